Context: an optimization exercise on an open-source flow, tuned for small area. The choices shown serve that exercise and are no tape-out recipe. Where RTL was checked, it was by simulation tests only, not by an equivalence proof against the original. Order is by start time. A run may have started before the one above it ended, and the first run may already hold edits. The series may have gaps, and a smaller design here may also do less where the tests do not look. Function not checked in runs 1 and 26: the RTL went through the layout flow alone.

### flow/config.mk
export PLATFORM = sky130hd
export DESIGN_NAME = apb_uart
export DESIGN_NICKNAME = apb_uart
export VERILOG_FILES = /design/flow/design.v
export SDC_FILE = /design/flow/constraint.sdc
export NUM_CORES = 4
export LEC_CHECK = 0
export CAP_MARGIN = 20
export CORE_MARGIN = 2
export CORE_UTILIZATION = 40
export SLEW_MARGIN = 20
### flow/constraint.sdc
create_clock -name core_clock -period 10.0 [get_ports {clk}]
set_input_delay 2.0000 -clock core_clock [delete_from_list [all_inputs] [get_ports {clk}]]
set_output_delay 2.0000 -clock core_clock [all_outputs]
set_load 0.01 [all_outputs]
### flow/design.v
module edge_detector (
   input    wire  clk,
                  data_in,
   output   wire  pulse_out
);
   reg  q;
   always @(posedge clk) begin
      q <= data_in;
   end
   assign pulse_out = data_in & ~q;
endmodule
module dual_port_RAM #(
   parameter WIDTH = 8,
   parameter DEPTH = 4,
   parameter ADDR_W = $clog2(DEPTH)
)(
   input  wire                clk,
   input  wire [WIDTH-1:0]    w_data,
   output reg  [WIDTH-1:0]    r_data,
   input  wire                w_en,
                              r_en,
   input  wire [ADDR_W-1:0]   w_addr,
                              r_addr
);
   reg [WIDTH-1:0] RAM [0:DEPTH-1];
   always @(posedge clk) begin
      if (w_en) begin
         RAM[w_addr] <= w_data;
      end
      else begin
         RAM[w_addr] <= RAM[w_addr];
      end
   end
   always @(posedge clk) begin
      if (r_en) begin
         r_data <= RAM[r_addr];
      end
      else begin
         r_data <= r_data;
      end
   end
endmodule
module syn_fifo #(
   parameter WIDTH = 8,
   parameter DEPTH = 16,
   parameter ADDR_W = $clog2(DEPTH)
)(
   input  wire             clk,
                           rst_n,
   input  wire [WIDTH-1:0] w_data,
   output wire [WIDTH-1:0] r_data,
   input  wire             w_request,
                           r_request,
   output wire             full_status,
                           empty_status
);
   reg   [ADDR_W:0]  w_ptr,
                     r_ptr;
   wire  w_en,
         r_en;
   assign w_en = w_request & ~full_status;
   assign r_en = r_request & ~empty_status;
   dual_port_RAM #(
      .WIDTH(WIDTH),
      .DEPTH(DEPTH)
   ) u_dual_port_RAM (
      .clk           (clk              ),
      .w_data        (w_data           ),
      .r_data        (r_data           ),
      .w_en          (w_en             ),
      .r_en          (r_en             ),
      .w_addr        (w_ptr[ADDR_W-1:0]),
      .r_addr        (r_ptr[ADDR_W-1:0])
   );
   always @(posedge clk, negedge rst_n) begin
      if (!rst_n) begin
         w_ptr <= 0;
      end
      else begin
         if (w_request & !full_status)  begin
            w_ptr <= w_ptr + 1'b1;
         end
         else begin
            w_ptr <= w_ptr;
         end
      end
   end
   always @(posedge clk, negedge rst_n) begin
      if (!rst_n) begin
         r_ptr <= 0;
      end
      else begin
         if (r_request & !empty_status)  begin
            r_ptr <= r_ptr + 1'b1;
         end
         else begin
            r_ptr <= r_ptr;
         end
      end
   end
   assign empty_status  = (w_ptr == r_ptr);
   assign full_status   = (w_ptr[ADDR_W-1:0] == r_ptr[ADDR_W-1:0]) && (w_ptr[ADDR_W] != r_ptr[ADDR_W]);
endmodule
module baud_generator (
   input  wire       clk,
                     rst_n,
                     en,
   input  wire [7:0] DLL,
                     DLH,
   output reg        baud_clk   
);
   wire  [15:0] divisor;
   reg   [15:0] counter;
   wire  [15:0] counter_compare;
   assign divisor = {DLH, DLL};
   assign counter_compare = divisor - 1;
   always @(posedge clk, negedge rst_n) begin
      if(!rst_n) begin
         baud_clk <= 0;
         counter <= 0;
      end
      else begin
         if (en) begin
            if (counter == counter_compare) begin
               baud_clk <= 1;
               counter <= 0;
            end
            else begin
               baud_clk <= 0;
               counter <= counter + 1;
            end
         end
         else begin
            counter <= counter;
         end
      end
   end
endmodule
module parity_gen (
   input  wire [7:0] tx_data,
   input  wire [1:0] WLS,
   input  wire       EPS,
   output wire       parity
);
   reg  xor_all;
   always @(*) begin
      case (WLS)
         2'b00: xor_all = tx_data[0]^tx_data[1]^tx_data[2]^tx_data[3]^tx_data[4];
         2'b01: xor_all = tx_data[0]^tx_data[1]^tx_data[2]^tx_data[3]^tx_data[4]^tx_data[5];
         2'b10: xor_all = tx_data[0]^tx_data[1]^tx_data[2]^tx_data[3]^tx_data[4]^tx_data[5]^tx_data[6];
         2'b11: xor_all = tx_data[0]^tx_data[1]^tx_data[2]^tx_data[3]^tx_data[4]^tx_data[5]^tx_data[6]^tx_data[7];
         default: xor_all = 1'b0; 
      endcase
   end
   assign parity = EPS ? xor_all : ~xor_all; 
endmodule
module PISO_reg (
   input  wire       clk,
                     en,
                     shift_load,
   input  wire [7:0] parallel_in,
   output wire       serial_out      
);
   reg [7:0] shift_reg;
   assign serial_out = shift_reg[0]; 
   always @(posedge clk) begin
      if (en) begin
         if (~shift_load) begin
            shift_reg <= parallel_in;
         end
         else begin
            shift_reg  <= {1'b0,shift_reg[7:1]};
         end
      end
      else begin
         shift_reg  <= shift_reg;
      end
   end
endmodule
module tx_tick_gen (
   input  wire       clk,
                     rst_n,
                     en,
                     OSM_SEL,
   output wire       tx_tick
);
   reg         tx_tick_tmp;
   reg   [3:0] counter;
   wire  [3:0] counter_compare;
   assign counter_compare = OSM_SEL ? (13 - 1) : (16 - 1);
   always @(posedge clk, negedge rst_n) begin
      if(!rst_n) begin
         tx_tick_tmp <= 0;
         counter <= 0;
      end
      else begin
         if (en) begin
            if (counter == counter_compare) begin
               tx_tick_tmp <= 1;
               counter <= 0;
            end
            else begin
               tx_tick_tmp <= 0;
               counter <= counter + 1;
            end
         end
         else begin
            counter <= counter;
         end
      end
   end
   edge_detector u_edge_detector (
      .clk        (clk        ),
      .data_in    (tx_tick_tmp),
      .pulse_out  (tx_tick    )
   );
 endmodule
module Tx_FSM (
   input  wire       clk,
                     rst_n,
                     tx_tick,
                     data_done,
                     PEN, STB,
                     tx_empty_status,
   output reg        syn_clr,
                     shift_load,
                     tx_done,
   output reg  [1:0] tx_control
);
   reg  [2:0] state, next_state;
   localparam IDLE   = 3'b000;
   localparam START  = 3'b001;
   localparam DATA   = 3'b010;
   localparam PARITY = 3'b011;
   localparam STOP1  = 3'b100;
   localparam STOP2  = 3'b101;
   always @(*) begin
      case (state) 
         IDLE:
            begin
               if (!tx_tick) begin
                  next_state = state;
               end
               else begin
                  if (!tx_empty_status) begin
                     next_state = START;
                  end
                  else begin
                     next_state = IDLE;
                  end
               end
            end
         START:
            begin
               if (!tx_tick) begin
                  next_state = state;
               end
               else begin
                  next_state = DATA;
               end
            end
         DATA:
            begin
               if (!tx_tick) begin
                  next_state = state;
               end
               else begin
                  if (!data_done) begin
                     next_state = state;
                  end
                  else begin
                     if (PEN) begin
                        next_state = PARITY;
                     end
                     else begin
                        next_state = STOP1;
                     end
                  end
               end
            end
         PARITY:
            begin
               if (!tx_tick) begin
                  next_state = PARITY;
               end
               else begin
                  next_state = STOP1;
               end
            end
         STOP1:
            begin
               if (!tx_tick) begin
                  next_state = STOP1;
               end
               else begin
                  if (STB) begin
                     next_state = STOP2;
                  end
                  else begin
                     if (tx_empty_status) begin
                        next_state = IDLE;
                     end
                     else begin
                        next_state = START;
                     end
                  end
               end
            end
         STOP2:
            begin
               if (!tx_tick) begin
                  next_state = STOP2;
               end 
               else begin
                  if (tx_empty_status) begin
                     next_state = IDLE;
                  end
                  else begin
                     next_state = START;
                  end
               end
            end
         default: next_state = IDLE;
      endcase
   end
   always @(posedge clk, negedge rst_n) begin
      if (!rst_n) begin
         state <= IDLE;
      end
      else begin
         state <= next_state;
      end
   end
   always @(*) begin
      case (state)
         IDLE:   {tx_done, tx_control, syn_clr, shift_load} = 5'b01100;
         START:  {tx_done, tx_control, syn_clr, shift_load} = 5'b10000;
         DATA:   {tx_done, tx_control, syn_clr, shift_load} = 5'b00111;
         PARITY: {tx_done, tx_control, syn_clr, shift_load} = 5'b01000;
         STOP1:  {tx_done, tx_control, syn_clr, shift_load} = 5'b01100;
         STOP2:  {tx_done, tx_control, syn_clr, shift_load} = 5'b01100;
         default: {tx_done, tx_control, syn_clr, shift_load} = 5'b01100;
      endcase
   end
endmodule
module UART_Tx(
   input  wire       clk,
                     rst_n,
                     tx_empty_status,
                     baud_clk,
                     PEN, EPS, STB, BGE,
                     OSM_SEL,
   input  wire [1:0] WLS,
   input  wire [7:0] tx_data,
   output wire       tx_done,
   output reg        UART_TX_O
);
   reg   [3:0] counter,
               counter_compare;
   wire        tx_tick,
               data_done,
               syn_clr,
               tx_done_tmp,
               shift_load,
               serial_out,
               parity;
   wire  [1:0] tx_control;
   tx_tick_gen u_tx_tick_gen (
      .clk              (clk           ),
      .rst_n            (rst_n         ),
      .en               (baud_clk & BGE),
      .OSM_SEL          (OSM_SEL       ),
      .tx_tick          (tx_tick       )
   );
   Tx_FSM u_Tx_FSM (
      .clk              (clk              ),
      .rst_n            (rst_n            ),
      .tx_tick          (tx_tick          ),
      .data_done        (data_done        ),
      .PEN              (PEN              ),
      .STB              (STB              ),
      .tx_empty_status  (tx_empty_status  ),
      .syn_clr          (syn_clr          ),
      .shift_load       (shift_load       ),
      .tx_done          (tx_done_tmp      ),
      .tx_control       (tx_control       )
   );
   edge_detector u_edge_detector (
      .clk        (clk        ),
      .data_in    (tx_done_tmp),
      .pulse_out  (tx_done    )
   );
   always @(posedge clk, negedge rst_n) begin
      if (!rst_n) begin
         counter <= 0;
      end
      else begin
         if (~syn_clr) begin
            counter <= 0;
         end
         else begin
            if (tx_tick) begin
               counter <= counter + 1;
            end
            else begin
               counter <= counter;
            end
         end
      end
   end
   always @(*) begin
      case (WLS)
         2'b00: counter_compare = 5 - 1;    
         2'b01: counter_compare = 6 - 1;     
         2'b10: counter_compare = 7 - 1;    
         2'b11: counter_compare = 8 - 1; 
         default: counter_compare = 5 - 1;
      endcase
   end
   assign data_done = (counter == counter_compare);
   PISO_reg u_PISO_reg (
      .clk        (clk        ),
      .en         (tx_tick    ),
      .shift_load (shift_load ),
      .parallel_in(tx_data    ),
      .serial_out (serial_out )
   );
   parity_gen u_parity_gen (
      .tx_data (tx_data ),
      .WLS     (WLS     ),
      .EPS     (EPS     ),
      .parity  (parity  )
   );
   always @(*) begin
      case (tx_control)
         2'b00: UART_TX_O = 1'b0;
         2'b01: UART_TX_O = serial_out;
         2'b10: UART_TX_O = parity;
         2'b11: UART_TX_O = 1'b1;
      endcase
   end
endmodule
module SIPO_reg (
   input  wire       clk,
                     en,
   input  wire       serial_in,
   output reg  [7:0] parallel_out     
);
   always @(posedge clk) begin
      if (en) begin
         parallel_out <= {serial_in, parallel_out[7:1]}; 
      end
      else begin
         parallel_out  <= parallel_out;
      end
   end
endmodule
module parity_store (
   input  wire    clk,
                  en,
                  data_in,
   output reg     parity
);
   always @(posedge clk) begin
      if (en) begin
         parity <= data_in;
      end
      else begin
         parity <= parity;
      end
   end
endmodule
module concat (
   input  wire [7:0] data_in,
   input  wire [1:0] WLS,
   output reg  [7:0] data_out
);
   always @(*) begin
      case (WLS)
         2'b00: data_out = {3'b000, data_in[7:3]};
         2'b01: data_out = {2'b00, data_in[7:2]};
         2'b10: data_out = {1'b0, data_in[7:1]};
         2'b11: data_out = data_in[7:0];
         default: data_out = 8'b0000_0000;
      endcase
   end
endmodule
module rx_tick_gen (
   input  wire    clk,
                  rst_n,
                  en,
                  OSM_SEL,
                  syn_clr,
   output wire    rx_tick
);
   reg         rx_tick_tmp;
   reg   [3:0] counter;
   wire  [3:0] counter_compare;
   wire  [3:0] counter_max;
   assign counter_compare = OSM_SEL ? (7 - 1) : (8 - 1);
   assign counter_max     = OSM_SEL ? (13 - 1) : (16 - 1);
   always @(posedge clk, negedge rst_n) begin
      if (!rst_n) begin
         rx_tick_tmp <= 0;
         counter <= 0;
      end
      else begin
         if (syn_clr) begin
            rx_tick_tmp <= 0;
            counter <= 0;
         end
         else begin
            if (en) begin
               if (counter == counter_compare) begin
                  rx_tick_tmp <= 1;
                  counter <= counter + 1;
               end
               else begin
                  if (counter == counter_max) begin
                     rx_tick_tmp <= 0;
                     counter <= 0;
                  end
                  else begin
                     rx_tick_tmp <= 0;
                     counter <= counter + 1;
                  end
               end
            end
            else begin
               counter <= counter;
            end            
         end
      end
   end
   edge_detector u_edge_detector (
      .clk        (clk        ),
      .data_in    (rx_tick_tmp),
      .pulse_out  (rx_tick    )
   );   
endmodule
module Rx_FSM (
   input  wire       clk,
                     rst_n,
                     rx_tick,
                     data_done,
                     PEN, STB,
                     UART_RX_I,
   output reg        syn_clr,
                     tick_clr,
                     par_en,
                     SIPO_en,
                     rx_done
);
   reg  [2:0] state, next_state;
   localparam GET_IDLE     = 3'b000;
   localparam GET_START    = 3'b001;
   localparam GET_DATA     = 3'b010;
   localparam GET_PARITY   = 3'b011;
   localparam GET_STOP1    = 3'b100;
   localparam GET_STOP2    = 3'b101;
   always @(*) begin
      case (state)
         GET_IDLE:   next_state = UART_RX_I ? GET_IDLE : GET_START;
         GET_START:
            begin
               if (!rx_tick) begin
                  next_state = state;
               end
               else begin
                  next_state = GET_DATA;
               end
            end
         GET_DATA:
            begin
               if (!rx_tick || !data_done) begin
                  next_state = state;
               end
               else begin
                  if (PEN) begin
                     next_state = GET_PARITY;
                  end
                  else begin
                     if (STB) begin
                        next_state = GET_STOP1;
                     end
                     else begin
                        next_state = GET_STOP2;
                     end
                  end
               end
            end
         GET_PARITY:
            begin
               if (!rx_tick) begin
                  next_state = state;
               end
               else begin
                  if (STB) begin
                     next_state = GET_STOP1;
                  end
                  else begin
                     next_state = GET_STOP2;
                  end
               end
            end
         GET_STOP1:
            begin
               if (!rx_tick) begin
                  next_state = state;
               end
               else begin
                  next_state = GET_STOP2;
               end
            end
         GET_STOP2:
            begin
               if (!rx_tick) begin
                  next_state = state;
               end
               else begin
                  if (UART_RX_I) begin
                     next_state =  GET_IDLE;
                  end
                  else begin
                     next_state = GET_START;
                  end
               end
            end
         default: next_state = GET_IDLE;
      endcase
   end
   always @(posedge clk, negedge rst_n) begin
      if (!rst_n) begin
         state <= GET_IDLE;
      end
      else begin
         state <= next_state;
      end
   end
   always @(*) begin
      case (state)
         GET_IDLE:   {rx_done, syn_clr, SIPO_en, par_en, tick_clr} = 5'b00001;
         GET_START:  {rx_done, syn_clr, SIPO_en, par_en, tick_clr} = 5'b00000;
         GET_DATA:   {rx_done, syn_clr, SIPO_en, par_en, tick_clr} = 5'b01100;
         GET_PARITY: {rx_done, syn_clr, SIPO_en, par_en, tick_clr} = 5'b00010;
         GET_STOP1:  {rx_done, syn_clr, SIPO_en, par_en, tick_clr} = 5'b00000;
         GET_STOP2:  {rx_done, syn_clr, SIPO_en, par_en, tick_clr} = 5'b10000;
         default:    {rx_done, syn_clr, SIPO_en, par_en, tick_clr} = 5'b00001;
      endcase
   end
endmodule
module UART_Rx (
   input  wire       clk,
                     baud_clk,
                     rst_n,
                     UART_RX_I,
                     PEN, STB, BGE,
                     OSM_SEL,
   input  wire [1:0] WLS,
   output wire       rx_done,
   output wire [7:0] rx_data
);
   reg   [3:0] counter,
               counter_compare;
   wire        syn_clr,
               rx_tick,
               rx_done_tmp,
               tick_clr,
               par_en,
               SIPO_en;
   wire  [7:0] rx_data_tmp;
   rx_tick_gen u_rx_tick_gen (
      .clk     (clk           ),
      .rst_n   (rst_n         ),
      .en      (baud_clk & BGE),
      .OSM_SEL (OSM_SEL       ),
      .syn_clr (tick_clr      ),
      .rx_tick (rx_tick       )
   );               
   Rx_FSM u_Rx_FSM (
      .clk        (clk        ),
      .rst_n      (rst_n      ),
      .rx_tick    (rx_tick    ),
      .data_done  (data_done  ),   
      .PEN        (PEN        ),
      .STB        (STB        ),
      .UART_RX_I  (UART_RX_I  ),
      .syn_clr    (syn_clr    ),
      .tick_clr   (tick_clr   ),
      .par_en     (par_en     ),
      .SIPO_en    (SIPO_en    ),
      .rx_done    (rx_done_tmp)   
   );
   edge_detector u_edge_detector (
      .clk        (clk        ),
      .data_in    (rx_done_tmp),
      .pulse_out  (rx_done    )
   );
   always @(posedge clk, negedge rst_n) begin
      if (!rst_n) begin
         counter <= 0;
      end
      else begin
         if (~syn_clr) begin
            counter <= 0;
         end 
         else begin
            if (rx_tick) begin
               counter <= counter + 1;
            end
            else begin
               counter <= counter;
            end            
         end
      end
   end
   always @(*) begin
      case (WLS)
         2'b00: counter_compare = 5 - 1;    
         2'b01: counter_compare = 6 - 1;     
         2'b10: counter_compare = 7 - 1;    
         2'b11: counter_compare = 8 - 1; 
         default: counter_compare = 5 - 1;
      endcase
   end
   assign data_done = (counter == counter_compare);
   SIPO_reg u_SIPO_reg (
      .clk           (clk              ),
      .en            (rx_tick & SIPO_en),
      .serial_in     (UART_RX_I        ),
      .parallel_out  (rx_data_tmp      )
   );
   parity_store u_parity_store (
      .clk     (clk              ),
      .en      (rx_tick & par_en ),
      .data_in (UART_RX_I        ),
      .parity  (                 )
   );
   concat u_concat (
      .data_in    (rx_data_tmp),
      .WLS        (WLS        ),
      .data_out   (rx_data    )
   );
endmodule
module UART_IP (
   input wire           clk,
                        rst_n,
                        en_tx_fifo_empty,
                        en_tx_fifo_full,
                        en_rx_fifo_empty,
                        en_rx_fifo_full,
                        tx_flag,
                        rx_flag,
                        PEN, EPS, STB, BGE, OSM_SEL,
   input  wire [1:0]    WLS,  
   input  wire [7:0]    TBR_i,
                        DLH, DLL,
   input  wire          UART_RX_I,
   output wire          UART_TX_O,
   output wire [7:0]    RBR_o,
   output wire          tx_fifo_empty,
                        tx_fifo_full,
                        rx_fifo_empty,
                        rx_fifo_full,
   output wire [7:0]    FSR_o
);
   wire        tx_empty_status,
               tx_full_status,
               rx_empty_status,
               rx_full_status,
               tx_done,
               rx_done,
               baud_clk;
   wire  [7:0] tx_data,
               rx_data;
   assign FSR_o = {4'b0000, rx_empty_status, rx_full_status, tx_empty_status, tx_full_status};
   assign tx_fifo_empty = en_tx_fifo_empty & tx_empty_status;
   assign tx_fifo_full  = en_tx_fifo_full  & tx_full_status;
   assign rx_fifo_empty = en_rx_fifo_empty & rx_empty_status;
   assign rx_fifo_full  = en_rx_fifo_full  & rx_full_status;
   baud_generator u_baud_generator (
      .clk        (clk     ),
      .rst_n      (rst_n   ),
      .en         (BGE     ),
      .DLH        (DLH     ),
      .DLL        (DLL     ),
      .baud_clk   (baud_clk)
   );
   syn_fifo #(
      .WIDTH         (8 ),
      .DEPTH         (16)
   ) u_Tx_FIFO (
      .clk           (clk              ),
      .rst_n         (rst_n            ),
      .w_data        (TBR_i            ),
      .r_data        (tx_data          ),
      .w_request     (tx_flag          ),
      .r_request     (tx_done          ),
      .full_status   (tx_full_status   ),
      .empty_status  (tx_empty_status  )
   );
   syn_fifo #(
      .WIDTH         (8 ),
      .DEPTH         (16)
   ) u_Rx_FIFO (
      .clk           (clk              ),
      .rst_n         (rst_n            ),
      .w_data        (rx_data          ),
      .r_data        (RBR_o            ),
      .w_request     (rx_done          ),
      .r_request     (rx_flag          ),
      .full_status   (rx_full_status   ),
      .empty_status  (rx_empty_status  )
   );
   UART_Tx u_UART_Tx (
      .clk              (clk              ),
      .rst_n            (rst_n            ),
      .tx_empty_status  (tx_empty_status  ),
      .baud_clk         (baud_clk         ),
      .PEN              (PEN              ),
      .EPS              (EPS              ),
      .STB              (STB              ),
      .BGE              (BGE              ),
      .OSM_SEL          (OSM_SEL          ),
      .WLS              (WLS              ),
      .tx_data          (tx_data          ),
      .tx_done          (tx_done          ),
      .UART_TX_O        (UART_TX_O        )
   );
   UART_Rx u_UART_Rx (
      .clk              (clk        ),
      .rst_n            (rst_n      ),
      .baud_clk         (baud_clk   ),
      .UART_RX_I        (UART_RX_I  ),
      .PEN              (PEN        ),
      .STB              (STB        ),
      .BGE              (BGE        ),
      .OSM_SEL          (OSM_SEL    ),
      .WLS              (WLS        ),
      .rx_done          (rx_done    ),
      .rx_data          (rx_data    )
   );
endmodule
module reg_bank (
   input  wire          clk,
                        rst_n,
                        w_e,
                        r_e,
   input  wire [7:0]    w_addr,
                        r_addr,
                        w_data,
   output reg  [7:0]    r_data,
   input  wire [7:0]    FSR,
                        RBR,
   output wire [7:0]    MDR,
                        DLL,
                        DLH,
                        LCR,
                        IER,
                        TBR,
   output reg           tx_flag,
   output wire          rx_flag
);
   reg [7:0] FSR_d;
   reg [7:0] MEM [0:7];
   assign MDR = MEM[0];
   assign DLL = MEM[1];
   assign DLH = MEM[2];
   assign LCR = MEM[3];
   assign IER = MEM[4];
   assign TBR = MEM[6];     
   always @(posedge clk, negedge rst_n) begin
      if (!rst_n) begin
         MEM[0] <= 0;
         MEM[1] <= 0;
         MEM[2] <= 0;
         MEM[3] <= 0;
         MEM[4] <= 0;
         MEM[6] <= 0;
      end
      else begin
         if (w_e) begin
            case (w_addr)
               0: MEM[0] <= {7'b0, w_data[0]};
               1: MEM[1] <= w_data;
               2: MEM[2] <= w_data;
               3: MEM[3] <= {2'b0, w_data[5:0]};
               4: MEM[4] <= {4'b0, w_data[3:0]};
               6: MEM[6] <= w_data;
            endcase
         end
      end
   end
   always @(posedge clk or negedge rst_n) begin
      if (!rst_n)
         FSR_d <= 8'b0;
      else
         FSR_d <= FSR;  
   end
   always @(*) begin
      MEM[7] = RBR;
   end
   always @(*) begin
      MEM[5] = FSR_d;
   end
   always @(*) begin
      case (r_addr)
         0: r_data = MEM[0];
         1: r_data = MEM[1];
         2: r_data = MEM[2];
         3: r_data = MEM[3];
         4: r_data = MEM[4];
         5: r_data = MEM[5];
         6: r_data = MEM[6];
         7: r_data = MEM[7];
         default: r_data = MEM[7];
      endcase
   end
   assign rx_flag = (r_addr == 7) ? 1'b1 : 1'b0;
   always @(posedge clk, negedge rst_n) begin
      if (!rst_n) begin
         tx_flag <= 0;
      end
      else begin
         if (w_e && (w_addr == 6)) begin
            tx_flag <= 1;
         end
         else begin
            tx_flag <= 0;
         end
      end
   end
endmodule
module apb_slave (
   input  wire          clk,
                        rst_n,
   input  wire          PENABLE,
                        PSEL,
                        PWRITE,
   input  wire [31:0]   PWDATA,
                        PADDR,
   output reg           PREADY,
   output wire          PSLVERR,
   output wire [31:0]   PRDATA,
   input  wire [7:0]    FSR,
                        RBR,
   output wire [7:0]    MDR,
                        DLL,
                        DLH,
                        LCR,
                        IER,
                        TBR,
   output wire          tx_flag,
   output wire          rx_flag   
);
   wire        w_en, r_en;
   wire  [7:0] r_data;
   wire        access_phase;
   reg         addr_vld;
   reg   [7:0] addr;
   assign access_phase = PENABLE & PSEL;
   reg delayed_access_phase_1;
   reg delayed_access_phase_2;
   always @(posedge clk or negedge rst_n) begin
       if (!rst_n) begin
           delayed_access_phase_1 <= 1'b0;
           delayed_access_phase_2 <= 1'b0;
           PREADY <= 1'b0;
       end else begin
           delayed_access_phase_1 <= access_phase; 
           delayed_access_phase_2 <= delayed_access_phase_1; 
           PREADY <= delayed_access_phase_2;
       end
   end
   always @(*) begin
      addr = PADDR[7:0];
      if (PADDR <= 8'h07) begin
         addr_vld = 1;
      end
      else begin
         addr_vld = 0;
      end
   end
   assign PSLVERR = PREADY && access_phase && (~addr_vld);
   assign r_en = PREADY && access_phase && addr_vld && (~PWRITE);
   assign w_en = PREADY && access_phase && addr_vld && PWRITE;
   reg_bank u_reg_bank (
      .clk     (clk     ),
      .rst_n   (rst_n   ),
      .w_e     (w_en    ),
      .r_e     (r_en    ),
      .w_addr  (addr    ),
      .r_addr  (addr    ),
      .w_data  (PWDATA[7:0]),
      .r_data  (r_data  ),
      .FSR     (FSR     ),
      .RBR     (RBR     ),
      .MDR     (MDR     ),
      .DLL     (DLL     ),
      .DLH     (DLH     ),
      .LCR     (LCR     ),
      .IER     (IER     ),
      .TBR     (TBR     ),
      .tx_flag (tx_flag ),
      .rx_flag (rx_flag )
   );
   assign PRDATA = r_en ? {24'b0, r_data} : {24'b0, r_data};
endmodule
module apb_uart (
   input  wire          clk,
                        rst_n,
   input  wire          UART_RX_I,
   output wire          UART_TX_O,
                        tx_fifo_empty,
                        tx_fifo_full,
                        rx_fifo_empty,
                        rx_fifo_full,
   input  wire          PENABLE,
                        PSEL,
                        PWRITE,
   input  wire [31:0]   PWDATA,
                        PADDR,
   output wire          PREADY,
   output wire          PSLVERR,
   output wire [31:0]   PRDATA
);
   wire [7:0]  MDR,
               DLL,
               DLH,
               LCR,
               IER,
               TBR,
               RBR,
               FSR;
   wire        tx_flag, tx_flag_tmp,
               rx_flag, rx_flag_tmp;
   apb_slave u_apb_slave (
      .clk     (clk     ),
      .rst_n   (rst_n   ),
      .PENABLE (PENABLE ),
      .PSEL    (PSEL    ),
      .PWRITE  (PWRITE  ),
      .PWDATA  (PWDATA  ),
      .PADDR   (PADDR   ),
      .PREADY  (PREADY  ),
      .PSLVERR (PSLVERR ),
      .PRDATA  (PRDATA  ),
      .FSR     (FSR     ),
      .RBR     (RBR     ),
      .MDR     (MDR     ),
      .DLL     (DLL     ),
      .DLH     (DLH     ),
      .LCR     (LCR     ),
      .IER     (IER     ),
      .TBR     (TBR     ),
      .tx_flag (tx_flag_tmp ),
      .rx_flag (rx_flag_tmp )
   );
   edge_detector u_tx_pulse (
      .clk(clk),
      .data_in(tx_flag_tmp),
      .pulse_out(tx_flag)
   );
   edge_detector u_rx_pulse (
      .clk(clk),
      .data_in(rx_flag_tmp),
      .pulse_out(rx_flag)
   );
   UART_IP u_UART_IP (
      .clk              (clk           ),
      .rst_n            (rst_n         ),
      .en_tx_fifo_empty (IER[1]        ),
      .en_tx_fifo_full  (IER[0]        ),
      .en_rx_fifo_empty (IER[3]        ),
      .en_rx_fifo_full  (IER[2]        ),
      .tx_flag          (tx_flag       ),
      .rx_flag          (rx_flag       ),
      .PEN              (LCR[3]        ),
      .EPS              (LCR[4]        ),
      .STB              (LCR[2]        ),
      .BGE              (LCR[5]        ),
      .OSM_SEL          (MDR[0]        ),
      .WLS              (LCR[1:0]      ),
      .TBR_i            (TBR           ),
      .DLL              (DLL           ),
      .DLH              (DLH           ),
      .UART_RX_I        (UART_RX_I     ),
      .UART_TX_O        (UART_TX_O     ),
      .RBR_o            (RBR           ),
      .tx_fifo_empty    (tx_fifo_empty ),
      .tx_fifo_full     (tx_fifo_full  ),
      .rx_fifo_empty    (rx_fifo_empty ),
      .rx_fifo_full     (rx_fifo_full  ),
      .FSR_o            (FSR           )
   );
endmodule
### flow/run.sh
#!/bin/bash
# synth_recipe.tcl (not shown) runs the flow's synth.tcl, then flattens the netlist and writes it again
# the make line also repeats each setting of config.mk as NAME=value (left out here)
make -C /OpenROAD-flow-scripts/flow DESIGN_CONFIG=/design/flow/config.mk WORK_HOME=/design/flow/orfs CLKGATE_MAP_FILE= SYNTH_SCRIPT=/design/flow/synth_recipe.tcl finish
==> run summary, run 1 <==
Setup WS post-layout=2.633 ns; synthesis warning total=19; Worst Path Arrival=about 5.4 ns; DR DRC count=0; worst slew pin tran=0.9818 ns; synth top area cells=edfxtp_1 (50%), dfrtp_1 (15%), mux4_2 (11%); average wire per standard cell=a little over 20 µm; H-tree Lvls=2; Most used DFF post-synth=edfxtp_1; Hold Path Class=reg2reg; hold path start=u_apb_slave.delayed_access_phase_2$_DFF_PN0_; Root Buffer=clkbuf_16; CP Class=in2out; Max-slew headroom=34.05%; largest net degree at the start of global routing=56; Clock Skews=between 0.02 and 0.03 ns; fmax=135.7 MHz; Detail Placement HPWL=24.63 mm; Critical Path RT=8.00 ns; Die Ht=212.0 µm; initial core utilization=approximately two fifths; vias in the first global route=9429; post-route cell area=19800 µm²; RSZ-0062 raised after global routing=false; max cap viols=0; clock buffer depth=3; post-cts resize count=0; area share of the largest cell type after synthesis=49.98%; gr ovfl total=0; FF+latch count, synth=a little under 400; PortBufs=60; GP Congestion=0.8190; 1st-iter DRT viols=766; crit path launch type=input port; Mean Syn Cell Area=15.42 µm²; CTS tree=built; Hold EP=u_apb_slave.PREADY$_DFF_PN0_; Via density=around 5.3; worst r2r src=u_UART_IP.u_Tx_FIFO.r_ptr[0]$_DFFE_PN0P_; setup_tns=0 ns; fin crit period=7.367 ns; worst r2r dst=u_UART_IP.u_Tx_FIFO.u_dual_port_RAM.RAM[15][2]$_DFFE_PP_; final setup violation count=0; CP max FO=7; cells after synthesis=1122; Unique masters post-synth=72; final count of pins violating max slew=0; Core Footprint=42890 µm²; global-route wire length before repair=55.92 mm; Post-Place Setup Slack=2.718 ns; Clock Sink Count=398; r2r setup slk=6.21 ns; Synth area leader=edfxtp_1; ANT cells=0; Final Hold Viols=0; DRT Wirelength=36.33 mm; synth cell count leaders=edfxtp_1 (288), dfrtp_1 (104), nand2_1 (92), mux4_2 (81), nor2_1 (55); drt pass-1 iters=5; die area=44940 µm²; FP Rows=76; Post-synth EDFFs=288; Via Count=9506; share of layout cells above drive strength 1=17.43%; Die Wd=212.0 µm; Layout area overhead=14.40%; final period utilization=73.67%; depth of the worst hold-timing path=0; cts bufs inserted=43; overall routing resource usage=16.50%; dpl cell area=18440 µm²; Post-synth ARST share=26.13%; Clock Latency Late Sink=0.56 ns; Crit. End Element=output pin; register area share after synthesis=65.71%; clk slew on worst S/H paths=roughly 0.060 ns; initial antenna violation count=1; postcts setup bufs=0; status=no timing/DRC/antenna violations; Worst Reg2Reg Path Length in Cells=7; hold_buf cts=0; I/O pin cnt=around 110; Detail Route Antenna Nets=0; nets@finish=1273; Cell Area, Synth=17300 µm²; most frequent cell after synthesis=edfxtp_1
==> routing by layer <==
layer | routed length [µm] | GRT usage (%) | vias up
li1 | - | - | 4367
met1 | 16290 | 23.22 | 4844
met2 | 17330 | 26.31 | 233
met3 | 1904 | 3.028 | 60
met4 | 793 | 4.784 | 2
met5 | 12 | 0 | -
==> layout by cell type, fill, tap and decap left out, types with 11 or more instances in the layout <==
master,count
edfxtp_1,288
dfrtp_1,102
nand2_1,92
mux4_2,81
clkdlybuf4s50_1,59
nor2_1,55
xnor2_1,49
clkbuf_16,44
mux2_2,41
o21ai_0,32
and2_1,26
conb_1,24
nor3_1,23
xor2_1,23
inv_1,22
nand3_1,20
nand4_1,18
a21oi_1,17
ha_1,16
buf_4,12
and3_1,11
clkbuf_1,11
==> logic make-up (layout without fill, tap and decap cells) <==
group / after synthesis / in the layout / share of synthesized area, %
mux: 133 / 133 / 13.85
flops: 398 / 398 / 65.71
buf+inv: 96 / 167 / 2.675
other cells: 1 / 24 / 0.02167
xor+xnor: 73 / 73 / 3.774
compound gates: 104 / 104 / 4.006
simple gates: 300 / 300 / 8.749
fa+ha+maj: 17 / 17 / 1.215
==> metrics by stage <==
stage	hold slack (ns)	utilization, %	std cells
6_report	0.3395	46.16	1801
5_1_grt	0.3418	46.16	1801
4_1_cts	0.3418	46.12	1801
3_5_place_dp	0.3387	42.99	1727
3_3_place_gp	0.3333	42.99	1727
2_1_floorplan	0.3312	-	1145
==> cell type report <==
cell class	instances	area, µm²
Clock buffer	61	1219
Clock inverter	13	122.6
Fill cell	3700	23090
Inverter	22	82.58
Multi-Input combinational cell	651	5585
Sequential cell	398	11370
Tap cell	585	732.0
Timing Repair Buffer	71	680.7
==> worst max-delay path: stages <==
cell and delay (ns):
clkdlybuf4s50_1 0.40, nor3_1 0.58, and2_0 0.39, nand2_1 0.22, nor3_1 0.67, a21oi_1 0.16
a21oi_1 0.17, a21o_1 0.19, clkdlybuf4s50_1 0.58
==> worst max path at each step <==
stage / startpoint / end / cells after the start
after floorplan: PADDR[3] / PRDATA[0] / 7
after global placement: PADDR[3] / PRDATA[0] / 8
after detailed placement: PADDR[3] / PRDATA[0] / 9
after CTS: PADDR[3] / PRDATA[0] / 9
after global routing: PADDR[3] / PRDATA[0] / 9
final: PADDR[3] / PRDATA[0] / 9
Power of run 1 is not shown: the default activity estimate is doubtful for this run.
==> run 2: changes to the inputs <==
==> flow/design.v (replaced) <==
module apb_uart (
   input  wire          clk,
                        rst_n,
   input  wire          UART_RX_I,
   output reg           UART_TX_O,
   output wire          tx_fifo_empty,
                        tx_fifo_full,
                        rx_fifo_empty,
                        rx_fifo_full,
   input  wire          PENABLE,
                        PSEL,
                        PWRITE,
   input  wire [31:0]   PWDATA,
                        PADDR,
   output reg           PREADY,
   output wire          PSLVERR,
   output wire [31:0]   PRDATA
);
   wire       access   = PSEL & PENABLE;
   wire       addr_vld = ~|PADDR[31:3];
   wire [7:0] addr     = PADDR[7:0];
   reg        dap1, dap2;
   always @(posedge clk or negedge rst_n) begin
      if (!rst_n) begin
         dap1   <= 1'b0;
         dap2   <= 1'b0;
         PREADY <= 1'b0;
      end else begin
         dap1   <= access;
         dap2   <= dap1;
         PREADY <= dap2;
      end
   end
   wire acc_rdy = PREADY & access;
   wire w_en    = acc_rdy & addr_vld & PWRITE;
   assign PSLVERR = acc_rdy & ~addr_vld;
   reg       mdr;
   reg [7:0] dll, dlh, tbr;
   reg [5:0] lcr;
   reg [3:0] ier;
   reg [3:0] fsr_d;
   reg       tx_flag;
   wire      t_empty, t_full, r_empty, r_full;
   always @(posedge clk or negedge rst_n) begin
      if (!rst_n) begin
         mdr     <= 1'b0;
         dll     <= 8'd0;
         dlh     <= 8'd0;
         lcr     <= 6'd0;
         ier     <= 4'd0;
         tbr     <= 8'd0;
         fsr_d   <= 4'd0;
         tx_flag <= 1'b0;
      end else begin
         if (w_en) begin
            case (PADDR[2:0])
               3'd0: mdr <= PWDATA[0];
               3'd1: dll <= PWDATA[7:0];
               3'd2: dlh <= PWDATA[7:0];
               3'd3: lcr <= PWDATA[5:0];
               3'd4: ier <= PWDATA[3:0];
               3'd6: tbr <= PWDATA[7:0];
               default: ;
            endcase
         end
         fsr_d   <= {r_empty, r_full, t_empty, t_full};
         tx_flag <= w_en & (PADDR[2:0] == 3'd6);
      end
   end
   wire       osm = mdr;
   wire [1:0] wls = lcr[1:0];
   wire       stb = lcr[2];
   wire       pen = lcr[3];
   wire       eps = lcr[4];
   wire       bge = lcr[5];
   reg  [7:0] rbr;
   reg  [7:0] rd;
   always @(*) begin
      case (addr)
         8'd0: rd = {7'd0, mdr};
         8'd1: rd = dll;
         8'd2: rd = dlh;
         8'd3: rd = {2'd0, lcr};
         8'd4: rd = {4'd0, ier};
         8'd5: rd = {4'd0, fsr_d};
         8'd6: rd = tbr;
         default: rd = rbr;
      endcase
   end
   assign PRDATA = {24'd0, rd};
   reg  tx_flag_q, rx_flag_q;
   wire rx_flag = (addr == 8'd7);
   always @(posedge clk) begin
      tx_flag_q <= tx_flag;
      rx_flag_q <= rx_flag;
   end
   wire tx_push = tx_flag & ~tx_flag_q;
   wire rx_pop  = rx_flag & ~rx_flag_q;
   assign tx_fifo_empty = ier[1] & t_empty;
   assign tx_fifo_full  = ier[0] & t_full;
   assign rx_fifo_empty = ier[3] & r_empty;
   assign rx_fifo_full  = ier[2] & r_full;
   reg  [15:0] bcnt;
   reg         baud_clk;
   wire [15:0] bcnt_inc = bcnt + 16'd1;
   always @(posedge clk or negedge rst_n) begin
      if (!rst_n) begin
         bcnt     <= 16'd0;
         baud_clk <= 1'b0;
      end else if (bge) begin
         if (bcnt_inc == {dlh, dll}) begin
            baud_clk <= 1'b1;
            bcnt     <= 16'd0;
         end else begin
            baud_clk <= 1'b0;
            bcnt     <= bcnt_inc;
         end
      end
   end
   wire baud_en = baud_clk & bge;
   reg  [4:0] twp, trp;
   reg  [7:0] tram [0:15];
   reg  [7:0] tx_data;
   wire       tx_pop;
   assign t_empty = (twp == trp);
   assign t_full  = (twp[3:0] == trp[3:0]) & (twp[4] ^ trp[4]);
   wire   t_wen   = tx_push & ~t_full;
   wire   t_ren   = tx_pop & ~t_empty;
   always @(posedge clk) begin
      if (t_wen) tram[twp[3:0]] <= tbr;
      if (t_ren) tx_data <= tram[trp[3:0]];
   end
   always @(posedge clk or negedge rst_n) begin
      if (!rst_n) begin
         twp <= 5'd0;
         trp <= 5'd0;
      end else begin
         if (t_wen) twp <= twp + 5'd1;
         if (t_ren) trp <= trp + 5'd1;
      end
   end
   reg  [4:0] rwp, rrp;
   reg  [7:0] rram [0:15];
   wire       rx_push;
   reg  [7:0] rx_data;
   assign r_empty = (rwp == rrp);
   assign r_full  = (rwp[3:0] == rrp[3:0]) & (rwp[4] ^ rrp[4]);
   wire   r_wen   = rx_push & ~r_full;
   wire   r_ren   = rx_pop & ~r_empty;
   always @(posedge clk) begin
      if (r_wen) rram[rwp[3:0]] <= rx_data;
      if (r_ren) rbr <= rram[rrp[3:0]];
   end
   always @(posedge clk or negedge rst_n) begin
      if (!rst_n) begin
         rwp <= 5'd0;
         rrp <= 5'd0;
      end else begin
         if (r_wen) rwp <= rwp + 5'd1;
         if (r_ren) rrp <= rrp + 5'd1;
      end
   end
   localparam [2:0] S_IDLE = 3'd0, S_START = 3'd1, S_DATA = 3'd2,
                    S_PARITY = 3'd3, S_STOP1 = 3'd4, S_STOP2 = 3'd5;
   reg  [3:0] ttc;
   reg        ttick;
   wire       ttc_end = (ttc == (osm ? 4'd12 : 4'd15));
   always @(posedge clk or negedge rst_n) begin
      if (!rst_n) begin
         ttc   <= 4'd0;
         ttick <= 1'b0;
      end else begin
         ttick <= baud_en & ttc_end;
         if (baud_en) ttc <= ttc_end ? 4'd0 : ttc + 4'd1;
      end
   end
   reg  [2:0] tst;
   reg  [3:0] tcnt;
   wire       t_in_data = (tst == S_DATA);
   wire       tdone     = (tcnt == {2'b01, wls});
   always @(posedge clk or negedge rst_n) begin
      if (!rst_n) begin
         tst <= S_IDLE;
      end else if (ttick) begin
         case (tst)
            S_IDLE:   if (!t_empty) tst <= S_START;
            S_START:  tst <= S_DATA;
            S_DATA:   if (tdone) tst <= pen ? S_PARITY : S_STOP1;
            S_PARITY: tst <= S_STOP1;
            S_STOP1:  tst <= stb ? S_STOP2 : (t_empty ? S_IDLE : S_START);
            S_STOP2:  tst <= t_empty ? S_IDLE : S_START;
            default:  tst <= S_IDLE;
         endcase
      end
   end
   always @(posedge clk or negedge rst_n) begin
      if (!rst_n)
         tcnt <= 4'd0;
      else if (!t_in_data)
         tcnt <= 4'd0;
      else if (ttick)
         tcnt <= tcnt + 4'd1;
   end
   reg  tstart_q, tovf;
   always @(posedge clk) begin
      tstart_q <= (tst == S_START);
      tovf     <= t_in_data & (tovf | (ttick & (tcnt[2:0] == 3'd7)));
   end
   assign tx_pop = (tst == S_START) & ~tstart_q;
   wire serial_out = ~tovf & tx_data[tcnt[2:0]];
   reg  xor_all;
   always @(*) begin
      case (wls)
         2'b00: xor_all = ^tx_data[4:0];
         2'b01: xor_all = ^tx_data[5:0];
         2'b10: xor_all = ^tx_data[6:0];
         default: xor_all = ^tx_data[7:0];
      endcase
   end
   wire parity = eps ? xor_all : ~xor_all;
   always @(*) begin
      case (tst)
         S_START:  UART_TX_O = 1'b0;
         S_DATA:   UART_TX_O = serial_out;
         S_PARITY: UART_TX_O = parity;
         default:  UART_TX_O = 1'b1;
      endcase
   end
   reg  [2:0] rst_s;
   wire       r_idle = (rst_s == S_IDLE);
   wire       r_in_data = (rst_s == S_DATA);
   reg  [3:0] rtc;
   reg        rtmp, rtq;
   wire [3:0] rtc_mid = osm ? 4'd6 : 4'd7;
   wire [3:0] rtc_max = osm ? 4'd12 : 4'd15;
   always @(posedge clk or negedge rst_n) begin
      if (!rst_n) begin
         rtc  <= 4'd0;
         rtmp <= 1'b0;
      end else if (r_idle) begin
         rtc  <= 4'd0;
         rtmp <= 1'b0;
      end else if (baud_en) begin
         if (rtc == rtc_mid) begin
            rtmp <= 1'b1;
            rtc  <= rtc + 4'd1;
         end else begin
            rtmp <= 1'b0;
            rtc  <= (rtc == rtc_max) ? 4'd0 : rtc + 4'd1;
         end
      end
   end
   always @(posedge clk) rtq <= rtmp;
   wire rtick = rtmp & ~rtq;
   reg  [3:0] rcnt;
   wire       rdone = (rcnt == {2'b01, wls});
   always @(posedge clk or negedge rst_n) begin
      if (!rst_n) begin
         rst_s <= S_IDLE;
      end else begin
         case (rst_s)
            S_IDLE:   if (!UART_RX_I) rst_s <= S_START;
            S_START:  if (rtick) rst_s <= S_DATA;
            S_DATA:   if (rtick & rdone)
                         rst_s <= pen ? S_PARITY : (stb ? S_STOP1 : S_STOP2);
            S_PARITY: if (rtick) rst_s <= stb ? S_STOP1 : S_STOP2;
            S_STOP1:  if (rtick) rst_s <= S_STOP2;
            S_STOP2:  if (rtick) rst_s <= UART_RX_I ? S_IDLE : S_START;
            default:  rst_s <= S_IDLE;
         endcase
      end
   end
   always @(posedge clk or negedge rst_n) begin
      if (!rst_n)
         rcnt <= 4'd0;
      else if (!r_in_data)
         rcnt <= 4'd0;
      else if (rtick)
         rcnt <= rcnt + 4'd1;
   end
   reg [7:0] sipo;
   reg       rstop2_q;
   always @(posedge clk) begin
      if (rtick & r_in_data) sipo <= {UART_RX_I, sipo[7:1]};
      rstop2_q <= (rst_s == S_STOP2);
   end
   assign rx_push = (rst_s == S_STOP2) & ~rstop2_q;
   always @(*) begin
      case (wls)
         2'b00: rx_data = {3'b000, sipo[7:3]};
         2'b01: rx_data = {2'b00, sipo[7:2]};
         2'b10: rx_data = {1'b0, sipo[7:1]};
         default: rx_data = sipo;
      endcase
   end
endmodule
==> flow/flow/run.sh (new file) <==
#!/bin/bash
# Standard ORFS layout, with port buffers of the smallest buffer cell and a CTS with no dummy loads.
set -euo pipefail
CTS="-sink_clustering_enable -repair_clock_nets -dont_use_dummy_load -buf_list \"sky130_fd_sc_hd__clkbuf_4\" -sink_clustering_size 10 -sink_clustering_max_diameter 40"
bash standard.sh "BUFFER_PORTS_ARGS=-buffer_cell sky130_fd_sc_hd__buf_1" "CTS_ARGS=$CTS" finish > standard_flow.log 2>&1
==> flow/standard.sh (new file) <==
#!/bin/bash
# synth_recipe.tcl (not shown) runs the flow's synth.tcl, then flattens the netlist and writes it again
# the make line also repeats each setting of config.mk as NAME=value (left out here)
make -C /OpenROAD-flow-scripts/flow DESIGN_CONFIG=/design/flow/config.mk WORK_HOME=/design/flow/orfs CLKGATE_MAP_FILE= SYNTH_SCRIPT=/design/flow/synth_recipe.tcl "${@:-finish}"
removed: flow/run.sh
==> run 2 against run 1 <==
Effect of this change: critical path depth shrank 2; die area decreased by 1.3%; clock-buffer cell count decreased by 4; via count is 0.64% lower; final cell count is 4.3% lower; fmax rose by 26%; still clean; sequential share of layout area increased by 3.6 points; synthesized cell count decreased by 1.4%; global-route usage fell by 0.18 points.
==> run summary, run 2 <==
Simple-Gate Fraction of Synth Area=8.083%; synth top area cells=edfxtp_1 (49%), dfrtp_1 (15%), mux4_2 (11%); Detail Placement HPWL=23.42 mm; fin crit period=between 5 and 6 ns; Via Count=approximately 9.4k; register area share after synthesis=65.19%; critical path's slowest cell=nor2_1; DRT Wirelength=35.58 mm; initial antenna violation count=3; fillers=between 3k and 4k; routed wl met2=16.82 mm; Critical Path Start=PADDR[3]; Adder-Cell Fraction of Synth Area=1.173%; clk slew on worst S/H paths=0.10 ns; max cap viols=0; crit path launch type=input port; Core Footprint=around 42000 µm²; fmax=around 170 MHz; largest net degree at the start of global routing=58; share of layout cells above drive strength 1=about 18%; Post-Place Setup Slack=4.123 ns; PortBufs=60; Setup WS post-layout=4.141 ns; mux contribution to synthesized area=~15%; Clock Latency Late Sink=0.82 ns; DR DRC count=0; Worst Path Arrival=3.86 ns; RSZ-0062 raised after global routing=false; CP max FO=15; clock buffer depth=3; Detail Route Antenna Nets=0; commonest non-fill, non-tap cell in the layout=edfxtp_1; hold_buf cts=0; die area=around 44000 µm²; met3 wire len=1.776 mm; I/O pin cnt=109; worst r2r src=rrp[0]$_DFFE_PN0P_; vias in the first global route=9355; hold path start=dap1$_DFF_PN0_; Most used DFF post-synth=edfxtp_1; Post-synth ARST share=26.67%; CP Class=in2out; storage element area=between 10000 and 15000 µm²; DR top layer=met5; synth cell count leaders=edfxtp_1 (280), dfrtp_1 (104), mux4_2 (83), nand2_1 (66), nor2_1 (66); nets@finish=1270; CP most frequent cell=buf_1; Layout area overhead=6.713%; Crit. End Element=output pin; Root Buffer=clkbuf_4; CP Buf/Inv Count=2; postcts setup bufs=0; Unique masters post-synth=65; Max-slew headroom=33.61%; Post-synth EDFFs=280; average wire per standard cell=between 20 and 25 µm; Via density=5.482; gr ovfl total=0; final period utilization=about three fifths; multi-input logic area=5555 µm²; Clock Sink Count=390; slowest stage delay, CP=0.48 ns; final setup violation count=0; FF+latch count, synth=390; Hold Path Class=reg2reg; 1st-iter DRT viols=between 800 and 900; Die Ht=210.6 µm; Top delay family on crit path=simple AND/OR/NAND/NOR gates; post-synthesis xor/xnor area fraction=3.232%; global-route wire length before repair=55.28 mm; area share of the largest cell type after synthesis=49.25%; Final Hold Viols=0; setup_tns=0 ns; overall routing resource usage=between 15 and 20%; main combinational cell family by area after synthesis=multiplexers; Synth area leader=edfxtp_1; initial core utilization=40.61%; M1 WL=16.25 mm; Critical Path RT=8.00 ns; H-tree Lvls=2; post-cts resize count=0; drt pass-1 iters=5; status=no timing/DRC/antenna violations; Cell Area, Synth=between 15000 and 20000 µm²; Compound-Gate Fraction of Synth Area=4.595%; synthesis warning total=1; Die Wd=210.6 µm; Mean Syn Cell Area=15.44 µm²; worst slew pin tran=0.9937 ns; most frequent cell after synthesis=edfxtp_1; CTS tree=built; final count of pins violating max slew=0; GP Congestion=slightly above 0.8; critical-path cell list=buf_1 > nor3_1 > nand2_1 > nor2_1 > a22oi_1 > o22ai_1 > buf_1; most frequent cells in the layout=edfxtp_1 (280), dfrtp_1 (102), mux4_2 (83); FP Rows=75; Clock Skews=roughly 0.084 ns; cells after synthesis=1106; cts bufs inserted=57
-- run 2: area by class of cell --
class,instances,share of cell area (%)
Sequential cell,390,61.10
Multi-Input combinational cell,637,30.49
Tap cell,539,3.701
Clock buffer,57,2.349
Timing Repair Buffer,74,1.834
Inverter,24,0.4944
Antenna cell,2,0.02747
-- run 2: logic make-up (layout without fill, tap and decap cells) --
kind of cell | Yosys count | in the layout
flip-flops | 390 | 390
adder cells (fa/ha/maj) | 16 | 16
XOR/XNOR | 63 | 63
buffers and inverters | 102 | 155
multiplexers | 141 | 141
AO/OA/AOI/OAI | 124 | 124
other | 1 | 26
AND/OR/NAND/NOR | 269 | 269
-- run 2: worst paths after layout --
path                                         end  slack (ns)  cells past startpoint
max reg2reg                rram[15][3]$_DFFE_PP_        6.31                      7
max                                    PRDATA[3]        4.14                      7
min                               dap2$_DFF_PN0_        0.36                      0
min in group asynchronous    tcnt[1]$_DFFE_PN0P_        1.28                      1
min reg2reg                       dap2$_DFF_PN0_        0.36                      0
max in group asynchronous     rrp[0]$_DFFE_PN0P_        7.44                      2
-- run 2: per-layer routing --
metal / GRT usage (%) / up-vias
met5: 0 / -
met2: 25.38 / 225
met4: 4.371 / 2
met3: 3.173 / 66
li1: - / 4341
met1: 23.59 / 4811
-- run 2: worst register-to-register path, delay by kind of cell (launching register included) --
family	cells	cell delay [ns]
xor+xnor	1	0.15
buf+inv	1	0.56
flops	1	0.35
simple gates	5	2.24
-- run 2: through the flow --
stage	std cells	area [µm²]	util (%)	hold slack (ns)
floorplan	1129	17160	-	0.3312
global placement	1664	17770	42.26	0.3356
detailed placement	1664	17770	42.26	0.3443
CTS	1721	18190	43.28	0.3688
global route	1723	18220	43.34	0.3841
finish	1723	18220	43.34	0.3628
Power of run 2 is not shown: the default activity estimate is doubtful for this run.
==> run 3: changes to the inputs <==
==> flow/flow/run.sh (replaced) <==
#!/bin/bash
# Standard ORFS layout, with port buffers of the smallest buffer cell and a CTS with no dummy loads.
set -euo pipefail
CTS="-sink_clustering_enable -repair_clock_nets -dont_use_dummy_load -buf_list \"sky130_fd_sc_hd__clkbuf_8\" -sink_clustering_size 20 -sink_clustering_max_diameter 60"
bash standard.sh "BUFFER_PORTS_ARGS=-buffer_cell sky130_fd_sc_hd__buf_1" "CTS_ARGS=$CTS" finish > standard_flow.log 2>&1
==> run 3 against run 2 <==
Effect of this change: via count down 1.9%; sequential share of layout area up 0.11 points; critical path depth up 1; final cell count down 1.7%; sequential cell count unchanged; first-iteration DRC count down 3.8%; die area unchanged; global-route usage down 0.35 points; register-to-register slack worse by 0.03 ns; synthesized area unchanged.
==> run summary, run 3 <==
CP Class=in2out; nets@finish=1242; drt pass-1 iters=5; GP Congestion=between 0.8 and 0.9; Clock Latency Late Sink=approximately 0.65 ns; fin crit period=approximately 5.9 ns; Via density=approximately 5.5; dpl cell area=between 15000 and 20000 µm²; Mean Syn Cell Area=approximately 15 µm²; fin cells=1693; Hold Path Class=reg2reg; Via Count=about 9.3k; post-route cell area=18190 µm²; Die Wd=210.6 µm; PortBufs=60; CTS tree=built; Final Hold Viols=0; Post-synth ARST share=26.67%; worst slew pin tran=between 1 and 1.5 ns; Crit. End Element=output pin; Max-slew headroom=32.70%; cells after synthesis=1106; DRT Wirelength=35.13 mm; DR DRC count=0; Die Ht=210.6 µm; FF+latch count, synth=390; clk slew on worst S/H paths=0.10 ns; Cell Area, Synth=17070 µm²; Layout area overhead=6.515%; fillers=3782; final period utilization=58.70%; Post-synth EDFFs=280; synth cell count leaders=edfxtp_1 (280), dfrtp_1 (104), mux4_2 (83), nand2_1 (66), nor2_1 (66); postcts setup bufs=0; final setup violation count=0; Clock Skews=0.1110 ns; I/O pin cnt=~110; post-cts resize count=0; share of layout cells above drive strength 1=between 10% and 20%; fmax=170.4 MHz; H-tree Lvls=1; multi-input logic area=between 5000 and 6000 µm²; max cap viols=0; storage element area=11130 µm²; most frequent cell after synthesis=edfxtp_1; clock buffer depth=3; commonest non-fill, non-tap cell in the layout=edfxtp_1; largest net degree at the start of global routing=between 50 and 60; RSZ-0062 raised after global routing=false; status=no timing/DRC/antenna violations; most frequent cells in the layout=edfxtp_1 (280), dfrtp_1 (102), mux4_2 (83); synth top area cells=edfxtp_1 (49%), dfrtp_1 (15%), mux4_2 (11%); synthesis warning total=1; Most used DFF post-synth=edfxtp_1; Detail Placement HPWL=approximately 23 mm; Post-Place Cells=1664; crit path launch type=input port; Unique masters post-synth=65; Core Footprint=~42000 µm²; initial core utilization=roughly two fifths; average wire per standard cell=slightly above 20 µm; die area=about 44000 µm²; Synth area leader=edfxtp_1; vias in the first global route=9060; register area share after synthesis=around two thirds; Clock Sink Count=390; 1st-iter DRT viols=846; cts bufs inserted=29; hold_buf cts=0; global-route wire length before repair=54.65 mm; setup_tns=0 ns; overall routing resource usage=15.96%; Detail Route Antenna Nets=0; Critical Path RT=8.00 ns; Worst Path Arrival=3.87 ns; worst hold slack=0.3229 ns; area share of the largest cell type after synthesis=49.25%; initial antenna violation count=1; CP max FO=13; FP Rows=75; ANT cells=0; final count of pins violating max slew=0; gr ovfl total=0; Root Buffer=clkbuf_8
## run 3: cell counts after synthesis
Identical to the previous run, type by type.
## run 3: through the flow
stage / util, % / worst slack [ns]
after detailed placement: 42.26 / 4.123
after CTS: 43.21 / 4.118
after floorplan: - / 4.876
final: 43.26 / 4.130
after global routing: 43.26 / 3.948
after global placement: 42.26 / 4.140
## run 3: final timing paths
check / startpoint / end / slack (ns) / cells past startpoint
min in group asynchronous: rst_n / trp[0]$_DFFE_PN0P_ / 1.45 / 1
max in group asynchronous: rst_n / rrp[0]$_DFFE_PN0P_ / 7.29 / 2
setup reg to reg: rrp[0]$_DFFE_PN0P_ / rram[15][2]$_DFFE_PP_ / 6.28 / 7
setup / recovery: PADDR[2] / PRDATA[3] / 4.13 / 8
hold reg to reg: tx_flag$_DFF_PN0_ / tx_flag_q$_DFF_P_ / 0.32 / 0
hold / removal: tx_flag$_DFF_PN0_ / tx_flag_q$_DFF_P_ / 0.32 / 0
## run 3: worst max-delay path, stage by stage
cell and delay [ns]:
buf_1 0.48, inv_1 0.34, nor2_1 0.25, a22oi_1 0.12, o22ai_1 0.16, nor2_1 0.07
o22ai_1 0.25, buf_1 0.20
## run 3: final cells by class
cell class | count | share of cell area, %
Timing Repair Buffer | 74 | 1.837
Tap cell | 539 | 3.708
Multi-Input combinational cell | 637 | 30.55
Clock buffer | 29 | 2.195
Sequential cell | 390 | 61.22
Inverter | 24 | 0.4954
## run 3: routing by layer
metal	share of wire [%]	GRT usage, %
met1	47	23.74
met2	48	25.26
met3	3.9	2.309
met4	1.7	3.060
met5	0.048	0
## run 3: cells by family after synthesis
| logic type | Yosys count | share of synthesized area [%] |
|---|---|---|
| flops | 390 | 65.19 |
| simple gates | 269 | 8.083 |
| mux | 141 | 14.62 |
| compound gates | 124 | 4.595 |
| buf+inv | 102 | 3.085 |
| xor+xnor | 63 | 3.232 |
| fa+ha+maj | 16 | 1.172 |
| other cells | 1 | 0.02196 |
Power of run 3 is not shown: the default activity estimate is doubtful for this run.
==> run 4: changes to the inputs <==
--- a/flow/design.v
+++ b/flow/design.v
@@ -103,17 +103,13 @@
    reg  [15:0] bcnt;
    reg         baud_clk;
-   wire [15:0] bcnt_inc = bcnt + 16'd1;
+   wire [15:0] bcnt_inc = bcnt + {15'd0, bge};
+   wire        bmatch   = bge & (bcnt_inc == {dlh, dll});
    always @(posedge clk or negedge rst_n) begin
       if (!rst_n) begin
          bcnt     <= 16'd0;
          baud_clk <= 1'b0;
-      end else if (bge) begin
-         if (bcnt_inc == {dlh, dll}) begin
-            baud_clk <= 1'b1;
-            bcnt     <= 16'd0;
-         end else begin
-            baud_clk <= 1'b0;
-            bcnt     <= bcnt_inc;
-         end
+      end else begin
+         bcnt     <= bmatch ? 16'd0 : bcnt_inc;
+         baud_clk <= bge ? bmatch : baud_clk;
       end
    end
@@ -136,6 +132,6 @@
          trp <= 5'd0;
       end else begin
-         if (t_wen) twp <= twp + 5'd1;
-         if (t_ren) trp <= trp + 5'd1;
+         twp <= twp + {4'd0, t_wen};
+         trp <= trp + {4'd0, t_ren};
       end
    end
@@ -157,6 +153,6 @@
          rrp <= 5'd0;
       end else begin
-         if (r_wen) rwp <= rwp + 5'd1;
-         if (r_ren) rrp <= rrp + 5'd1;
+         rwp <= rwp + {4'd0, r_wen};
+         rrp <= rrp + {4'd0, r_ren};
       end
    end
@@ -172,41 +168,40 @@
       end else begin
          ttick <= baud_en & ttc_end;
-         if (baud_en) ttc <= ttc_end ? 4'd0 : ttc + 4'd1;
-      end
-   end
-   reg  [2:0] tst;
-   reg  [3:0] tcnt;
-   wire       t_in_data = (tst == S_DATA);
-   wire       tdone     = (tcnt == {2'b01, wls});
-   always @(posedge clk or negedge rst_n) begin
-      if (!rst_n) begin
-         tst <= S_IDLE;
+         ttc   <= (baud_en & ttc_end) ? 4'd0 : ttc + {3'd0, baud_en};
+      end
+   end
+   reg  [4:0] ts;
+   wire       t_in_data = ts[4] | ts[3];
+   wire [3:0] tc        = {ts[4] & ts[3], ts[2:0]};
+   wire [3:0] tc1       = tc + 4'd1;
+   wire       tovf1     = ~ts[4] | (tc[2:0] == 3'd7);
+   wire       tdone     = (tc == {2'b01, wls});
+   wire [4:0] t_stop    = t_empty ? {2'b00, S_IDLE} : {2'b00, S_START};
+   always @(posedge clk or negedge rst_n) begin
+      if (!rst_n) begin
+         ts <= {2'b00, S_IDLE};
       end else if (ttick) begin
-         case (tst)
-            S_IDLE:   if (!t_empty) tst <= S_START;
-            S_START:  tst <= S_DATA;
-            S_DATA:   if (tdone) tst <= pen ? S_PARITY : S_STOP1;
-            S_PARITY: tst <= S_STOP1;
-            S_STOP1:  tst <= stb ? S_STOP2 : (t_empty ? S_IDLE : S_START);
-            S_STOP2:  tst <= t_empty ? S_IDLE : S_START;
-            default:  tst <= S_IDLE;
-         endcase
-      end
-   end
-   always @(posedge clk or negedge rst_n) begin
-      if (!rst_n)
-         tcnt <= 4'd0;
-      else if (!t_in_data)
-         tcnt <= 4'd0;
-      else if (ttick)
-         tcnt <= tcnt + 4'd1;
-   end
-   reg  tstart_q, tovf;
-   always @(posedge clk) begin
-      tstart_q <= (tst == S_START);
-      tovf     <= t_in_data & (tovf | (ttick & (tcnt[2:0] == 3'd7)));
-   end
-   assign tx_pop = (tst == S_START) & ~tstart_q;
-   wire serial_out = ~tovf & tx_data[tcnt[2:0]];
+         if (t_in_data) begin
+            if (tdone)
+               ts <= {2'b00, pen ? S_PARITY : S_STOP1};
+            else
+               ts <= (tovf1 & ~tc1[3]) ? {2'b01, tc1[2:0]} : {1'b1, tc1};
+         end else begin
+            case (ts[2:0])
+               S_IDLE:   if (!t_empty) ts <= {2'b00, S_START};
+               S_START:  ts <= 5'b10000;
+               S_PARITY: ts <= {2'b00, S_STOP1};
+               S_STOP1:  ts <= stb ? {2'b00, S_STOP2} : t_stop;
+               S_STOP2:  ts <= t_stop;
+               default:  ts <= {2'b00, S_IDLE};
+            endcase
+         end
+      end
+   end
+   wire t_start = (ts == {2'b00, S_START});
+   reg  tstart_q;
+   always @(posedge clk) tstart_q <= t_start;
+   assign tx_pop = t_start & ~tstart_q;
+   wire serial_out = ts[4] & ~ts[3] & tx_data[ts[2:0]];
    reg  xor_all;
    always @(*) begin
@@ -220,70 +215,58 @@
    wire parity = eps ? xor_all : ~xor_all;
    always @(*) begin
-      case (tst)
-         S_START:  UART_TX_O = 1'b0;
-         S_DATA:   UART_TX_O = serial_out;
-         S_PARITY: UART_TX_O = parity;
-         default:  UART_TX_O = 1'b1;
-      endcase
-   end
-   reg  [2:0] rst_s;
-   wire       r_idle = (rst_s == S_IDLE);
-   wire       r_in_data = (rst_s == S_DATA);
+      if (t_in_data)
+         UART_TX_O = serial_out;
+      else if (ts[2:0] == S_START)
+         UART_TX_O = 1'b0;
+      else if (ts[2:0] == S_PARITY)
+         UART_TX_O = parity;
+      else
+         UART_TX_O = 1'b1;
+   end
+   reg  [4:0] rs;
+   wire       r_in_data = rs[4];
+   wire       r_idle    = (rs == {2'b00, S_IDLE});
    reg  [3:0] rtc;
    reg        rtmp, rtq;
-   wire [3:0] rtc_mid = osm ? 4'd6 : 4'd7;
-   wire [3:0] rtc_max = osm ? 4'd12 : 4'd15;
+   wire       rtc_mid = (rtc == (osm ? 4'd6 : 4'd7));
+   wire       rtc_max = (rtc == (osm ? 4'd12 : 4'd15));
    always @(posedge clk or negedge rst_n) begin
       if (!rst_n) begin
          rtc  <= 4'd0;
          rtmp <= 1'b0;
-      end else if (r_idle) begin
-         rtc  <= 4'd0;
-         rtmp <= 1'b0;
-      end else if (baud_en) begin
-         if (rtc == rtc_mid) begin
-            rtmp <= 1'b1;
-            rtc  <= rtc + 4'd1;
-         end else begin
-            rtmp <= 1'b0;
-            rtc  <= (rtc == rtc_max) ? 4'd0 : rtc + 4'd1;
-         end
+      end else begin
+         rtc  <= (r_idle | (baud_en & rtc_max)) ? 4'd0 : rtc + {3'd0, baud_en};
+         rtmp <= ~r_idle & (baud_en ? rtc_mid : rtmp);
       end
    end
    always @(posedge clk) rtq <= rtmp;
    wire rtick = rtmp & ~rtq;
-   reg  [3:0] rcnt;
-   wire       rdone = (rcnt == {2'b01, wls});
-   always @(posedge clk or negedge rst_n) begin
-      if (!rst_n) begin
-         rst_s <= S_IDLE;
-      end else begin
-         case (rst_s)
-            S_IDLE:   if (!UART_RX_I) rst_s <= S_START;
-            S_START:  if (rtick) rst_s <= S_DATA;
-            S_DATA:   if (rtick & rdone)
-                         rst_s <= pen ? S_PARITY : (stb ? S_STOP1 : S_STOP2);
-            S_PARITY: if (rtick) rst_s <= stb ? S_STOP1 : S_STOP2;
-            S_STOP1:  if (rtick) rst_s <= S_STOP2;
-            S_STOP2:  if (rtick) rst_s <= UART_RX_I ? S_IDLE : S_START;
-            default:  rst_s <= S_IDLE;
+   wire rdone = (rs[3:0] == {2'b01, wls});
+   wire [4:0] r_stop = {2'b00, stb ? S_STOP1 : S_STOP2};
+   always @(posedge clk or negedge rst_n) begin
+      if (!rst_n) begin
+         rs <= {2'b00, S_IDLE};
+      end else if (r_in_data) begin
+         if (rtick)
+            rs <= rdone ? (pen ? {2'b00, S_PARITY} : r_stop) : {1'b1, rs[3:0] + 4'd1};
+      end else begin
+         case (rs[3:0])
+            {1'b0, S_IDLE}:   if (!UART_RX_I) rs <= {2'b00, S_START};
+            {1'b0, S_START}:  if (rtick) rs <= 5'b10000;
+            {1'b0, S_PARITY}: if (rtick) rs <= r_stop;
+            {1'b0, S_STOP1}:  if (rtick) rs <= {2'b00, S_STOP2};
+            {1'b0, S_STOP2}:  if (rtick) rs <= UART_RX_I ? {2'b00, S_IDLE} : {2'b00, S_START};
+            default:          rs <= {2'b00, S_IDLE};
          endcase
       end
    end
-   always @(posedge clk or negedge rst_n) begin
-      if (!rst_n)
-         rcnt <= 4'd0;
-      else if (!r_in_data)
-         rcnt <= 4'd0;
-      else if (rtick)
-         rcnt <= rcnt + 4'd1;
-   end
+   wire r_stop2 = (rs == {2'b00, S_STOP2});
    reg [7:0] sipo;
    reg       rstop2_q;
    always @(posedge clk) begin
       if (rtick & r_in_data) sipo <= {UART_RX_I, sipo[7:1]};
-      rstop2_q <= (rst_s == S_STOP2);
-   end
-   assign rx_push = (rst_s == S_STOP2) & ~rstop2_q;
+      rstop2_q <= r_stop2;
+   end
+   assign rx_push = r_stop2 & ~rstop2_q;
    always @(*) begin
       case (wls)
==> flow/flow/run.sh (replaced) <==
#!/bin/bash
# The standard layout, with three changes:
#  - synthesis: the standard synthesis (synth_recipe.tcl), then the combinational cells are
#    mapped again by ABC for area (flow/remap.tcl); the registers stay as they are;
#  - the port buffers are the smallest buffer cell (buf_1), and the buffers ABC added are removed;
#  - clock tree: clkbuf_8 cells, clusters of up to 20 sinks, no dummy loads.
# Each tool's output is in the ORFS logs under orfs/logs; make's output goes to standard_flow.log.
set -euo pipefail
WORK=$(pwd)
printf 'source %s/synth_recipe.tcl\nsource %s/flow/remap.tcl\n' "$WORK" "$WORK" > "$WORK/remap_synth.tcl"
CTS="-sink_clustering_enable -repair_clock_nets -dont_use_dummy_load -buf_list sky130_fd_sc_hd__clkbuf_8 -sink_clustering_size 20 -sink_clustering_max_diameter 60"
bash standard.sh "SYNTH_SCRIPT=$WORK/remap_synth.tcl" "BUFFER_PORTS_ARGS=-buffer_cell sky130_fd_sc_hd__buf_1" \
   "CTS_ARGS=$CTS" REMOVE_ABC_BUFFERS=1 finish > standard_flow.log 2>&1
==> flow/flow/area.script (new file) <==
strash
dch
map -a -B 0
&get -n
&st
&dch
&nf -R 1000
&put
topo
==> flow/flow/genmodels.py (new file) <==
# Writes Verilog models of the combinational cells of a liberty file (from each output pin's
# function), for yosys to techmap mapped cells back into logic.
import re, sys
lib = open(sys.argv[1]).read()
out = open(sys.argv[2], 'w')
names = []
cells = [(m.start(), m.group(1)) for m in re.finditer(r'\bcell\s*\(\s*"?([\w]+)"?\s*\)', lib)]
for i, (p, name) in enumerate(cells):
    body = lib[p:cells[i + 1][0] if i + 1 < len(cells) else len(lib)]
    if re.search(r'\b(ff|latch|statetable)\s*\(', body):
        continue
    pins = []
    for m in re.finditer(r'\bpin\s*\(\s*"?(\w+)"?\s*\)\s*\{', body):
        # pin body up to the matching brace
        d, j = 1, m.end()
        while d:
            d += {'{': 1, '}': -1}.get(body[j], 0); j += 1
        pb = body[m.end():j]
        dirm = re.search(r'direction\s*:\s*"?(\w+)"?', pb)
        fm = re.search(r'\bfunction\s*:\s*"([^"]*)"', pb)
        pins.append((m.group(1), dirm.group(1) if dirm else '', fm.group(1) if fm else None))
    outs = [p for p in pins if p[1] == 'output']
    ins = [p for p in pins if p[1] == 'input']
    if not outs or any(o[2] is None for o in outs) or 'tristate' in body or not ins and not outs:
        continue
    if any(re.search(r'\b(three_state)\b', body) for _ in [0]):
        continue
    names.append(name)
    out.write(f'module {name} ({", ".join(p[0] for p in ins + outs)});\n')
    for p in ins: out.write(f'  input {p[0]};\n')
    for p in outs:
        f = p[2]
        f = re.sub(r'\)\s*\(', ') & (', f)
        f = re.sub(r'(\w|\))\s+(?=[\w!(])', r'\1 & ', f)
        f = f.replace('!', '~').replace('*', '&').replace('+', '|')
        out.write(f'  output {p[0]};\n  assign {p[0]} = {f};\n')
    out.write('endmodule\n')
print(len(names), 'cells', file=sys.stderr)
==> flow/flow/remap.tcl (new file) <==
# Runs after synth_recipe.tcl, in the same Yosys session: maps the combinational cells of the
# standard synthesis back to logic and has ABC map that logic again for area. The registers are
# left as the standard synthesis made them (same instances, names and cell types).
set flowdir [file dirname [file normalize [info script]]]
set models $::env(OBJECTS_DIR)/comb_models.v
exec -- $::env(PYTHON_EXE) $flowdir/genmodels.py [lindex $::env(LIB_FILES) 0] $models
techmap -map $models
techmap
abc -script $flowdir/area.script {*}$lib_args {*}$lib_dont_use_args -constr $::env(OBJECTS_DIR)/abc.constr
opt_clean -purge
hilomap -singleton -hicell {*}$::env(TIEHI_CELL_AND_PORT) -locell {*}$::env(TIELO_CELL_AND_PORT)
splitnets
# left out here: clean up, hide names made inside functions
tee -o $::env(REPORTS_DIR)/remap_stat.txt stat {*}$lib_args
# left out here: write 1_2_yosys.v
==> run 4 against run 3 <==
Effect of this change: the run now fails in 1_2_yosys.
==> run summary, run 4 <==
status=aborted with a tool error; Fail Step=1_2_yosys; Tool Error=ERROR: TCL interpreter returned an error: 334 cells; synthesis warning total=1
==> run 5: changes to the inputs <==
==> flow/flow/run.sh (replaced) <==
#!/bin/bash
# Standard ORFS layout, with port buffers of the smallest buffer cell and a CTS with no dummy loads.
set -euo pipefail
CTS="-sink_clustering_enable -repair_clock_nets -dont_use_dummy_load -buf_list \"sky130_fd_sc_hd__clkbuf_8\" -sink_clustering_size 20 -sink_clustering_max_diameter 60"
bash standard.sh "BUFFER_PORTS_ARGS=-buffer_cell sky130_fd_sc_hd__buf_1" "CTS_ARGS=$CTS" finish > standard_flow.log 2>&1
removed: flow/flow/area.script
removed: flow/flow/genmodels.py
removed: flow/flow/remap.tcl
==> run 5 against run 4 <==
Effect of this change: now clean on timing, DRC and antenna.
==> run summary, run 5 <==
status=no timing/DRC/antenna violations; vias in the first global route=roughly 9k; nets@finish=approximately 1.2k; GP Congestion=0.7877; initial antenna violation count=0; initial core utilization=40.36%; die area=43890 µm²; Synth area leader=edfxtp_1; Worst Path Arrival=between 3 and 4 ns; cells after synthesis=1056; Clock Skews=~0.12 ns; worst slew pin tran=0.9229 ns; mux contribution to synthesized area=14.83%; PortBufs=60; Unique masters post-synth=65; Core Footprint=41850 µm²; 1st-iter DRT viols=590; clock buffer depth=3; DR DRC count=0; DRT Wirelength=34.66 mm; most frequent cell after synthesis=edfxtp_1; FP Rows=75; synth cell count leaders=edfxtp_1 (280), dfrtp_1 (100), mux4_2 (82), nor2_1 (53), xnor2_1 (47); area share of the largest cell type after synthesis=about half; Detail Placement HPWL=between 20 and 25 mm; max cap viols=0; Most used DFF post-synth=edfxtp_1; hold_buf cts=0; Compound-Gate Fraction of Synth Area=about 4.2%; overall routing resource usage=15.99%; fillers=3717; final period utilization=59.50%; Die Ht=about 210 µm; Clock Latency Late Sink=0.66 ns; main combinational cell family by area after synthesis=multiplexers; setup_tns=0 ns; share of layout cells above drive strength 1=~18%; Final Hold Viols=0; crit path launch type=input port; global-route wire length before repair=53.79 mm; I/O pin cnt=approximately 110; Post-synth EDFFs=280; CP Class=in2out; postcts setup bufs=0; final count of pins violating max slew=0; clk slew on worst S/H paths=0.11 ns; CTS tree=built; storage element area=between 10000 and 15000 µm²; register area share after synthesis=65.18%; Clock Sink Count=385; Max-slew headroom=38.35%; cts bufs inserted=31; most frequent cells in the layout=edfxtp_1 (280), dfrtp_1 (98), mux4_2 (82); RSZ-0062 raised after global routing=false; worst hold slack=0.3606 ns; Simple-Gate Fraction of Synth Area=7.006%; average wire per standard cell=20.98 µm; post-synthesis xor/xnor area fraction=under 10%; multi-input logic area=5513 µm²; Via Count=8913; Root Buffer=clkbuf_8; Die Wd=209.5 µm; Layout area overhead=6.977%; commonest non-fill, non-tap cell in the layout=edfxtp_1; Via density=5.395; fin crit period=5.950 ns; synth top area cells=edfxtp_1 (50%), dfrtp_1 (15%), mux4_2 (11%); Critical Path RT=8.00 ns; Adder-Cell Fraction of Synth Area=under 10%; fmax=168.1 MHz; Mean Syn Cell Area=16.00 µm²; FF+latch count, synth=385; Cell Area, Synth=16890 µm²; synthesis warning total=1; final setup violation count=0; Crit. End Element=output pin; largest net degree at the start of global routing=57; H-tree Lvls=1; CP max FO=24; Detail Route Antenna Nets=0; drt pass-1 iters=5; Post-synth ARST share=between 20% and 30%; Hold Path Class=reg2reg; post-cts resize count=0; gr ovfl total=0
## run 5: stage by stage
| stage | worst slack, ns | instances | util [%] | instance area (µm²) |
|---|---|---|---|---|
| final | 4.050 | 1652 | 43.18 | 18070 |
| after global routing | 3.852 | 1651 | 43.17 | 18070 |
| after CTS | 4.061 | 1650 | 43.12 | 18050 |
| after detailed placement | 4.050 | 1619 | 42.10 | 17620 |
| after global placement | 4.077 | 1619 | 42.09 | 17620 |
| after floorplan | 4.698 | 1079 | - | 16980 |
## run 5: final timing paths
kind | slack, ns | end | cells after the start | startpoint
worst max-delay path | 4.05 | PRDATA[1] | 8 | PADDR[0]
worst min-delay path | 0.36 | dap2$_DFF_PN0_ | 0 | dap1$_DFF_PN0_
worst max register to register | 6.49 | bcnt[9]$_DFF_PN0_ | 8 | lcr[5]$_DFFE_PN0P_
worst min register to register | 0.36 | dap2$_DFF_PN0_ | 0 | dap1$_DFF_PN0_
max in group asynchronous | 7.23 | rrp[0]$_DFF_PN0_ | 2 | rst_n
min in group asynchronous | 1.39 | trp[3]$_DFF_PN0_ | 1 | rst_n
## run 5: kinds of logic (layout without fill, tap and decap cells)
| group | after synthesis | in the layout |
|---|---|---|
| AOI/OAI and AO/OA | 110 | 110 |
| and+or+nand+nor | 223 | 223 |
| other | 1 | 25 |
| xor gates and xnor gates | 75 | 75 |
| adders and majority gates | 23 | 23 |
| buffers and inverters | 96 | 129 |
| muxes | 143 | 143 |
| DFF | 385 | 385 |
## run 5: final cells by class
type / instances / area share (%)
Antenna cell: 1 / 0.01385
Clock buffer: 31 / 2.361
Inverter: 19 / 0.3946
Multi-Input combinational cell: 598 / 30.50
Sequential cell: 385 / 60.94
Tap cell: 539 / 3.732
Timing Repair Buffer: 79 / 2.056
## run 5: critical path, stage by stage
cell and delay, ns:
buf_1 0.07, buf_4 0.26, nor2b_1 0.41, nand2_1 0.10, o211ai_1 0.13, o21ai_0 0.20, o21ai_0 0.54, buf_1 0.22
## run 5: metal layers
layer | vias up | GRT usage [%] | wire, µm
met1 | 4607 | 22.81 | 16050
li1 | 4103 | - | -
met2 | 158 | 26.39 | 16750
met4 | 0 | 3.766 | 680
met3 | 45 | 2.005 | 1179
met5 | - | 0 | 0
Power of run 5 is not shown: the default activity estimate is doubtful for this run.
==> run 6: changes to the inputs <==
==> flow/flow/run.sh (replaced) <==
#!/bin/bash
# The standard layout, with three changes:
#  - synthesis: the standard synthesis (synth_recipe.tcl), then the combinational cells are
#    mapped again by ABC for area (flow/remap.tcl); the registers stay as they are;
#  - the port buffers are the smallest buffer cell (buf_1), and the buffers ABC added are removed;
#  - clock tree: clkbuf_8 cells, clusters of up to 20 sinks, no dummy loads.
# Each tool's output is in the ORFS logs under orfs/logs; make's output goes to standard_flow.log.
set -euo pipefail
WORK=$(pwd)
printf 'source %s/synth_recipe.tcl\nsource %s/flow/remap.tcl\n' "$WORK" "$WORK" > "$WORK/remap_synth.tcl"
CTS="-sink_clustering_enable -repair_clock_nets -dont_use_dummy_load -buf_list sky130_fd_sc_hd__clkbuf_8 -sink_clustering_size 20 -sink_clustering_max_diameter 60"
bash standard.sh "SYNTH_SCRIPT=$WORK/remap_synth.tcl" "BUFFER_PORTS_ARGS=-buffer_cell sky130_fd_sc_hd__buf_1" \
   "CTS_ARGS=$CTS" REMOVE_ABC_BUFFERS=1 finish > standard_flow.log 2>&1
==> flow/flow/area.script (new file) <==
strash
dch
map -a -B 0
&get -n
&st
&dch
&nf -R 1000
&put
topo
==> flow/flow/genmodels.py (new file) <==
# Writes Verilog models of the combinational cells of a liberty file (from each output pin's
# function), for yosys to techmap mapped cells back into logic.
import re, sys
lib = open(sys.argv[1]).read()
out = open(sys.argv[2], 'w')
names = []
cells = [(m.start(), m.group(1)) for m in re.finditer(r'\bcell\s*\(\s*"?([\w]+)"?\s*\)', lib)]
for i, (p, name) in enumerate(cells):
    body = lib[p:cells[i + 1][0] if i + 1 < len(cells) else len(lib)]
    if re.search(r'\b(ff|latch|statetable)\s*\(', body):
        continue
    pins = []
    for m in re.finditer(r'\bpin\s*\(\s*"?(\w+)"?\s*\)\s*\{', body):
        # pin body up to the matching brace
        d, j = 1, m.end()
        while d:
            d += {'{': 1, '}': -1}.get(body[j], 0); j += 1
        pb = body[m.end():j]
        dirm = re.search(r'direction\s*:\s*"?(\w+)"?', pb)
        fm = re.search(r'\bfunction\s*:\s*"([^"]*)"', pb)
        pins.append((m.group(1), dirm.group(1) if dirm else '', fm.group(1) if fm else None))
    outs = [p for p in pins if p[1] == 'output']
    ins = [p for p in pins if p[1] == 'input']
    if not outs or any(o[2] is None for o in outs) or 'tristate' in body or not ins and not outs:
        continue
    if any(re.search(r'\b(three_state)\b', body) for _ in [0]):
        continue
    names.append(name)
    out.write(f'module {name} ({", ".join(p[0] for p in ins + outs)});\n')
    for p in ins: out.write(f'  input {p[0]};\n')
    for p in outs:
        f = p[2]
        f = re.sub(r'\)\s*\(', ') & (', f)
        f = re.sub(r'(\w|\))\s+(?=[\w!(])', r'\1 & ', f)
        f = f.replace('!', '~').replace('*', '&').replace('+', '|')
        out.write(f'  output {p[0]};\n  assign {p[0]} = {f};\n')
    out.write('endmodule\n')
==> flow/flow/remap.tcl (new file) <==
# Runs after synth_recipe.tcl, in the same Yosys session: maps the combinational cells of the
# standard synthesis back to logic and has ABC map that logic again for area. The registers are
# left as the standard synthesis made them (same instances, names and cell types).
set flowdir [file dirname [file normalize [info script]]]
set models $::env(OBJECTS_DIR)/comb_models.v
exec -- $::env(PYTHON_EXE) $flowdir/genmodels.py [lindex $::env(LIB_FILES) 0] $models
techmap -map $models
techmap
abc -script $flowdir/area.script {*}$lib_args {*}$lib_dont_use_args -constr $::env(OBJECTS_DIR)/abc.constr
opt_clean -purge
hilomap -singleton -hicell {*}$::env(TIEHI_CELL_AND_PORT) -locell {*}$::env(TIELO_CELL_AND_PORT)
splitnets
# left out here: clean up, hide names made inside functions
tee -o $::env(REPORTS_DIR)/remap_stat.txt stat {*}$lib_args
# left out here: write 1_2_yosys.v
==> run 6 against run 5 <==
Effect of this change: highest routed layer unchanged; final area fell by 3.5%; final cell count rose by 1.2%; fmax rose by 1.2%; core utilization rose by 0.91 points; synthesized area fell by 5.5%; routed wire length fell by 1.5%; still clean on timing, DRC and antenna.
==> run summary, run 6 <==
fmax=about 170 MHz; Cell Area, Synth=15960 µm²; Die Ht=slightly above 200 µm; clk slew on worst S/H paths=0.12 ns; Max-slew headroom=32.18%; average wire per standard cell=20.42 µm; global-route wire length before repair=52.21 mm; Detail Placement HPWL=about 22 mm; final setup violation count=0; final period utilization=58.80%; final count of pins violating max slew=0; vias in the first global route=8736; drt pass-1 iters=5; 1st-iter DRT viols=622; Clock Sink Count=385; overall routing resource usage=16.43%; clock buffer depth=3; fin crit period=5.880 ns; multi-input logic area=4931 µm²; Clock Latency Late Sink=0.60 ns; storage element area=11010 µm²; max cap viols=0; RSZ-0062 raised after global routing=false; CP Class=in2out; gr ovfl total=0; setup_tns=0 ns; cts bufs inserted=27; PortBufs=60; fillers=3556; largest net degree at the start of global routing=74; most frequent cells in the layout=edfxtp_1 (280), dfrtp_1 (98), nor2_1 (78); post-cts resize count=0; initial antenna violation count=1; DRT Wirelength=34.14 mm; Clock Skews=0.07434 ns; Via density=approximately 5.4; H-tree Lvls=1; Critical Path RT=8.00 ns; I/O pin cnt=109; Detail Route Antenna Nets=0; Die Wd=203.7 µm; crit path launch type=input port; Hold Path Class=reg2reg; cells after synthesis=1021; share of layout cells above drive strength 1=around a tenth; commonest non-fill, non-tap cell in the layout=edfxtp_1; Worst Path Arrival=3.88 ns; status=no timing/DRC/antenna violations; nets@finish=around 1.2k; Layout area overhead=9.267%; Crit. End Element=output pin; fin util=about 44%; worst slew pin tran=~1 ns; hold_buf cts=0; DR DRC count=0; Final Hold Viols=0; die area=41510 µm²; Core Footprint=about 40000 µm²; Root Buffer=clkbuf_8; FP Rows=73; initial core utilization=40.35%; CTS tree=built; GP Congestion=between 0.8 and 0.9; ANT cells=0; synthesis warning total=1; Via Count=9050; CP max FO=11; Mean Syn Cell Area=approximately 16 µm²; postcts setup bufs=0
==> run 6: cell types whose count changed in the layout (fill, tap and decap cells not counted), moves of 9 or more <==
cell	previous run	this run
mux2_2	38	0
nor2_1	53	78
nand3_1	33	13
o21ai_0	29	53
ha_1	23	0
mux4_2	82	60
mux2_1	0	37
a22oi_1	4	21
and2_0	0	16
clkinv_1	0	31
inv_1	19	0
xnor2_1	47	38
==> run 6: per-layer routing <==
| metal | track usage (%) | share of wire [%] |
|---|---|---|
| met5 | 0 | 0 |
| met4 | 3.754 | 2.2 |
| met3 | 1.614 | 3.2 |
| met2 | 27.11 | 49 |
| met1 | 23.63 | 45 |
==> run 6: cell type report <==
| type | instances | share of cell area [%] |
|---|---|---|
| flip-flops and latches | 385 | 63.16 |
| multi-input cells | 628 | 28.28 |
| well taps | 525 | 3.767 |
| clock buffers | 27 | 2.131 |
| repair buffers | 76 | 2.002 |
| inverters | 31 | 0.6673 |
==> run 6: per-stage QoR <==
| stage | hold WS (ns) | std cells | area [µm²] | setup WS, ns |
|---|---|---|---|---|
| after floorplan | 0.3312 | 1044 | 16050 | 4.950 |
| after global placement | 0.3358 | 1645 | 17060 | 4.228 |
| after detailed placement | 0.3411 | 1645 | 17060 | 4.146 |
| after CTS | 0.3461 | 1672 | 17430 | 4.141 |
| after global routing | 0.3428 | 1672 | 17440 | 3.883 |
| final | 0.3454 | 1672 | 17440 | 4.120 |
==> run 6: path summary, 6_finish.rpt <==
check	slack, ns	start	depth (start not counted)	to
worst max-delay path	4.12	PADDR[1]	7	PRDATA[4]
worst min-delay path	0.35	tx_flag$_DFF_PN0_	0	tx_flag_q$_DFF_P_
worst max register to register	6.31	lcr[5]$_DFFE_PN0P_	14	bcnt[0]$_DFF_PN0_
worst min register to register	0.35	tx_flag$_DFF_PN0_	0	tx_flag_q$_DFF_P_
max in group asynchronous	7.29	rst_n	2	rs[3]$_DFFE_PN0P_
min in group asynchronous	1.33	rst_n	1	bcnt[11]$_DFF_PN0_
==> run 6: critical path, stage by stage <==
cell and delay (ns):
buf_1 0.30, nor2b_1 0.68, o21ai_0 0.20, a22oi_1 0.21, a21oi_1 0.07, o21ai_0 0.23
buf_1 0.18
Power of run 6 is not shown: the default activity estimate is doubtful for this run.
==> run 7: changes to the inputs <==
--- a/flow/config.mk
+++ b/flow/config.mk
@@ -6,6 +6,6 @@
 export NUM_CORES = 4
 export LEC_CHECK = 0
-export CAP_MARGIN = 20
+export CAP_MARGIN = 0
 export CORE_MARGIN = 2
 export CORE_UTILIZATION = 40
-export SLEW_MARGIN = 20
+export SLEW_MARGIN = 0
==> run 7 against run 6 <==
Effect of this change: clock skew is 0.00092 ns lower; core utilization hardly changed; non-clock buffer count did not move; die area did not move; fmax hardly changed; critical path type unchanged; highest routed layer unchanged.
==> run summary, run 7 <==
average wire per standard cell=a little over 20 µm; global-route wire length before repair=52.21 mm; ANT cells=0; Critical Path RT=8.00 ns; PortBufs=60; Die Ht=203.7 µm; CTS tree=built; CP Class=in2out; met1 GRT Util=23.63%; DR DRC count=0; Clock Sink Count=385; Hold Path Class=reg2reg; final setup violation count=0; crit path launch type=input port; worst slew pin tran=1.207 ns; FP Rows=73; global routing's busiest layer=met2; synthesis warning total=1; initial core utilization=40.35%; Cell Area, Synth=around 16000 µm²; cells after synthesis=1021; initial antenna violation count=1; vias in the first global route=between 8k and 9k; commonest non-fill, non-tap cell in the layout=edfxtp_1; RSZ-0062 raised after global routing=false; GP Congestion=0.8352; post-cts resize count=0; Mean Syn Cell Area=15.63 µm²; final count of pins violating max slew=0; Via density=roughly 5.4; post-route cell area=17430 µm²; Final Hold Viols=0; max cap viols=0; status=no timing/DRC/antenna violations; Clock Latency Late Sink=around 0.60 ns; Via Count=9064; Worst Path Arrival=3.88 ns; clock buffer depth=3; most frequent cells in the layout=edfxtp_1 (280), dfrtp_1 (98), nor2_1 (79); Layout area overhead=9.228%; CP max FO=11; hold_buf cts=0; H-tree Lvls=1; overall routing resource usage=16.43%; share of layout cells above drive strength 1=9.329%; Die Wd=between 200 and 250 µm; largest net degree at the start of global routing=74; gr ovfl total=0; Detail Route Antenna Nets=0; die area=a little over 40000 µm²; DRT Wirelength=34.11 mm; Clock Skews=0.07342 ns; drt pass-1 iters=5; postcts setup bufs=0; nets@finish=1219; clk slew on worst S/H paths=0.12 ns; 1st-iter DRT viols=634; Detail Placement HPWL=22.46 mm; fillers=3555; Root Buffer=clkbuf_8; setup_tns=0 ns; cts bufs inserted=27; Crit. End Element=output pin; fmax=170.1 MHz; I/O pin cnt=roughly 110; dpl cell area=17060 µm²; Max-slew headroom=18.96%; fin crit period=5.880 ns; met3 Use GR=under 10%; final period utilization=just under 60%; met2 GRT Util=27.11%; Core Footprint=39550 µm²
run 7: cell count changes in the layout (fill, tap and decap cells not counted):
| cell | delta |
|---|---|
| o21ai_1 | +1 |
| o21ai_2 | -1 |
| nor2_1 | +1 |
| nor2_2 | -1 |
run 7: metal layers:
layer	vias to the layer above	routed length, µm
li1	4199	-
met1	4635	15500
met2	186	16760
met3	44	1094
met4	0	754
met5	-	0
run 7: stage by stage:
| step | worst slack (ns) | utilization [%] | cells | hold WS, ns |
|---|---|---|---|---|
| floorplan | 4.950 | - | 1044 | 0.3312 |
| global placement | 4.228 | 43.14 | 1645 | 0.3358 |
| detailed placement | 4.146 | 43.14 | 1645 | 0.3411 |
| CTS | 4.141 | 44.08 | 1672 | 0.3461 |
| global route | 3.883 | 44.08 | 1672 | 0.3428 |
| finish | 4.120 | 44.08 | 1672 | 0.3455 |
run 7: critical path, stage by stage:
cell and delay (ns):
buf_1 0.30, nor2b_1 0.68, o21ai_0 0.20, a22oi_1 0.21, a21oi_1 0.07, o21ai_0 0.23
buf_1 0.18
run 7: path summary, 6_finish.rpt:
path | startpoint | endpoint | slack [ns] | depth (start not counted)
max | PADDR[1] | PRDATA[4] | 4.12 | 7
min | tx_flag$_DFF_PN0_ | tx_flag_q$_DFF_P_ | 0.35 | 0
max reg2reg | lcr[5]$_DFFE_PN0P_ | bcnt[0]$_DFF_PN0_ | 6.31 | 14
min reg2reg | tx_flag$_DFF_PN0_ | tx_flag_q$_DFF_P_ | 0.35 | 0
max in group asynchronous | rst_n | rs[3]$_DFFE_PN0P_ | 7.29 | 2
min in group asynchronous | rst_n | bcnt[11]$_DFF_PN0_ | 1.33 | 1
run 7: final cells by class:
cell class	count	area [µm²]	area share [%]
Clock buffer	27	371.6	2.132
Inverter	31	116.4	0.6675
Multi-Input combinational cell	628	4925	28.25
Sequential cell	385	11010	63.18
Tap cell	525	656.9	3.768
Timing Repair Buffer	76	349.1	2.003
Power of run 7 is not shown: the default activity estimate is doubtful for this run.
==> run 8: changes to the inputs <==
--- a/flow/config.mk
+++ b/flow/config.mk
@@ -6,6 +6,7 @@
 export NUM_CORES = 4
 export LEC_CHECK = 0
-export CAP_MARGIN = 0
+export CAP_MARGIN = 20
 export CORE_MARGIN = 2
-export CORE_UTILIZATION = 40
-export SLEW_MARGIN = 0
+export CORE_UTILIZATION = 60
+export GPL_TIMING_DRIVEN = 0
+export SLEW_MARGIN = 20
==> run 8 against run 7 <==
Effect of this change: still clean on timing, DRC and antenna; first-iteration DRC count rose by 43%; register-to-register slack improved by 0.05 ns; clock skew rose by 0.017 ns; die area fell by 33%; fmax fell by 3.8%; global-route usage rose by 7.5 points.
==> run summary, run 8 <==
status=no timing/DRC/antenna violations; average wire per standard cell=between 20 and 25 µm; Hold Path Class=reg2reg; fillers=between 1.5k and 2k; Via Count=9129; r2r setup slk=6.36 ns; drt pass-1 iters=5; vias in the first global route=8861; largest net degree at the start of global routing=between 40 and 50; storage element area=11020 µm²; Cell Area, Synth=between 15000 and 20000 µm²; clk slew on worst S/H paths=around 0.060 ns; initial core utilization=61.24%; Final Hold Viols=0; PortBufs=60; synthesis warning total=1; hold_buf cts=0; post-cts resize count=0; postcts setup bufs=0; worst slew pin tran=0.9864 ns; nets@finish=between 1k and 1.5k; gr ovfl total=0; RSZ-0062 raised after global routing=false; fin crit period=6.110 ns; GP Congestion=0.8568; Max-slew headroom=roughly a third; cts bufs inserted=29; final setup violation count=0; Detail Placement HPWL=22.19 mm; die area=~28000 µm²; Die Wd=167.1 µm; Clock Sink Count=385; Clock Latency Late Sink=0.63 ns; Detail Route Antenna Nets=0; crit path launch type=input port; most frequent cells in the layout=edfxtp_1 (280), dfrtp_1 (96), nor2_1 (77); FP Rows=approximately 60; overall routing resource usage=23.90%; Setup WS post-layout=3.890 ns; Worst Path Arrival=4.11 ns; Crit. End Element=output pin; global-route wire length before repair=51.47 mm; H-tree Lvls=1; Via density=6.189; CP max FO=11; I/O pin cnt=109; fmax=163.7 MHz; ANT cells=0; commonest non-fill, non-tap cell in the layout=edfxtp_1; Core Footprint=26060 µm²; Mean Syn Cell Area=15.63 µm²; CP Class=in2out; Critical Path RT=about 8.0 ns; CTS tree=built; DRT Wirelength=33.12 mm; share of layout cells above drive strength 1=10.09%; final period utilization=about three fifths; Layout area overhead=8.436%; clock buffer depth=3; final count of pins violating max slew=0; Root Buffer=clkbuf_8; cells after synthesis=between 1k and 1.5k; max cap viols=0; 1st-iter DRT viols=905; multi-input logic area=4984 µm²; DR DRC count=0; Die Ht=about 170 µm; Clock Skews=around 0.090 ns; initial antenna violation count=0; setup_tns=0 ns; Post-Place Setup Slack=3.945 ns
run 8: metal layers:
metal	share of wire (%)	global-route usage (%)	wire (µm)
met4	1.9	4.648	644
met5	0	0	0
met3	6.5	2.505	2161
met2	47	37.48	15580
met1	44	37.40	14730
run 8: worst max-delay path: stages:
cell and delay (ns):
buf_1 0.30, nor2b_1 0.70, o21ai_0 0.21, a22oi_1 0.31, a21oi_1 0.11, o21ai_0 0.29, buf_1 0.19
run 8: layout make-up:
| type | count | area share, % |
|---|---|---|
| Clock buffer | 29 | 2.306 |
| Inverter | 31 | 0.6724 |
| Multi-Input combinational cell | 628 | 28.80 |
| Sequential cell | 385 | 63.68 |
| Tap cell | 335 | 2.422 |
| Timing Repair Buffer | 67 | 2.118 |
run 8: final timing paths:
kind,startpoint,cells past startpoint,end
min in group asynchronous,rst_n,1,trp[2]$_DFF_PN0_
min reg2reg,dap1$_DFF_PN0_,0,dap2$_DFF_PN0_
max,PADDR[1],7,PRDATA[4]
max in group asynchronous,rst_n,3,rrp[0]$_DFF_PN0_
min,dap1$_DFF_PN0_,0,dap2$_DFF_PN0_
max reg2reg,lcr[5]$_DFFE_PN0P_,14,bcnt[0]$_DFF_PN0_
run 8: stage by stage:
step	instances	hold WS [ns]	instance area (µm²)	util, %
2_1_floorplan	1044	0.3312	16050	-
3_3_place_gp	1439	0.3324	16690	64.05
3_5_place_dp	1446	0.3347	16900	64.87
4_1_cts	1475	0.3389	17300	66.40
5_1_grt	1475	0.3647	17310	66.41
6_report	1475	0.3490	17310	66.41
Power of run 8 is not shown: the default activity estimate is doubtful for this run.
==> run 9: changes to the inputs <==
--- a/flow/flow/run.sh
+++ b/flow/flow/run.sh
@@ -11,3 +11,3 @@
 CTS="-sink_clustering_enable -repair_clock_nets -dont_use_dummy_load -buf_list sky130_fd_sc_hd__clkbuf_8 -sink_clustering_size 20 -sink_clustering_max_diameter 60"
 bash standard.sh "SYNTH_SCRIPT=$WORK/remap_synth.tcl" "BUFFER_PORTS_ARGS=-buffer_cell sky130_fd_sc_hd__buf_1" \
-   "CTS_ARGS=$CTS" REMOVE_ABC_BUFFERS=1 finish > standard_flow.log 2>&1
+   "CTS_ARGS=$CTS" REMOVE_ABC_BUFFERS=1 SKIP_REPAIR_TIE_FANOUT=1 finish > standard_flow.log 2>&1
--- a/flow/config.mk
+++ b/flow/config.mk
@@ -8,5 +8,4 @@
 export CAP_MARGIN = 20
 export CORE_MARGIN = 2
-export CORE_UTILIZATION = 60
-export GPL_TIMING_DRIVEN = 0
+export CORE_UTILIZATION = 40
 export SLEW_MARGIN = 20
==> run 9 against run 8 <==
Effect of this change: critical path type unchanged; non-clock buffer count is 11 higher; die area is 49% higher; synthesized cell count stayed put; clock skew is 0.040 ns lower; worst hold slack better by 0.0027 ns.
==> run summary, run 9 <==
hold_buf cts=0; setup_tns=0 ns; largest net degree at the start of global routing=71; final period utilization=between 50% and 60%; final count of pins violating max slew=0; CP Class=in2out; initial core utilization=40.35%; DR DRC count=0; Via density=5.433; commonest non-fill, non-tap cell in the layout=edfxtp_1; post-cts resize count=0; Cell Area, Synth=15960 µm²; drt pass-1 iters=5; fin crit period=5.969 ns; crit path launch type=input port; Core Footprint=39550 µm²; Layout area overhead=9.079%; Hold Path Class=reg2reg; Die Ht=slightly above 200 µm; most frequent cells in the layout=edfxtp_1 (280), dfrtp_1 (98), nor2_1 (78); die area=41510 µm²; CP most frequent cell=buf_1; ANT cells=0; Mean Syn Cell Area=around 16 µm²; gr ovfl total=0; I/O pin cnt=109; Critical Path RT=around 8.0 ns; final setup violation count=0; postcts setup bufs=0; Detail Placement HPWL=22.80 mm; status=no timing/DRC/antenna violations; cts bufs inserted=30; CTS tree=built; PortBufs=60; slowest stage delay, CP=0.47 ns; clock buffer depth=3; Worst Path Arrival=just under 4 ns; Root Buffer=clkbuf_8; Clock Skews=roughly 0.051 ns; CP Buf/Inv Count=2; cells after synthesis=1021; vias in the first global route=9047; RSZ-0062 raised after global routing=false; Clock Latency Late Sink=0.63 ns; Max-slew headroom=26.40%; clk slew on worst S/H paths=0.08 ns; fmax=167.5 MHz; synthesis warning total=1; nets@finish=between 1k and 1.5k; GP Congestion=0.8298; critical path's slowest cell=nor3_1; CP max FO=8; Top delay family on crit path=simple AND/OR/NAND/NOR gates; worst slew pin tran=1.100 ns; average wire per standard cell=20.86 µm; critical-path cell list=buf_1 > nor3_1 > and2_0 > nand2_1 > a21oi_1 > o21ai_0 > buf_1; max cap viols=0; Detail Route Antenna Nets=0; H-tree Lvls=1; share of layout cells above drive strength 1=approximately a tenth; r2r setup slk=6.26 ns; Crit. End Element=output pin; DRT Wirelength=about 35 mm; Clock Sink Count=385; global-route wire length before repair=between 50 and 60 mm; 1st-iter DRT viols=665; Die Wd=203.7 µm; Final Hold Viols=0; initial antenna violation count=0; Via Count=8986; FP Rows=73; overall routing resource usage=16.94%
-- run 9: cell types whose count changed in the layout (fill, tap and decap cells not counted), sizes merged --
| cell | delta |
|---|---|
| conb | -23 |
| clkbuf | +2 |
| buf | +10 |
-- run 9: worst paths after layout --
kind	start	to	cells after the start
setup / recovery	PADDR[4]	PRDATA[2]	7
hold / removal	dap1$_DFF_PN0_	dap2$_DFF_PN0_	0
setup reg to reg	lcr[5]$_DFFE_PN0P_	bcnt[0]$_DFF_PN0_	14
hold reg to reg	dap1$_DFF_PN0_	dap2$_DFF_PN0_	0
max in group asynchronous	rst_n	rrp[0]$_DFF_PN0_	2
min in group asynchronous	rst_n	tx_flag$_DFF_PN0_	1
-- run 9: worst register-to-register path, stage by stage, from the launching register on --
cell,delay (ns)
dfrtp_1,0.57
and4_1,0.34
and3_1,0.35
nand3_1,0.26
clkinv_1,0.11
and3_1,0.22
and2_0,0.25
nand4_1,0.18
nand2_1,0.15
xor2_1,0.15
nand3_1,0.11
nor2_1,0.12
and4_1,0.58
a21oi_1,0.09
o21a_1,0.13
-- run 9: stage by stage --
| step | area, µm² | hold WS [ns] | utilization (%) | cells | worst slack [ns] |
|---|---|---|---|---|---|
| floorplan | 15960 | 0.3312 | - | 1021 | 4.950 |
| global placement | 16990 | 0.3351 | 42.96 | 1624 | 4.006 |
| detailed placement | 16990 | 0.3371 | 42.96 | 1624 | 4.010 |
| CTS | 17400 | 0.3555 | 44.00 | 1654 | 4.014 |
| global route | 17410 | 0.3628 | 44.02 | 1654 | 3.859 |
| finish | 17410 | 0.3516 | 44.02 | 1654 | 4.031 |
-- run 9: layout make-up --
cell class              instances  area, µm²
multi-input cells             605       4845
repair buffers                 78      364.1
clock buffers                  30      412.9
well taps                     525      656.9
flip-flops and latches        385      11010
inverters                      31      116.4
fillers                      3546      22140
-- run 9: per-layer routing --
metal | global-route usage, % | vias to the layer above | wire length [µm]
li1 | - | 4181 | -
met1 | 23.66 | 4549 | 15420
met2 | 27.93 | 199 | 16780
met3 | 2.205 | 57 | 1307
met4 | 4.849 | 0 | 991
met5 | 0 | - | 0
Power of run 9 is not shown: the default activity estimate is doubtful for this run.
==> run 10: changes to the inputs <==
--- a/flow/flow/run.sh
+++ b/flow/flow/run.sh
@@ -11,3 +11,3 @@
 CTS="-sink_clustering_enable -repair_clock_nets -dont_use_dummy_load -buf_list sky130_fd_sc_hd__clkbuf_8 -sink_clustering_size 20 -sink_clustering_max_diameter 60"
 bash standard.sh "SYNTH_SCRIPT=$WORK/remap_synth.tcl" "BUFFER_PORTS_ARGS=-buffer_cell sky130_fd_sc_hd__buf_1" \
-   "CTS_ARGS=$CTS" REMOVE_ABC_BUFFERS=1 SKIP_REPAIR_TIE_FANOUT=1 finish > standard_flow.log 2>&1
+   "CTS_ARGS=$CTS" REMOVE_ABC_BUFFERS=1 finish > standard_flow.log 2>&1
==> flow/flow/area.script (replaced) <==
strash
&get -n
&deepsyn -T 30
&put
dch
map -a -B 0
mfs2
&get -n
&st
&dch
&nf -R 1000
&put
topo
==> run 10 against run 9 <==
Effect of this change: synthesized area down 3.1%; final cell count up 7.1%; critical path depth down 1; clock skew up 0.014 ns; final area down 2.0%; worst setup slack worse by 0.0052 ns; register-to-register slack worse by 0.47 ns; critical path type unchanged; critical endpoint is now PRDATA[1].
==> run summary, run 10 <==
status=no timing/DRC/antenna violations; DR DRC count=0; CTS tree=built; initial core utilization=slightly above 40%; Mean Syn Cell Area=13.85 µm²; clk slew on worst S/H paths=0.09 ns; I/O pin cnt=109; final count of pins violating max slew=0; Hold Path Class=reg2reg; Hold EP=PREADY$_DFF_PN0_; Clock Skews=0.06460 ns; post-cts resize count=0; gr ovfl total=0; Critical Path RT=~8.0 ns; worst slew pin tran=1.157 ns; final period utilization=59.74%; 1st-iter DRT viols=882; nets@finish=1325; ANT cells=0; Final Hold Viols=0; PortBufs=60; Detail Placement HPWL=~25 mm; drt pass-1 iters=7; Die Ht=around 200 µm; H-tree Lvls=1; Detail Route Antenna Nets=0; average wire per standard cell=~22 µm; cts bufs inserted=30; Crit. End Element=output pin; hold path start=dap2$_DFF_PN0_; Die Wd=200.6 µm; Clock Sink Count=slightly below 400; FP Rows=72; RSZ-0062 raised after global routing=false; r2r setup slk=5.79 ns; DRT Wirelength=around 38 mm; CP Class=in2out; Cell Area, Synth=15460 µm²; synthesis warning total=1; Max-slew headroom=approximately 23%; fillers=3567; Worst Path Arrival=3.97 ns; clock buffer depth=3; vias in the first global route=9584; Via density=~5.6; setup_tns=0 ns; final setup violation count=0; cells after synthesis=1116; global-route wire length before repair=roughly 60 mm; share of layout cells above drive strength 1=5.666%; Core Footprint=38380 µm²; depth of the worst hold-timing path=0; Worst Reg2Reg Path Length in Cells=15; postcts setup bufs=0; CP max FO=13; commonest non-fill, non-tap cell in the layout=edfxtp_1; overall routing resource usage=18.85%; most frequent cells in the layout=edfxtp_1 (280), nor2_1 (107), dfrtp_1 (100); worst r2r src=lcr[5]$_DFFE_PN0P_; max cap viols=0; Layout area overhead=10.41%; fin crit period=5.974 ns; Via Count=9916; worst r2r dst=bcnt[0]$_DFF_PN0_; largest net degree at the start of global routing=67; hold_buf cts=0; die area=40230 µm²; Clock Latency Late Sink=0.64 ns; GP Congestion=roughly 0.85; crit path launch type=input port; initial antenna violation count=1; Root Buffer=clkbuf_8; fmax=approximately 170 MHz
==> run 10: worst max-delay path, cell delays in order <==
cell,delay [ns]
buf_1,0.23
and2_0,0.36
a21oi_1,0.59
o221ai_1,0.25
o31ai_1,0.34
buf_1,0.19
==> run 10: cell type report <==
| class | instances | area, µm² | share of cell area, % |
|---|---|---|---|
| Timing Repair Buffer | 84 | 409.1 | 2.397 |
| Sequential cell | 385 | 11010 | 64.51 |
| Clock buffer | 30 | 412.9 | 2.419 |
| Multi-Input combinational cell | 735 | 4516 | 26.46 |
| Tap cell | 518 | 648.1 | 3.797 |
| Inverter | 19 | 71.32 | 0.4179 |
==> run 10: worst max path at each step <==
stage	slack, ns	endpoint	startpoint
detailed placement	4.08	PRDATA[1]	PADDR[0]
finish	4.03	PRDATA[1]	PADDR[0]
global placement	4.07	PRDATA[1]	PADDR[0]
floorplan	4.72	PRDATA[1]	PADDR[4]
CTS	4.07	PRDATA[1]	PADDR[0]
global route	3.86	PRDATA[1]	PADDR[0]
==> run 10: through the flow <==
step                std cells  instance area [µm²]  util, %  setup slack [ns]  hold slack, ns
global route             1771                17070    44.47             3.862          0.3488
global placement         1741                16650    43.39             4.072          0.3367
floorplan                1139                15540        -             4.721          0.3312
detailed placement       1741                16650    43.39             4.083          0.3373
finish                   1771                17070    44.47             4.026          0.3297
CTS                      1771                17070    44.47             4.074          0.3382
==> run 10: metal layers <==
layer	wire [µm]	global-route usage, %	up-vias
li1	-	-	4581
met5	13	0	-
met3	1856	2.403	65
met4	965	5.344	2
met1	16810	26.36	4976
met2	18440	31.13	292
Power of run 10 is not shown: the default activity estimate is doubtful for this run.
==> run 11: changes to the inputs <==
--- a/flow/flow/run.sh
+++ b/flow/flow/run.sh
@@ -4,4 +4,5 @@
 #    mapped again by ABC for area (flow/remap.tcl); the registers stay as they are;
 #  - the port buffers are the smallest buffer cell (buf_1), and the buffers ABC added are removed;
+#  - one tie cell drives all the constant outputs;
 #  - clock tree: clkbuf_8 cells, clusters of up to 20 sinks, no dummy loads.
 # Each tool's output is in the ORFS logs under orfs/logs; make's output goes to standard_flow.log.
@@ -11,3 +12,3 @@
 CTS="-sink_clustering_enable -repair_clock_nets -dont_use_dummy_load -buf_list sky130_fd_sc_hd__clkbuf_8 -sink_clustering_size 20 -sink_clustering_max_diameter 60"
 bash standard.sh "SYNTH_SCRIPT=$WORK/remap_synth.tcl" "BUFFER_PORTS_ARGS=-buffer_cell sky130_fd_sc_hd__buf_1" \
-   "CTS_ARGS=$CTS" REMOVE_ABC_BUFFERS=1 finish > standard_flow.log 2>&1
+   "CTS_ARGS=$CTS" REMOVE_ABC_BUFFERS=1 SKIP_REPAIR_TIE_FANOUT=1 finish > standard_flow.log 2>&1
==> run 11 against run 10 <==
Effect of this change: still clean; first-iteration DRC count rose by 0.45%; fmax rose by 0.35%; routed wire length fell by 1.8%; highest routed layer is now met4; non-clock buffer count rose by 3; clock-buffer cell count fell by 1; clock skew rose by 0.00055 ns; die area did not move; critical path depth did not move.
==> run summary, run 11 <==
I/O pin cnt=109; multi-input logic area=4409 µm²; ANT cells=0; Detail Placement HPWL=24.27 mm; Worst Reg2Reg Path Length in Cells=15; Via Count=9836; global routing's busiest layer=met2; Detail Route Antenna Nets=0; fmax=168.0 MHz; gr ovfl total=0; FP Rows=just over 70; status=no timing/DRC/antenna violations; Mean Syn Cell Area=13.85 µm²; Cell Area, Synth=15460 µm²; Worst Path Arrival=~4 ns; final period utilization=59.53%; RSZ-0062 raised after global routing=false; vias in the first global route=9488; GP Congestion=0.8232; worst r2r dst=bcnt[0]$_DFF_PN0_; max cap viols=0; die area=40230 µm²; depth of the worst hold-timing path=0; fin crit period=5.953 ns; Critical Path RT=about 8 ns; r2r setup slk=about 5.9 ns; Clock Latency Late Sink=0.63 ns; cells after synthesis=1116; met3 Use GR=2.127%; Final Hold Viols=0; Layout area overhead=9.777%; global-route wire length before repair=~57 mm; share of layout cells above drive strength 1=5.601%; Crit. End Element=output pin; cts bufs inserted=29; most frequent cells in the layout=edfxtp_1 (280), nor2_1 (107), dfrtp_1 (100); Core Footprint=38380 µm²; worst r2r src=lcr[5]$_DFFE_PN0P_; fillers=3563; crit path launch type=input port; storage element area=11010 µm²; worst slew pin tran=approximately 1.2 ns; DRT Wirelength=37.41 mm; H-tree Lvls=1; Hold EP=dap2$_DFF_PN0_; Clock Skews=0.06514 ns; Die Wd=between 200 and 250 µm; Die Ht=approximately 200 µm; Root Buffer=clkbuf_8; CTS tree=built; hold_buf cts=0; PortBufs=60; setup_tns=0 ns; Hold Path Class=reg2reg; average wire per standard cell=21.38 µm; largest net degree at the start of global routing=76; Max-slew headroom=between 10% and 20%; clk slew on worst S/H paths=0.07 ns; 1st-iter DRT viols=886; CP Class=in2out; initial antenna violation count=0; Via density=around 5.6; hold path start=dap1$_DFF_PN0_; met1 GRT Util=a little over a quarter; final setup violation count=0; Clock Sink Count=385; commonest non-fill, non-tap cell in the layout=edfxtp_1; postcts setup bufs=0; initial core utilization=40.28%; met2 GRT Util=30.23%; synthesis warning total=1; final count of pins violating max slew=0; nets@finish=1304; clock buffer depth=3; drt pass-1 iters=5; CP max FO=11; post-cts resize count=0; DR DRC count=0; overall routing resource usage=18.40%
==> run 11: stage by stage <==
step	util, %	std cells	instance area, µm²	setup WS [ns]	hold WS, ns
floorplan	-	1116	15460	4.721	0.3312
global placement	43.17	1721	16570	4.016	0.3347
global route	44.22	1750	16970	3.841	0.3661
detailed placement	43.17	1721	16570	4.096	0.3417
finish	44.22	1750	16970	4.047	0.3600
CTS	44.21	1750	16970	4.081	0.3627
==> run 11: layout make-up <==
cell class | instances | share of cell area (%)
Multi-Input combinational cell | 712 | 25.98
Clock buffer | 29 | 2.352
Tap cell | 518 | 3.819
Inverter | 19 | 0.4203
Sequential cell | 385 | 64.88
Timing Repair Buffer | 87 | 2.544
==> run 11: metal layers <==
metal	up-vias	share of wire, %
li1	4558	-
met3	51	4.7
met5	-	0
met2	252	48
met1	4975	45
met4	0	1.9
==> run 11: critical path, cell delays in order <==
cell      delay, ns
buf_1          0.21
and2_0         0.36
a21oi_1        0.58
o221ai_1       0.25
o31ai_1        0.35
buf_1          0.19
==> run 11: how the worst max path moves through the flow <==
stage | startpoint | end | slack [ns] | cells past startpoint
after detailed placement | PADDR[1] | PRDATA[1] | 4.10 | 6
final | PADDR[1] | PRDATA[1] | 4.05 | 6
after global routing | PADDR[0] | PRDATA[1] | 3.84 | 6
after global placement | PADDR[0] | PRDATA[1] | 4.02 | 6
after floorplan | PADDR[4] | PRDATA[1] | 4.72 | 5
after CTS | PADDR[1] | PRDATA[1] | 4.08 | 6
Power of run 11 is not shown: the default activity estimate is doubtful for this run.
==> run 12: changes to the inputs <==
==> flow/flow/holdmux_map.v (new file) <==
module sky130_fd_sc_hd__mux2_1 (A0, A1, S, X);
  input A0, A1, S;
  output X;
  sky130_fd_sc_hd__a22o_1 _TECHMAP_REPLACE_ (.A1(S), .A2(A1), .B1(~S), .B2(A0), .X(X));
endmodule
==> flow/flow/not_map.v (new file) <==
module \$_NOT_ (A, Y);
  input A;
  output Y;
  sky130_fd_sc_hd__inv_1 _TECHMAP_REPLACE_ (.A(A), .Y(Y));
endmodule
--- a/flow/flow/remap.tcl
+++ b/flow/flow/remap.tcl
@@ -9,4 +9,11 @@
 abc -script $flowdir/area.script {*}$lib_args {*}$lib_dont_use_args -constr $::env(OBJECTS_DIR)/abc.constr
 opt_clean -purge
+# ABC maps the hold multiplexers of the async-reset registers to mux2 cells; an a22o with the
+# inverted select, shared by the bits of a register, is smaller.
+select -set holdmux t:sky130_fd_sc_hd__dfrtp_* %ci1:+[D] %ci1:+[X] t:sky130_fd_sc_hd__mux2_1 %i
+techmap -map $flowdir/holdmux_map.v @holdmux
+opt_merge
+techmap -map $flowdir/not_map.v
+opt_clean -purge
 hilomap -singleton -hicell {*}$::env(TIEHI_CELL_AND_PORT) -locell {*}$::env(TIELO_CELL_AND_PORT)
 splitnets
==> run 12 against run 11 <==
Effect of this change: the run now fails in 1_2_yosys.
==> run summary, run 12 <==
status=aborted with a tool error; Fail Step=1_2_yosys; Tool Error=ERROR: TCL interpreter returned an error: invalid command name "D"; synthesis warning total=1
==> run 13: changes to the inputs <==
--- a/flow/flow/remap.tcl
+++ b/flow/flow/remap.tcl
@@ -11,7 +11,7 @@
 # ABC maps the hold multiplexers of the async-reset registers to mux2 cells; an a22o with the
 # inverted select, shared by the bits of a register, is smaller.
-select -set holdmux t:sky130_fd_sc_hd__dfrtp_* %ci1:+[D] %ci1:+[X] t:sky130_fd_sc_hd__mux2_1 %i
+select -set holdmux t:sky130_fd_sc_hd__dfrtp_* %ci1:+\[D\] %ci1:+\[X\] t:sky130_fd_sc_hd__mux2_1 %i
 techmap -map $flowdir/holdmux_map.v @holdmux
-opt_merge
+opt_merge t:\$_NOT_
 techmap -map $flowdir/not_map.v
 opt_clean -purge
==> run 13 against run 12 <==
Effect of this change: the run fails in 1_synth.
==> run summary, run 13 <==
synthesis warning total=1; status=aborted with a tool error; Tool Error=[ERROR STA-0171] /design/flow/orfs/results/sky130hd/apb_uart/base/1_2_yosys.v line 5512, syntax error; Fail Step=1_synth
==> run 14: changes to the inputs <==
--- a/flow/flow/area.script
+++ b/flow/flow/area.script
@@ -12,2 +12,5 @@
 &put
 topo
+stime -c
+upsize -c
+dnsize -c
--- a/flow/flow/remap.tcl
+++ b/flow/flow/remap.tcl
@@ -13,4 +13,5 @@
 select -set holdmux t:sky130_fd_sc_hd__dfrtp_* %ci1:+\[D\] %ci1:+\[X\] t:sky130_fd_sc_hd__mux2_1 %i
 techmap -map $flowdir/holdmux_map.v @holdmux
+simplemap
 opt_merge t:\$_NOT_
 techmap -map $flowdir/not_map.v
==> run 14 against run 13 <==
Effect of this change: now clean on timing, DRC and antenna.
==> run summary, run 14 <==
GP Congestion=between 0.8 and 0.9; Core Footprint=38380 µm²; Top delay family on crit path=simple AND/OR/NAND/NOR gates; final count of pins violating max slew=0; PortBufs=60; cts bufs inserted=29; average wire per standard cell=21.27 µm; initial core utilization=40.31%; DR top layer=met4; Layout area overhead=9.600%; 1st-iter DRT viols=around 900; ANT cells=0; CP Buf/Inv Count=2; hold_buf cts=0; Worst Reg2Reg Path Length in Cells=14; CP Class=in2out; global-route wire length before repair=about 57 mm; fillers=3522; DR DRC count=0; FP Rows=72; initial antenna violation count=0; max cap viols=0; drt pass-1 iters=5; Via density=roughly 5.6; Die Ht=200.7 µm; M1 WL=16.47 mm; nets@finish=1308; Via Count=9877; commonest non-fill, non-tap cell in the layout=edfxtp_1; worst slew pin tran=1.143 ns; Mean Syn Cell Area=13.79 µm²; dpl cell area=16550 µm²; synthesis warning total=1; Clock Sink Count=385; Final Hold Viols=0; die area=about 40000 µm²; critical-path cell list=buf_1 > and2_0 > nand2_1 > nand3_1 > a221oi_1 > a31oi_1 > buf_1; overall routing resource usage=18.20%; I/O pin cnt=109; gr ovfl total=0; Critical Path RT=approximately 8.0 ns; Root Buffer=clkbuf_8; share of layout cells above drive strength 1=6.068%; most frequent cells in the layout=edfxtp_1 (280), nor2_1 (106), dfrtp_1 (100); CP most frequent cell=buf_1; Worst Path Arrival=3.82 ns; routed wl met2=approximately 18 mm; final setup violation count=0; Crit. End Element=output pin; H-tree Lvls=1; crit path launch type=input port; vias in the first global route=9555; RSZ-0062 raised after global routing=false; clk slew on worst S/H paths=0.10 ns; CP max FO=13; critical path's slowest cell=and2_0; cells after synthesis=1122; fmax=roughly 170 MHz; Clock Latency Late Sink=0.61 ns; slowest stage delay, CP=0.41 ns; multi-input logic area=4388 µm²; post-cts resize count=0; final period utilization=58.16%; setup_tns=0 ns; Cell Area, Synth=15470 µm²; fin crit period=approximately 5.8 ns; Max-slew headroom=23.51%; postcts setup bufs=0; CTS tree=built; number of cells on the critical path=7; Detail Route Antenna Nets=0; largest net degree at the start of global routing=68; Die Wd=200.7 µm; DRT Wirelength=around 37 mm; clock buffer depth=3; Detail Placement HPWL=around 24 mm; storage element area=roughly 11000 µm²; status=no timing/DRC/antenna violations; met3 wire len=1.693 mm; depth of the worst hold-timing path=0; post-route cell area=16960 µm²; Hold Path Class=reg2reg; Clock Skews=about 0.078 ns
==> run 14: worst paths after layout <==
kind	start	endpoint	slack, ns
min in group asynchronous	rst_n	twp[1]$_DFF_PN0_	1.38
max in group asynchronous	rst_n	ts[0]$_DFFE_PN0P_	7.34
min	dap2$_DFF_PN0_	PREADY$_DFF_PN0_	0.33
max reg2reg	lcr[5]$_DFFE_PN0P_	bcnt[0]$_DFF_PN0_	6.09
min reg2reg	dap2$_DFF_PN0_	PREADY$_DFF_PN0_	0.33
max	PADDR[0]	PRDATA[3]	4.18
==> run 14: per-stage QoR <==
stage	setup slack (ns)	hold slack (ns)	utilization, %	cells
after floorplan	4.721	0.3312	-	1122
after global placement	4.215	0.3371	43.13	1725
after detailed placement	4.203	0.3443	43.13	1725
after CTS	4.194	0.3365	44.17	1754
after global routing	4.003	0.3445	44.18	1754
final	4.184	0.3337	44.18	1754
==> run 14: layer usage <==
layer	vias to the layer above	GRT usage (%)
met5	-	0
met4	0	4.841
met3	59	2.110
met2	259	30.31
met1	4971	25.51
li1	4588	-
==> run 14: cell type report <==
cell class	instances	share of cell area [%]
clock buffer	29	2.354
inverter	25	0.5534
multi-input combinational	712	25.88
sequential	385	64.94
tap	518	3.822
timing repair buffer	85	2.457
Power of run 14 is not shown: the default activity estimate is doubtful for this run.
==> run 15: changes to the inputs <==
--- a/flow/flow/run.sh
+++ b/flow/flow/run.sh
@@ -12,3 +12,3 @@
 CTS="-sink_clustering_enable -repair_clock_nets -dont_use_dummy_load -buf_list sky130_fd_sc_hd__clkbuf_8 -sink_clustering_size 20 -sink_clustering_max_diameter 60"
 bash standard.sh "SYNTH_SCRIPT=$WORK/remap_synth.tcl" "BUFFER_PORTS_ARGS=-buffer_cell sky130_fd_sc_hd__buf_1" \
-   "CTS_ARGS=$CTS" REMOVE_ABC_BUFFERS=1 SKIP_REPAIR_TIE_FANOUT=1 finish > standard_flow.log 2>&1
+   "CTS_ARGS=$CTS" REMOVE_ABC_BUFFERS=1 SKIP_REPAIR_TIE_FANOUT=1 EARLY_SIZING_CAP_RATIO=2 "PRE_GLOBAL_PLACE_TCL=$WORK/flow/pre_gpl.tcl" finish > standard_flow.log 2>&1
==> flow/flow/area.script (replaced) <==
strash
&get -n
&deepsyn -T 30
&put
dch
map -a -B 0
mfs2
&get -n
&st
&dch
&nf -R 1000
&put
topo
==> flow/flow/pre_gpl.tcl (new file) <==
# Before global placement: size drivers up by their load early, before buffering.
set_opt_config -set_early_sizing_cap_ratio $::env(EARLY_SIZING_CAP_RATIO)
==> run 15 against run 14 <==
Effect of this change: clock skew is 0.016 ns lower; routed wire length is 3.9% higher; register-to-register slack worse by 0.30 ns; highest routed layer is now met5; core utilization is 0.54 points higher; fmax is 0.65% lower; via count is 0.93% higher.
==> run summary, run 15 <==
Clock Latency Late Sink=0.61 ns; r2r setup slk=between 5 and 6 ns; CP max FO=13; die area=40070 µm²; Core Footprint=37760 µm²; Crit. End Element=output pin; largest net degree at the start of global routing=55; overall routing resource usage=19.16%; clk slew on worst S/H paths=0.11 ns; most frequent cells in the layout=edfxtp_1 (280), nor2_1 (105), dfrtp_1 (100); post-cts resize count=0; CP Buf/Inv Count=2; ANT cells=0; worst slew pin tran=roughly 1.2 ns; status=no timing/DRC/antenna violations; depth of the worst hold-timing path=0; global-route wire length before repair=59.57 mm; CTS tree=built; hold_buf cts=0; Die Wd=200.2 µm; met1 GRT Util=26.40%; gr ovfl total=0; DR DRC count=0; Die Ht=200.2 µm; Final Hold Viols=0; critical path's slowest cell=a21oi_1; setup_tns=0 ns; average wire per standard cell=about 22 µm; DRT Wirelength=38.76 mm; Hold Path Class=reg2reg; slowest stage delay, CP=0.49 ns; Via Count=9969; H-tree Lvls=1; global routing's busiest layer=met2; Via density=5.700; multi-input logic area=4324 µm²; Detail Placement HPWL=25.28 mm; Worst Reg2Reg Path Length in Cells=15; commonest non-fill, non-tap cell in the layout=edfxtp_1; fin crit period=5.854 ns; Worst Path Arrival=3.85 ns; Layout area overhead=9.697%; RSZ-0062 raised after global routing=false; initial core utilization=40.77%; met3 Use GR=under 10%; Root Buffer=clkbuf_8; Mean Syn Cell Area=~14 µm²; Cell Area, Synth=15390 µm²; Top delay family on crit path=compound AO/OA/AOI/OAI gates; CP Class=in2out; Clock Sink Count=385; cells after synthesis=~1.1k; Critical Path RT=8.00 ns; worst r2r src=lcr[5]$_DFFE_PN0P_; crit path launch type=input port; final count of pins violating max slew=0; hold path start=dap1$_DFF_PN0_; fillers=~3.4k; clock buffer depth=3; max cap viols=0; cts bufs inserted=27; share of layout cells above drive strength 1=5.654%; storage element area=11010 µm²; final period utilization=58.54%; critical-path cell list=buf_1 > and2_0 > a21oi_1 > o221ai_1 > o31ai_1 > buf_1; Hold EP=dap2$_DFF_PN0_; FP Rows=between 70 and 80; Max-slew headroom=22.20%; worst r2r dst=bcnt[0]$_DFF_PN0_; vias in the first global route=approximately 9.8k; 1st-iter DRT viols=between 900 and 1k; GP Congestion=about 0.84; drt pass-1 iters=5; PortBufs=60; final setup violation count=0; postcts setup bufs=0; CP most frequent cell=buf_1; I/O pin cnt=109; synthesis warning total=1; initial antenna violation count=1; met2 GRT Util=around a third; Clock Skews=around 0.062 ns; fmax=170.8 MHz; nets@finish=1310; Detail Route Antenna Nets=0
run 15: cell types whose count changed in the layout (fill, tap and decap cells not counted), sizes merged:
cell,change
clkbuf,-2
buf,+4
run 15: stage by stage:
step	std cells	hold WS (ns)	cell area [µm²]	worst slack, ns	util [%]
6_report	1749	0.3627	16890	4.146	44.73
5_1_grt	1749	0.3809	16890	3.959	44.73
4_1_cts	1749	0.3655	16880	4.184	44.72
3_5_place_dp	1722	0.3404	16510	4.190	43.73
3_3_place_gp	1722	0.3371	16510	4.165	43.72
2_1_floorplan	1122	0.3312	15390	4.721	-
run 15: worst max-delay path by stage:
| stage | start | end | slack, ns | depth (start not counted) |
|---|---|---|---|---|
| 2_1_floorplan | PADDR[4] | PRDATA[1] | 4.72 | 5 |
| 3_3_place_gp | PADDR[0] | PRDATA[1] | 4.17 | 6 |
| 3_5_place_dp | PADDR[0] | PRDATA[1] | 4.19 | 6 |
| 4_1_cts | PADDR[0] | PRDATA[1] | 4.18 | 6 |
| 5_1_grt | PADDR[0] | PRDATA[3] | 3.96 | 7 |
| 6_report | PADDR[0] | PRDATA[1] | 4.15 | 6 |
run 15: worst register-to-register path, cell delays in order, from the launching register on:
cell and delay (ns):
dfrtp_1 0.66, nand2_1 0.16, nor3_1 0.26, and2_0 0.32, and3_1 0.34, nand4_1 0.15
nor2_1 0.35, nand3_1 0.19, nor2_1 0.26, xnor2_1 0.22, o21ai_0 0.16, xnor2_1 0.18
a2111oi_2 0.40, buf_4 0.28, o21bai_1 0.13, a21oi_1 0.06
run 15: final cells by class:
| class | instances | area share [%] |
|---|---|---|
| Sequential cell | 385 | 65.20 |
| Inverter | 25 | 0.5557 |
| Clock buffer | 27 | 2.201 |
| Tap cell | 511 | 3.786 |
| Timing Repair Buffer | 89 | 2.645 |
| Multi-Input combinational cell | 712 | 25.61 |
run 15: layer usage:
layer,wire length (µm),vias up,part of all wire (%)
met3,2080,68,5.4
met4,1106,2,2.9
met1,16840,5023,43
met5,5,-,0.013
li1,-,4583,-
met2,18730,293,48
Power of run 15 is not shown: the default activity estimate is doubtful for this run.
==> run 16: changes to the inputs <==
--- a/flow/flow/run.sh
+++ b/flow/flow/run.sh
@@ -12,3 +12,3 @@
 CTS="-sink_clustering_enable -repair_clock_nets -dont_use_dummy_load -buf_list sky130_fd_sc_hd__clkbuf_8 -sink_clustering_size 20 -sink_clustering_max_diameter 60"
 bash standard.sh "SYNTH_SCRIPT=$WORK/remap_synth.tcl" "BUFFER_PORTS_ARGS=-buffer_cell sky130_fd_sc_hd__buf_1" \
-   "CTS_ARGS=$CTS" REMOVE_ABC_BUFFERS=1 SKIP_REPAIR_TIE_FANOUT=1 EARLY_SIZING_CAP_RATIO=2 "PRE_GLOBAL_PLACE_TCL=$WORK/flow/pre_gpl.tcl" finish > standard_flow.log 2>&1
+   "CTS_ARGS=$CTS" REMOVE_ABC_BUFFERS=1 SKIP_REPAIR_TIE_FANOUT=1 EARLY_SIZING_CAP_RATIO=6 "PRE_GLOBAL_PLACE_TCL=$WORK/flow/pre_gpl.tcl" finish > standard_flow.log 2>&1
==> run 16 against run 15 <==
Effect of this change: non-clock buffer count unchanged; register-to-register slack about the same; synthesized cell count unchanged; final area unchanged; synthesized area unchanged; clock skew unchanged; final cell count unchanged; critical path type unchanged; fmax unchanged; clock-buffer cell count unchanged; core utilization unchanged; die area unchanged.
==> run summary, run 16 <==
I/O pin cnt=109; CP Class=in2out; Via Count=around 10k; largest net degree at the start of global routing=between 50 and 60; gr ovfl total=0; Die Wd=200.2 µm; critical path's slowest cell=a21oi_1; most frequent cells in the layout=edfxtp_1 (280), nor2_1 (105), dfrtp_1 (100); GP Congestion=0.8421; initial core utilization=about two fifths; Setup WS post-layout=4.146 ns; slowest stage delay, CP=approximately 0.49 ns; Max-slew headroom=22.20%; synthesis warning total=1; CTS tree=built; final setup violation count=0; status=no timing/DRC/antenna violations; commonest non-fill, non-tap cell in the layout=edfxtp_1; average wire per standard cell=approximately 22 µm; Critical Path RT=~8 ns; drt pass-1 iters=5; global routing's busiest layer=met2; cells after synthesis=1122; max cap viols=0; Detail Route Antenna Nets=0; Worst Path Arrival=~3.9 ns; final period utilization=58.54%; vias in the first global route=9825; postcts setup bufs=0; Clock Skews=0.06210 ns; fin crit period=5.854 ns; CP most frequent cell=buf_1; die area=around 40000 µm²; Post-Place Cells=1722; met1 GRT Util=26.40%; cts bufs inserted=27; post-cts resize count=0; fmax=170.8 MHz; Crit. End Element=output pin; H-tree Lvls=1; Root Buffer=clkbuf_8; final count of pins violating max slew=0; nets@finish=between 1k and 1.5k; clk slew on worst S/H paths=~0.11 ns; Final Hold Viols=0; Cell Area, Synth=between 15000 and 20000 µm²; Via density=between 5 and 6; initial antenna violation count=1; DR DRC count=0; met2 GRT Util=31.68%; Detail Placement HPWL=25.28 mm; met3 Use GR=2.701%; Post-Place Setup Slack=4.190 ns; DRT Wirelength=38.76 mm; 1st-iter DRT viols=slightly below 1k; RSZ-0062 raised after global routing=false; overall routing resource usage=a little under a fifth; share of layout cells above drive strength 1=5.654%; crit path launch type=input port; ANT cells=0; Core Footprint=about 38000 µm²; Layout area overhead=9.697%; critical-path cell list=buf_1 > and2_0 > a21oi_1 > o221ai_1 > o31ai_1 > buf_1; setup_tns=0 ns; fin cells=1749; PortBufs=60; Mean Syn Cell Area=between 10 and 15 µm²; Clock Sink Count=between 300 and 400; Hold Path Class=reg2reg; worst slew pin tran=1.163 ns; CP max FO=13; hold_buf cts=0; global-route wire length before repair=59.57 mm; FP Rows=71; clock buffer depth=3; Clock Latency Late Sink=0.61 ns; Die Ht=200.2 µm
==> run 16: per-stage QoR <==
stage	utilization [%]	instance area, µm²	hold slack [ns]
after floorplan	-	15390	0.3312
after global placement	43.72	16510	0.3371
after detailed placement	43.73	16510	0.3404
after CTS	44.72	16880	0.3655
after global routing	44.73	16890	0.3809
final	44.73	16890	0.3627
==> run 16: final cells by class <==
type	count	area, µm²
timing repair buffer	89	446.7
inverter	25	93.84
sequential	385	11010
clock buffer	27	371.6
fill	3434	20870
tap	511	639.4
multi-input combinational	712	4324
==> run 16: path summary, 6_finish.rpt <==
kind | from | endpoint | slack (ns) | depth (start not counted)
setup / recovery | PADDR[0] | PRDATA[1] | 4.15 | 6
hold / removal | dap1$_DFF_PN0_ | dap2$_DFF_PN0_ | 0.36 | 0
setup reg to reg | lcr[5]$_DFFE_PN0P_ | bcnt[0]$_DFF_PN0_ | 5.79 | 15
hold reg to reg | dap1$_DFF_PN0_ | dap2$_DFF_PN0_ | 0.36 | 0
max in group asynchronous | rst_n | ts[2]$_DFFE_PN0P_ | 7.30 | 2
min in group asynchronous | rst_n | twp[3]$_DFF_PN0_ | 1.43 | 1
==> run 16: worst max-delay path: cells and delay by family <==
kind | cells | cell delay [ns]
compound gates | 3 | 1.08
buf+inv | 2 | 0.42
simple gates | 1 | 0.34
==> run 16: layer usage <==
| layer | up-vias | routed length [µm] |
|---|---|---|
| li1 | 4583 | - |
| met1 | 5023 | 16840 |
| met2 | 293 | 18730 |
| met3 | 68 | 2080 |
| met4 | 2 | 1106 |
| met5 | - | 5 |
Power of run 16 is not shown: the default activity estimate is doubtful for this run.
==> run 17: changes to the inputs <==
--- a/flow/flow/run.sh
+++ b/flow/flow/run.sh
@@ -12,3 +12,3 @@
 CTS="-sink_clustering_enable -repair_clock_nets -dont_use_dummy_load -buf_list sky130_fd_sc_hd__clkbuf_8 -sink_clustering_size 20 -sink_clustering_max_diameter 60"
 bash standard.sh "SYNTH_SCRIPT=$WORK/remap_synth.tcl" "BUFFER_PORTS_ARGS=-buffer_cell sky130_fd_sc_hd__buf_1" \
-   "CTS_ARGS=$CTS" REMOVE_ABC_BUFFERS=1 SKIP_REPAIR_TIE_FANOUT=1 EARLY_SIZING_CAP_RATIO=6 "PRE_GLOBAL_PLACE_TCL=$WORK/flow/pre_gpl.tcl" finish > standard_flow.log 2>&1
+   "CTS_ARGS=$CTS" REMOVE_ABC_BUFFERS=1 SKIP_REPAIR_TIE_FANOUT=1 finish > standard_flow.log 2>&1
removed: flow/flow/pre_gpl.tcl
==> run 17 against run 16 <==
Effect of this change: still clean on timing, DRC and antenna; final cell count did not move; synthesized cell count stayed put; die area unchanged; sequential share of layout area unchanged; sequential cell count stayed put; worst hold slack unchanged; core utilization is the same; synthesized area unchanged; global-route usage stayed put; routed wire length unchanged; critical path depth did not move; final area stayed put.
==> run summary, run 17 <==
status=no timing/DRC/antenna violations; DR DRC count=0; Detail Route Antenna Nets=0; Detail Placement HPWL=around 25 mm; Die Wd=200.2 µm; final count of pins violating max slew=0; worst hold slack=0.3627 ns; Via Count=9969; fin util=44.73%; Core Footprint=37760 µm²; 1st-iter DRT viols=965; I/O pin cnt=109; Clock Latency Late Sink=0.61 ns; DRT Wirelength=38.76 mm; final period utilization=58.54%; multi-input logic area=4324 µm²; postcts setup bufs=0; fmax=170.8 MHz; Layout area overhead=9.697%; Die Ht=roughly 200 µm; Mean Syn Cell Area=13.72 µm²; ANT cells=0; average wire per standard cell=22.16 µm; RSZ-0062 raised after global routing=false; Root Buffer=clkbuf_8; clk slew on worst S/H paths=0.11 ns; Final Hold Viols=0; global-route wire length before repair=59.57 mm; fillers=~3.4k; CP Class=in2out; Critical Path RT=8.00 ns; CP max FO=13; die area=40070 µm²; Crit. End Element=output pin; initial core utilization=between 40% and 50%; Clock Sink Count=385; GP Congestion=0.8421; Max-slew headroom=22.20%; CTS tree=built; worst slew pin tran=1.163 ns; Via density=5.700; clock buffer depth=3; gr ovfl total=0; vias in the first global route=slightly below 10k; initial antenna violation count=1; share of layout cells above drive strength 1=5.654%; Cell Area, Synth=15390 µm²; nets@finish=1310; Post-Place Setup Slack=around 4.2 ns; storage element area=between 10000 and 15000 µm²; FP Rows=71; post-cts resize count=0; setup_tns=0 ns; Clock Skews=0.06210 ns; Setup WS post-layout=slightly above 4 ns; fin crit period=just under 6 ns; most frequent cells in the layout=edfxtp_1 (280), nor2_1 (105), dfrtp_1 (100); cells after synthesis=1122; synthesis warning total=1; crit path launch type=input port; cts bufs inserted=27; hold_buf cts=0; drt pass-1 iters=5; overall routing resource usage=19.16%; H-tree Lvls=1; max cap viols=0; largest net degree at the start of global routing=55; PortBufs=60; commonest non-fill, non-tap cell in the layout=edfxtp_1; Hold Path Class=reg2reg; final setup violation count=0; Worst Path Arrival=3.85 ns
==> run 17: critical path: stages <==
cell and delay (ns):
buf_1 0.23, and2_0 0.34, a21oi_1 0.49, o221ai_1 0.26, o31ai_1 0.33, buf_1 0.19
==> run 17: area by class of cell <==
type                            count  area share, %
Sequential cell                   385          65.20
Tap cell                          511          3.786
Clock buffer                       27          2.201
Timing Repair Buffer               89          2.645
Inverter                           25         0.5557
Multi-Input combinational cell    712          25.61
==> run 17: final timing paths <==
check,start,to,slack (ns),cells past startpoint
worst max register to register,lcr[5]$_DFFE_PN0P_,bcnt[0]$_DFF_PN0_,5.79,15
worst min register to register,dap1$_DFF_PN0_,dap2$_DFF_PN0_,0.36,0
worst max-delay path,PADDR[0],PRDATA[1],4.15,6
worst min-delay path,dap1$_DFF_PN0_,dap2$_DFF_PN0_,0.36,0
min in group asynchronous,rst_n,twp[3]$_DFF_PN0_,1.43,1
max in group asynchronous,rst_n,ts[2]$_DFFE_PN0P_,7.30,2
==> run 17: routing by layer <==
layer | vias to the layer above | wire [µm] | track usage (%)
li1 | 4583 | - | -
met1 | 5023 | 16840 | 26.40
met2 | 293 | 18730 | 31.68
met3 | 68 | 2080 | 2.701
met4 | 2 | 1106 | 5.677
met5 | - | 5 | 0
==> run 17: through the flow <==
stage,std cells,instance area [µm²]
final,1749,16890
after global routing,1749,16890
after CTS,1749,16880
after detailed placement,1722,16510
after global placement,1722,16510
after floorplan,1122,15390
Power of run 17 is not shown: the default activity estimate is doubtful for this run.
==> run 18: changes to the inputs <==
--- a/flow/flow/run.sh
+++ b/flow/flow/run.sh
@@ -12,3 +12,3 @@
 CTS="-sink_clustering_enable -repair_clock_nets -dont_use_dummy_load -buf_list sky130_fd_sc_hd__clkbuf_8 -sink_clustering_size 20 -sink_clustering_max_diameter 60"
 bash standard.sh "SYNTH_SCRIPT=$WORK/remap_synth.tcl" "BUFFER_PORTS_ARGS=-buffer_cell sky130_fd_sc_hd__buf_1" \
-   "CTS_ARGS=$CTS" REMOVE_ABC_BUFFERS=1 SKIP_REPAIR_TIE_FANOUT=1 finish > standard_flow.log 2>&1
+   "CTS_ARGS=$CTS" REMOVE_ABC_BUFFERS=1 SKIP_REPAIR_TIE_FANOUT=1 UPSIZE_MIN_FANOUT=12 finish > standard_flow.log 2>&1
--- a/flow/flow/remap.tcl
+++ b/flow/flow/remap.tcl
@@ -22,2 +22,4 @@
 tee -o $::env(REPORTS_DIR)/remap_stat.txt stat {*}$lib_args
 # left out here: write 1_2_yosys.v
+# weak cells with many loads: next drive strength (flow/upsize.py)
+exec -- $::env(PYTHON_EXE) $flowdir/upsize.py [lindex $::env(LIB_FILES) 0] $::env(RESULTS_DIR)/1_2_yosys.v $::env(UPSIZE_MIN_FANOUT)
==> flow/flow/upsize.py (new file) <==
# Gives the weakest combinational cells of a netlist that drive many loads the next drive
# strength of the same cell (same function and pins), so that placement does not have to
# buffer their nets. Usage: upsize.py LIB NETLIST MIN_FANOUT (rewrites NETLIST).
import re, sys
lib, path, fmin = sys.argv[1], sys.argv[2], int(sys.argv[3])
names = set(re.findall(r'cell\s*\(\s*"?(sky130_fd_sc_hd__\w+)"?\s*\)', open(lib).read()))
text = open(path).read()
inst = re.compile(r'^(\s*)(sky130_fd_sc_hd__(\w+?)_(\d+))(\s+\S+\s*\()(.*?)\);', re.M | re.S)
conn = re.compile(r'\.(\w+)\(\s*([^()]*?)\s*\)')
loads = {}
outs = {}
for m in inst.finditer(text):
    for pin, net in conn.findall(m.group(6)):
        if pin in ('X', 'Y', 'Q', 'Q_N', 'HI', 'LO', 'SUM', 'COUT'):
            continue
        loads[net] = loads.get(net, 0) + 1
ports = set(n.strip() for n in re.findall(r'^\s*output\s+(?:\[[^\]]*\]\s*)?([^;]+);', text, re.M))
def upsize(m):
    base, size = m.group(3), int(m.group(4))
    if size > 1 or base.startswith(('df', 'edf', 'sdf', 'dl', 'conb', 'buf', 'clk', 'inv', 'tap', 'fill', 'decap')):
        return m.group(0)
    out = [net for pin, net in conn.findall(m.group(6)) if pin in ('X', 'Y')]
    if len(out) != 1 or loads.get(out[0], 0) + (out[0].split('[')[0] in ports) < fmin:
        return m.group(0)
    bigger = f'sky130_fd_sc_hd__{base}_2'
    if bigger not in names:
        return m.group(0)
    return m.group(1) + bigger + m.group(5) + m.group(6) + ');'
new = inst.sub(upsize, text)
open(path, 'w').write(new)
==> run 18 against run 17 <==
Effect of this change: final cell count down 0.29%; final area about the same; sequential cell count unchanged; first-iteration DRC count down 4.4%; synthesized cell count unchanged; critical path depth unchanged; worst setup slack about the same; fmax about the same; non-clock buffer count down 7; clock skew up 0.063 ns; clock-buffer cell count up 2; largest cell class unchanged; highest routed layer is now met4.
==> run summary, run 18 <==
status=no timing/DRC/antenna violations; RSZ-0062 raised after global routing=false; Detail Route Antenna Nets=0; Clock Sink Count=between 300 and 400; postcts setup bufs=0; Via Count=9971; clock buffer depth=3; critical-path cell list=buf_1 > and2_0 > a21oi_1 > o221ai_1 > o31ai_1 > buf_1; slowest stage delay, CP=about 0.50 ns; Clock Latency Late Sink=0.65 ns; FP Rows=between 70 and 80; Critical Path RT=approximately 8 ns; clk slew on worst S/H paths=0.09 ns; ANT cells=0; synthesis warning total=1; fmax=170.8 MHz; crit path launch type=input port; I/O pin cnt=109; cells after synthesis=1122; average wire per standard cell=21.88 µm; critical path's slowest cell=a21oi_1; Via density=5.717; initial core utilization=40.80%; Root Buffer=clkbuf_8; gr ovfl total=0; nets@finish=about 1.3k; final setup violation count=0; share of layout cells above drive strength 1=6.245%; 1st-iter DRT viols=923; Clock Skews=0.1247 ns; post-cts resize count=0; CP Buf/Inv Count=2; initial antenna violation count=0; hold_buf cts=0; Mean Syn Cell Area=13.76 µm²; cts bufs inserted=29; fillers=about 3.5k; CP max FO=13; largest net degree at the start of global routing=67; max cap viols=0; fin crit period=5.855 ns; vias in the first global route=around 9.9k; drt pass-1 iters=6; Worst Reg2Reg Path Length in Cells=15; worst slew pin tran=1.156 ns; Final Hold Viols=0; Core Footprint=37840 µm²; commonest non-fill, non-tap cell in the layout=edfxtp_1; Die Wd=200.5 µm; CTS tree=built; global-route wire length before repair=59.06 mm; Die Ht=200.5 µm; Crit. End Element=output pin; DRT Wirelength=38.17 mm; GP Congestion=0.8187; die area=40190 µm²; Top delay family on crit path=compound AO/OA/AOI/OAI gates; final period utilization=58.55%; DR DRC count=0; most frequent cells in the layout=edfxtp_1 (280), nor2_1 (107), dfrtp_1 (100); number of cells on the critical path=6; Detail Placement HPWL=24.81 mm; PortBufs=60; Max-slew headroom=22.64%; Layout area overhead=9.409%; Hold Path Class=reg2reg; CP most frequent cell=buf_1; Worst Path Arrival=3.85 ns; final count of pins violating max slew=0; depth of the worst hold-timing path=0; Cell Area, Synth=15440 µm²; H-tree Lvls=1; CP Class=in2out; setup_tns=0 ns; overall routing resource usage=18.88%
-- run 18: per-layer routing --
metal | share of wire, % | vias to the layer above | global-route usage (%)
li1 | - | 4592 | -
met2 | 49 | 297 | 31.63
met5 | 0 | - | 0
met1 | 43 | 5022 | 25.84
met3 | 5.4 | 60 | 2.662
met4 | 2.7 | 0 | 5.344
-- run 18: area by class of cell --
cell class,instances,area (µm²),share of cell area (%)
multi-input cells,712,4348,25.74
flip-flops and latches,385,11010,65.18
repair buffers,82,401.6,2.378
well taps,511,639.4,3.785
inverters,25,93.84,0.5555
clock buffers,29,399.1,2.363
-- run 18: final timing paths --
kind,from,endpoint,slack [ns]
max,PADDR[0],PRDATA[1],4.15
min,dap1$_DFF_PN0_,dap2$_DFF_PN0_,0.35
max reg2reg,lcr[5]$_DFFE_PN0P_,bcnt[0]$_DFF_PN0_,5.91
min reg2reg,dap1$_DFF_PN0_,dap2$_DFF_PN0_,0.35
max in group asynchronous,rst_n,bcnt[8]$_DFF_PN0_,7.40
min in group asynchronous,rst_n,twp[2]$_DFF_PN0_,1.32
-- run 18: worst reg2reg max path, delay by kind of cell, from the launching register on --
| family | cells | cell delay (ns) |
|---|---|---|
| AOI/OAI and AO/OA | 4 | 0.63 |
| xor gates and xnor gates | 2 | 0.39 |
| buffers and inverters | 1 | 0.28 |
| DFF | 1 | 0.68 |
| and+or+nand+nor | 8 | 1.97 |
-- run 18: stage by stage --
stage	cell area [µm²]	utilization [%]	setup slack [ns]	cells	hold slack [ns]
CTS	16890	44.63	4.164	1744	0.3585
floorplan	15440	-	4.707	1122	0.3312
detailed placement	16490	43.58	4.167	1715	0.3379
global route	16890	44.64	3.938	1744	0.3659
finish	16890	44.64	4.145	1744	0.3545
global placement	16470	43.52	4.217	1713	0.3376
Power of run 18 is not shown: the default activity estimate is doubtful for this run.
==> run 19: changes to the inputs <==
--- a/flow/flow/run.sh
+++ b/flow/flow/run.sh
@@ -12,3 +12,3 @@
 CTS="-sink_clustering_enable -repair_clock_nets -dont_use_dummy_load -buf_list sky130_fd_sc_hd__clkbuf_8 -sink_clustering_size 20 -sink_clustering_max_diameter 60"
 bash standard.sh "SYNTH_SCRIPT=$WORK/remap_synth.tcl" "BUFFER_PORTS_ARGS=-buffer_cell sky130_fd_sc_hd__buf_1" \
-   "CTS_ARGS=$CTS" REMOVE_ABC_BUFFERS=1 SKIP_REPAIR_TIE_FANOUT=1 UPSIZE_MIN_FANOUT=12 finish > standard_flow.log 2>&1
+   "CTS_ARGS=$CTS" REMOVE_ABC_BUFFERS=1 SKIP_REPAIR_TIE_FANOUT=1 finish > standard_flow.log 2>&1
--- a/flow/flow/remap.tcl
+++ b/flow/flow/remap.tcl
@@ -22,4 +22,2 @@
 tee -o $::env(REPORTS_DIR)/remap_stat.txt stat {*}$lib_args
 # left out here: write 1_2_yosys.v
-# weak cells with many loads: next drive strength (flow/upsize.py)
-exec -- $::env(PYTHON_EXE) $flowdir/upsize.py [lindex $::env(LIB_FILES) 0] $::env(RESULTS_DIR)/1_2_yosys.v $::env(UPSIZE_MIN_FANOUT)
--- a/flow/config.mk
+++ b/flow/config.mk
@@ -8,4 +8,4 @@
 export CAP_MARGIN = 20
 export CORE_MARGIN = 2
-export CORE_UTILIZATION = 40
+export CORE_UTILIZATION = 30
 export SLEW_MARGIN = 20
removed: flow/flow/upsize.py
==> run 19 against run 18 <==
Effect of this change: non-clock buffer count is 6 higher; final area is 1.2% higher; synthesized area is 0.30% lower; register-to-register slack hardly changed; routed wire length is 2.5% higher; worst setup slack worse by 0.23 ns; first-iteration DRC count is 1.4% lower; core utilization is 11 points lower; clock skew is 0.076 ns lower; sequential share of layout area is 0.80 points lower; worst hold slack better by 0.013 ns; critical endpoint is now PRDATA[4]; synthesized cell count stayed put.
==> run summary, run 19 <==
status=no timing/DRC/antenna violations; CP most frequent cell=buf_1; global routing's busiest layer=met2; clock buffer depth=3; PortBufs=60; Critical Path RT=8.00 ns; Clock Skews=0.04886 ns; nets@finish=1308; Post-Place Cells=1889; fmax=164.4 MHz; vias in the first global route=9691; most frequent cells in the layout=edfxtp_1 (280), nor2_1 (106), dfrtp_1 (100); DRT Wirelength=39.12 mm; Die Ht=230.5 µm; Post-Place Setup Slack=3.924 ns; Worst Path Arrival=4.08 ns; die area=53140 µm²; r2r setup slk=about 5.9 ns; Cell Area, Synth=~15000 µm²; critical-path cell list=buf_1 > and2_0 > nand2_1 > nand3_1 > a221oi_1 > a21oi_1 > buf_1; Detail Placement HPWL=26.19 mm; Via Count=10.07k; Core Footprint=50990 µm²; Clock Sink Count=~390; Root Buffer=clkbuf_8; I/O pin cnt=109; Layout area overhead=11.10%; slowest stage delay, CP=0.45 ns; CP max FO=13; fin crit period=6.081 ns; met3 Use GR=2.372%; gr ovfl total=0; GP Congestion=0.8054; cells after synthesis=~1.1k; overall routing resource usage=14.51%; Clock Latency Late Sink=0.62 ns; CP Class=in2out; worst slew pin tran=1.054 ns; Setup WS post-layout=3.919 ns; average wire per standard cell=20.39 µm; hold path start=dap2$_DFF_PN0_; critical path's slowest cell=and2_0; cts bufs inserted=26; worst r2r dst=bcnt[0]$_DFF_PN0_; Max-slew headroom=between 20 and 30%; synthesis warning total=1; largest net degree at the start of global routing=79; Worst Reg2Reg Path Length in Cells=15; fin cells=1919; 1st-iter DRT viols=910; crit path launch type=input port; commonest non-fill, non-tap cell in the layout=edfxtp_1; met1 GRT Util=20.31%; fillers=4952; setup_tns=0 ns; max cap viols=0; initial antenna violation count=5; clk slew on worst S/H paths=0.10 ns; global-route wire length before repair=about 60 mm; Final Hold Viols=0; post-cts resize count=0; depth of the worst hold-timing path=0; final period utilization=between 60% and 70%; H-tree Lvls=1; worst r2r src=lcr[5]$_DFFE_PN0P_; FP Rows=83; initial core utilization=between 30% and 40%; fin util=33.54%; Detail Route Antenna Nets=0; final setup violation count=0; RSZ-0062 raised after global routing=false; share of layout cells above drive strength 1=5.744%; Via density=around 5.2; Hold Path Class=reg2reg; DR DRC count=0; Die Wd=230.5 µm; drt pass-1 iters=5; hold_buf cts=0; final count of pins violating max slew=0; CTS tree=built; postcts setup bufs=0; Hold EP=PREADY$_DFF_PN0_; met2 GRT Util=a little under a quarter; Crit. End Element=output pin; Mean Syn Cell Area=around 14 µm²
run 19: changes by cell type in the layout (fill, tap and decap cells not counted), sizes merged:
cell / change
diode: +3
buf: +6
clkbuf: -3
run 19: critical path: cells and delay by family:
family                 cells  cell delay [ns]
AOI/OAI and AO/OA          2             0.42
buffers and inverters      2             0.64
and+or+nand+nor            3             1.01
run 19: how the worst max path moves through the flow:
| stage | start | endpoint | slack [ns] | depth (start not counted) |
|---|---|---|---|---|
| after floorplan | PADDR[4] | PRDATA[1] | 4.72 | 5 |
| after global placement | PADDR[0] | PRDATA[4] | 3.89 | 7 |
| after detailed placement | PADDR[0] | PRDATA[4] | 3.92 | 7 |
| after CTS | PADDR[0] | PRDATA[4] | 3.92 | 7 |
| after global routing | PADDR[0] | PRDATA[4] | 3.79 | 7 |
| final | PADDR[0] | PRDATA[4] | 3.92 | 7 |
run 19: layout make-up:
| class | instances | area (µm²) | area share (%) |
|---|---|---|---|
| multi-input combinational | 712 | 4339 | 25.37 |
| inverter | 25 | 93.84 | 0.5487 |
| sequential | 385 | 11010 | 64.38 |
| antenna | 3 | 7.507 | 0.04389 |
| timing repair buffer | 88 | 442.9 | 2.590 |
| clock buffer | 26 | 357.8 | 2.092 |
| tap | 680 | 850.8 | 4.975 |
run 19: through the flow:
| step | hold slack [ns] | instance area [µm²] |
|---|---|---|
| after floorplan | 0.3312 | 15390 |
| after global placement | 0.3373 | 16720 |
| after detailed placement | 0.3449 | 16720 |
| after CTS | 0.3729 | 17080 |
| after global routing | 0.3804 | 17100 |
| final | 0.3675 | 17100 |
run 19: layer usage:
metal	vias to the layer above	share of wire (%)	wire, µm
li1	4596	-	-
met1	5060	45	17600
met2	361	46	18010
met3	53	6.4	2488
met4	2	2.6	1013
met5	-	0.031	12
Power of run 19 is not shown: the default activity estimate is doubtful for this run.
==> run 20: changes to the inputs <==
--- a/flow/config.mk
+++ b/flow/config.mk
@@ -8,4 +8,4 @@
 export CAP_MARGIN = 20
 export CORE_MARGIN = 2
-export CORE_UTILIZATION = 30
+export CORE_UTILIZATION = 55
 export SLEW_MARGIN = 20
==> run 20 against run 19 <==
Effect of this change: die area decreased by 45%; core utilization up 27 points; critical path type unchanged; via count fell by 2.4%; critical path depth fell by 1; synthesized area unchanged; synthesized cell count stayed put; clock-buffer cell count increased by 3; still clean on timing, DRC and antenna; global-route usage up 11 points; non-clock buffer count shrank 5; sequential share of layout area up 1.5 points.
==> run summary, run 20 <==
Clock Skews=0.07978 ns; CP Buf/Inv Count=2; most frequent cells in the layout=edfxtp_1 (280), nor2_1 (107), dfrtp_1 (100); CP most frequent cell=buf_1; status=no timing/DRC/antenna violations; average wire per standard cell=22.73 µm; critical-path cell list=buf_1 > and2_0 > a21oi_1 > o221ai_1 > o31ai_1 > buf_1; commonest non-fill, non-tap cell in the layout=edfxtp_1; critical path's slowest cell=a21oi_1; CP Class=in2out; vias in the first global route=9419; Crit. End Element=output pin; slowest stage delay, CP=~0.56 ns; initial antenna violation count=0; ANT cells=0; CTS tree=built; Root Buffer=clkbuf_8; DR DRC count=0; Mean Syn Cell Area=13.72 µm²; fin crit period=6.063 ns; final setup violation count=0; Max-slew headroom=27.49%; Clock Sink Count=385; gr ovfl total=0; Critical Path RT=8.00 ns; DRT Wirelength=roughly 37 mm; synthesis warning total=1; Clock Latency Late Sink=0.63 ns; fmax=between 150 and 200 MHz; GP Congestion=~0.87; Detail Placement HPWL=24.43 mm; clock buffer depth=3; Worst Path Arrival=4.06 ns; initial core utilization=55.56%; RSZ-0062 raised after global routing=false; global-route wire length before repair=55.68 mm; hold_buf cts=0; clk slew on worst S/H paths=0.07 ns; largest net degree at the start of global routing=55; drt pass-1 iters=5; final count of pins violating max slew=0; cells after synthesis=1122; 1st-iter DRT viols=about 980; share of layout cells above drive strength 1=5.511%; post-cts resize count=0; max cap viols=0; PortBufs=60; die area=29340 µm²; Top delay family on crit path=compound AO/OA/AOI/OAI gates; Via density=6.099; cts bufs inserted=29; Via Count=9831; Hold Path Class=reg2reg; nets@finish=about 1.3k; Die Ht=between 150 and 200 µm; final period utilization=60.63%; crit path launch type=input port; Layout area overhead=8.607%; worst slew pin tran=between 1 and 1.5 ns; Final Hold Viols=0; I/O pin cnt=109; Detail Route Antenna Nets=0; CP max FO=13; Die Wd=171.3 µm; setup_tns=0 ns; postcts setup bufs=0; Cell Area, Synth=roughly 15000 µm²; FP Rows=a little over 60; overall routing resource usage=25.22%; H-tree Lvls=1; Core Footprint=27710 µm²
[run 20: through the flow]
step	worst slack (ns)	instance area [µm²]	hold WS [ns]	std cells	util, %
floorplan	4.721	15390	0.3312	1122	-
global placement	4.038	16310	0.3335	1583	58.87
detailed placement	4.041	16320	0.3347	1583	58.89
CTS	4.028	16720	0.3503	1612	60.34
global route	3.821	16720	0.3539	1612	60.34
finish	3.937	16720	0.3504	1612	60.34
[run 20: worst reg2reg max path: stages, from the launching register on]
cell and delay (ns):
dfrtp_1 0.65, nand2_1 0.16, nor3_1 0.29, and2_0 0.33
and3_1 0.32, nand4_1 0.15, nor2_1 0.34, nand3_1 0.20
nor2_1 0.27, xnor2_1 0.23, o21ai_0 0.15, xnor2_1 0.17
a2111oi_2 0.37, buf_4 0.28, o21bai_1 0.14, a21oi_1 0.05
[run 20: layout make-up]
| class | instances | area, µm² |
|---|---|---|
| tap | 378 | 473.0 |
| sequential | 385 | 11010 |
| inverter | 25 | 93.84 |
| timing repair buffer | 83 | 401.6 |
| fill | 2270 | 10990 |
| clock buffer | 29 | 399.1 |
| multi-input combinational | 712 | 4340 |
[run 20: per-layer routing]
layer / track usage, % / wire length (µm) / up-vias
li1: - / - / 4594
met1: 36.90 / 16570 / 4924
met2: 40.76 / 17520 / 267
met3: 3.175 / 1804 / 46
met4: 6.080 / 752 / 0
met5: 0 / 0 / -
[run 20: worst paths after layout]
kind / from / cells after the start / slack, ns / endpoint
worst max-delay path: PADDR[0] / 6 / 3.94 / PRDATA[1]
worst min-delay path: dap1$_DFF_PN0_ / 0 / 0.35 / dap2$_DFF_PN0_
worst max register to register: lcr[5]$_DFFE_PN0P_ / 15 / 5.78 / bcnt[0]$_DFF_PN0_
worst min register to register: dap1$_DFF_PN0_ / 0 / 0.35 / dap2$_DFF_PN0_
max in group asynchronous: rst_n / 2 / 7.39 / ttc[3]$_DFF_PN0_
min in group asynchronous: rst_n / 1 / 1.45 / rwp[3]$_DFF_PN0_
Power of run 20 is not shown: the default activity estimate is doubtful for this run.
==> run 21: changes to the inputs <==
==> flow/flow/run.sh (replaced) <==
#!/bin/bash
# The standard layout, with three changes:
#  - synthesis: the standard synthesis (synth_recipe.tcl), then the combinational cells are
#    mapped again by ABC for area (flow/remap.tcl); the registers stay as they are;
#  - the port buffers are the smallest buffer cell (buf_1), and the buffers ABC added are removed;
#  - one tie cell drives all the constant outputs;
#  - clock tree: clkbuf_8 cells, clusters of up to 20 sinks within 50 um, no dummy loads.
# Each tool's output is in the ORFS logs under orfs/logs; make's output goes to standard_flow.log.
set -euo pipefail
WORK=$(pwd)
printf 'source %s/synth_recipe.tcl\nsource %s/flow/remap.tcl\n' "$WORK" "$WORK" > "$WORK/remap_synth.tcl"
CTS="-sink_clustering_enable -repair_clock_nets -dont_use_dummy_load -buf_list sky130_fd_sc_hd__clkbuf_8 -sink_clustering_size 20 -sink_clustering_max_diameter 50"
bash standard.sh "SYNTH_SCRIPT=$WORK/remap_synth.tcl" "BUFFER_PORTS_ARGS=-buffer_cell sky130_fd_sc_hd__buf_1" \
   "CTS_ARGS=$CTS" REMOVE_ABC_BUFFERS=1 SKIP_REPAIR_TIE_FANOUT=1 finish > standard_flow.log 2>&1
--- a/flow/config.mk
+++ b/flow/config.mk
@@ -8,4 +8,4 @@
 export CAP_MARGIN = 20
 export CORE_MARGIN = 2
-export CORE_UTILIZATION = 55
+export CORE_UTILIZATION = 40
 export SLEW_MARGIN = 20
==> run 21 against run 20 <==
Effect of this change: non-clock buffer count grew 6; via count grew 2.2%; synthesized cell count unchanged; routed wire length rose by 6.2%; clock skew down 0.0019 ns; critical endpoint unchanged; critical path depth stayed put; final cell count increased by 9.2%; clock-buffer cell count is 9 higher; first-iteration DRC count shrank 0.10%; worst hold slack gained 0.0045 ns.
==> run summary, run 21 <==
crit path launch type=input port; DRT Wirelength=38.92 mm; setup_tns=0 ns; Detail Placement HPWL=25.28 mm; H-tree Lvls=2; hold_buf cts=0; postcts setup bufs=0; global-route wire length before repair=around 60 mm; Detail Route Antenna Nets=0; cts bufs inserted=38; share of layout cells above drive strength 1=6.485%; initial core utilization=roughly 41%; Crit. End Element=output pin; CP Class=in2out; I/O pin cnt=109; clk slew on worst S/H paths=0.08 ns; most frequent cells in the layout=edfxtp_1 (280), nor2_1 (105), dfrtp_1 (100); CP max FO=13; clock buffer depth=3; Max-slew headroom=25.47%; Via Count=10.05k; Mean Syn Cell Area=13.72 µm²; Final Hold Viols=0; FP Rows=71; average wire per standard cell=approximately 22 µm; final period utilization=58.53%; synthesis warning total=1; worst hold slack=0.3549 ns; max cap viols=0; drt pass-1 iters=5; CTS tree=built; cells after synthesis=1122; ANT cells=0; Cell Area, Synth=15390 µm²; 1st-iter DRT viols=between 900 and 1k; vias in the first global route=9984; final setup violation count=0; largest net degree at the start of global routing=55; Via density=~5.7; commonest non-fill, non-tap cell in the layout=edfxtp_1; gr ovfl total=0; Clock Latency Late Sink=0.56 ns; Core Footprint=37760 µm²; Worst Path Arrival=3.85 ns; status=no timing/DRC/antenna violations; overall routing resource usage=19.25%; Die Wd=200.2 µm; Die Ht=200.2 µm; die area=40070 µm²; initial antenna violation count=1; worst slew pin tran=1.114 ns; Clock Skews=0.07792 ns; DR DRC count=0; RSZ-0062 raised after global routing=false; fmax=170.9 MHz; fillers=~3.4k; post-cts resize count=0; Root Buffer=clkbuf_8; final count of pins violating max slew=0; Clock Sink Count=385; Critical Path RT=~8 ns; fin crit period=5.853 ns; GP Congestion=between 0.8 and 0.9; Layout area overhead=10.68%; Hold Path Class=reg2reg; PortBufs=60; nets@finish=1321
[run 21: worst max-delay path, cell delays in order]
cell and delay [ns]:
buf_1 0.24, and2_0 0.34, a21oi_1 0.49, o221ai_1 0.26, o31ai_1 0.33, buf_1 0.19
[run 21: per-layer routing]
layer	GRT usage [%]	share of wire, %	vias up	routed length (µm)
met1	26.14	43	5028	16810
met5	0	0.013	-	5
met2	31.71	48	335	18580
met4	6.237	2.8	2	1102
li1	-	-	4609	-
met3	3.124	6.2	73	2422
[run 21: per-stage QoR]
stage	utilization [%]	worst slack [ns]	std cells	instance area, µm²
after floorplan	-	4.721	1122	15390
after global placement	43.72	4.165	1722	16510
after detailed placement	43.73	4.190	1722	16510
after CTS	45.12	4.180	1760	17040
after global routing	45.13	3.943	1760	17040
final	45.13	4.147	1760	17040
[run 21: final timing paths]
check | from | end | slack, ns | cells past startpoint
worst min register to register | dap1$_DFF_PN0_ | dap2$_DFF_PN0_ | 0.35 | 0
worst max-delay path | PADDR[0] | PRDATA[1] | 4.15 | 6
max in group asynchronous | rst_n | ts[0]$_DFFE_PN0P_ | 7.25 | 2
min in group asynchronous | rst_n | twp[1]$_DFF_PN0_ | 1.49 | 1
worst min-delay path | dap1$_DFF_PN0_ | dap2$_DFF_PN0_ | 0.35 | 0
worst max register to register | lcr[5]$_DFFE_PN0P_ | bcnt[0]$_DFF_PN0_ | 5.76 | 15
[run 21: layout make-up]
type,instances,area (µm²),share of cell area [%]
clock buffers,38,523.0,3.070
flip-flops and latches,385,11010,64.63
repair buffers,89,446.7,2.622
inverters,25,93.84,0.5508
multi-input cells,712,4324,25.38
well taps,511,639.4,3.753
Power of run 21 is not shown: the default activity estimate is doubtful for this run.
==> run 22: changes to the inputs <==
==> flow/flow/run.sh (replaced) <==
#!/bin/bash
# The standard layout, with three changes:
#  - synthesis: the standard synthesis (synth_recipe.tcl), then the combinational cells are
#    mapped again by ABC for area (flow/remap.tcl); the registers stay as they are;
#  - the port buffers are the smallest buffer cell (buf_1), and the buffers ABC added are removed;
#  - one tie cell drives all the constant outputs;
#  - clock tree: clkbuf_4 leaf cells in clusters of up to 10 sinks, clkbuf_8 above them, no dummy loads.
# Each tool's output is in the ORFS logs under orfs/logs; make's output goes to standard_flow.log.
set -euo pipefail
WORK=$(pwd)
printf 'source %s/synth_recipe.tcl\nsource %s/flow/remap.tcl\n' "$WORK" "$WORK" > "$WORK/remap_synth.tcl"
CTS="-sink_clustering_enable -repair_clock_nets -dont_use_dummy_load -buf_list sky130_fd_sc_hd__clkbuf_4 -root_buf sky130_fd_sc_hd__clkbuf_8 -tree_buf sky130_fd_sc_hd__clkbuf_8 -sink_clustering_size 10 -sink_clustering_max_diameter 40"
bash standard.sh "SYNTH_SCRIPT=$WORK/remap_synth.tcl" "BUFFER_PORTS_ARGS=-buffer_cell sky130_fd_sc_hd__buf_1" \
   "CTS_ARGS=$CTS" REMOVE_ABC_BUFFERS=1 SKIP_REPAIR_TIE_FANOUT=1 finish > standard_flow.log 2>&1
==> run 22 against run 21 <==
Effect of this change: sequential share of layout area is 0.33 points higher; core utilization is 0.23 points lower; largest cell class unchanged; still clean on timing, DRC and antenna; final cell count is 0.91% higher; via count is 0.82% higher; fmax is 0.27% higher; synthesized cell count stayed put; die area stayed put; register-to-register slack hardly changed; clock skew is 0.022 ns higher; sequential cell count stayed put.
==> run summary, run 22 <==
status=no timing/DRC/antenna violations; Clock Latency Late Sink=0.60 ns; GP Congestion=0.8421; fin cells=between 1.5k and 2k; Max-slew headroom=23.75%; overall routing resource usage=19.39%; vias in the first global route=10.06k; Worst Reg2Reg Path Length in Cells=15; Hold Path Class=reg2reg; Mean Syn Cell Area=13.72 µm²; post-cts resize count=0; final period utilization=58.37%; largest net degree at the start of global routing=55; Detail Placement HPWL=25.28 mm; RSZ-0062 raised after global routing=false; Critical Path Sink=PRDATA[1]; nets@finish=1337; clk slew on worst S/H paths=0.07 ns; Post-Place Cells=1722; 1st-iter DRT viols=877; gr ovfl total=0; Clock Sink Count=about 390; I/O pin cnt=109; hold_buf cts=0; Critical Path Start=PADDR[1]; max cap viols=0; Post-Place Setup Slack=approximately 4.2 ns; Via density=5.703; Layout area overhead=10.12%; Die Wd=200.2 µm; Root Buffer=clkbuf_8; worst r2r dst=bcnt[0]$_DFF_PN0_; FP Rows=slightly above 70; Worst Path Arrival=3.84 ns; PortBufs=60; Via Count=10.13k; worst slew pin tran=1.139 ns; initial core utilization=40.77%; ANT cells=0; clock buffer depth=3; Final Hold Viols=0; commonest non-fill, non-tap cell in the layout=edfxtp_1; Critical Path RT=8.00 ns; CP most frequent cell=buf_1; setup_tns=0 ns; final count of pins violating max slew=0; slowest stage delay, CP=0.49 ns; CP Class=in2out; most frequent cells in the layout=edfxtp_1 (280), nor2_1 (105), dfrtp_1 (100); Cell Area, Synth=15390 µm²; Core Footprint=37760 µm²; Setup WS post-layout=4.163 ns; fillers=roughly 3.5k; Crit. End Element=output pin; final setup violation count=0; CP max FO=11; fin crit period=5.837 ns; cells after synthesis=1122; worst r2r src=lcr[5]$_DFFE_PN0P_; r2r setup slk=roughly 5.8 ns; crit path launch type=input port; postcts setup bufs=0; synthesis warning total=1; Detail Route Antenna Nets=0; critical path's slowest cell=a21oi_1; share of layout cells above drive strength 1=7.668%; die area=40070 µm²; CTS tree=built; initial antenna violation count=1; cts bufs inserted=54; fmax=171.3 MHz; dpl cell area=16510 µm²; post-route cell area=16950 µm²; critical-path cell list=buf_1 > and2_0 > a21oi_1 > o221ai_1 > o31ai_1 > buf_1; Die Ht=200.2 µm; global-route wire length before repair=60.08 mm; H-tree Lvls=2; drt pass-1 iters=6; Clock Skews=0.1003 ns; average wire per standard cell=~22 µm; DRT Wirelength=38.98 mm; DR DRC count=0
==> run 22: layout make-up <==
cell class                      instances  area (µm²)  area share (%)
Multi-Input combinational cell        712        4324           25.51
Clock buffer                           54       436.7           2.576
Inverter                               25       93.84          0.5536
Sequential cell                       385       11010           64.95
Tap cell                              511       639.4           3.772
Timing Repair Buffer                   89       446.7           2.635
==> run 22: critical path, delay by kind of cell <==
kind,cells,cell delay [ns]
simple gates,1,0.35
buf+inv,2,0.40
compound gates,3,1.08
==> run 22: per-stage QoR <==
stage / hold WS, ns / util (%)
6_report: 0.3519 / 44.90
2_1_floorplan: 0.3312 / -
3_5_place_dp: 0.3404 / 43.73
5_1_grt: 0.3689 / 44.90
3_3_place_gp: 0.3371 / 43.72
4_1_cts: 0.3539 / 44.89
==> run 22: per-layer routing <==
layer | vias to the layer above | routed length, µm | GRT usage [%]
met2 | 341 | 18370 | 31.24
met5 | - | 5 | 0
met1 | 5032 | 16680 | 26.21
met4 | 2 | 1297 | 7.436
met3 | 91 | 2631 | 3.580
li1 | 4663 | - | -
==> run 22: how the worst min path moves through the flow <==
stage / start / endpoint / slack, ns / depth (start not counted)
2_1_floorplan: dap2$_DFF_PN0_ / PREADY$_DFF_PN0_ / 0.33 / 0
3_3_place_gp: dap1$_DFF_PN0_ / dap2$_DFF_PN0_ / 0.34 / 0
3_5_place_dp: dap2$_DFF_PN0_ / PREADY$_DFF_PN0_ / 0.34 / 0
4_1_cts: dap1$_DFF_PN0_ / dap2$_DFF_PN0_ / 0.35 / 0
5_1_grt: dap2$_DFF_PN0_ / PREADY$_DFF_PN0_ / 0.37 / 0
6_report: dap1$_DFF_PN0_ / dap2$_DFF_PN0_ / 0.35 / 0
Power of run 22 is not shown: the default activity estimate is doubtful for this run.
==> run 23: changes to the inputs <==
--- a/flow/design.v
+++ b/flow/design.v
@@ -157,5 +157,5 @@
       end
    end
-   localparam [2:0] S_IDLE = 3'd0, S_START = 3'd1, S_DATA = 3'd2,
+   localparam [2:0] S_IDLE = 3'd0, S_START = 3'd1, S_FIRST = 3'd2,
                     S_PARITY = 3'd3, S_STOP1 = 3'd4, S_STOP2 = 3'd5;
    reg  [3:0] ttc;
@@ -177,8 +177,10 @@
    wire       tovf1     = ~ts[4] | (tc[2:0] == 3'd7);
    wire       tdone     = (tc == {2'b01, wls});
-   wire [4:0] t_stop    = t_empty ? {2'b00, S_IDLE} : {2'b00, S_START};
+   wire [4:0] t_stop    = t_empty ? {2'b00, S_IDLE} : {2'b00, S_FIRST};
    always @(posedge clk or negedge rst_n) begin
       if (!rst_n) begin
          ts <= {2'b00, S_IDLE};
+      end else if (ts == {2'b00, S_FIRST}) begin
+         ts <= {2'b00, S_START};
       end else if (ttick) begin
          if (t_in_data) begin
@@ -189,5 +191,5 @@
          end else begin
             case (ts[2:0])
-               S_IDLE:   if (!t_empty) ts <= {2'b00, S_START};
+               S_IDLE:   if (!t_empty) ts <= {2'b00, S_FIRST};
                S_START:  ts <= 5'b10000;
                S_PARITY: ts <= {2'b00, S_STOP1};
@@ -199,8 +201,5 @@
       end
    end
-   wire t_start = (ts == {2'b00, S_START});
-   reg  tstart_q;
-   always @(posedge clk) tstart_q <= t_start;
-   assign tx_pop = t_start & ~tstart_q;
+   assign tx_pop = (ts == {2'b00, S_FIRST});
    wire serial_out = ts[4] & ~ts[3] & tx_data[ts[2:0]];
    reg  xor_all;
@@ -217,5 +216,5 @@
       if (t_in_data)
          UART_TX_O = serial_out;
-      else if (ts[2:0] == S_START)
+      else if (ts[2:0] == S_START || ts[2:0] == S_FIRST)
          UART_TX_O = 1'b0;
       else if (ts[2:0] == S_PARITY)
@@ -243,5 +242,5 @@
    wire rtick = rtmp & ~rtq;
    wire rdone = (rs[3:0] == {2'b01, wls});
-   wire [4:0] r_stop = {2'b00, stb ? S_STOP1 : S_STOP2};
+   wire [4:0] r_stop = {2'b00, stb ? S_STOP1 : S_FIRST};
    always @(posedge clk or negedge rst_n) begin
       if (!rst_n) begin
@@ -255,5 +254,6 @@
             {1'b0, S_START}:  if (rtick) rs <= 5'b10000;
             {1'b0, S_PARITY}: if (rtick) rs <= r_stop;
-            {1'b0, S_STOP1}:  if (rtick) rs <= {2'b00, S_STOP2};
+            {1'b0, S_STOP1}:  if (rtick) rs <= {2'b00, S_FIRST};
+            {1'b0, S_FIRST}:  rs <= {2'b00, S_STOP2};
             {1'b0, S_STOP2}:  if (rtick) rs <= UART_RX_I ? {2'b00, S_IDLE} : {2'b00, S_START};
             default:          rs <= {2'b00, S_IDLE};
@@ -261,12 +261,9 @@
       end
    end
-   wire r_stop2 = (rs == {2'b00, S_STOP2});
    reg [7:0] sipo;
-   reg       rstop2_q;
    always @(posedge clk) begin
       if (rtick & r_in_data) sipo <= {UART_RX_I, sipo[7:1]};
-      rstop2_q <= r_stop2;
-   end
-   assign rx_push = r_stop2 & ~rstop2_q;
+   end
+   assign rx_push = (rs == {2'b00, S_FIRST});
    always @(*) begin
       case (wls)
==> flow/flow/run.sh (replaced) <==
#!/bin/bash
# The standard layout, with three changes:
#  - synthesis: the standard synthesis (synth_recipe.tcl), then the combinational cells are
#    mapped again by ABC for area (flow/remap.tcl); the registers stay as they are;
#  - the port buffers are the smallest buffer cell (buf_1), and the buffers ABC added are removed;
#  - one tie cell drives all the constant outputs;
#  - clock tree: clkbuf_8 cells, clusters of up to 20 sinks, no dummy loads.
# Each tool's output is in the ORFS logs under orfs/logs; make's output goes to standard_flow.log.
set -euo pipefail
WORK=$(pwd)
printf 'source %s/synth_recipe.tcl\nsource %s/flow/remap.tcl\n' "$WORK" "$WORK" > "$WORK/remap_synth.tcl"
CTS="-sink_clustering_enable -repair_clock_nets -dont_use_dummy_load -buf_list sky130_fd_sc_hd__clkbuf_8 -sink_clustering_size 20 -sink_clustering_max_diameter 60"
bash standard.sh "SYNTH_SCRIPT=$WORK/remap_synth.tcl" "BUFFER_PORTS_ARGS=-buffer_cell sky130_fd_sc_hd__buf_1" \
   "CTS_ARGS=$CTS" REMOVE_ABC_BUFFERS=1 SKIP_REPAIR_TIE_FANOUT=1 finish > standard_flow.log 2>&1
==> run 23 against run 22 <==
Effect of this change: register-to-register slack gained 0.29 ns; clock-buffer cell count down 23; global-route usage fell by 0.56 points; critical endpoint is now PRDATA[6]; sequential share of layout area rose by 0.24 points; still clean; first-iteration DRC count is 6.3% lower; critical path depth is 1 higher.
==> run summary, run 23 <==
setup_tns=0 ns; postcts setup bufs=0; CP Class=in2out; CTS tree=built; fin crit period=around 6.5 ns; FP Rows=71; cells after synthesis=~1.1k; post-cts resize count=0; commonest non-fill, non-tap cell in the layout=edfxtp_1; GP Congestion=0.8572; slowest stage delay, CP=0.79 ns; Detail Route Antenna Nets=0; RSZ-0062 raised after global routing=false; Via density=5.660; Hold Path Class=reg2reg; overall routing resource usage=between 10% and 20%; average wire per standard cell=roughly 21 µm; storage element area=10970 µm²; H-tree Lvls=1; DRT Wirelength=~37 mm; gr ovfl total=0; multi-input logic area=4328 µm²; worst r2r src=lcr[5]$_DFFE_PN0P_; Core Footprint=~38000 µm²; Hold EP=dap2$_DFF_PN0_; vias in the first global route=9396; CP Buf/Inv Count=2; final setup violation count=0; I/O pin cnt=109; DR DRC count=0; Crit. End Element=output pin; worst hold slack=0.3453 ns; cts bufs inserted=31; Post-Place Cells=1711; ANT cells=0; crit path launch type=input port; Critical Path RT=8.00 ns; Via Count=9859; hold_buf cts=0; most frequent cells in the layout=edfxtp_1 (280), nor2_1 (113), dfrtp_1 (100); worst slew pin tran=1.109 ns; drt pass-1 iters=6; depth of the worst hold-timing path=0; status=no timing/DRC/antenna violations; critical-path cell list=buf_1 > nor3_1 > nand2_1 > nor3b_1 > a22oi_1 > nand2_1 > buf_1; fin cells=roughly 1.7k; hold path start=dap1$_DFF_PN0_; Clock Sink Count=383; Root Buffer=clkbuf_8; clk slew on worst S/H paths=0.06 ns; Critical Path Start=PADDR[4]; synthesis warning total=1; Die Wd=~200 µm; Clock Skews=0.06044 ns; Worst Path Arrival=4.49 ns; Layout area overhead=9.636%; PortBufs=60; share of layout cells above drive strength 1=under 10%; Cell Area, Synth=15350 µm²; fillers=between 3k and 4k; nets@finish=about 1.3k; max cap viols=0; final count of pins violating max slew=0; Mean Syn Cell Area=13.67 µm²; clock buffer depth=3; Clock Latency Late Sink=roughly 0.64 ns; Worst Reg2Reg Path Length in Cells=14; CP max FO=7; Detail Placement HPWL=24.50 mm; Max-slew headroom=25.77%; fmax=154.1 MHz; largest net degree at the start of global routing=60; Final Hold Viols=0; final period utilization=64.91%; 1st-iter DRT viols=822; global-route wire length before repair=56.76 mm; initial antenna violation count=0; r2r setup slk=between 6 and 7 ns; Top delay family on crit path=simple AND/OR/NAND/NOR gates; initial core utilization=between 40% and 50%; worst r2r dst=bcnt[3]$_DFF_PN0_; Die Ht=199.9 µm; die area=39950 µm²; critical path's slowest cell=nor3b_1
==> run 23: changes by cell type in the layout (fill, tap and decap cells not counted), moves of 5 or more <==
cell      change
a22oi_1      +15
buf_4        -12
clkbuf_4     -49
clkbuf_8     +26
nor2_1        +8
nor3_1       -22
nor4_1        +7
o21ai_0      -13
o221ai_1      -8
o22ai_1       +5
xnor2_1       +5
==> run 23: layout make-up <==
cell class	instances	share of cell area, %
clock buffers	31	2.536
inverters	28	0.6246
repair buffers	77	2.119
multi-input cells	712	25.72
well taps	511	3.800
flip-flops and latches	383	65.20
==> run 23: worst max path at each step <==
stage                endpoint  depth (start not counted)  slack [ns]
CTS                 PRDATA[4]                          7        3.60
detailed placement  PRDATA[4]                          7        3.61
global route        PRDATA[7]                          7        3.37
global placement    PRDATA[4]                          7        3.61
floorplan           PRDATA[4]                          5        4.89
finish              PRDATA[6]                          7        3.51
==> run 23: per-layer routing <==
| metal | vias to the layer above | global-route usage [%] | part of all wire (%) |
|---|---|---|---|
| li1 | 4571 | - | - |
| met1 | 4912 | 27.33 | 46 |
| met2 | 321 | 29.80 | 46 |
| met3 | 55 | 2.823 | 5.9 |
| met4 | 0 | 4.938 | 2.3 |
| met5 | - | 0 | 0 |
==> run 23: stage by stage <==
step	setup slack, ns	util [%]	cell area, µm²
5_1_grt	3.370	44.57	16830
4_1_cts	3.601	44.52	16810
2_1_floorplan	4.888	-	15350
6_report	3.509	44.57	16830
3_3_place_gp	3.611	43.37	16370
3_5_place_dp	3.605	43.39	16380
Power of run 23 is not shown: the default activity estimate is doubtful for this run.
==> run 24: changes to the inputs <==
--- a/flow/flow/run.sh
+++ b/flow/flow/run.sh
@@ -2,5 +2,5 @@
 # The standard layout, with three changes:
 #  - synthesis: the standard synthesis (synth_recipe.tcl), then the combinational cells are
-#    mapped again by ABC for area (flow/remap.tcl); the registers stay as they are;
+#    mapped again by ABC for area, the smallest of several seeds (flow/remap.tcl); the registers stay as they are;
 #  - the port buffers are the smallest buffer cell (buf_1), and the buffers ABC added are removed;
 #  - one tie cell drives all the constant outputs;
==> flow/flow/remap.tcl (replaced) <==
# Runs after synth_recipe.tcl, in the same Yosys session: maps the combinational cells of the
# standard synthesis back to logic and has ABC map that logic again for area, several times with
# different seeds of ABC's &deepsyn, and keeps the smallest result. The registers are left as the
# standard synthesis made them (same instances, names and cell types).
set flowdir [file dirname [file normalize [info script]]]
set models $::env(OBJECTS_DIR)/comb_models.v
exec -- $::env(PYTHON_EXE) $flowdir/genmodels.py [lindex $::env(LIB_FILES) 0] $models
techmap -map $models
techmap
design -save remap_in
set fh [open $flowdir/area.script r]
set template [read $fh]
close $fh
set best_area ""
foreach seed {0 1 2 3 4 5} {
  design -load remap_in
  set script $::env(OBJECTS_DIR)/area_seed$seed.script
  set fh [open $script w]
  puts -nonewline $fh [string map [list "&deepsyn -T 30" "&deepsyn -T 30 -S $seed"] $template]
  close $fh
  abc -script $script {*}$lib_args {*}$lib_dont_use_args -constr $::env(OBJECTS_DIR)/abc.constr
  opt_clean -purge
  # ABC maps the hold multiplexers of the async-reset registers to mux2 cells; an a22o with the
  # inverted select, shared by the bits of a register, is smaller.
  select -set holdmux t:sky130_fd_sc_hd__dfrtp_* %ci1:+\[D\] %ci1:+\[X\] t:sky130_fd_sc_hd__mux2_1 %i
  techmap -map $flowdir/holdmux_map.v @holdmux
  simplemap
  opt_merge t:\$_NOT_
  techmap -map $flowdir/not_map.v
  opt_clean -purge
  set st [tee -q -s result.string stat {*}$lib_args]
  regexp {Chip area for module[^:]*: ([0-9.]+)} $st -> area
  puts "remap seed $seed: area $area"
  if {$best_area eq "" || $area < $best_area} {
    set best_area $area
    design -save remap_best
  }
}
design -load remap_best
puts "remap: kept area $best_area"
hilomap -singleton -hicell {*}$::env(TIEHI_CELL_AND_PORT) -locell {*}$::env(TIELO_CELL_AND_PORT)
splitnets
# left out here: clean up, hide names made inside functions
tee -o $::env(REPORTS_DIR)/remap_stat.txt stat {*}$lib_args
# left out here: write 1_2_yosys.v
==> run 24 against run 23 <==
Effect of this change: global-route usage fell by 0.90 points; highest routed layer unchanged; clock skew fell by 0.0055 ns; synthesized area barely moved; sequential cell count did not move; register-to-register slack got worse by 0.30 ns; routed wire length fell by 3.9%; die area barely moved; still clean on timing, DRC and antenna; worst hold slack improved by 0.012 ns; largest cell class unchanged; fmax rose by 8.5%.
==> run summary, run 24 <==
Worst Path Arrival=3.98 ns; Detail Placement HPWL=23.64 mm; initial core utilization=roughly two fifths; setup_tns=0 ns; met3 Use GR=2.873%; met1 GRT Util=25.54%; H-tree Lvls=1; Clock Sink Count=about 380; final count of pins violating max slew=0; global routing's busiest layer=met2; Detail Route Antenna Nets=0; fmax=approximately 170 MHz; final setup violation count=0; DRT Wirelength=35.87 mm; worst hold slack=around 0.36 ns; Final Hold Viols=0; die area=39920 µm²; Max-slew headroom=between 20% and 30%; Via density=roughly 5.7; gr ovfl total=0; crit path launch type=input port; Clock Latency Late Sink=0.63 ns; CP most frequent cell=buf_1; CP max FO=16; Hold Path Class=reg2reg; commonest non-fill, non-tap cell in the layout=edfxtp_1; ANT cells=0; hold_buf cts=0; FP Rows=71; critical-path cell list=buf_1 > and2_0 > nand2_1 > nand3_1 > a221oi_1 > a31oi_1 > buf_1; status=no timing/DRC/antenna violations; average wire per standard cell=20.63 µm; most frequent cells in the layout=edfxtp_1 (280), nor2_1 (108), dfrtp_1 (100); CTS tree=built; slowest stage delay, CP=0.47 ns; Clock Skews=0.05494 ns; met2 GRT Util=28.90%; vias in the first global route=9307; post-route cell area=approximately 17000 µm²; overall routing resource usage=17.94%; postcts setup bufs=0; Die Ht=199.8 µm; Via Count=9827; clock buffer depth=3; synthesis warning total=1; fillers=3408; largest net degree at the start of global routing=84; global-route wire length before repair=54.54 mm; cells after synthesis=1117; Layout area overhead=9.514%; Crit. End Element=output pin; RSZ-0062 raised after global routing=false; PortBufs=60; 1st-iter DRT viols=874; I/O pin cnt=roughly 110; cts bufs inserted=29; drt pass-1 iters=5; Die Wd=roughly 200 µm; DR DRC count=0; Core Footprint=37670 µm²; Cell Area, Synth=15330 µm²; CP Class=in2out; fin crit period=5.982 ns; Mean Syn Cell Area=13.73 µm²; fin util=44.59%; share of layout cells above drive strength 1=4.642%; initial antenna violation count=0; GP Congestion=just over 0.9; Critical Path RT=8.00 ns; clk slew on worst S/H paths=0.09 ns; final period utilization=59.82%; nets@finish=1300; post-cts resize count=0; critical path's slowest cell=buf_1; dpl cell area=16380 µm²; max cap viols=0; Root Buffer=clkbuf_8; worst slew pin tran=1.136 ns
## run 24: area by class of cell
type	instances	area (µm²)	share of cell area [%]
flip-flops and latches	383	10970	65.33
multi-input cells	706	4282	25.50
well taps	511	639.4	3.807
clock buffers	29	399.1	2.377
repair buffers	82	397.9	2.369
inverters	28	105.1	0.6258
## run 24: final timing paths
path | cells after the start | from | to | slack, ns
min in group asynchronous | 1 | rst_n | PREADY$_DFF_PN0_ | 1.27
max in group asynchronous | 2 | rst_n | rs[3]$_DFFE_PN0P_ | 7.69
min | 0 | dap1$_DFF_PN0_ | dap2$_DFF_PN0_ | 0.36
max | 7 | PADDR[2] | PRDATA[0] | 4.02
min reg2reg | 0 | dap1$_DFF_PN0_ | dap2$_DFF_PN0_ | 0.36
max reg2reg | 14 | lcr[5]$_DFFE_PN0P_ | bcnt[12]$_DFF_PN0_ | 5.74
## run 24: critical path: cells and delay by family
| family | cells | cell delay [ns] |
|---|---|---|
| and+or+nand+nor | 3 | 0.99 |
| AOI/OAI and AO/OA | 2 | 0.33 |
| buffers and inverters | 2 | 0.65 |
## run 24: metal layers
| metal | vias up | part of all wire [%] |
|---|---|---|
| met5 | - | 0 |
| met2 | 282 | 47 |
| met3 | 60 | 5.5 |
| met1 | 4922 | 45 |
| met4 | 0 | 2.4 |
| li1 | 4563 | - |
## run 24: metrics by stage
stage / setup slack, ns / std cells
2_1_floorplan: 4.852 / 1117
5_1_grt: 3.821 / 1739
3_3_place_gp: 4.112 / 1710
3_5_place_dp: 4.073 / 1710
6_report: 4.018 / 1739
4_1_cts: 4.050 / 1739
Power of run 24 is not shown: the default activity estimate is doubtful for this run.
==> run 25: changes to the inputs <==
--- a/flow/design.v
+++ b/flow/design.v
@@ -163,12 +163,10 @@
    wire       ttc_end = (ttc == (osm ? 4'd12 : 4'd15));
    always @(posedge clk or negedge rst_n) begin
-      if (!rst_n) begin
-         ttc   <= 4'd0;
-         ttick <= 1'b0;
-      end else begin
-         ttick <= baud_en & ttc_end;
-         ttc   <= (baud_en & ttc_end) ? 4'd0 : ttc + {3'd0, baud_en};
-      end
-   end
+      if (!rst_n)
+         ttc <= 4'd0;
+      else
+         ttc <= (baud_en & ttc_end) ? 4'd0 : ttc + {3'd0, baud_en};
+   end
+   always @(posedge clk) ttick <= baud_en & ttc_end;
    reg  [4:0] ts;
    wire       t_in_data = ts[4] | ts[3];
@@ -230,12 +228,7 @@
    wire       rtc_mid = (rtc == (osm ? 4'd6 : 4'd7));
    wire       rtc_max = (rtc == (osm ? 4'd12 : 4'd15));
-   always @(posedge clk or negedge rst_n) begin
-      if (!rst_n) begin
-         rtc  <= 4'd0;
-         rtmp <= 1'b0;
-      end else begin
-         rtc  <= (r_idle | (baud_en & rtc_max)) ? 4'd0 : rtc + {3'd0, baud_en};
-         rtmp <= ~r_idle & (baud_en ? rtc_mid : rtmp);
-      end
+   always @(posedge clk) begin
+      rtc  <= (r_idle | (baud_en & rtc_max)) ? 4'd0 : rtc + {3'd0, baud_en};
+      rtmp <= ~r_idle & (baud_en ? rtc_mid : rtmp);
    end
    always @(posedge clk) rtq <= rtmp;
==> run 25 against run 24 <==
Effect of this change: still clean on timing, DRC and antenna; die area down 0.40%; fmax decreased by 2.8%; final cell count is 0.40% lower; via count fell by 0.75%; synthesized cell count is 0.54% lower; sequential cell count stayed put; worst setup slack lost 0.17 ns; worst hold slack worse by 0.0014 ns; critical path depth is 2 higher; clock skew decreased by 0.0073 ns; routed wire length up 1.5%; core utilization is 0.20 points lower.
==> run summary, run 25 <==
overall routing resource usage=18.24%; GP Congestion=0.8237; FP Rows=71; crit path launch type=input port; Clock Latency Late Sink=between 0.6 and 0.7 ns; hold_buf cts=0; global-route wire length before repair=about 55 mm; ANT cells=0; met1 GRT Util=25.80%; max cap viols=0; largest net degree at the start of global routing=86; average wire per standard cell=21.01 µm; global routing's busiest layer=met2; status=no timing/DRC/antenna violations; drt pass-1 iters=6; Critical Path RT=8.00 ns; die area=39760 µm²; met2 GRT Util=29.82%; cells after synthesis=1111; clk slew on worst S/H paths=~0.08 ns; post-cts resize count=0; gr ovfl total=0; Worst Path Arrival=4.15 ns; Hold Path Class=reg2reg; vias in the first global route=9429; postcts setup bufs=0; H-tree Lvls=1; Root Buffer=clkbuf_8; Via density=5.631; Mean Syn Cell Area=approximately 14 µm²; CP Class=in2out; fin crit period=6.153 ns; commonest non-fill, non-tap cell in the layout=edfxtp_1; CP max FO=7; RSZ-0062 raised after global routing=false; met3 Use GR=2.700%; Die Ht=199.4 µm; initial core utilization=just over 40%; I/O pin cnt=109; most frequent cells in the layout=edfxtp_1 (280), nor2_1 (102), nand2_1 (100); DR DRC count=0; setup_tns=0 ns; Detail Route Antenna Nets=0; Max-slew headroom=32.24%; fillers=3496; dpl cell area=~16000 µm²; 1st-iter DRT viols=about 940; Layout area overhead=9.472%; DRT Wirelength=36.39 mm; Core Footprint=37670 µm²; CTS tree=built; initial antenna violation count=1; Final Hold Viols=0; final count of pins violating max slew=0; fmax=162.5 MHz; synthesis warning total=1; PortBufs=60; Cell Area, Synth=15270 µm²; worst slew pin tran=slightly above 1 ns; final setup violation count=0; share of layout cells above drive strength 1=4.914%; Via Count=9753; final period utilization=61.53%; Die Wd=between 150 and 200 µm; Clock Skews=0.04766 ns; nets@finish=1293; cts bufs inserted=28; clock buffer depth=3; Clock Sink Count=383; Crit. End Element=output pin; post-route cell area=~17000 µm²; Detail Placement HPWL=23.98 mm
## run 25: path summary, 6_finish.rpt
path	from	endpoint	slack (ns)	depth (start not counted)
min in group asynchronous	rst_n	trp[4]$_DFF_PN0_	1.27	1
max	PADDR[4]	PRDATA[6]	3.85	9
max in group asynchronous	rst_n	rwp[2]$_DFF_PN0_	7.72	2
min reg2reg	dap2$_DFF_PN0_	PREADY$_DFF_PN0_	0.36	0
max reg2reg	lcr[5]$_DFFE_PN0P_	bcnt[1]$_DFF_PN0_	5.60	12
min	dap2$_DFF_PN0_	PREADY$_DFF_PN0_	0.36	0
## run 25: cell type report
cell class	count	area [µm²]	area share (%)
Inverter	28	105.1	0.6287
Clock buffer	28	385.4	2.305
Tap cell	511	639.4	3.825
Sequential cell	383	10940	65.44
Timing Repair Buffer	82	397.9	2.380
Multi-Input combinational cell	700	4249	25.42
## run 25: per-layer routing
layer  part of all wire, %  wire length [µm]
met3                   5.6              2046
met2                    47             17100
met4                   2.3               824
met5                 0.022                 8
met1                    45             16420
## run 25: stage by stage
step | cells | setup slack, ns | hold slack, ns | util [%]
final | 1732 | 3.847 | 0.3562 | 44.38
after global routing | 1732 | 3.634 | 0.3661 | 44.38
after CTS | 1732 | 3.827 | 0.3570 | 44.34
after global placement | 1704 | 3.896 | 0.3330 | 43.31
after detailed placement | 1704 | 3.826 | 0.3379 | 43.32
after floorplan | 1111 | 4.856 | 0.3312 | -
## run 25: critical path, cell delays in order
cell and delay [ns]:
buf_1 0.07, nor3_1 0.42, nand2_1 0.30, nor2_1 0.30
nand2_1 0.23, nand3_1 0.35, a32oi_1 0.10, o21ai_0 0.18
buf_1 0.19
Power of run 25 is not shown: the default activity estimate is doubtful for this run.
==> run 26: changes to the inputs <==
--- a/flow/design.v
+++ b/flow/design.v
@@ -122,5 +122,5 @@
    assign t_full  = (twp[3:0] == trp[3:0]) & (twp[4] ^ trp[4]);
    wire   t_wen   = tx_push & ~t_full;
-   wire   t_ren   = tx_pop & ~t_empty;
+   wire   t_ren   = tx_pop;
    always @(posedge clk) begin
       if (t_wen) tram[twp[3:0]] <= tbr;
==> run 26 against run 25 <==
Effect of this change: clock skew grew 0.0089 ns; worst hold slack gained 0.0021 ns; first-iteration DRC count shrank 0.53%; final cell count shrank 0.40%; via count grew 0.43%; synthesized area grew 0.24%; routed wire length grew 2.1%.
==> run summary, run 26 <==
status=no timing/DRC/antenna violations; max cap viols=0; CP most frequent cell=buf_1; Crit. End Element=output pin; CP max FO=16; ANT cells=0; share of layout cells above drive strength 1=5.025%; Mean Syn Cell Area=13.82 µm²; post-route cell area=16760 µm²; fmax=approximately 160 MHz; Clock Sink Count=between 300 and 400; Detail Route Antenna Nets=0; final period utilization=61.77%; H-tree Lvls=1; Via Count=9795; RSZ-0062 raised after global routing=false; Clock Latency Late Sink=0.63 ns; nets@finish=around 1.3k; cells after synthesis=1108; 1st-iter DRT viols=934; CP Class=in2out; setup_tns=0 ns; fin crit period=between 6 and 7 ns; most frequent cells in the layout=edfxtp_1 (280), dfrtp_1 (94), nor2_1 (94); Detail Placement HPWL=about 25 mm; Worst Path Arrival=4.18 ns; Layout area overhead=9.515%; synthesis warning total=1; critical path's slowest cell=nand3_1; Max-slew headroom=26.49%; I/O pin cnt=109; postcts setup bufs=0; Root Buffer=clkbuf_8; Critical Path RT=roughly 8 ns; Die Ht=199.6 µm; slowest stage delay, CP=0.50 ns; final count of pins violating max slew=0; hold_buf cts=0; Core Footprint=37670 µm²; FP Rows=71; global-route wire length before repair=about 57 mm; gr ovfl total=0; post-cts resize count=0; CTS tree=built; fin util=44.51%; DRT Wirelength=37.15 mm; fillers=between 3k and 4k; Hold Path Class=reg2reg; cts bufs inserted=29; vias in the first global route=9386; final setup violation count=0; dpl cell area=16340 µm²; Final Hold Viols=0; PortBufs=60; largest net degree at the start of global routing=76; initial core utilization=40.64%; Cell Area, Synth=15310 µm²; critical-path cell list=buf_1 > and2_0 > nand2_1 > nand3_1 > a22oi_1 > o21ai_0 > buf_1; overall routing resource usage=about a fifth; commonest non-fill, non-tap cell in the layout=edfxtp_1; DR DRC count=0; average wire per standard cell=21.54 µm; drt pass-1 iters=6; Die Wd=199.6 µm; worst slew pin tran=1.099 ns; clk slew on worst S/H paths=~0.08 ns; Via density=5.678; die area=39850 µm²; clock buffer depth=3; Clock Skews=0.05655 ns; initial antenna violation count=0; GP Congestion=roughly 0.82; crit path launch type=input port
## run 26: per-layer routing
layer | share of wire, % | GRT usage (%) | up-vias | wire, µm
li1 | - | - | 4518 | -
met1 | 46 | 27.61 | 4926 | 17120
met2 | 47 | 30.48 | 297 | 17380
met3 | 5.1 | 2.447 | 54 | 1909
met4 | 2.0 | 4.636 | 0 | 748
met5 | 0 | 0 | - | 0
## run 26: stage by stage
| step | hold WS, ns | setup slack (ns) | cells |
|---|---|---|---|
| after floorplan | 0.3312 | 4.904 | 1108 |
| after CTS | 0.3604 | 3.828 | 1723 |
| after detailed placement | 0.3395 | 3.830 | 1694 |
| after global placement | 0.3355 | 3.835 | 1694 |
| final | 0.3584 | 3.823 | 1725 |
| after global routing | 0.3646 | 3.598 | 1725 |
## run 26: cell type report
cell class	count	area, µm²	area share (%)
Sequential cell	383	10940	65.26
Multi-Input combinational cell	698	4325	25.80
Tap cell	511	639.4	3.814
Clock buffer	29	399.1	2.381
Timing Repair Buffer	77	357.8	2.135
Inverter	27	101.3	0.6046
## run 26: worst max-delay path, delay by kind of cell
| kind | cells | cell delay (ns) |
|---|---|---|
| AND/OR/NAND/NOR | 3 | 1.18 |
| buffers and inverters | 2 | 0.60 |
| AO/OA/AOI/OAI | 2 | 0.40 |
## run 26: worst paths after layout
path	start	cells after the start	slack, ns	endpoint
max	PADDR[2]	7	3.82	PRDATA[4]
min	dap2$_DFF_PN0_	0	0.36	PREADY$_DFF_PN0_
max reg2reg	lcr[5]$_DFFE_PN0P_	14	6.06	bcnt[1]$_DFF_PN0_
min reg2reg	dap2$_DFF_PN0_	0	0.36	PREADY$_DFF_PN0_
max in group asynchronous	rst_n	2	7.38	rrp[4]$_DFF_PN0_
min in group asynchronous	rst_n	1	1.27	ttc[2]$_DFF_PN0_
Power of run 26 is not shown: the default activity estimate is doubtful for this run.
==> run 27: changes to the inputs <==
--- a/flow/design.v
+++ b/flow/design.v
@@ -122,5 +122,5 @@
    assign t_full  = (twp[3:0] == trp[3:0]) & (twp[4] ^ trp[4]);
    wire   t_wen   = tx_push & ~t_full;
-   wire   t_ren   = tx_pop;
+   wire   t_ren   = tx_pop & ~t_empty;
    always @(posedge clk) begin
       if (t_wen) tram[twp[3:0]] <= tbr;
--- a/flow/flow/remap.tcl
+++ b/flow/flow/remap.tcl
@@ -13,5 +13,5 @@
 close $fh
 set best_area ""
-foreach seed {0 1 2 3 4 5} {
+foreach seed {0 1 2 3 4 5 6 7 8 9} {
   design -load remap_in
   set script $::env(OBJECTS_DIR)/area_seed$seed.script
==> run 27 against run 26 <==
Effect of this change: global-route usage shrank 0.92 points; fmax grew 1.8%; final area shrank 0.12%; critical endpoint is now PRDATA[1]; largest cell class unchanged.
==> run summary, run 27 <==
Cell Area, Synth=15270 µm²; Clock Latency Late Sink=0.66 ns; Setup WS post-layout=3.932 ns; vias in the first global route=9215; Layout area overhead=9.662%; clk slew on worst S/H paths=0.11 ns; global-route wire length before repair=55.20 mm; Critical Path RT=8.00 ns; CP max FO=9; I/O pin cnt=109; RSZ-0062 raised after global routing=false; initial antenna violation count=4; final period utilization=60.68%; PortBufs=60; FP Rows=just over 70; initial core utilization=40.54%; nets@finish=1293; worst hold slack=0.3654 ns; gr ovfl total=0; Clock Sink Count=383; Core Footprint=between 30000 and 40000 µm²; fin cells=1732; Root Buffer=clkbuf_8; worst slew pin tran=around 1 ns; CP Buf/Inv Count=3; Top delay family on crit path=compound AO/OA/AOI/OAI gates; Via density=5.639; clock buffer depth=3; H-tree Lvls=1; fin crit period=6.068 ns; crit path launch type=input port; most frequent cells in the layout=edfxtp_1 (280), nand2_1 (122), dfrtp_1 (94); Post-Place Cells=1702; cells after synthesis=between 1k and 1.5k; final setup violation count=0; drt pass-1 iters=8; fmax=~160 MHz; Hold Path Class=reg2reg; overall routing resource usage=18.11%; Die Wd=199.4 µm; synthesis warning total=1; Final Hold Viols=0; average wire per standard cell=20.72 µm; CTS tree=built; hold_buf cts=0; DR DRC count=0; ANT cells=0; status=no timing/DRC/antenna violations; die area=between 30000 and 40000 µm²; Worst Path Arrival=a little over 4 ns; Crit. End Element=output pin; CP Class=in2out; DRT Wirelength=35.89 mm; Via Count=9767; commonest non-fill, non-tap cell in the layout=edfxtp_1; setup_tns=0 ns; Die Ht=199.4 µm; CP most frequent cell=buf_1; postcts setup bufs=0; Post-Place Setup Slack=roughly 3.8 ns; largest net degree at the start of global routing=between 60 and 70; Detail Route Antenna Nets=0; Mean Syn Cell Area=13.74 µm²; max cap viols=0; slowest stage delay, CP=0.51 ns; Detail Placement HPWL=23.33 mm; GP Congestion=0.8421; Clock Skews=0.1054 ns; critical-path cell list=buf_1 > clkinv_1 > nor2_1 > a221oi_1 > a31oi_1 > a211oi_1 > a21oi_1 > buf_1; Max-slew headroom=31.68%; post-cts resize count=0; cts bufs inserted=30; 1st-iter DRT viols=between 900 and 1k; share of layout cells above drive strength 1=5.160%; critical path's slowest cell=nor2_1; final count of pins violating max slew=0
==> run 27: cell count changes in the layout (fill, tap and decap cells not counted), moves of 9 or more <==
cell and delta:
nand2b_1 -9, a22o_1 -12, and3_1 +10, nand2_1 +40, nand3_1 +9, a21oi_1 -10
==> run 27: metrics by stage <==
stage | instance area (µm²) | util [%]
after floorplan | 15270 | -
after global placement | 16320 | 43.33
after detailed placement | 16320 | 43.33
after CTS | 16730 | 44.43
after global routing | 16740 | 44.45
final | 16740 | 44.45
==> run 27: layer usage <==
| layer | global-route usage [%] | vias to the layer above | share of wire (%) |
|---|---|---|---|
| met5 | 0 | - | 0.12 |
| met4 | 4.582 | 8 | 2.3 |
| met3 | 3.105 | 65 | 6.0 |
| met2 | 28.47 | 293 | 46 |
| met1 | 26.21 | 4863 | 46 |
| li1 | - | 4538 | - |
==> run 27: cell type report <==
| type | count | area [µm²] |
|---|---|---|
| Fill cell | 3421 | 20920 |
| Sequential cell | 383 | 10940 |
| Multi-Input combinational cell | 702 | 4274 |
| Tap cell | 511 | 639.4 |
| Clock buffer | 30 | 412.9 |
| Timing Repair Buffer | 80 | 379.1 |
| Inverter | 26 | 97.59 |
==> run 27: final timing paths <==
path,to,cells past startpoint,startpoint,slack (ns)
max,PRDATA[1],8,PADDR[0],3.93
min,PREADY$_DFF_PN0_,0,dap2$_DFF_PN0_,0.37
max reg2reg,bcnt[2]$_DFF_PN0_,12,lcr[5]$_DFFE_PN0P_,6.11
min reg2reg,PREADY$_DFF_PN0_,0,dap2$_DFF_PN0_,0.37
max in group asynchronous,fsr_d[0]$_DFF_PN0_,2,rst_n,7.39
min in group asynchronous,dll[0]$_DFFE_PN0P_,1,rst_n,1.27
Power of run 27 is not shown: the default activity estimate is doubtful for this run.

[what the ideal ports hide]
Ports are ideal in the flow. The routed layouts listed here were re-timed in OpenROAD. Step 1, drivers: a clkbuf_16 drives clk and a buf_2 each remaining input, both assumed. Step 2 moves the port delays by t, midway between the first and last clock arrival at a register: inputs arrive t later, outputs are due t later. That takes back most of the time a late clock gives input paths. Slacks: ideal ports / drivers / drivers and shift; pairs: ideal ports / drivers.
run | t, ns | slack for setup (ns) | worst setup path after step 2
run 1 | 0.603 | 2.633 / 2.611 / 2.611 | input to output
run 2 | 0.818 | 4.141 / 4.113 / 4.113 | input to output
run 3 | 0.653 | 4.130 / 4.074 / 4.074 | input to output
run 5 | 0.649 | 4.050 / 4.027 / 4.027 | input to output
run 6 | 0.615 | 4.120 / 4.082 / 4.082 | input to output
run 7 | 0.615 | 4.120 / 4.083 / 4.083 | input to output
run 8 | 0.627 | 3.890 / 3.854 / 3.854 | input to output
run 9 | 0.656 | 4.031 / 4.009 / 4.009 | input to output
run 10 | 0.658 | 4.026 / 3.994 / 3.994 | input to output
run 11 | 0.636 | 4.047 / 4.017 / 4.017 | input to output
run 14 | 0.622 | 4.184 / 4.158 / 4.158 | input to output
run 15 | 0.635 | 4.146 / 4.114 / 4.114 | input to output
run 16 | 0.635 | 4.146 / 4.114 / 4.114 | input to output
run 17 | 0.635 | 4.146 / 4.114 / 4.114 | input to output
run 18 | 0.642 | 4.145 / 4.115 / 4.115 | input to output
run 19 | 0.635 | 3.919 / 3.868 / 3.868 | input to output
run 20 | 0.631 | 3.937 / 3.897 / 3.897 | input to output
run 21 | 0.567 | 4.147 / 4.116 / 4.116 | input to output
run 22 | 0.597 | 4.163 / 4.129 / 4.129 | input to output
run 23 | 0.661 | 3.509 / 3.489 / 3.489 | input to output
run 24 | 0.653 | 4.018 / 3.993 / 3.993 | input to output
run 25 | 0.640 | 3.847 / 3.827 / 3.827 | input to output
run 26 | 0.651 | 3.823 / 3.801 / 3.801 | input to output
run 27 | 0.657 | 3.932 / 3.908 / 3.908 | input to output
After both steps every run listed still meets setup and hold. The setup slack of run 3, which loses most, moves by -0.056 ns with the drivers and by -0.056 ns with both steps.
